Background: an optimization exercise with open tools, aiming at small area. Do not read the settings as production practice.
At most, simulation tests tie the RTL to the original design; equivalence was not proved.
Order is by start time. A run may have started before the one above it ended, and the first run may already hold edits.
The series may have gaps, and a smaller design here may also do less where the tests do not look.
No functional check of the RTL was part of runs 3 and 4.
The clock cells of runs 10 to 15 come from the design's own scripts or RTL, not from TritonCTS.
The clock input has no modelled driver; a real chip could not lean on it and would need a root buffer or a full tree.
Power figures rest on the tool's default switching activity, not on a simulated workload.

File: run.sh
#!/bin/bash
# synth_recipe.tcl (not shown) runs the flow's synth.tcl, then flattens the netlist and writes it again
# the make line also repeats each setting of config.mk as NAME=value (left out here)
make -C /OpenROAD-flow-scripts/flow DESIGN_CONFIG=/design/flow/config.mk WORK_HOME=/design/flow/orfs CLKGATE_MAP_FILE= SYNTH_SCRIPT=/design/flow/synth_recipe.tcl finish
File: config.mk
export PLATFORM = sky130hd
export DESIGN_NAME = top
export DESIGN_NICKNAME = top
export VERILOG_FILES = /design/flow/design.v
export SDC_FILE = /design/flow/constraint.sdc
export NUM_CORES = 4
export LEC_CHECK = 0
export CAP_MARGIN = 20
export CORE_MARGIN = 2
export CORE_UTILIZATION = 40
export SLEW_MARGIN = 20
File: design.v
module arbiter (
    input  wire [1:0] dens_N,
    input  wire [1:0] dens_E,
    input  wire [1:0] dens_S,
    input  wire [1:0] dens_W,
    input  wire       ped_N,
    input  wire       ped_E,
    input  wire       ped_S,
    input  wire       ped_W,
    input  wire       emergency_N,
    input  wire       emergency_E,
    input  wire       emergency_S,
    input  wire       emergency_W,
    output reg        grant_N,
    output reg        grant_E,
    output reg        grant_S,
    output reg        grant_W
);
    integer score_N, score_E, score_S, score_W;
    always @(*) begin
        grant_N = 0; grant_E = 0; grant_S = 0; grant_W = 0;
        if (emergency_N | emergency_E | emergency_S | emergency_W) begin
            score_N = (emergency_N ? 100 : 0) + dens_N + (ped_N ? 2 : 0);
            score_E = (emergency_E ? 100 : 0) + dens_E + (ped_E ? 2 : 0);
            score_S = (emergency_S ? 100 : 0) + dens_S + (ped_S ? 2 : 0);
            score_W = (emergency_W ? 100 : 0) + dens_W + (ped_W ? 2 : 0);
        end else begin
            score_N = dens_N + (ped_N ? 2 : 0);
            score_E = dens_E + (ped_E ? 2 : 0);
            score_S = dens_S + (ped_S ? 2 : 0);
            score_W = dens_W + (ped_W ? 2 : 0);
        end
        if (score_N >= score_E && score_N >= score_S && score_N >= score_W) grant_N = 1;
        else if (score_E >= score_N && score_E >= score_S && score_E >= score_W) grant_E = 1;
        else if (score_S >= score_N && score_S >= score_E && score_S >= score_W) grant_S = 1;
        else grant_W = 1;
    end
endmodule
module lane_fsm #(
    parameter TIMER_WIDTH = 16,
    parameter GREEN_MIN = 50,   
    parameter GREEN_STEP = 25,  
    parameter YELLOW_TIME = 15  
)(
    input  wire clk,
    input  wire reset,
    input  wire grant,              
    input  wire ped_req,               
    input  wire [1:0] density,         
    output reg  green,
    output reg  yellow,
    output reg  red
);
    localparam S_RED    = 2'd0;
    localparam S_GREEN  = 2'd1;
    localparam S_YELLOW = 2'd2;
    reg [1:0] state, next_state;
    reg [TIMER_WIDTH-1:0] timer, next_timer;
    always @(posedge clk or posedge reset) begin
        if (reset) begin
            state <= S_RED;
            timer <= 0;
        end else begin
            state <= next_state;
            timer <= next_timer;
        end
    end
    always @(*) begin
        next_state = state;
        next_timer = timer;
        case (state)
            S_RED: begin
                if (grant) begin
                    next_state = S_GREEN;
                    next_timer = GREEN_MIN + (density * GREEN_STEP);
                    if (ped_req) next_timer = next_timer + GREEN_STEP;
                end
            end
            S_GREEN: begin
                if (timer == 0) begin
                    next_state = S_YELLOW;
                    next_timer = YELLOW_TIME; 
                end else begin
                    next_timer = timer - 1;
                end
            end
            S_YELLOW: begin
                if (timer == 0) begin
                    next_state = S_RED;
                    next_timer = 0;
                end else begin
                    next_timer = timer - 1;
                end
            end
            default: begin
                next_state = S_RED;
                next_timer = 0;
            end
        endcase
    end
    always @(*) begin
        green  = (state == S_GREEN);
        yellow = (state == S_YELLOW);
        red    = (state == S_RED);
    end
endmodule
module top (
    input  wire clk,
    input  wire reset,
    input  wire [1:0] sensor_N,
    input  wire [1:0] sensor_E,
    input  wire [1:0] sensor_S,
    input  wire [1:0] sensor_W,
    input  wire       ped_N,
    input  wire       ped_E,
    input  wire       ped_S,
    input  wire       ped_W,
    input  wire       emergency_N,
    input  wire       emergency_E,
    input  wire       emergency_S,
    input  wire       emergency_W,
    output wire green_N, yellow_N, red_N,
    output wire green_E, yellow_E, red_E,
    output wire green_S, yellow_S, red_S,
    output wire green_W, yellow_W, red_W
);
    wire grant_N, grant_E, grant_S, grant_W;
    arbiter arb_u (
        .dens_N(sensor_N), .dens_E(sensor_E), .dens_S(sensor_S), .dens_W(sensor_W),
        .ped_N(ped_N), .ped_E(ped_E), .ped_S(ped_S), .ped_W(ped_W),
        .emergency_N(emergency_N), .emergency_E(emergency_E), .emergency_S(emergency_S), .emergency_W(emergency_W),
        .grant_N(grant_N), .grant_E(grant_E), .grant_S(grant_S), .grant_W(grant_W)
    );
    lane_fsm #(.GREEN_MIN(100), .GREEN_STEP(50), .YELLOW_TIME(30)) laneN(
        .clk(clk), .reset(reset), .grant(grant_N), .ped_req(ped_N), .density(sensor_N),
        .green(green_N), .yellow(yellow_N), .red(red_N)
    );
    lane_fsm laneE(
        .clk(clk), .reset(reset), .grant(grant_E), .ped_req(ped_E), .density(sensor_E),
        .green(green_E), .yellow(yellow_E), .red(red_E)
    );
    lane_fsm laneS(
        .clk(clk), .reset(reset), .grant(grant_S), .ped_req(ped_S), .density(sensor_S),
        .green(green_S), .yellow(yellow_S), .red(red_S)
    );
    lane_fsm laneW(
        .clk(clk), .reset(reset), .grant(grant_W), .ped_req(ped_W), .density(sensor_W),
        .green(green_W), .yellow(yellow_W), .red(red_W)
    );
endmodule
File: constraint.sdc
create_clock -name core_clock -period 6.0 [get_ports {clk}]
set_input_delay 1.2000 -clock core_clock [delete_from_list [all_inputs] [get_ports {clk}]]
set_output_delay 1.2000 -clock core_clock [all_outputs]
set_load 0.01 [all_outputs]
==> qor.yml, run 1 <==
synth_top_family_by_area: "compound AO/OA/AOI/OAI gates"
clk_pin_slew_worst_paths_ns: 0.06
grt_overflow: 0
path_cells: "clkdlybuf4s50_1 -> ha_1 -> ha_1 -> mux2i_1 -> inv_1 -> ha_1 -> and3b_1 -> o21a_1 -> nor3_1 -> a221oi_1 -> or3_1 -> and2_4 -> a2111o_1"
cts_sinks: 72
chipHeight_um: 128
synth_xor_area_share_pct: 2.99
grt_pass1_vias: 5554
io_buffer_count: 29
worstPathMaxFanout: 17
synthArstFlopShare_pct: 100
synth_simple_gate_area_share_pct: 22.8
placed_cell_area_um2: 6570
min_period_over_period_pct: 86.0
power.total_mw: 2.44
post-cts-setup-buffers: 0
rsz0062_at_grt: "false"
p_int_mw: 1.49
clock-root-buffer: "clkbuf_16"
viasPerCell: 5.87
stdcell_area_um2: 6910
vdd_drop_max_mv: 0.219
netlist_area_um2: 6140
crit_required_ns: 6.23
final_net_count: 864
numCtsBuffers: 9
fp-row-count: 45
drt_iter0_markers: 419
core_um2: 15100
p_comb_share_pct: 38.9
grt_pass1_wl_um: 26300
htreeDepth: 3
synth-main-ff-cell: "dfrtp_1"
die_x_um: 128
cts_buffer_depth: 2
seq_area_frac_synth_pct: 29.3
max_freq_ghz: 0.194
syn_inst: 767
synth_compound_area_share_pct: 24.6
synth_mux_area_share_pct: 2.08
synthAdderAreaFrac_pct: 13.2
vias: 5723
hold_violations: 0
worstPathArrival_ns: 5.39
wire_per_inst_um: 15.6
ioPinCount: 30
p_sw_mw: 0.954
drcViolationCount: 0
start_util_pct: 40.7
cp-start-kind: "input pin"
dp_hpwl_um: 11200
fin_skew_ns: 0.00532
pwr-share-seq_pct: 35.5
post-place-ws_ns: 0.522
crit_top_cell: "ha_1"
finalSetupViolCount: 0
crit_path_end_kind: "flop"
maxCapViolCount: 0
swShare_pct: 39.1
slew_headroom_pct: 32.9
cts_tree: "done"
setup_tns_ns: 0
crit_family: "simple AND/OR/NAND/NOR gates"
diodes: 0
status: "no timing/DRC/antenna violations"
clock_latency_ns: 0.35
layout-drive-gt1-share_pct: 4.96
grt_max_degree: 40
setup_slack_ns: 0.841
max_stage_delay_ns: 0.72
grt_antenna_before_repair: 0
die_area_um2: 16400
fillCellCount: 1463
synth-edff-count: 0
finalCriticalPeriod_ns: 5.16
final_antenna_net_count: 0
p_leak_nw: 2.97
path_class: "input pin to flop"
power_density_nw_per_um2: 353
grt_usage_pct: 19.7
worst_pin_slew_ns: 0.997
routed_wl_um: 15200
synth_nets: 849
drt_pass1_iterations: 5
yosys.area.top_type: "dfrtp_1"
hp-class: "flop to flop"
ys_types: 66
crit_buf_inv: 2
ctsHoldBuffers: 0
slew_violations: 0
ys_top_cells_by_area: "dfrtp_1 (29%), ha_1 (13%), o21ai_0 (6.4%)"
ys_warn_count: 3
slowest_stage: "clkdlybuf4s50_1"
synth_top_area_share_pct: 29.3
synth_commonest_cells: "nor2_1 (89), o21ai_0 (79), dfrtp_1 (72), nand2_1 (66)"
cts.repair.resized: 0
avgSynthCellArea_um2: 8.01
hold-worst-slack_ns: 0.486
finalWeightedCongestion: 0.871
ff2ff_setup_slack_ns: 2.92
yosysMostFrequentCell: "nor2_1"
ys_ff_latch: 72
power_frac_clock_pct: 25.7
synthToLayoutAreaGrowth_pct: 12.5
## sequential cells by signal (all words and copies together) (netlist names)
register,cells
laneE.timer,16
laneN.timer,16
laneS.timer,16
laneW.timer,16
laneE.state,2
laneN.state,2
laneS.state,2
laneW.state,2
## layer usage
layer / global-route usage, % / routed length (um) / vias to the layer above
li1: - / - / 2833
met1: 25.4 / 7100 / 2750
met2: 33.4 / 7270 / 122
met3: 4.59 / 664 / 18
met4: 5.30 / 185 / 0
met5: 0 / 0 / -
## placed cells by master (no fill, tap or decap), types with 17 or more instances in the layout
cell / synthesis / layout
nand3_1: 17 / 17
nand2_1: 66 / 66
a21oi_1: 64 / 64
nor2_1: 89 / 89
o21ai_0: 79 / 79
a31oi_1: 17 / 17
inv_1: 42 / 41
clkdlybuf4s50_1: 0 / 29
ha_1: 64 / 64
nor3_1: 35 / 34
dfrtp_1: 72 / 72
## worst register-to-register path: stages (launching register included)
cell	delay, ns
dfrtp_1	0.42
or3_1	0.41
nor3_1	0.42
nand2_1	0.27
or4_1	0.58
a21oi_1	0.42
a21oi_1	0.08
a311oi_1	0.28
a21oi_1	0.08
## power by group through the flow
stage,sequential [mW],clock (mW),combinational [mW]
5_1_grt,0.899,0.659,1.09
3_5_place_dp,0.865,0,0.945
4_1_cts,0.861,0.637,0.949
3_3_place_gp,0.858,0,0.912
6_report,0.865,0.626,0.948
2_1_floorplan,0.810,0,0.758
## final timing paths
| kind | startpoint | to | cells past startpoint |
|---|---|---|---|
| worst max-delay path | ped_N | laneS.timer[7]$_DFFE_PP0P_ | 13 |
| worst min register to register | laneN.timer[13]$_DFFE_PP0P_ | laneN.timer[13]$_DFFE_PP0P_ | 1 |
| min in group asynchronous | reset | laneN.timer[7]$_DFFE_PP0P_ | 2 |
| worst min-delay path | laneN.timer[13]$_DFFE_PP0P_ | laneN.timer[13]$_DFFE_PP0P_ | 1 |
| max in group asynchronous | reset | laneW.timer[5]$_DFFE_PP0P_ | 3 |
| worst max register to register | laneE.timer[3]$_DFFE_PP0P_ | laneE.timer[1]$_DFFE_PP0P_ | 8 |
## kinds of logic (layout without fill, tap and decap cells)
| family | Yosys count | count (layout) |
|---|---|---|
| and+or+nand+nor | 287 | 287 |
| AOI/OAI and AO/OA | 236 | 236 |
| buffers and inverters | 74 | 94 |
| DFF | 72 | 72 |
| adders and majority gates | 65 | 65 |
| xor gates and xnor gates | 21 | 21 |
| muxes | 12 | 12 |
## metrics by stage
step,cells,util [%]
after floorplan,767,-
after global placement,959,43.6
after detailed placement,959,43.6
after CTS,975,45.8
after global routing,975,45.8
final,975,45.8
## area by class of cell
cell class	count	area, um2	share of cell area (%)
clock inverter	6	108	1.56
timing repair buffer	36	343	4.96
tap	188	235	3.40
multi-input combinational	621	4040	58.4
clock buffer	10	229	3.31
inverter	42	158	2.28
sequential	72	1800	26.1
==> run 2, diff against run 1 <==
==> design.v (replaced) <==
module arbiter (
    input  wire [1:0] dens_N, dens_E, dens_S, dens_W,
    input  wire       ped_N, ped_E, ped_S, ped_W,
    input  wire       emergency_N, emergency_E, emergency_S, emergency_W,
    output wire       grant_N, grant_E, grant_S, grant_W
);
    wire [3:0] kN = {emergency_N, {1'b0, dens_N} + {ped_N, 1'b0}};
    wire [3:0] kE = {emergency_E, {1'b0, dens_E} + {ped_E, 1'b0}};
    wire [3:0] kS = {emergency_S, {1'b0, dens_S} + {ped_S, 1'b0}};
    wire [3:0] kW = {emergency_W, {1'b0, dens_W} + {ped_W, 1'b0}};
    wire ne = kN >= kE;
    wire sw = kS >= kW;
    wire [3:0] k1 = ne ? kN : kE;
    wire [3:0] k2 = sw ? kS : kW;
    wire t = k1 >= k2;
    assign grant_N = t & ne;
    assign grant_E = t & ~ne;
    assign grant_S = ~t & sw;
    assign grant_W = ~t & ~sw;
endmodule
module lane_n (
    input  wire       clk,
    input  wire       reset,
    input  wire       grant,
    input  wire       ped_req,
    input  wire [1:0] density,
    output reg        green,
    output reg        yellow,
    output wire       red
);
    reg  [8:0] c;
    reg  [8:0] lg;
    always @(*) begin
        case ({density, ped_req})
            3'd0: lg = 9'd343;
            3'd1: lg = 9'd92;
            3'd2: lg = 9'd92;
            3'd3: lg = 9'd367;
            3'd4: lg = 9'd367;
            3'd5: lg = 9'd62;
            3'd6: lg = 9'd62;
            3'd7: lg = 9'd318;
            default: lg = 9'd0;
        endcase
    end
    wire g_end = ~c[0] & ~c[1] & ~c[2] & c[3] & c[4] & ~c[5] & ~c[8];
    wire y_end = c[1] & c[3] & c[6];
    assign red = ~(green | yellow);
    always @(posedge clk or posedge reset) begin
        if (reset) begin
            green  <= 1'b0;
            yellow <= 1'b0;
        end else begin
            green  <= (red & grant) | (green & ~g_end);
            yellow <= (green & g_end) | (yellow & ~y_end);
        end
    end
    always @(posedge clk)
        c <= red ? lg : {c[7:0], c[8] ^ c[3]};
endmodule
module lane_esw (
    input  wire       clk,
    input  wire       reset,
    input  wire       grant,
    input  wire       ped_req,
    input  wire [1:0] density,
    output reg        green,
    output reg        yellow,
    output wire       red
);
    reg  [7:0] c;
    reg  [7:0] lg;
    always @(*) begin
        case ({density, ped_req})
            3'd0: lg = 8'd87;
            3'd1: lg = 8'd77;
            3'd2: lg = 8'd77;
            3'd3: lg = 8'd173;
            3'd4: lg = 8'd173;
            3'd5: lg = 8'd53;
            3'd6: lg = 8'd53;
            3'd7: lg = 8'd45;
            default: lg = 8'd0;
        endcase
    end
    wire g_end = ~c[0] & ~c[1] & ~c[4] & ~c[6] & ~c[7];
    wire y_end = c[0] & c[2] & c[3];
    assign red = ~(green | yellow);
    always @(posedge clk or posedge reset) begin
        if (reset) begin
            green  <= 1'b0;
            yellow <= 1'b0;
        end else begin
            green  <= (red & grant) | (green & ~g_end);
            yellow <= (green & g_end) | (yellow & ~y_end);
        end
    end
    always @(posedge clk)
        c <= red ? lg : {c[6:0], ~(c[7] ^ c[2])};
endmodule
module top (
    input  wire clk,
    input  wire reset,
    input  wire [1:0] sensor_N,
    input  wire [1:0] sensor_E,
    input  wire [1:0] sensor_S,
    input  wire [1:0] sensor_W,
    input  wire       ped_N,
    input  wire       ped_E,
    input  wire       ped_S,
    input  wire       ped_W,
    input  wire       emergency_N,
    input  wire       emergency_E,
    input  wire       emergency_S,
    input  wire       emergency_W,
    output wire green_N, yellow_N, red_N,
    output wire green_E, yellow_E, red_E,
    output wire green_S, yellow_S, red_S,
    output wire green_W, yellow_W, red_W
);
    wire grant_N, grant_E, grant_S, grant_W;
    arbiter arb_u (
        .dens_N(sensor_N), .dens_E(sensor_E), .dens_S(sensor_S), .dens_W(sensor_W),
        .ped_N(ped_N), .ped_E(ped_E), .ped_S(ped_S), .ped_W(ped_W),
        .emergency_N(emergency_N), .emergency_E(emergency_E), .emergency_S(emergency_S), .emergency_W(emergency_W),
        .grant_N(grant_N), .grant_E(grant_E), .grant_S(grant_S), .grant_W(grant_W)
    );
    lane_n laneN(
        .clk(clk), .reset(reset), .grant(grant_N), .ped_req(ped_N), .density(sensor_N),
        .green(green_N), .yellow(yellow_N), .red(red_N)
    );
    lane_esw laneE(
        .clk(clk), .reset(reset), .grant(grant_E), .ped_req(ped_E), .density(sensor_E),
        .green(green_E), .yellow(yellow_E), .red(red_E)
    );
    lane_esw laneS(
        .clk(clk), .reset(reset), .grant(grant_S), .ped_req(ped_S), .density(sensor_S),
        .green(green_S), .yellow(yellow_S), .red(red_S)
    );
    lane_esw laneW(
        .clk(clk), .reset(reset), .grant(grant_W), .ped_req(ped_W), .density(sensor_W),
        .green(green_W), .yellow(yellow_W), .red(red_W)
    );
endmodule
==> run 2 against run 1 <==
Still clean on timing, DRC and antenna. Sequential power shrank 42%. Count of clock-buffer cells in the layout fell by 3. Register-to-register slack improved by 1.4 ns. Non-clock buffer count decreased by 7. Clock skew shrank 0.00079 ns. Via count down 73%. Die area is 63% lower. Highest routed layer unchanged.
==> qor.yml, run 2 <==
final_common_cell: "dfxtp_1"
dpl.cell_count: 318  # -67%
final_cell_mix: "dfxtp_1 (33), ha_1 (29), clkdlybuf4s50_1 (29)"
ctsHoldBuffers: 0  # unchanged
synth_nets: 271  # -68%
synth-main-ff-cell: "dfxtp_1"
grt_util_met2_pct: 20.9  # -13 points
p_sw_mw: 0.385  # -60%
avgSynthCellArea_um2: 9.71  # +21%
core_um2: 5170  # -66%
slew_headroom_pct: 49.6  # +17 points
grt_antenna_before_repair: 0  # unchanged
die_x_um: 77.8  # -39%
final_antenna_net_count: 0  # unchanged
synth_mux_area_share_pct: 9.66  # +7.6 points
pwr-share-seq_pct: 43.2  # +7.7 points
hold_violations: 0  # unchanged
fillCellCount: 485  # -67%
dp_hpwl_um: 2970  # -74%
finalSetupViolCount: 0  # unchanged
crit_path_end_kind: "flop"
grtUsageMet3_pct: 3.60  # -0.99 points
cts_sinks: 41  # -43%
drt_iter0_markers: 44  # -89%
synthToLayoutAreaGrowth_pct: 21.7
syn_inst: 224  # -71%
io_buffer_count: 29  # unchanged
grt_pass1_wl_um: 6810  # -74%
drt_pass1_iterations: 4  # -1
grt_usage_pct: 14.1  # -5.7 points
status: "no timing/DRC/antenna violations"
seq_area_frac_synth_pct: 39.6  # +10 points
power_density_nw_per_um2: 437  # +24%
rsz0062_at_grt: "false"
largest_register_ffs: 9
synth_compound_area_share_pct: 11.7  # -13 points
chipHeight_um: 77.8  # -39%
finalCriticalPeriod_ns: 4.21  # -0.947 ns
p_leak_nw: 1.25  # -58%
grt_pass1_vias: 1532  # -72%
clk_pin_slew_worst_paths_ns: 0.07  # about the same
diodes: 0  # unchanged
swShare_pct: 33.2  # -5.9 points
cp-start-kind: "input pin"
p_int_mw: 0.773  # -48%
cts.repair.resized: 0  # unchanged
numCtsBuffers: 5  # -4
final_net_count: 302  # -65%
power_frac_clock_pct: 19.6  # -6.1 points
htreeDepth: 2  # -1
path_class: "input pin to flop"
cts_tree: "done"
vdd_drop_max_mv: 0.215  # -2.0%
yosys.area.top_type: "dfxtp_1"
finalWeightedCongestion: 0.740  # -15%
fp-row-count: 26  # -42%
synth_xor_area_share_pct: 1.61  # -1.4 points
met1_usage_pct: 18.9  # -6.5 points
p_comb_share_pct: 37.2  # -1.7 points
layout-drive-gt1-share_pct: 8.98  # +4.0 points
setup_tns_ns: 0  # unchanged
die_area_um2: 6050  # -63%
ys_types: 36  # -45%
start_util_pct: 42.1  # +1.4 points
clock_latency_ns: 0.29  # -0.06 ns
ys_ff_latch: 41  # -43%
min_period_over_period_pct: 70.2  # -16 points
drcViolationCount: 0  # unchanged
post-cts-setup-buffers: 0  # unchanged
grt_max_degree: 14  # -65%
synth_commonest_cells: "dfxtp_1 (33), ha_1 (29), inv_1 (21), nand2_1 (21)"
synth_simple_gate_area_share_pct: 16.2  # -6.6 points
vias: 1563  # -73%
final_util_pct: 51.2  # +5.4 points
synth-edff-count: 0  # unchanged
viasPerCell: 4.79  # -18%
synth_top_family_by_area: "adder cells"
ioPinCount: 30  # unchanged
max_freq_ghz: 0.237  # +22%
hp-class: "flop to flop"
yosysMostFrequentCell: "dfxtp_1"
worstPathArrival_ns: 4.39  # -1.00 ns
synthArstFlopShare_pct: 19.5  # -80 points
wire_per_inst_um: 11.7  # -25%
ys_top_cells_by_area: "dfxtp_1 (30%), ha_1 (17%), dfrtp_1 (9.2%)"
routed_wl_um: 3800  # -75%
netlist_area_um2: 2180  # -65%
hold-worst-slack_ns: 0.428  # -0.0578 ns
maxCapViolCount: 0  # unchanged
largest_register: "laneN.c"
power.total_mw: 1.16  # -53%
crit_required_ns: 6.18  # -0.05 ns
final_cells: 326  # -67%
cts_buffer_depth: 2  # unchanged
clock-root-buffer: "clkbuf_8"
worstPathMaxFanout: 6  # -11
worst_pin_slew_ns: 0.753  # -0.244 ns
grt_overflow: 0  # unchanged
ys_warn_count: 2  # -1
grt_busiest_layer: "met2"
slew_violations: 0  # unchanged
synthAdderAreaFrac_pct: 16.7  # +3.5 points
synth_top_area_share_pct: 30.4  # +1.0 points
fin_skew_ns: 0.00453  # -0.000795 ns
## run 2: layer usage
layer	wire length (um)	share of wire [%]	up-vias
li1	-	-	831
met1	2030	53	697
met2	1520	40	30
met3	172	4.5	5
met4	72	1.9	0
met5	0	0	-
## run 2: cell families after synthesis
logic type,count (synthesis)
mux,19
flops,41
xor+xnor,4
compound gates,36
simple gates,69
buf+inv,26
fa+ha+maj,29
## run 2: metrics by stage
step	setup WS, ns	area, um2
floorplan	2.24	2180
global placement	1.56	2530
detailed placement	1.46	2530
CTS	1.78	2650
global route	1.51	2650
finish	1.79	2650
## run 2: worst paths after layout
path / startpoint / endpoint / slack [ns] / depth (start not counted)
max: sensor_W[1] / laneN.green$_DFF_PP0_ / 1.79 / 12
min: laneE.c[5]$_DFF_P_ / laneE.c[6]$_DFF_P_ / 0.43 / 1
max reg2reg: laneN.green$_DFF_PP0_ / laneN.c[0]$_DFF_P_ / 4.36 / 3
min reg2reg: laneE.c[5]$_DFF_P_ / laneE.c[6]$_DFF_P_ / 0.43 / 1
max in group asynchronous: reset / laneE.green$_DFF_PP0_ / 4.61 / 2
min in group asynchronous: reset / laneS.yellow$_DFF_PP0_ / 1.15 / 2
## run 2: critical path, stage by stage
cell,delay (ns)
clkdlybuf4s50_1,0.54
ha_1,0.36
inv_1,0.04
ha_1,0.25
a2111oi_0,0.33
or3_1,0.35
mux2i_1,0.24
ha_1,0.24
or2_2,0.29
a21oi_1,0.19
a21oi_1,0.09
a32o_1,0.27
## run 2: power by group through the flow
stage               Sequential [mW]  Combinational, mW  Clock (mW)
global placement              0.507              0.432           0
global route                  0.522              0.494       0.244
finish                        0.500              0.431       0.227
floorplan                     0.493              0.295           0
detailed placement            0.507              0.436           0
CTS                           0.502              0.439       0.233
## run 2: area by class of cell
| cell class | instances | area [um2] | share of cell area, % |
|---|---|---|---|
| Multi-Input combinational cell | 157 | 1210 | 45.8 |
| Tap cell | 70 | 87.6 | 3.31 |
| Clock buffer | 7 | 86.3 | 3.26 |
| Inverter | 21 | 78.8 | 2.98 |
| Timing Repair Buffer | 29 | 290 | 11.0 |
| Sequential cell | 41 | 861 | 32.5 |
| Clock inverter | 1 | 30.0 | 1.13 |
==> run 3, diff against run 2 <==
--- a/design.v
+++ b/design.v
@@ -5,13 +5,24 @@
     output wire       grant_N, grant_E, grant_S, grant_W
 );
-    wire [3:0] kN = {emergency_N, {1'b0, dens_N} + {ped_N, 1'b0}};
-    wire [3:0] kE = {emergency_E, {1'b0, dens_E} + {ped_E, 1'b0}};
-    wire [3:0] kS = {emergency_S, {1'b0, dens_S} + {ped_S, 1'b0}};
-    wire [3:0] kW = {emergency_W, {1'b0, dens_W} + {ped_W, 1'b0}};
-    wire ne = kN >= kE;
-    wire sw = kS >= kW;
+    function ge;    
+        input [3:0] a, b;
+        reg g3, e3, g2, e2, g1, e1, g0;
+        begin
+            g3 = a[3] & ~b[3]; e3 = ~(a[3] ^ b[3]);
+            g2 = a[2] & ~b[2]; e2 = ~(a[2] ^ b[2]);
+            g1 = a[1] & ~b[1]; e1 = ~(a[1] ^ b[1]);
+            g0 = a[0] | ~b[0];
+            ge = g3 | e3 & (g2 | e2 & (g1 | e1 & g0));
+        end
+    endfunction
+    wire [3:0] kN = {emergency_N, dens_N[1] & ped_N, dens_N[1] ^ ped_N, dens_N[0]};
+    wire [3:0] kE = {emergency_E, dens_E[1] & ped_E, dens_E[1] ^ ped_E, dens_E[0]};
+    wire [3:0] kS = {emergency_S, dens_S[1] & ped_S, dens_S[1] ^ ped_S, dens_S[0]};
+    wire [3:0] kW = {emergency_W, dens_W[1] & ped_W, dens_W[1] ^ ped_W, dens_W[0]};
+    wire ne = ge(kN, kE);
+    wire sw = ge(kS, kW);
     wire [3:0] k1 = ne ? kN : kE;
     wire [3:0] k2 = sw ? kS : kW;
-    wire t = k1 >= k2;
+    wire t = ge(k1, k2);
     assign grant_N = t & ne;
     assign grant_E = t & ~ne;
--- a/config.mk
+++ b/config.mk
@@ -6,4 +6,5 @@
 export NUM_CORES = 4
 export LEC_CHECK = 0
+export ABC_AREA = 1
 export CAP_MARGIN = 20
 export CORE_MARGIN = 2
==> run 3 against run 2 <==
Maximum frequency rose by 23%. Via count rose by 10%. Design area fell by 1.0%. Count of clock-buffer cells in the layout fell by 1. Non-clock buffer count did not move. Flip-flop and latch count did not move. Largest cell class unchanged. Largest power group unchanged.
==> qor.yml, run 3 <==
crit_family: "adder cells"
syn_inst: 286  # +28%
rsz0062_at_grt: "false"
synth_commonest_cells: "inv_1 (57), nand2_1 (55), dfxtp_1 (33), o21ai_0 (32), ha_1 (28)"
grt_pass1_wl_um: 6890  # +1.2%
status: "no timing/DRC/antenna violations"
wire_per_inst_um: 9.70  # -17%
core_um2: 5170  # unchanged
stdcell_area_um2: 2620  # -1.0%
path_class: "input pin to flop"
ys_top_cells_by_area: "dfxtp_1 (30%), ha_1 (16%), inv_1 (9.9%)"
crit_buf_inv: 2  # unchanged
final_cells: 391  # +20%
ff2ff_setup_slack_ns: 4.42  # +0.06 ns
seq_area_frac_synth_pct: 39.7  # +0.16 points
final_antenna_net_count: 0  # unchanged
cp-start-kind: "input pin"
routed_wl_um: 3790  # -0.11%
cts_buffer_depth: 2  # unchanged
synth-main-ff-cell: "dfxtp_1"
synthToLayoutAreaGrowth_pct: 20.9
r2r-start: "laneN.green$_DFF_PP0_"
die_x_um: 77.6  # -0.19%
drt_pass1_iterations: 4  # unchanged
setup_tns_ns: 0  # unchanged
endpoint: "laneE.green$_DFF_PP0_"
slew_headroom_pct: 57.3  # +7.7 points
vias: 1727  # +10%
cts_sinks: 41  # unchanged
hold_violations: 0  # unchanged
grt_max_degree: 13  # -1
chipHeight_um: 77.6  # -0.19%
slowest_stage: "clkdlybuf4s50_1"
post-cts-setup-buffers: 0  # unchanged
rr_worst_depth: 5  # +2
io_buffer_count: 29  # unchanged
crit_top_cell: "nand2_1"
fin_skew_ns: 0.00565  # +0.00113 ns
clock_latency_ns: 0.29  # about the same
largest_register_ffs: 9  # unchanged
finalWeightedCongestion: 0.810  # +9.5%
max_freq_ghz: 0.292  # +23%
hp-class: "flop to flop"
die_area_um2: 6020  # -0.39%
placed_cell_area_um2: 2540  # +0.25%
dp_hpwl_um: 3100  # +4.4%
crit_start: "sensor_S[1]"
fp-row-count: 26  # unchanged
grt_antenna_before_repair: 0  # unchanged
path_cells: "clkdlybuf4s50_1 -> ha_1 -> ha_1 -> o21ai_1 -> nand2_1 -> nand2_1 -> nand2_1 -> nand2_2 -> nand2_2 -> inv_1 -> nand2_1 -> o21ai_0 -> ha_1 -> nand2_1 -> nand2_1 -> nand2_1 -> nand2_1 -> nand2_2 -> nand2_2 -> nand2_1 -> nand2_1"
layout-drive-gt1-share_pct: 7.48  # -1.5 points
ctsHoldBuffers: 0  # unchanged
ioPinCount: 30  # unchanged
numCtsBuffers: 5  # unchanged
vdd_drop_max_mv: 0.128  # -40%
r2r_end: "laneN.green$_DFF_PP0_"
maxCapViolCount: 0  # unchanged
htreeDepth: 2  # unchanged
ys_warn_count: 3  # +1
worst_pin_slew_ns: 0.638  # -0.115 ns
power_density_nw_per_um2: 254  # -42%
worstPathArrival_ns: 3.62  # -0.77 ns
p_leak_nw: 1.33  # +6.5%
final_cell_mix: "inv_1 (57), nand2_1 (55), dfxtp_1 (33)"
max_stage_delay_ns: 0.47  # -0.07 ns
finalCriticalPeriod_ns: 3.42  # -0.789 ns
grt_overflow: 0  # unchanged
avgSynthCellArea_um2: 7.58  # -22%
grt_usage_pct: 14.3  # +0.28 points
synth-edff-count: 0  # unchanged
min_period_over_period_pct: 57.1  # -13 points
yosys.area.top_type: "dfxtp_1"
yosysMostFrequentCell: "inv_1"
drt_iter0_markers: 39  # -11%
final_net_count: 366  # +21%
worstPathMaxFanout: 5  # -1
crit_path_end_kind: "flop"
grt_pass1_vias: 1625  # +6.1%
dpl.cell_count: 383  # +20%
cp.depth: 21  # +9
final_common_cell: "inv_1"
netlist_area_um2: 2170  # -0.40%
diodes: 0  # unchanged
clk_pin_slew_worst_paths_ns: 0.08  # about the same
synth_top_area_share_pct: 30.5  # +0.12 points
clock-root-buffer: "clkbuf_8"
largest_register: "laneN.c"
synthArstFlopShare_pct: 19.5  # unchanged
crit_required_ns: 6.19  # about the same
start_util_pct: 41.9  # -0.17 points
drcViolationCount: 0  # unchanged
slew_violations: 0  # unchanged
cts.repair.resized: 0  # unchanged
viasPerCell: 4.42  # -7.9%
cts_tree: "done"
ys_ff_latch: 41  # unchanged
finalSetupViolCount: 0  # unchanged
ys_types: 22  # -39%
synth_nets: 332  # +23%
==> run 3: cell count changes after synthesis, moves of 4 or more <==
cell      delta
a21o_1       -4
inv_2        +5
nor2_1       +9
mux2_2       -4
nand2_1     +34
o21ai_0     +16
nand3_1      +8
inv_1       +36
nand2_2      +6
nor3_1       -6
nand2b_1     -4
mux2i_1     -12
==> run 3: layout make-up <==
type | instances | area, um2
Fill cell | 529 | 2550
Inverter | 65 | 262
Sequential cell | 41 | 861
Clock buffer | 6 | 72.6
Multi-Input combinational cell | 178 | 1040
Tap cell | 70 | 87.6
Timing Repair Buffer | 29 | 290
Clock inverter | 2 | 10.0
==> run 3: how the worst min path moves through the flow <==
stage,start,to,slack [ns],cells after the start
2_1_floorplan,laneN.c[7]$_SDFF_PP0_,laneN.c[8]$_DFF_P_,0.41,2
3_3_place_gp,laneN.c[7]$_SDFF_PP0_,laneN.c[8]$_DFF_P_,0.41,2
3_5_place_dp,laneN.c[7]$_SDFF_PP0_,laneN.c[8]$_DFF_P_,0.42,2
4_1_cts,laneN.c[7]$_SDFF_PP0_,laneN.c[8]$_DFF_P_,0.43,2
5_1_grt,laneE.c[1]$_DFF_P_,laneE.c[2]$_SDFF_PP1_,0.46,1
6_report,laneN.c[7]$_SDFF_PP0_,laneN.c[8]$_DFF_P_,0.43,2
==> run 3: stage by stage <==
step	utilization [%]	setup WS [ns]	hold WS [ns]	total power, mW
floorplan	-	2.95	0.406	0.442
global placement	49.1	2.28	0.408	0.500
finish	50.7	2.58	0.432	0.666
global route	50.7	2.28	0.459	0.723
CTS	50.7	2.56	0.435	0.677
detailed placement	49.1	2.24	0.417	0.505
==> run 3: power by group <==
part	leakage [nW]	total, mW	switching, mW	internal [mW]
clock network	0.0450	0.172	0.0910	0.0806
registers	0.369	0.327	0.0178	0.310
logic	0.919	0.167	0.0915	0.0759
total	1.33	0.666	0.200	0.466
==> run 3: kinds of logic (layout without fill, tap and decap cells) <==
group                    after synthesis  count (layout)  share of synthesized area (%)
AND/OR/NAND/NOR                      103             103                           20.0
buffers and inverters                 67             102                           12.4
AO/OA/AOI/OAI                         47              47                           11.7
flip-flops                            41              41                           39.7
adder cells (fa/ha/maj)               28              28                           16.2
==> run 3: per-layer routing <==
layer,track usage [%],share of wire (%)
met1,18.8,53
met2,21.9,42
met3,3.60,3.1
met4,6.96,2.3
met5,0,0
==> run 3: worst register-to-register path, cell delays in order (launching register included) <==
cell     delay [ns]
dfrtp_1        0.43
nor2_1         0.49
inv_1          0.28
a21oi_1        0.20
nand2_1        0.07
nand2_1        0.05
==> run 4, diff against run 3 <==
==> design.v (replaced) <==
module top(clk, reset, sensor_N, sensor_E, sensor_S, sensor_W, ped_N, ped_E, ped_S, ped_W, emergency_N, emergency_E, emergency_S, emergency_W, green_N, yellow_N, red_N, green_E, yellow_E, red_E, green_S
, yellow_S, red_S, green_W, yellow_W, red_W);
  input clk;
  wire clk;
  input reset;
  wire reset;
  input [1:0] sensor_N;
  wire [1:0] sensor_N;
  input [1:0] sensor_E;
  wire [1:0] sensor_E;
  input [1:0] sensor_S;
  wire [1:0] sensor_S;
  input [1:0] sensor_W;
  wire [1:0] sensor_W;
  input ped_N;
  wire ped_N;
  input ped_E;
  wire ped_E;
  input ped_S;
  wire ped_S;
  input ped_W;
  wire ped_W;
  input emergency_N;
  wire emergency_N;
  input emergency_E;
  wire emergency_E;
  input emergency_S;
  wire emergency_S;
  input emergency_W;
  wire emergency_W;
  output green_N;
  reg green_N;
  output yellow_N;
  reg yellow_N;
  output red_N;
  wire red_N;
  output green_E;
  reg green_E;
  output yellow_E;
  reg yellow_E;
  output red_E;
  wire red_E;
  output green_S;
  reg green_S;
  output yellow_S;
  reg yellow_S;
  output red_S;
  wire red_S;
  output green_W;
  reg green_W;
  output yellow_W;
  reg yellow_W;
  output red_W;
  wire red_W;
  reg [7:0] n_0;
  wire n_1;
  wire n_10;
  wire n_100;
  wire n_101;
  wire n_102;
  wire n_103;
  wire n_104;
  wire n_105;
  wire n_106;
  wire n_107;
  wire n_108;
  wire n_109;
  wire n_11;
  wire n_110;
  wire n_111;
  wire n_112;
  wire n_113;
  wire n_114;
  wire n_115;
  wire n_116;
  wire n_117;
  wire n_118;
  reg [8:0] n_119;
  wire n_12;
  wire n_120;
  wire n_121;
  wire n_122;
  wire n_123;
  wire n_124;
  wire n_125;
  wire n_126;
  wire n_127;
  wire n_128;
  wire n_129;
  wire n_13;
  wire n_130;
  wire n_131;
  wire n_132;
  wire n_133;
  wire n_134;
  wire n_135;
  wire n_136;
  wire n_137;
  wire n_138;
  wire n_139;
  wire n_14;
  wire n_140;
  wire n_141;
  wire n_142;
  wire n_143;
  wire n_144;
  wire n_145;
  wire n_146;
  wire n_147;
  wire n_148;
  wire n_149;
  wire n_15;
  wire n_150;
  wire n_16;
  wire n_17;
  wire n_18;
  wire n_19;
  wire n_2;
  wire n_20;
  wire n_21;
  wire n_22;
  wire n_23;
  wire n_24;
  wire n_25;
  wire n_26;
  wire n_27;
  wire n_28;
  wire n_29;
  wire n_3;
  wire n_30;
  wire n_31;
  wire n_32;
  wire n_33;
  wire n_34;
  wire n_35;
  wire n_36;
  wire n_37;
  wire n_38;
  wire n_39;
  wire n_4;
  wire n_40;
  wire n_41;
  wire n_42;
  wire n_43;
  wire n_44;
  wire n_45;
  wire n_46;
  wire n_47;
  wire n_48;
  wire n_49;
  wire n_5;
  wire n_50;
  wire n_51;
  wire n_52;
  wire n_53;
  wire n_54;
  wire n_55;
  wire n_56;
  wire n_57;
  wire n_58;
  wire n_59;
  reg [7:0] n_6;
  wire n_60;
  wire n_61;
  wire n_62;
  wire n_63;
  wire n_64;
  wire n_65;
  wire n_66;
  wire n_67;
  wire n_68;
  wire n_69;
  wire n_7;
  wire n_70;
  wire n_71;
  wire n_72;
  wire n_73;
  wire n_74;
  wire n_75;
  wire n_76;
  wire n_77;
  wire n_78;
  wire n_79;
  wire n_8;
  wire n_80;
  wire n_81;
  wire n_82;
  wire n_83;
  reg [7:0] n_84;
  wire n_85;
  wire n_86;
  wire n_87;
  wire n_88;
  wire n_89;
  wire n_9;
  wire n_90;
  wire n_91;
  wire n_92;
  wire n_93;
  wire n_94;
  wire n_95;
  wire n_96;
  wire n_97;
  wire n_98;
  wire n_99;
  assign n_32 = ( ~ (n_19) & ~ (n_30) & ~ (n_31) ) | ( ~ (n_19) & ~ (n_20) & ~ (n_31) ) | ( ~ (n_28) & ~ (n_30) & ~ (n_31) ) | ( ~ (n_28) & ~ (n_20) & ~ (n_31) );
  assign n_33 = ( (emergency_W) ) | ( ~ (emergency_S) );
  assign n_34 = ( ~ (n_30) & ~ (n_20) ) | ( ~ (n_19) & ~ (n_28) ) | ( ~ (n_33) );
  assign n_35 = ( (n_32) & (n_29) ) | ( (n_34) & (n_29) );
  assign n_36 = ( ~ (n_32) & ~ (n_34) ) | ( ~ (n_29) );
  assign n_37 = ( ~ (n_32) & ~ (n_34) ) | ( ~ (n_28) ) | ( ~ (n_29) );
  assign n_38 = ( ~ (n_19) & ~ (n_35) ) | ( ~ (n_37) );
  assign n_39 = ( ~ (n_99) ) | ( ~ (n_98) ) | ( ~ (n_38) );
  assign n_40 = ( ~ (n_99) & ~ (n_38) ) | ( ~ (n_98) & ~ (n_38) );
  assign n_41 = ( (n_17) & (n_37) ) | ( (n_35) & (n_37) ) | ( (n_17) & (n_30) ) | ( (n_35) & (n_30) );
  assign n_42 = ( ~ (n_109) & ~ (n_106) & ~ (n_100) ) | ( ~ (n_98) & ~ (n_104) );
  assign n_43 = ( ~ (n_41) ) | ( ~ (n_42) );
  assign n_44 = ( ~ (n_108) & ~ (n_101) ) | ( ~ (n_107) ) | ( ~ (sensor_N[0]) );
  assign n_45 = ( ~ (sensor_W[0]) & ~ (n_35) );
  assign n_50 = ( ~ (n_36) & ~ (sensor_S[0]) ) | ( ~ (n_25) & ~ (n_100) ) | ( ~ (n_44) );
  assign n_53 = ( ~ (n_45) & ~ (n_50) ) | ( ~ (n_41) & ~ (n_42) );
  assign n_57 = ( ~ (n_39) & ~ (n_40) ) | ( ~ (n_43) & ~ (n_40) ) | ( ~ (n_53) & ~ (n_40) );
  assign n_63 = ( ~ (n_111) & ~ (n_57) ) | ( ~ (n_110) );
  assign n_72 = ( (n_111) & (n_110) ) | ( (n_57) & (n_110) );
  assign n_49 = ( ~ (n_22) & ~ (n_35) & ~ (n_72) ) | ( ~ (n_113) & ~ (n_23) );
  assign n_74 = ( ~ (n_84[3]) ) | ( ~ (n_84[2]) ) | ( ~ (n_84[0]) );
  assign n_48 = ( (n_74) & (yellow_W) ) | ( (green_W) & (n_113) );
  assign n_76 = ( (n_84[2]) ) | ( (n_84[7]) );
  assign n_77 = ( ~ (n_84[2]) ) | ( ~ (n_84[7]) );
  assign n_47 = ( ~ (n_76) ) | ( ~ (n_77) );
  assign n_78 = ( ~ (n_84[6]) ) | ( ~ (n_22) );
  assign n_79 = ( ~ (sensor_W[0]) & ~ (sensor_W[1]) ) | ( ~ (red_W) ) | ( ~ (n_16) );
  assign n_46 = ( ~ (n_78) ) | ( ~ (n_79) );
  assign n_80 = ( ~ (n_0[4]) & ~ (n_0[1]) );
  assign n_81 = ( ~ (n_0[0]) & ~ (n_0[6]) & ~ (n_0[7]) );
  assign n_82 = ( ~ (n_80) ) | ( ~ (n_81) );
  assign n_3 = ( (red_S) & (n_35) & (n_63) ) | ( (n_82) & (green_S) );
  assign n_83 = ( ~ (n_0[3]) ) | ( ~ (n_0[2]) ) | ( ~ (n_0[0]) );
  assign n_2 = ( (green_S) & (n_80) & (n_81) ) | ( (n_83) & (yellow_S) );
  assign n_85 = ( (n_0[2]) ) | ( (n_0[7]) );
  assign n_86 = ( ~ (n_0[2]) ) | ( ~ (n_0[7]) );
  assign n_1 = ( ~ (n_85) ) | ( ~ (n_86) );
  assign n_128 = ( (n_148) & (n_145) ) | ( (n_0[6]) & (n_10) );
  assign n_87 = ( (n_6[4]) ) | ( (n_6[0]) ) | ( (n_6[6]) );
  assign n_88 = ( ~ (n_6[1]) & ~ (n_6[7]) & ~ (n_87) );
  assign n_149 = ( ~ (n_14) & ~ (n_100) & ~ (n_63) ) | ( ~ (n_88) & ~ (n_26) );
  assign n_89 = ( ~ (n_6[3]) ) | ( ~ (n_6[2]) ) | ( ~ (n_6[0]) );
  assign n_144 = ( (n_89) & (yellow_E) ) | ( (green_E) & (n_88) );
  assign n_90 = ( (n_6[2]) ) | ( (n_6[7]) );
  assign n_91 = ( ~ (n_6[2]) ) | ( ~ (n_6[7]) );
  assign n_143 = ( ~ (n_90) ) | ( ~ (n_91) );
  assign n_142 = ( (n_12) & (n_8) ) | ( (n_6[6]) & (n_14) );
  assign n_92 = ( ~ (n_84[0]) ) | ( ~ (n_22) );
  assign n_141 = ( ~ (sensor_W[0]) & ~ (n_22) & ~ (n_20) ) | ( ~ (n_92) );
  assign n_93 = ( ~ (n_119[2]) & ~ (n_119[0]) & ~ (n_119[1]) );
  assign n_94 = ( (n_119[5]) ) | ( ~ (n_119[4]) ) | ( ~ (n_120) ) | ( ~ (n_93) );
  assign n_126 = ( (red_N) & (n_100) & (n_72) ) | ( (n_94) & (green_N) );
  assign n_95 = ( ~ (n_119[3]) ) | ( ~ (n_119[1]) ) | ( ~ (n_119[6]) );
  assign n_96 = ( ~ (yellow_N) ) | ( ~ (n_95) );
  assign n_125 = ( ~ (n_24) & ~ (n_94) ) | ( ~ (n_96) );
  assign n_97 = ( ~ (yellow_N) & ~ (green_N) ) | ( ~ (n_119[7]) );
  assign n_124 = ( ~ (n_132) ) | ( ~ (n_97) );
  assign n_75 = ( (n_0[0]) & (n_139) ) | ( (red_S) & (n_139) );
  assign n_27 = ( ~ (ped_W) );
  assign n_26 = ( ~ (green_E) );
  assign n_25 = ( ~ (sensor_E[0]) );
  assign n_24 = ( ~ (green_N) );
  assign n_23 = ( ~ (green_W) );
  assign n_22 = ( (green_W) ) | ( (yellow_W) );
  assign red_W = ( ~ (n_22) );
  assign n_21 = ( ~ (n_84[3]) ) | ( ~ (n_22) );
  assign n_20 = ( (ped_W) ) | ( (sensor_W[1]) );
  assign n_19 = ( (ped_W) & (sensor_W[1]) );
  assign n_18 = ( ~ (ped_W) ) | ( ~ (sensor_W[1]) );
  assign n_17 = ( ~ (n_20) ) | ( ~ (n_18) );
  assign n_16 = ( ~ (sensor_W[0]) & ~ (n_17) ) | ( ~ (n_27) & ~ (n_17) );
  assign n_15 = ( (sensor_W[0]) & (n_17) ) | ( (n_16) ) | ( (n_22) );
  assign n_73 = ( ~ (n_21) ) | ( ~ (n_15) );
  assign n_14 = ( (yellow_E) ) | ( (green_E) );
  assign red_E = ( ~ (n_14) );
  assign n_13 = ( ~ (sensor_E[0]) & ~ (sensor_E[1]) ) | ( ~ (ped_E) & ~ (sensor_E[1]) );
  assign n_12 = ( ~ (n_14) & ~ (n_13) );
  assign n_11 = ( ~ (n_6[5]) & ~ (red_E) );
  assign n_71 = ( ~ (n_12) & ~ (n_11) );
  assign n_10 = ( (yellow_S) ) | ( (green_S) );
  assign red_S = ( ~ (n_10) );
  assign n_70 = ( (n_6[4]) & (n_14) ) | ( (n_12) );
  assign n_9 = ( ~ (n_6[3]) & ~ (red_E) );
  assign n_8 = ( ~ (sensor_E[0]) & ~ (ped_E) ) | ( ~ (sensor_E[1]) );
  assign n_7 = ( ~ (sensor_E[0]) & ~ (n_8) ) | ( ~ (ped_E) & ~ (n_8) );
  assign n_5 = ( ~ (sensor_E[1]) & ~ (sensor_E[0]) & ~ (ped_E) ) | ( ~ (red_E) );
  assign n_4 = ( ~ (n_7) & ~ (n_5) );
  assign n_69 = ( ~ (n_9) & ~ (n_4) );
  assign n_68 = ( (n_6[2]) & (n_14) ) | ( (n_4) );
  assign n_150 = ( ~ (sensor_S[0]) & ~ (sensor_S[1]) ) | ( ~ (ped_S) & ~ (sensor_S[1]) );
  assign n_148 = ( ~ (n_10) & ~ (n_150) );
  assign n_147 = ( ~ (n_0[5]) & ~ (red_S) );
  assign n_67 = ( ~ (n_148) & ~ (n_147) );
  assign n_66 = ( (n_6[0]) & (n_5) ) | ( (red_E) & (n_5) );
  assign n_65 = ( (n_0[4]) & (n_10) ) | ( (n_148) );
  assign n_146 = ( ~ (n_0[3]) & ~ (red_S) );
  assign n_145 = ( ~ (sensor_S[0]) & ~ (ped_S) ) | ( ~ (sensor_S[1]) );
  assign n_140 = ( ~ (sensor_S[0]) & ~ (n_145) ) | ( ~ (ped_S) & ~ (n_145) );
  assign n_139 = ( ~ (sensor_S[1]) & ~ (sensor_S[0]) & ~ (ped_S) ) | ( ~ (red_S) );
  assign n_138 = ( ~ (n_140) & ~ (n_139) );
  assign n_64 = ( ~ (n_146) & ~ (n_138) );
  assign red_N = ( ~ (yellow_N) & ~ (green_N) );
  assign n_137 = ( ~ (yellow_N) & ~ (green_N) ) | ( ~ (n_119[5]) );
  assign n_136 = ( ~ (sensor_N[1]) ) | ( ~ (ped_N) );
  assign n_135 = ( ~ (ped_N) & ~ (sensor_N[0]) );
  assign n_134 = ( ~ (ped_N) ) | ( ~ (sensor_N[0]) );
  assign n_133 = ( ~ (n_134) );
  assign n_132 = ( ~ (n_135) & ~ (n_133) ) | ( ~ (red_N) );
  assign n_131 = ( ~ (sensor_N[1]) & ~ (n_132) ) | ( ~ (ped_N) & ~ (n_132) );
  assign n_130 = ( ~ (yellow_N) & ~ (green_N) & ~ (sensor_N[1]) );
  assign n_129 = ( ~ (n_131) & ~ (n_130) );
  assign n_62 = ( ~ (n_137) ) | ( ~ (n_129) );
  assign n_127 = ( ~ (n_134) ) | ( ~ (n_130) );
  assign n_61 = ( (n_119[4]) & (n_127) ) | ( (red_N) & (n_127) );
  assign n_123 = ( ~ (n_119[3]) & ~ (red_N) ) | ( ~ (n_129) );
  assign n_60 = ( ~ (n_127) ) | ( ~ (n_123) );
  assign n_122 = ( ~ (n_119[2]) & ~ (red_N) );
  assign n_59 = ( ~ (n_135) & ~ (n_122) ) | ( ~ (n_130) & ~ (n_122) );
  assign n_58 = ( (n_0[2]) & (n_10) ) | ( (n_138) );
  assign n_121 = ( ~ (n_119[0]) & ~ (red_N) );
  assign n_56 = ( ~ (n_130) & ~ (n_121) ) | ( ~ (n_132) );
  assign n_120 = ( ~ (n_119[8]) & (n_119[3]) );
  assign n_118 = ( ~ (n_119[3]) & (n_119[8]) );
  assign n_117 = ( ~ (n_120) & ~ (n_118) );
  assign n_55 = ( ~ (red_N) & ~ (n_117) ) | ( (n_131) );
  assign n_116 = ( ~ (n_84[5]) & ~ (red_W) );
  assign n_115 = ( (sensor_W[0]) & (red_W) & (n_20) ) | ( (sensor_W[1]) & (red_W) & (n_20) );
  assign n_54 = ( ~ (n_116) & ~ (n_115) );
  assign n_52 = ( (n_84[2]) & (n_15) ) | ( (red_W) & (n_15) );
  assign n_51 = ( (n_84[4]) & (n_22) ) | ( (n_115) );
  assign n_114 = ( (n_84[4]) ) | ( (n_84[1]) ) | ( (n_84[6]) );
  assign n_113 = ( ~ (n_84[0]) & ~ (n_84[7]) & ~ (n_114) );
  assign n_112 = ( ~ (emergency_N) & ~ (emergency_E) );
  assign n_111 = ( ~ (emergency_S) & ~ (emergency_W) & ~ (n_112) );
  assign n_110 = ( ~ (emergency_S) & ~ (emergency_W) ) | ( ~ (n_112) );
  assign n_109 = ( (sensor_E[1]) & (ped_E) );
  assign n_108 = ( ~ (emergency_E) & (emergency_N) );
  assign n_107 = ( (emergency_N) ) | ( ~ (emergency_E) );
  assign n_106 = ( ~ (sensor_E[1]) & ~ (ped_E) );
  assign n_105 = ( ~ (sensor_E[1]) & ~ (ped_E) ) | ( (sensor_N[1]) & (ped_N) );
  assign n_104 = ( ~ (sensor_N[1]) & ~ (ped_N) );
  assign n_103 = ( (sensor_N[1]) & ~ (sensor_E[1]) ) | ( (sensor_N[1]) & ~ (ped_E) ) | ( (ped_N) & ~ (sensor_E[1]) ) | ( (ped_N) & ~ (ped_E) );
  assign n_102 = ( (sensor_N[0]) ) | ( ~ (sensor_E[0]) );
  assign n_101 = ( (n_105) & (n_103) ) | ( (n_105) & (n_102) ) | ( (n_103) & (n_102) );
  assign n_100 = ( (n_108) & (n_107) ) | ( (n_101) & (n_107) );
  assign n_99 = ( (n_109) ) | ( (n_100) );
  assign n_98 = ( ~ (n_108) & ~ (n_101) ) | ( ~ (n_107) ) | ( ~ (n_136) );
  assign n_28 = ( ~ (sensor_S[1]) ) | ( ~ (ped_S) );
  assign n_29 = ( (emergency_S) ) | ( ~ (emergency_W) );
  assign n_30 = ( ~ (sensor_S[1]) & ~ (ped_S) );
  assign n_31 = ( ~ (sensor_S[0]) & (sensor_W[0]) );
  always @(posedge clk)
    n_84[1] <= n_141;
  always @(posedge clk)
    n_84[3] <= n_52;
  always @(posedge clk)
    n_84[4] <= n_73;
  always @(posedge clk)
    n_84[5] <= n_51;
  always @(posedge clk)
    n_84[6] <= n_54;
  always @(posedge clk)
    n_84[7] <= n_46;
  always @(posedge clk)
    if (red_W) n_84[0] <= 1'h1;
    else n_84[0] <= n_47;
  always @(posedge clk)
    if (red_W) n_84[2] <= 1'h1;
    else n_84[2] <= n_84[1];
  always @(posedge clk)
    n_0[1] <= n_75;
  always @(posedge clk)
    n_0[3] <= n_58;
  always @(posedge clk)
    n_0[4] <= n_64;
  always @(posedge clk)
    n_0[5] <= n_65;
  always @(posedge clk)
    n_0[6] <= n_67;
  always @(posedge clk)
    n_0[7] <= n_128;
  always @(posedge clk)
    if (red_S) n_0[0] <= 1'h1;
    else n_0[0] <= n_1;
  always @(posedge clk)
    if (red_S) n_0[2] <= 1'h1;
    else n_0[2] <= n_0[1];
  always @(posedge clk)
    n_6[1] <= n_66;
  always @(posedge clk)
    n_6[3] <= n_68;
  always @(posedge clk)
    n_6[4] <= n_69;
  always @(posedge clk)
    n_6[5] <= n_70;
  always @(posedge clk)
    n_6[6] <= n_71;
  always @(posedge clk)
    n_6[7] <= n_142;
  always @(posedge clk)
    if (red_E) n_6[0] <= 1'h1;
    else n_6[0] <= n_143;
  always @(posedge clk)
    if (red_E) n_6[2] <= 1'h1;
    else n_6[2] <= n_6[1];
  always @(posedge clk)
    n_119[0] <= n_55;
  always @(posedge clk)
    n_119[1] <= n_56;
  always @(posedge clk)
    n_119[3] <= n_59;
  always @(posedge clk)
    n_119[4] <= n_60;
  always @(posedge clk)
    n_119[5] <= n_61;
  always @(posedge clk)
    n_119[6] <= n_62;
  always @(posedge clk)
    n_119[8] <= n_124;
  always @(posedge clk)
    if (red_N) n_119[2] <= 1'h1;
    else n_119[2] <= n_119[1];
  always @(posedge clk)
    if (red_N) n_119[7] <= 1'h0;
    else n_119[7] <= n_119[6];
  always @(posedge clk, posedge reset)
    if (reset) green_N <= 1'h0;
    else green_N <= n_126;
  always @(posedge clk, posedge reset)
    if (reset) yellow_N <= 1'h0;
    else yellow_N <= n_125;
  always @(posedge clk, posedge reset)
    if (reset) green_E <= 1'h0;
    else green_E <= n_149;
  always @(posedge clk, posedge reset)
    if (reset) yellow_E <= 1'h0;
    else yellow_E <= n_144;
  always @(posedge clk, posedge reset)
    if (reset) green_S <= 1'h0;
    else green_S <= n_3;
  always @(posedge clk, posedge reset)
    if (reset) yellow_S <= 1'h0;
    else yellow_S <= n_2;
  always @(posedge clk, posedge reset)
    if (reset) green_W <= 1'h0;
    else green_W <= n_49;
  always @(posedge clk, posedge reset)
    if (reset) yellow_W <= 1'h0;
    else yellow_W <= n_48;
endmodule
==> run 4 against run 3 <==
Count of clock-buffer cells in the layout grew 1. Still clean on timing, DRC and antenna. Register-to-register slack lost 0.10 ns. Clock power grew 31%. Sequential power grew 38%. Utilization grew 1.1 points. Hold slack lost 0.0035 ns. Maximum frequency grew 16%.
==> qor.yml, run 4 <==
routed_wl_um: 3740  # -1.4%
worstPathMaxFanout: 8  # +3
fillCellCount: 493  # -6.8%
ys_ff_latch: 41  # unchanged
ys_top_cells_by_area: "dfxtp_1 (34%), nand2_1 (16%), dfrtp_1 (10%)"
final_cells: 379  # -3.1%
layout-drive-gt1-share_pct: 5.77  # -1.7 points
hold_violations: 0  # unchanged
avgSynthCellArea_um2: 7.10  # -6.3%
synthToLayoutAreaGrowth_pct: 25.1
power.total_mw: 1.01  # +51%
fp-row-count: 25  # -3.8%
max_freq_ghz: 0.339  # +16%
vias: 1687  # -2.3%
grt_max_degree: 13  # unchanged
synth-main-ff-cell: "dfxtp_1"
post-cts-setup-buffers: 0  # unchanged
crit_start: "green_S$_DFF_PP0_"
dp_hpwl_um: 2960  # -4.6%
cts_buffer_depth: 2  # unchanged
hold_start: "n_119[7]$_SDFF_PP0_"
drt_pass1_iterations: 4  # unchanged
finalWeightedCongestion: 0.780  # -3.8%
final_cell_mix: "nand2_1 (84), inv_1 (45), dfxtp_1 (33)"
path_class: "flop to primary output"
chipHeight_um: 73.9  # -4.8%
setup_slack_ns: 3.05  # +0.469 ns
rsz0062_at_grt: "false"
synth_commonest_cells: "nand2_1 (84), inv_1 (45), dfxtp_1 (33), nor2_1 (21), o21ai_0 (18)"
setup_tns_ns: 0  # unchanged
post-place-ws_ns: 2.82  # +0.583 ns
largest_register_ffs: 9  # unchanged
clock_latency_ns: 0.29  # about the same
clock-root-buffer: "clkbuf_8"
diodes: 0  # unchanged
numCtsBuffers: 5  # unchanged
viasPerCell: 4.45  # +0.78%
die_x_um: 73.9  # -4.8%
seq_area_frac_synth_pct: 44.1  # +4.4 points
yosysMostFrequentCell: "nand2_1"
grt_antenna_before_repair: 0  # unchanged
min_period_over_period_pct: 49.2  # -7.8 points
synth-edff-count: 0  # unchanged
cts.repair.resized: 0  # unchanged
yosys.area.top_type: "dfxtp_1"
ys_warn_count: 1  # -2
netlist_area_um2: 1950  # -9.9%
core_um2: 4720  # -8.7%
io_buffer_count: 29  # unchanged
start_util_pct: 41.3  # -0.57 points
p_leak_nw: 1.25  # -6.1%
synthArstFlopShare_pct: 19.5  # unchanged
dpl.cell_count: 371  # -3.1%
die_area_um2: 5450  # -9.4%
power_density_nw_per_um2: 413  # +62%
synth_nets: 301  # -9.3%
clk_pin_slew_worst_paths_ns: 0.08  # about the same
r2r-start: "yellow_N$_DFF_PP0_"
worstPathArrival_ns: 1.75  # -1.87 ns
drcViolationCount: 0  # unchanged
slew_violations: 0  # unchanged
maxCapViolCount: 0  # unchanged
finalSetupViolCount: 0  # unchanged
grt_overflow: 0  # unchanged
grt_pass1_wl_um: 6820  # -1.0%
slew_headroom_pct: 66.9  # +9.6 points
status: "no timing/DRC/antenna violations"
cts_sinks: 41  # unchanged
drt_iter0_markers: 70  # +79%
ioPinCount: 30  # unchanged
finalCriticalPeriod_ns: 2.95  # -0.469 ns
hp-class: "flop to flop"
final_net_count: 337  # -7.9%
cp-start-kind: "flop"
final_util_pct: 51.7  # +1.1 points
cts_tree: "done"
worst_pin_slew_ns: 0.494  # -0.144 ns
final_antenna_net_count: 0  # unchanged
ctsHoldBuffers: 0  # unchanged
crit_required_ns: 4.80  # -1.39 ns
final_common_cell: "nand2_1"
wire_per_inst_um: 9.87  # +1.8%
vdd_drop_max_mv: 0.181  # +41%
crit_path_end_kind: "primary output"
grt_pass1_vias: 1631  # +0.37%
htreeDepth: 2  # unchanged
syn_inst: 275  # -3.8%
ys_types: 22  # unchanged
largest_register: "n_119"
synth_top_area_share_pct: 33.8  # +3.4 points
grt_usage_pct: 16.2  # +1.8 points
fin_skew_ns: 0.00407  # -0.00158 ns
==> run 4: cell types whose count changed in the layout (fill, tap and decap cells not counted), moves of 3 or more <==
| cell | previous run | this run |
|---|---|---|
| nor2_1 | 25 | 21 |
| nand2_1 | 55 | 84 |
| inv_2 | 5 | 1 |
| a21oi_1 | 6 | 14 |
| o31ai_1 | 4 | 1 |
| o21ai_0 | 32 | 18 |
| a22oi_1 | 3 | 0 |
| nand3_1 | 12 | 16 |
| inv_1 | 57 | 45 |
| nor3_1 | 1 | 5 |
| ha_1 | 28 | 8 |
| o21a_1 | 0 | 4 |
==> run 4: cells by family (layout without fill, tap and decap cells) <==
group	Yosys count	after routing	share of synthesized area [%]
AOI/OAI and AO/OA	41	41	11.9
buffers and inverters	46	83	8.85
DFF	41	41	44.1
and+or+nand+nor	139	139	30.0
adders and majority gates	8	8	5.13
==> run 4: critical path, stage by stage, from the launching register on <==
cell             delay, ns
dfrtp_1               0.42
nor2_1                0.41
clkdlybuf4s50_1       0.63
==> run 4: metal layers <==
| layer | up-vias | track usage, % | part of all wire (%) |
|---|---|---|---|
| li1 | 934 | - | - |
| met1 | 726 | 21.3 | 51 |
| met2 | 22 | 25.3 | 43 |
| met3 | 5 | 4.25 | 3.4 |
| met4 | 0 | 6.06 | 1.8 |
| met5 | - | 0 | 0 |
==> run 4: final timing paths <==
check | slack [ns] | cells after the start | to
min in group asynchronous | 1.15 | 2 | green_S$_DFF_PP0_
worst min-delay path | 0.43 | 2 | n_119[8]$_DFF_P_
worst min register to register | 0.43 | 2 | n_119[8]$_DFF_P_
worst max-delay path | 3.05 | 2 | red_S
max in group asynchronous | 4.61 | 2 | yellow_E$_DFF_PP0_
worst max register to register | 4.32 | 7 | n_119[5]$_DFF_P_
==> run 4: area by class of cell <==
class | instances | area (um2) | area share (%)
multi-input combinational | 188 | 918 | 37.6
sequential | 41 | 861 | 35.2
timing repair buffer | 29 | 290 | 11.9
inverter | 46 | 173 | 7.07
clock buffer | 7 | 86.3 | 3.53
tap | 67 | 83.8 | 3.43
clock inverter | 1 | 30.0 | 1.23
==> run 4: through the flow <==
| step | hold WS [ns] | area (um2) |
|---|---|---|
| 6_report | 0.429 | 2440 |
| 4_1_cts | 0.431 | 2440 |
| 3_3_place_gp | 0.409 | 2330 |
| 2_1_floorplan | 0.400 | 1950 |
| 5_1_grt | 0.459 | 2440 |
| 3_5_place_dp | 0.413 | 2330 |
==> run 4: power by group <==
| group | internal, mW | total, mW | switching [mW] |
|---|---|---|---|
| logic | 0.158 | 0.332 | 0.174 |
| registers | 0.385 | 0.450 | 0.0645 |
| clock network | 0.136 | 0.226 | 0.0907 |
| total | 0.679 | 1.01 | 0.329 |
==> run 5, diff against run 4 <==
==> design.v (replaced) <==
module top(clk, reset, sensor_N, sensor_E, sensor_S, sensor_W, ped_N, ped_E, ped_S, ped_W, emergency_N, emergency_E, emergency_S, emergency_W, green_N, yellow_N, red_N, green_E, yellow_E, red_E, green_S
, yellow_S, red_S, green_W, yellow_W, red_W);
  input clk;
  wire clk;
  input reset;
  wire reset;
  input [1:0] sensor_N;
  wire [1:0] sensor_N;
  input [1:0] sensor_E;
  wire [1:0] sensor_E;
  input [1:0] sensor_S;
  wire [1:0] sensor_S;
  input [1:0] sensor_W;
  wire [1:0] sensor_W;
  input ped_N;
  wire ped_N;
  input ped_E;
  wire ped_E;
  input ped_S;
  wire ped_S;
  input ped_W;
  wire ped_W;
  input emergency_N;
  wire emergency_N;
  input emergency_E;
  wire emergency_E;
  input emergency_S;
  wire emergency_S;
  input emergency_W;
  wire emergency_W;
  output green_N;
  reg green_N;
  output yellow_N;
  reg yellow_N;
  output red_N;
  wire red_N;
  output green_E;
  reg green_E;
  output yellow_E;
  reg yellow_E;
  output red_E;
  wire red_E;
  output green_S;
  reg green_S;
  output yellow_S;
  reg yellow_S;
  output red_S;
  wire red_S;
  output green_W;
  reg green_W;
  output yellow_W;
  reg yellow_W;
  output red_W;
  wire red_W;
  reg [7:0] laneE_c ;
  reg [8:0] laneN_c ;
  reg [7:0] laneS_c ;
  reg [7:0] laneW_c ;
  wire n0;
  wire n1;
  wire n10;
  wire n100;
  wire n101;
  wire n102;
  wire n103;
  wire n104;
  wire n105;
  wire n106;
  wire n107;
  wire n108;
  wire n109;
  wire n11;
  wire n110;
  wire n111;
  wire n112;
  wire n113;
  wire n114;
  wire n115;
  wire n116;
  wire n117;
  wire n118;
  wire n119;
  wire n12;
  wire n120;
  wire n121;
  wire n122;
  wire n123;
  wire n124;
  wire n125;
  wire n126;
  wire n127;
  wire n128;
  wire n129;
  wire n13;
  wire n130;
  wire n131;
  wire n132;
  wire n133;
  wire n134;
  wire n135;
  wire n136;
  wire n137;
  wire n138;
  wire n139;
  wire n14;
  wire n140;
  wire n141;
  wire n142;
  wire n143;
  wire n144;
  wire n145;
  wire n146;
  wire n15;
  wire n16;
  wire n17;
  wire n18;
  wire n19;
  wire n2;
  wire n20;
  wire n21;
  wire n22;
  wire n23;
  wire n24;
  wire n25;
  wire n26;
  wire n27;
  wire n28;
  wire n29;
  wire n3;
  wire n30;
  wire n31;
  wire n32;
  wire n33;
  wire n34;
  wire n35;
  wire n36;
  wire n37;
  wire n38;
  wire n39;
  wire n4;
  wire n40;
  wire n41;
  wire n42;
  wire n43;
  wire n44;
  wire n45;
  wire n46;
  wire n47;
  wire n48;
  wire n49;
  wire n5;
  wire n50;
  wire n51;
  wire n52;
  wire n53;
  wire n54;
  wire n55;
  wire n56;
  wire n57;
  wire n58;
  wire n59;
  wire n6;
  wire n60;
  wire n61;
  wire n62;
  wire n63;
  wire n64;
  wire n65;
  wire n66;
  wire n67;
  wire n68;
  wire n69;
  wire n7;
  wire n70;
  wire n71;
  wire n72;
  wire n73;
  wire n74;
  wire n75;
  wire n76;
  wire n77;
  wire n78;
  wire n79;
  wire n8;
  wire n80;
  wire n81;
  wire n82;
  wire n83;
  wire n84;
  wire n85;
  wire n86;
  wire n87;
  wire n88;
  wire n89;
  wire n9;
  wire n90;
  wire n91;
  wire n92;
  wire n93;
  wire n94;
  wire n95;
  wire n96;
  wire n97;
  wire n98;
  wire n99;
  g_o21ai_0 u_000_ (
    .A1(sensor_W[1]),
    .A2(ped_W),
    .B1(n107),
    .Y(n106)
  );
  g_o22a_1 u_001_ (
    .A1(n21),
    .A2(sensor_S[0]),
    .B1(n108),
    .B2(n106),
    .X(n105)
  );
  g_a221o_1 u_002_ (
    .A1(emergency_S),
    .A2(n16),
    .B1(n108),
    .B2(n106),
    .C1(n105),
    .X(n104)
  );
  g_o21ai_0 u_003_ (
    .A1(emergency_S),
    .A2(n16),
    .B1(n104),
    .Y(n103)
  );
  g_inv_1 u_004_ (
    .A(n103),
    .Y(n102)
  );
  g_nand3_1 u_005_ (
    .A(sensor_W[1]),
    .B(ped_W),
    .C(n103),
    .Y(n101)
  );
  g_o21ai_0 u_006_ (
    .A1(n107),
    .A2(n103),
    .B1(n101),
    .Y(n100)
  );
  g_nor2_1 u_007_ (
    .A(emergency_N),
    .B(n15),
    .Y(n99)
  );
  g_nand2_1 u_008_ (
    .A(n143),
    .B(n128),
    .Y(n98)
  );
  g_nand2b_1 u_009_ (
    .A_N(sensor_N[0]),
    .B(sensor_E[0]),
    .Y(n97)
  );
  g_nor2_1 u_010_ (
    .A(sensor_N[1]),
    .B(ped_N),
    .Y(n96)
  );
  g_nand2_1 u_011_ (
    .A(sensor_E[1]),
    .B(ped_E),
    .Y(n95)
  );
  g_o21a_1 u_012_ (
    .A1(sensor_N[1]),
    .A2(ped_N),
    .B1(n95),
    .X(n94)
  );
  g_o21ai_0 u_013_ (
    .A1(n97),
    .A2(n94),
    .B1(n98),
    .Y(n93)
  );
  g_nand2_1 u_014_ (
    .A(n97),
    .B(n94),
    .Y(n92)
  );
  g_nand2_1 u_015_ (
    .A(emergency_N),
    .B(n15),
    .Y(n91)
  );
  g_a31oi_1 u_016_ (
    .A1(n93),
    .A2(n92),
    .A3(n91),
    .B1(n99),
    .Y(n90)
  );
  g_nor2_1 u_017_ (
    .A(n143),
    .B(n90),
    .Y(n89)
  );
  g_a211o_1 u_018_ (
    .A1(n96),
    .A2(n90),
    .B1(n89),
    .C1(n100),
    .X(n88)
  );
  g_nand3_1 u_019_ (
    .A(sensor_N[1]),
    .B(ped_N),
    .C(n90),
    .Y(n31)
  );
  g_o32a_1 u_020_ (
    .A1(sensor_W[1]),
    .A2(ped_W),
    .A3(n102),
    .B1(n95),
    .B2(n90),
    .X(n32)
  );
  g_or3_1 u_021_ (
    .A(sensor_S[1]),
    .B(ped_S),
    .C(n103),
    .X(n33)
  );
  g_or2_0 u_022_ (
    .A(sensor_S[0]),
    .B(n103),
    .X(n34)
  );
  g_mux2i_1 u_023_ (
    .A0(sensor_E[0]),
    .A1(sensor_N[0]),
    .S(n90),
    .Y(n35)
  );
  g_o211a_1 u_024_ (
    .A1(sensor_W[0]),
    .A2(n102),
    .B1(n34),
    .C1(n35),
    .X(n36)
  );
  g_or3_1 u_025_ (
    .A(emergency_N),
    .B(emergency_E),
    .C(n110),
    .X(n37)
  );
  g_a32oi_1 u_026_ (
    .A1(n31),
    .A2(n32),
    .A3(n33),
    .B1(n36),
    .B2(n88),
    .Y(n38)
  );
  g_o21bai_1 u_027_ (
    .A1(n88),
    .A2(n36),
    .B1_N(n38),
    .Y(n39)
  );
  g_o21ai_0 u_028_ (
    .A1(n109),
    .A2(n39),
    .B1(n37),
    .Y(n40)
  );
  g_o21a_1 u_029_ (
    .A1(n109),
    .A2(n39),
    .B1(n37),
    .X(n41)
  );
  g_a32o_1 u_030_ (
    .A1(red_W),
    .A2(n103),
    .A3(n40),
    .B1(n111),
    .B2(green_W),
    .X(n48)
  );
  g_nand3_1 u_031_ (
    .A(laneW_c [3]),
    .B(laneW_c [2]),
    .C(laneW_c [0]),
    .Y(n42)
  );
  g_nand2_1 u_032_ (
    .A(yellow_W),
    .B(n42),
    .Y(n43)
  );
  g_o21ai_0 u_033_ (
    .A1(n22),
    .A2(n111),
    .B1(n43),
    .Y(n47)
  );
  g_o21ai_0 u_034_ (
    .A1(yellow_W),
    .A2(green_W),
    .B1(laneW_c [6]),
    .Y(n44)
  );
  g_o21ai_0 u_035_ (
    .A1(n9),
    .A2(n115),
    .B1(n44),
    .Y(n45)
  );
  g_or3_1 u_036_ (
    .A(laneS_c [0]),
    .B(laneS_c [4]),
    .C(laneS_c [6]),
    .X(n46)
  );
  g_or3_1 u_037_ (
    .A(laneS_c [1]),
    .B(laneS_c [7]),
    .C(n46),
    .X(n49)
  );
  g_a32o_1 u_038_ (
    .A1(red_S),
    .A2(n102),
    .A3(n40),
    .B1(n49),
    .B2(green_S),
    .X(n3)
  );
  g_nand3_1 u_039_ (
    .A(laneS_c [0]),
    .B(laneS_c [3]),
    .C(laneS_c [2]),
    .Y(n52)
  );
  g_nand2_1 u_040_ (
    .A(yellow_S),
    .B(n52),
    .Y(n56)
  );
  g_o21ai_0 u_041_ (
    .A1(n19),
    .A2(n49),
    .B1(n56),
    .Y(n2)
  );
  g_o21ai_0 u_042_ (
    .A1(yellow_S),
    .A2(green_S),
    .B1(laneS_c [6]),
    .Y(n62)
  );
  g_o21ai_0 u_043_ (
    .A1(n136),
    .A2(n132),
    .B1(n62),
    .Y(n0)
  );
  g_or3_1 u_044_ (
    .A(laneE_c [4]),
    .B(laneE_c [0]),
    .C(laneE_c [6]),
    .X(n71)
  );
  g_or3_1 u_045_ (
    .A(laneE_c [1]),
    .B(laneE_c [7]),
    .C(n71),
    .X(n73)
  );
  g_nor2_1 u_046_ (
    .A(n6),
    .B(n90),
    .Y(n75)
  );
  g_a22o_1 u_047_ (
    .A1(green_E),
    .A2(n73),
    .B1(n75),
    .B2(n41),
    .X(n145)
  );
  g_nand3_1 u_048_ (
    .A(laneE_c [3]),
    .B(laneE_c [2]),
    .C(laneE_c [0]),
    .Y(n76)
  );
  g_nand2_1 u_049_ (
    .A(yellow_E),
    .B(n76),
    .Y(n77)
  );
  g_o21ai_0 u_050_ (
    .A1(n20),
    .A2(n73),
    .B1(n77),
    .Y(n140)
  );
  g_nand2_1 u_051_ (
    .A(laneE_c [6]),
    .B(n6),
    .Y(n78)
  );
  g_nand2_1 u_052_ (
    .A(n144),
    .B(n95),
    .Y(n79)
  );
  g_o21ai_0 u_053_ (
    .A1(n4),
    .A2(n79),
    .B1(n78),
    .Y(n138)
  );
  g_nor2_1 u_054_ (
    .A(laneW_c [0]),
    .B(red_W),
    .Y(n80)
  );
  g_nor2_1 u_055_ (
    .A(n8),
    .B(n80),
    .Y(n137)
  );
  g_nand4bb_1 u_056_ (
    .A_N(laneN_c [5]),
    .B_N(laneN_c [8]),
    .C(laneN_c [3]),
    .D(laneN_c [4]),
    .Y(n81)
  );
  g_or4_1 u_057_ (
    .A(laneN_c [2]),
    .B(laneN_c [0]),
    .C(laneN_c [1]),
    .D(n81),
    .X(n82)
  );
  g_a32o_1 u_058_ (
    .A1(red_N),
    .A2(n90),
    .A3(n41),
    .B1(n82),
    .B2(green_N),
    .X(n122)
  );
  g_nand3_1 u_059_ (
    .A(laneN_c [3]),
    .B(laneN_c [1]),
    .C(laneN_c [6]),
    .Y(n83)
  );
  g_nand2_1 u_060_ (
    .A(yellow_N),
    .B(n83),
    .Y(n84)
  );
  g_o21ai_0 u_061_ (
    .A1(n18),
    .A2(n82),
    .B1(n84),
    .Y(n121)
  );
  g_a21o_1 u_062_ (
    .A1(laneN_c [7]),
    .A2(n130),
    .B1(n126),
    .X(n120)
  );
  g_xor2_1 u_063_ (
    .A(laneS_c [2]),
    .B(laneS_c [7]),
    .X(n85)
  );
  g_o21ai_0 u_064_ (
    .A1(yellow_S),
    .A2(green_S),
    .B1(n85),
    .Y(n30)
  );
  g_and2_0 u_065_ (
    .A(laneN_c [6]),
    .B(n130),
    .X(n29)
  );
  g_xor2_1 u_066_ (
    .A(laneW_c [2]),
    .B(laneW_c [7]),
    .X(n86)
  );
  g_o21ai_0 u_067_ (
    .A1(yellow_W),
    .A2(green_W),
    .B1(n86),
    .Y(n28)
  );
  g_nand2b_1 u_068_ (
    .A_N(laneE_c [1]),
    .B(n6),
    .Y(n27)
  );
  g_nand2b_1 u_069_ (
    .A_N(laneN_c [1]),
    .B(n130),
    .Y(n26)
  );
  g_xor2_1 u_070_ (
    .A(laneE_c [2]),
    .B(laneE_c [7]),
    .X(n87)
  );
  g_nand2_1 u_071_ (
    .A(n6),
    .B(n87),
    .Y(n25)
  );
  g_or2_0 u_072_ (
    .A(laneS_c [1]),
    .B(red_S),
    .X(n24)
  );
  g_or2_0 u_073_ (
    .A(laneW_c [1]),
    .B(red_W),
    .X(n23)
  );
  g_inv_1 u_074_ (
    .A(green_W),
    .Y(n22)
  );
  g_inv_1 u_075_ (
    .A(sensor_W[0]),
    .Y(n21)
  );
  g_inv_1 u_076_ (
    .A(green_E),
    .Y(n20)
  );
  g_inv_1 u_077_ (
    .A(green_S),
    .Y(n19)
  );
  g_inv_1 u_078_ (
    .A(green_N),
    .Y(n18)
  );
  g_inv_1 u_079_ (
    .A(sensor_N[1]),
    .Y(n17)
  );
  g_inv_1 u_080_ (
    .A(emergency_W),
    .Y(n16)
  );
  g_inv_1 u_081_ (
    .A(emergency_E),
    .Y(n15)
  );
  g_nor2_1 u_082_ (
    .A(yellow_S),
    .B(green_S),
    .Y(red_S)
  );
  g_nor2_1 u_083_ (
    .A(laneS_c [0]),
    .B(red_S),
    .Y(n14)
  );
  g_o31a_1 u_084_ (
    .A1(sensor_S[1]),
    .A2(sensor_S[0]),
    .A3(ped_S),
    .B1(red_S),
    .X(n13)
  );
  g_nor2_1 u_085_ (
    .A(n14),
    .B(n13),
    .Y(n74)
  );
  g_nor2_1 u_086_ (
    .A(yellow_W),
    .B(green_W),
    .Y(red_W)
  );
  g_and2_0 u_087_ (
    .A(sensor_W[0]),
    .B(ped_W),
    .X(n12)
  );
  g_nand2_1 u_088_ (
    .A(sensor_W[1]),
    .B(ped_W),
    .Y(n11)
  );
  g_o21ai_0 u_089_ (
    .A1(sensor_W[0]),
    .A2(ped_W),
    .B1(sensor_W[1]),
    .Y(n10)
  );
  g_inv_1 u_090_ (
    .A(n10),
    .Y(n9)
  );
  g_o31a_1 u_091_ (
    .A1(sensor_W[1]),
    .A2(sensor_W[0]),
    .A3(ped_W),
    .B1(red_W),
    .X(n8)
  );
  g_o21ai_0 u_092_ (
    .A1(n12),
    .A2(n10),
    .B1(n8),
    .Y(n7)
  );
  g_o21a_1 u_093_ (
    .A1(laneW_c [3]),
    .A2(red_W),
    .B1(n7),
    .X(n72)
  );
  g_or2_0 u_094_ (
    .A(yellow_E),
    .B(green_E),
    .X(n6)
  );
  g_inv_1 u_095_ (
    .A(n6),
    .Y(red_E)
  );
  g_a21o_1 u_096_ (
    .A1(sensor_E[0]),
    .A2(ped_E),
    .B1(sensor_E[1]),
    .X(n5)
  );
  g_nand2_1 u_097_ (
    .A(red_E),
    .B(n5),
    .Y(n4)
  );
  g_o21a_1 u_098_ (
    .A1(laneE_c [5]),
    .A2(red_E),
    .B1(n4),
    .X(n70)
  );
  g_nand2_1 u_099_ (
    .A(laneE_c [4]),
    .B(n6),
    .Y(n1)
  );
  g_nand2_1 u_100_ (
    .A(n4),
    .B(n1),
    .Y(n69)
  );
  g_nand2_1 u_101_ (
    .A(laneE_c [3]),
    .B(n6),
    .Y(n146)
  );
  g_xnor2_1 u_102_ (
    .A(sensor_E[0]),
    .B(ped_E),
    .Y(n144)
  );
  g_or2_0 u_103_ (
    .A(sensor_E[1]),
    .B(ped_E),
    .X(n143)
  );
  g_or3_1 u_104_ (
    .A(sensor_E[0]),
    .B(n6),
    .C(n143),
    .X(n142)
  );
  g_o21a_1 u_105_ (
    .A1(n4),
    .A2(n144),
    .B1(n142),
    .X(n141)
  );
  g_nand2_1 u_106_ (
    .A(n146),
    .B(n141),
    .Y(n68)
  );
  g_o21a_1 u_107_ (
    .A1(laneE_c [2]),
    .A2(red_E),
    .B1(n141),
    .X(n67)
  );
  g_and2_0 u_108_ (
    .A(sensor_S[0]),
    .B(ped_S),
    .X(n139)
  );
  g_o21ai_0 u_109_ (
    .A1(sensor_S[1]),
    .A2(n139),
    .B1(red_S),
    .Y(n136)
  );
  g_o21a_1 u_110_ (
    .A1(laneS_c [5]),
    .A2(red_S),
    .B1(n136),
    .X(n66)
  );
  g_nand2_1 u_111_ (
    .A(laneE_c [0]),
    .B(n6),
    .Y(n135)
  );
  g_nand2_1 u_112_ (
    .A(n142),
    .B(n135),
    .Y(n65)
  );
  g_o21ai_0 u_113_ (
    .A1(yellow_S),
    .A2(green_S),
    .B1(laneS_c [4]),
    .Y(n134)
  );
  g_nand2_1 u_114_ (
    .A(n136),
    .B(n134),
    .Y(n64)
  );
  g_o21ai_0 u_115_ (
    .A1(sensor_S[0]),
    .A2(ped_S),
    .B1(sensor_S[1]),
    .Y(n133)
  );
  g_inv_1 u_116_ (
    .A(n133),
    .Y(n132)
  );
  g_o21ai_0 u_117_ (
    .A1(n139),
    .A2(n133),
    .B1(n13),
    .Y(n131)
  );
  g_o21a_1 u_118_ (
    .A1(laneS_c [3]),
    .A2(red_S),
    .B1(n131),
    .X(n63)
  );
  g_or2_0 u_119_ (
    .A(yellow_N),
    .B(green_N),
    .X(n130)
  );
  g_inv_1 u_120_ (
    .A(n130),
    .Y(red_N)
  );
  g_nand2_1 u_121_ (
    .A(n17),
    .B(red_N),
    .Y(n129)
  );
  g_nand2_1 u_122_ (
    .A(sensor_N[1]),
    .B(ped_N),
    .Y(n128)
  );
  g_xor2_1 u_123_ (
    .A(ped_N),
    .B(sensor_N[0]),
    .X(n127)
  );
  g_nor2_1 u_124_ (
    .A(n130),
    .B(n127),
    .Y(n126)
  );
  g_nand2_1 u_125_ (
    .A(n128),
    .B(n126),
    .Y(n125)
  );
  g_nand2_1 u_126_ (
    .A(n129),
    .B(n125),
    .Y(n124)
  );
  g_a21o_1 u_127_ (
    .A1(laneN_c [5]),
    .A2(n130),
    .B1(n124),
    .X(n61)
  );
  g_a21o_1 u_128_ (
    .A1(ped_N),
    .A2(sensor_N[0]),
    .B1(n129),
    .X(n123)
  );
  g_o21a_1 u_129_ (
    .A1(laneN_c [4]),
    .A2(red_N),
    .B1(n123),
    .X(n60)
  );
  g_nor2_1 u_130_ (
    .A(laneN_c [3]),
    .B(red_N),
    .Y(n119)
  );
  g_o21ai_0 u_131_ (
    .A1(n124),
    .A2(n119),
    .B1(n123),
    .Y(n59)
  );
  g_o32a_1 u_132_ (
    .A1(ped_N),
    .A2(sensor_N[0]),
    .A3(n129),
    .B1(red_N),
    .B2(laneN_c [2]),
    .X(n58)
  );
  g_o21ai_0 u_133_ (
    .A1(yellow_S),
    .A2(green_S),
    .B1(laneS_c [2]),
    .Y(n118)
  );
  g_nand2_1 u_134_ (
    .A(n131),
    .B(n118),
    .Y(n57)
  );
  g_nor2_1 u_135_ (
    .A(laneN_c [0]),
    .B(red_N),
    .Y(n117)
  );
  g_a31oi_1 u_136_ (
    .A1(n17),
    .A2(red_N),
    .A3(n127),
    .B1(n117),
    .Y(n55)
  );
  g_xnor2_1 u_137_ (
    .A(laneN_c [3]),
    .B(laneN_c [8]),
    .Y(n116)
  );
  g_o21ai_0 u_138_ (
    .A1(red_N),
    .A2(n116),
    .B1(n125),
    .Y(n54)
  );
  g_o21ai_0 u_139_ (
    .A1(sensor_W[1]),
    .A2(n12),
    .B1(red_W),
    .Y(n115)
  );
  g_o21a_1 u_140_ (
    .A1(laneW_c [5]),
    .A2(red_W),
    .B1(n115),
    .X(n53)
  );
  g_o21ai_0 u_141_ (
    .A1(yellow_W),
    .A2(green_W),
    .B1(laneW_c [2]),
    .Y(n114)
  );
  g_nand2_1 u_142_ (
    .A(n7),
    .B(n114),
    .Y(n51)
  );
  g_o21ai_0 u_143_ (
    .A1(yellow_W),
    .A2(green_W),
    .B1(laneW_c [4]),
    .Y(n113)
  );
  g_nand2_1 u_144_ (
    .A(n115),
    .B(n113),
    .Y(n50)
  );
  g_or3_1 u_145_ (
    .A(laneW_c [4]),
    .B(laneW_c [1]),
    .C(laneW_c [6]),
    .X(n112)
  );
  g_or3_1 u_146_ (
    .A(laneW_c [0]),
    .B(laneW_c [7]),
    .C(n112),
    .X(n111)
  );
  g_nor2_1 u_147_ (
    .A(emergency_S),
    .B(emergency_W),
    .Y(n110)
  );
  g_o21a_1 u_148_ (
    .A1(emergency_N),
    .A2(emergency_E),
    .B1(n110),
    .X(n109)
  );
  g_o21a_1 u_149_ (
    .A1(sensor_S[1]),
    .A2(ped_S),
    .B1(n11),
    .X(n108)
  );
  g_nand2_1 u_150_ (
    .A(sensor_S[1]),
    .B(ped_S),
    .Y(n107)
  );
  always @(posedge clk)
    laneW_c [1] <= n137;
  always @(posedge clk)
    laneW_c [3] <= n51;
  always @(posedge clk)
    laneW_c [4] <= n72;
  always @(posedge clk)
    laneW_c [5] <= n50;
  always @(posedge clk)
    laneW_c [6] <= n53;
  always @(posedge clk)
    laneW_c [7] <= n45;
  always @(posedge clk)
    laneW_c [0] <= n28;
  always @(posedge clk)
    laneW_c [2] <= n23;
  always @(posedge clk)
    laneS_c [1] <= n74;
  always @(posedge clk)
    laneS_c [3] <= n57;
  always @(posedge clk)
    laneS_c [4] <= n63;
  always @(posedge clk)
    laneS_c [5] <= n64;
  always @(posedge clk)
    laneS_c [6] <= n66;
  always @(posedge clk)
    laneS_c [7] <= n0;
  always @(posedge clk)
    laneS_c [0] <= n30;
  always @(posedge clk)
    laneS_c [2] <= n24;
  always @(posedge clk)
    laneE_c [1] <= n65;
  always @(posedge clk)
    laneE_c [3] <= n67;
  always @(posedge clk)
    laneE_c [4] <= n68;
  always @(posedge clk)
    laneE_c [5] <= n69;
  always @(posedge clk)
    laneE_c [6] <= n70;
  always @(posedge clk)
    laneE_c [7] <= n138;
  always @(posedge clk)
    laneE_c [0] <= n25;
  always @(posedge clk)
    laneE_c [2] <= n27;
  always @(posedge clk)
    laneN_c [0] <= n54;
  always @(posedge clk)
    laneN_c [1] <= n55;
  always @(posedge clk)
    laneN_c [3] <= n58;
  always @(posedge clk)
    laneN_c [4] <= n59;
  always @(posedge clk)
    laneN_c [5] <= n60;
  always @(posedge clk)
    laneN_c [6] <= n61;
  always @(posedge clk)
    laneN_c [8] <= n120;
  always @(posedge clk)
    laneN_c [2] <= n26;
  always @(posedge clk)
    laneN_c [7] <= n29;
  always @(posedge clk, posedge reset)
    if (reset) green_N <= 1'h0;
    else green_N <= n122;
  always @(posedge clk, posedge reset)
    if (reset) yellow_N <= 1'h0;
    else yellow_N <= n121;
  always @(posedge clk, posedge reset)
    if (reset) green_E <= 1'h0;
    else green_E <= n145;
  always @(posedge clk, posedge reset)
    if (reset) yellow_E <= 1'h0;
    else yellow_E <= n140;
  always @(posedge clk, posedge reset)
    if (reset) green_S <= 1'h0;
    else green_S <= n3;
  always @(posedge clk, posedge reset)
    if (reset) yellow_S <= 1'h0;
    else yellow_S <= n2;
  always @(posedge clk, posedge reset)
    if (reset) green_W <= 1'h0;
    else green_W <= n48;
  always @(posedge clk, posedge reset)
    if (reset) yellow_W <= 1'h0;
    else yellow_W <= n47;
endmodule
module g_a211o_1 (input wire A1, input wire A2, input wire B1, input wire C1, output wire X);
    assign X = ( (A1) & (A2) ) | ( (B1) ) | ( (C1) );
endmodule
module g_a21o_1 (input wire A1, input wire A2, input wire B1, output wire X);
    assign X = ( (A1) & (A2) ) | ( (B1) );
endmodule
module g_a221o_1 (input wire A1, input wire A2, input wire B1, input wire B2, input wire C1, output wire X);
    assign X = ( (B1) & (B2) ) | ( (A1) & (A2) ) | ( (C1) );
endmodule
module g_a22o_1 (input wire A1, input wire A2, input wire B1, input wire B2, output wire X);
    assign X = ( (B1) & (B2) ) | ( (A1) & (A2) );
endmodule
module g_a31oi_1 (input wire A1, input wire A2, input wire A3, input wire B1, output wire Y);
    assign Y = ( ~ (A1) & ~ (B1) ) | ( ~ (A2) & ~ (B1) ) | ( ~ (A3) & ~ (B1) );
endmodule
module g_a32o_1 (input wire A1, input wire A2, input wire A3, input wire B1, input wire B2, output wire X);
    assign X = ( (A1) & (A2) & (A3) ) | ( (B1) & (B2) );
endmodule
module g_a32oi_1 (input wire A1, input wire A2, input wire A3, input wire B1, input wire B2, output wire Y);
    assign Y = ( ~ (A1) & ~ (B1) ) | ( ~ (A1) & ~ (B2) ) | ( ~ (A2) & ~ (B1) ) | ( ~ (A3) & ~ (B1) ) | ( ~ (A2) & ~ (B2) ) | ( ~ (A3) & ~ (B2) );
endmodule
module g_and2_0 (input wire A, input wire B, output wire X);
    assign X = ( (A) & (B) );
endmodule
module g_inv_1 (input wire A, output wire Y);
    assign Y = ( ~ (A) );
endmodule
module g_mux2i_1 (input wire A0, input wire A1, input wire S, output wire Y);
    assign Y = ( ~ (A0) & ~ (S) ) | ( ~ (A1) & (S) );
endmodule
module g_nand2_1 (input wire A, input wire B, output wire Y);
    assign Y = ( ~ (A) ) | ( ~ (B) );
endmodule
module g_nand2b_1 (input wire A_N, input wire B, output wire Y);
    assign Y = ( (A_N) ) | ( ~ (B) );
endmodule
module g_nand3_1 (input wire A, input wire B, input wire C, output wire Y);
    assign Y = ( ~ (A) ) | ( ~ (B) ) | ( ~ (C) );
endmodule
module g_nand4bb_1 (input wire A_N, input wire B_N, input wire C, input wire D, output wire Y);
    assign Y = ( (A_N) ) | ( (B_N) ) | ( ~ (C) ) | ( ~ (D) );
endmodule
module g_nor2_1 (input wire A, input wire B, output wire Y);
    assign Y = ( ~ (A) & ~ (B) );
endmodule
module g_o211a_1 (input wire A1, input wire A2, input wire B1, input wire C1, output wire X);
    assign X = ( (A1) & (B1) & (C1) ) | ( (A2) & (B1) & (C1) );
endmodule
module g_o21a_1 (input wire A1, input wire A2, input wire B1, output wire X);
    assign X = ( (A1) & (B1) ) | ( (A2) & (B1) );
endmodule
module g_o21ai_0 (input wire A1, input wire A2, input wire B1, output wire Y);
    assign Y = ( ~ (A1) & ~ (A2) ) | ( ~ (B1) );
endmodule
module g_o21bai_1 (input wire A1, input wire A2, input wire B1_N, output wire Y);
    assign Y = ( ~ (A1) & ~ (A2) ) | ( (B1_N) );
endmodule
module g_o22a_1 (input wire A1, input wire A2, input wire B1, input wire B2, output wire X);
    assign X = ( (A1) & (B1) ) | ( (A2) & (B1) ) | ( (A1) & (B2) ) | ( (A2) & (B2) );
endmodule
module g_o31a_1 (input wire A1, input wire A2, input wire A3, input wire B1, output wire X);
    assign X = ( (A1) & (B1) ) | ( (A2) & (B1) ) | ( (A3) & (B1) );
endmodule
module g_o32a_1 (input wire A1, input wire A2, input wire A3, input wire B1, input wire B2, output wire X);
    assign X = ( (A1) & (B1) ) | ( (A1) & (B2) ) | ( (A2) & (B1) ) | ( (A3) & (B1) ) | ( (A2) & (B2) ) | ( (A3) & (B2) );
endmodule
module g_or2_0 (input wire A, input wire B, output wire X);
    assign X = ( (A) ) | ( (B) );
endmodule
module g_or3_1 (input wire A, input wire B, input wire C, output wire X);
    assign X = ( (A) ) | ( (B) ) | ( (C) );
endmodule
module g_or4_1 (input wire A, input wire B, input wire C, input wire D, output wire X);
    assign X = ( (A) ) | ( (B) ) | ( (C) ) | ( (D) );
endmodule
module g_xnor2_1 (input wire A, input wire B, output wire Y);
    assign Y = ( ~ (A) & ~ (B) ) | ( (A) & (B) );
endmodule
module g_xor2_1 (input wire A, input wire B, output wire X);
    assign X = ( (A) & ~ (B) ) | ( ~ (A) & (B) );
endmodule
--- a/config.mk
+++ b/config.mk
@@ -6,7 +6,8 @@
 export NUM_CORES = 4
 export LEC_CHECK = 0
-export ABC_AREA = 1
 export CAP_MARGIN = 20
 export CORE_MARGIN = 2
 export CORE_UTILIZATION = 40
 export SLEW_MARGIN = 20
+export SYNTH_HIERARCHICAL = 1
+export SYNTH_MINIMUM_KEEP_SIZE = 0
==> run 5 against run 4 <==
Worst setup slack got worse by 0.74 ns. First-iteration DRC count increased by 40%. Global-route usage decreased by 0.45 points. Design area decreased by 9.8%. Highest routed layer unchanged. Sequential power increased by 13%. Combinational power increased by 14%. Sequential share of layout area increased by 3.8 points. Die area decreased by 11%. Final cell count decreased by 26%. Clock skew increased by 0.0025 ns. Synthesized area decreased by 12%.
==> qor.yml, run 5 <==
ys_top_cells_by_area: "dfxtp_1 (38%), dfrtp_1 (12%), o21ai_1 (8.2%)"
finalCriticalPeriod_ns: 3.69  # +0.735 ns
finalWeightedCongestion: 0.838  # +7.4%
final_net_count: 247  # -27%
grt_pass1_vias: 1322  # -19%
die_area_um2: 4830  # -11%
swShare_pct: 31.6  # -1.1 points
grt_max_degree: 14  # +1
ys_warn_count: 7  # +6
ys_types: 29  # +32%
viasPerCell: 5.25  # +18%
setup_tns_ns: 0  # unchanged
synth_top_area_share_pct: 38.5  # +4.6 points
min_period_over_period_pct: 61.5  # +12 points
status: "no timing/DRC/antenna violations"
power_density_nw_per_um2: 520  # +26%
hold_end: "laneW_c[2]$_DFF_P_"
r2r_end: "laneE_c[3]$_DFF_P_"
slew_headroom_pct: 57.7  # -9.3 points
synth-edff-count: 0  # unchanged
clock-root-buffer: "clkbuf_8"
yosysMostFrequentCell: "dfxtp_1"
hp-class: "flop to flop"
vias: 1470  # -13%
die_x_um: 69.5  # -5.9%
ioPinCount: 30  # unchanged
syn_inst: 193  # -30%
final_cell_mix: "dfxtp_1 (33), clkdlybuf4s50_1 (29), o21ai_1 (28), nand2_1 (28)"
worstPathMaxFanout: 7  # -1
p_int_mw: 0.785  # +16%
p_sw_mw: 0.362  # +10%
maxCapViolCount: 0  # unchanged
cts.repair.resized: 0  # unchanged
diodes: 0  # unchanged
drt_iter0_markers: 98  # +40%
placed_cell_area_um2: 2070  # -11%
pwr-share-seq_pct: 44.5  # about the same
vdd_drop_max_mv: 0.250  # +39%
cts_tree: "done"
finalSetupViolCount: 0  # unchanged
synth-main-ff-cell: "dfxtp_1"
largest_register: "laneN_c"
slew_violations: 0  # unchanged
chipHeight_um: 69.5  # -5.9%
grt_pass1_wl_um: 6110  # -10%
final_util_pct: 54.3  # +2.6 points
crit_path_end_kind: "flop"
crit_required_ns: 6.18  # +1.38 ns
io_buffer_count: 29  # unchanged
max_freq_ghz: 0.271  # -20%
fin_skew_ns: 0.00661  # +0.00253 ns
fillCellCount: 375  # -24%
cts_sinks: 41  # unchanged
grt_overflow: 0  # unchanged
routed_wl_um: 3650  # -2.4%
fp-row-count: 23  # -8.0%
numCtsBuffers: 5  # unchanged
wire_per_inst_um: 13.0  # +32%
min_path_cells: 1  # -1
p_leak_nw: 0.969  # -23%
ctsHoldBuffers: 0  # unchanged
dp_hpwl_um: 2790  # -5.6%
ys_ff_latch: 41  # unchanged
path_class: "input pin to flop"
worst_pin_slew_ns: 0.632  # +0.138 ns
power.total_mw: 1.15  # +14%
ff_latch_area_um2: 861  # unchanged
start_util_pct: 42.3  # +0.98 points
drcViolationCount: 0  # unchanged
drt_pass1_iterations: 4  # unchanged
synthArstFlopShare_pct: 19.5  # unchanged
htreeDepth: 2  # unchanged
r2r-start: "green_E$_DFF_PP0_"
rsz0062_at_grt: "false"
hold-worst-slack_ns: 0.440  # +0.0111 ns
multi_input_area_um2: 803  # -13%
yosys.area.top_type: "dfxtp_1"
avgSynthCellArea_um2: 8.89  # +25%
clk_pin_slew_worst_paths_ns: 0.08  # about the same
synth_commonest_cells: "dfxtp_1 (33), nand2_1 (28), o21ai_1 (28), inv_1 (14), nor2_1 (14)"
clock_latency_ns: 0.29  # about the same
seq_area_frac_synth_pct: 50.1  # +6.0 points
netlist_area_um2: 1720  # -12%
synth_nets: 211  # -30%
final_common_cell: "dfxtp_1"
largest_register_ffs: 9  # unchanged
ff2ff_setup_slack_ns: 4.46  # +0.14 ns
crit_start: "sensor_W[1]"
worstPathArrival_ns: 3.87  # +2.12 ns
cp-start-kind: "input pin"
final_antenna_net_count: 0  # unchanged
hold_start: "laneW_c[1]$_DFF_P_"
stdcell_area_um2: 2200  # -9.8%
power_frac_clock_pct: 22.6  # +0.2 points
grt_antenna_before_repair: 0  # unchanged
cts_buffer_depth: 2  # unchanged
core_um2: 4060  # -14%
rr_worst_depth: 4  # -3
layout-drive-gt1-share_pct: 3.48  # -2.3 points
post-cts-setup-buffers: 0  # unchanged
hold_violations: 0  # unchanged
synthToLayoutAreaGrowth_pct: 28.4
p_comb_share_pct: 33.0  # about the same
grt_usage_pct: 15.7  # -0.45 points
run 5: cell types whose count changed after synthesis, moves of 5 or more:
cell     change
nand2_1     -56
a21oi_1     -14
ha_1         -8
nor3_1       -5
nor2_1       -7
nand3_1     -10
o21ai_1     +28
o21a_1       +8
o21ai_0     -18
or3_1        +9
inv_1       -31
or2_1        +6
run 5: final cells by class:
class	count	area share, %
clock buffer	5	3.12
clock inverter	3	2.95
inverter	14	2.39
timing repair buffer	29	13.2
sequential	41	39.1
tap	50	2.84
multi-input combinational	138	36.5
run 5: worst max-delay path, stage by stage:
cell	delay [ns]
clkdlybuf4s50_1	0.60
nand2_1	0.08
o21a_1	0.12
o22a_1	0.21
a221o_1	0.25
o21ai_1	0.21
inv_1	0.14
o32a_1	0.30
a32oi_1	0.18
o21bai_1	0.16
o21ai_1	0.15
a32o_1	0.27
run 5: power by group through the flow:
stage | clock (mW) | combinational, mW | sequential [mW]
2_1_floorplan | 0 | 0.243 | 0.499
5_1_grt | 0.276 | 0.423 | 0.531
3_3_place_gp | 0 | 0.374 | 0.513
6_report | 0.259 | 0.378 | 0.510
4_1_cts | 0.264 | 0.384 | 0.511
3_5_place_dp | 0 | 0.381 | 0.517
run 5: how the worst max path moves through the flow:
stage / cells past startpoint / endpoint / slack (ns)
2_1_floorplan: 10 / green_S$_DFF_PP0_ / 2.86
4_1_cts: 12 / green_S$_DFF_PP0_ / 2.36
3_5_place_dp: 12 / green_S$_DFF_PP0_ / 2.05
6_report: 12 / green_S$_DFF_PP0_ / 2.31
5_1_grt: 12 / green_W$_DFF_PP0_ / 2.19
3_3_place_gp: 12 / green_W$_DFF_PP0_ / 2.12
run 5: cell families (layout without fill, tap and decap cells):
group           Yosys count  after routing  share of synthesized area [%]
compound gates           60             60                           23.5
mux                       1              1                          0.583
buf+inv                  14             51                           3.06
simple gates             71             71                           19.7
flops                    41             41                           50.1
xor+xnor                  6              6                           3.06
run 5: Yosys stat by module (local to each module, per instance), excerpt:
| module | cells inside | times used |
|---|---|---|
| g_and2_0 | 1 | 3 |
| top | 42 | 1 |
| g_nand2_1 | 1 | 28 |
| g_a31oi_1 | 1 | 2 |
| g_nor2_1 | 1 | 14 |
| g_o211a_1 | 1 | 1 |
| g_or3_1 | 1 | 9 |
| g_o32a_1 | 1 | 2 |
| g_nand3_1 | 1 | 6 |
run 5: metrics by stage:
stage	setup WS [ns]	std cells
after global placement	2.12	272
after global routing	2.19	280
final	2.31	280
after floorplan	2.86	193
after CTS	2.36	280
after detailed placement	2.05	272
run 5: metal layers:
layer | up-vias | wire, um | global-route usage [%]
met5 | - | 0 | 0
li1 | 749 | - | -
met1 | 677 | 1800 | 21.9
met4 | 0 | 44 | 5.88
met2 | 40 | 1630 | 24.0
met3 | 4 | 178 | 3.20
==> run 6, diff against run 5 <==
--- a/config.mk
+++ b/config.mk
@@ -9,4 +9,6 @@
 export CORE_MARGIN = 2
 export CORE_UTILIZATION = 40
+export CTS_CLUSTER_DIAMETER = 200
+export CTS_CLUSTER_SIZE = 50
 export SLEW_MARGIN = 20
 export SYNTH_HIERARCHICAL = 1
==> run 6 against run 5 <==
Still clean on timing, DRC and antenna. Utilization did not move. Clock power hardly changed. Hold slack unchanged. Die area stayed put. Critical path depth unchanged. Power is the same. Critical path type unchanged. Highest routed layer unchanged.
==> qor.yml, run 6 <==
status: "no timing/DRC/antenna violations"
p_int_mw: 0.785  # unchanged
swShare_pct: 31.6  # unchanged
synth_top_area_share_pct: 38.5  # unchanged
ff2ff_setup_slack_ns: 4.46  # about the same
final_common_cell: "dfxtp_1"
cts.repair.resized: 0  # unchanged
wire_per_inst_um: 13.0  # unchanged
hp-class: "flop to flop"
hold-worst-slack_ns: 0.440  # unchanged
power.total_mw: 1.15  # unchanged
io_buffer_count: 29  # unchanged
max_freq_ghz: 0.271  # unchanged
vias: 1470  # unchanged
drt_pass1_iterations: 4  # unchanged
finalCriticalPeriod_ns: 3.69  # unchanged
hold_end: "laneW_c[2]$_DFF_P_"
cts_sinks: 41  # unchanged
slew_violations: 0  # unchanged
clock-root-buffer: "clkbuf_8"
yosysMostFrequentCell: "dfxtp_1"
r2r_end: "laneE_c[3]$_DFF_P_"
seq_area_frac_synth_pct: 50.1  # unchanged
drcViolationCount: 0  # unchanged
dpl.cell_count: 272  # unchanged
worstPathArrival_ns: 3.87  # about the same
syn_inst: 193  # unchanged
maxCapViolCount: 0  # unchanged
core_um2: 4060  # unchanged
synth-main-ff-cell: "dfxtp_1"
grt_max_degree: 14  # unchanged
htreeDepth: 2  # unchanged
final_util_pct: 54.3  # unchanged
cts_buffer_depth: 2  # unchanged
final_cells: 280  # unchanged
crit_required_ns: 6.18  # about the same
path_class: "input pin to flop"
grt_antenna_before_repair: 0  # unchanged
p_leak_nw: 0.969  # unchanged
cp-start-kind: "input pin"
r2r-start: "green_E$_DFF_PP0_"
pwr-share-seq_pct: 44.5  # about the same
final_net_count: 247  # unchanged
synth_nets: 211  # unchanged
post-place-ws_ns: 2.05  # unchanged
grt_overflow: 0  # unchanged
power_density_nw_per_um2: 520  # unchanged
final_antenna_net_count: 0  # unchanged
p_comb_share_pct: 33.0  # about the same
largest_register_ffs: 9  # unchanged
largest_register: "laneN_c"
grt_pass1_vias: 1322  # unchanged
finalSetupViolCount: 0  # unchanged
min_path_cells: 1  # unchanged
grt_util_met2_pct: 24.0  # unchanged
yosys.area.top_type: "dfxtp_1"
fp-row-count: 23  # unchanged
ys_warn_count: 7  # unchanged
ioPinCount: 30  # unchanged
grt_pass1_wl_um: 6110  # unchanged
finalWeightedCongestion: 0.838  # unchanged
ctsHoldBuffers: 0  # unchanged
met1_usage_pct: 21.9  # unchanged
grtUsageMet3_pct: 3.20  # unchanged
viasPerCell: 5.25  # unchanged
clk_pin_slew_worst_paths_ns: 0.08  # about the same
routed_wl_um: 3650  # unchanged
final_cell_mix: "dfxtp_1 (33), clkdlybuf4s50_1 (29), o21ai_1 (28), nand2_1 (28)"
die_x_um: 69.5  # unchanged
drt_iter0_markers: 98  # unchanged
ys_types: 29  # unchanged
min_period_over_period_pct: 61.5  # unchanged
placed_cell_area_um2: 2070  # unchanged
p_sw_mw: 0.362  # unchanged
ys_ff_latch: 41  # unchanged
diodes: 0  # unchanged
numCtsBuffers: 5  # unchanged
vdd_drop_max_mv: 0.250  # unchanged
cts_tree: "done"
fillCellCount: 375  # unchanged
netlist_area_um2: 1720  # unchanged
die_area_um2: 4830  # unchanged
crit_path_end_kind: "flop"
rr_worst_depth: 4  # unchanged
ys_top_cells_by_area: "dfxtp_1 (38%), dfrtp_1 (12%), o21ai_1 (8.2%)"
synth_commonest_cells: "dfxtp_1 (33), nand2_1 (28), o21ai_1 (28), inv_1 (14), nor2_1 (14)"
slew_headroom_pct: 57.7  # unchanged
synthArstFlopShare_pct: 19.5  # unchanged
post-cts-setup-buffers: 0  # unchanged
setup_tns_ns: 0  # unchanged
grt_busiest_layer: "met2"
dp_hpwl_um: 2790  # unchanged
worstPathMaxFanout: 7  # unchanged
rsz0062_at_grt: "false"
grt_usage_pct: 15.7  # unchanged
setup_slack_ns: 2.31  # unchanged
layout-drive-gt1-share_pct: 3.48  # unchanged
stdcell_area_um2: 2200  # unchanged
fin_skew_ns: 0.00661  # unchanged
chipHeight_um: 69.5  # unchanged
power_frac_clock_pct: 22.6  # about the same
synthToLayoutAreaGrowth_pct: 28.4  # unchanged
synth-edff-count: 0  # unchanged
hold_start: "laneW_c[1]$_DFF_P_"
hold_violations: 0  # unchanged
clock_latency_ns: 0.29  # about the same
avgSynthCellArea_um2: 8.89  # unchanged
start_util_pct: 42.3  # unchanged
worst_pin_slew_ns: 0.632  # unchanged
run 6: cell counts in the layout (fill, tap and decap cells not counted):
No cell type changed its count.
run 6: routing by layer:
| layer | vias up | share of wire (%) | routed length [um] |
|---|---|---|---|
| met4 | 0 | 1.2 | 44 |
| met3 | 4 | 4.9 | 178 |
| li1 | 749 | - | - |
| met1 | 677 | 49 | 1800 |
| met2 | 40 | 45 | 1630 |
| met5 | - | 0 | 0 |
run 6: cell families after synthesis:
family / count (synthesis) / synth area share (%)
buffers and inverters: 14 / 3.06
DFF: 41 / 50.1
xor gates and xnor gates: 6 / 3.06
muxes: 1 / 0.583
AOI/OAI and AO/OA: 60 / 23.5
and+or+nand+nor: 71 / 19.7
run 6: final cells by class:
type / count / area [um2] / share of cell area [%]
clock buffer: 5 / 68.8 / 3.12
clock inverter: 3 / 65.1 / 2.95
inverter: 14 / 52.6 / 2.39
multi-input combinational: 138 / 803 / 36.5
sequential: 41 / 861 / 39.1
tap: 50 / 62.6 / 2.84
timing repair buffer: 29 / 290 / 13.2
run 6: power groups by stage:
stage	clock, mW	sequential [mW]	combinational (mW)
finish	0.259	0.510	0.378
CTS	0.264	0.511	0.384
global placement	0	0.513	0.374
global route	0.276	0.531	0.423
floorplan	0	0.499	0.243
detailed placement	0	0.517	0.381
run 6: worst max path at each step:
stage	start	endpoint	slack [ns]	cells past startpoint
2_1_floorplan	sensor_S[1]	green_S$_DFF_PP0_	2.86	10
3_3_place_gp	sensor_W[1]	green_W$_DFF_PP0_	2.12	12
3_5_place_dp	sensor_W[1]	green_S$_DFF_PP0_	2.05	12
4_1_cts	sensor_W[1]	green_S$_DFF_PP0_	2.36	12
5_1_grt	sensor_W[1]	green_W$_DFF_PP0_	2.19	12
6_report	sensor_W[1]	green_S$_DFF_PP0_	2.31	12
run 6: per-module statistics from Yosys, one instance, submodules excluded, a selection:
module	times used	cell area (um2)	cells	flip-flops and latches
g_o211a_1	1	10.0	1	0
g_a32oi_1	1	8.76	1	0
g_mux2i_1	1	10.0	1	0
g_a22o_1	1	8.76	1	0
g_o31a_1	2	8.76	1	0
g_nand2_1	28	3.75	1	0
g_nand4bb_1	1	11.3	1	0
run 6: worst max-delay path, stage by stage:
cell and delay [ns]:
clkdlybuf4s50_1 0.60, nand2_1 0.08, o21a_1 0.12, o22a_1 0.21, a221o_1 0.25, o21ai_1 0.21, inv_1 0.14, o32a_1 0.30
a32oi_1 0.18, o21bai_1 0.16, o21ai_1 0.15, a32o_1 0.27
==> run 7, diff against run 6 <==
==> flow/run.sh (new file) <==
#!/bin/bash
# Standard ORFS layout, with two changes: the port buffers are the smallest
# buffer (buf_1), and CTS adds no dummy loads.
set -euo pipefail
bash standard.sh \
  BUFFER_PORTS_ARGS="-buffer_cell sky130_fd_sc_hd__buf_1" \
  CTS_ARGS="-sink_clustering_enable -repair_clock_nets -dont_use_dummy_load" \
  finish > standard.log 2>&1
==> standard.sh (new file) <==
#!/bin/bash
# synth_recipe.tcl (not shown) runs the flow's synth.tcl, then flattens the netlist and writes it again
# the make line also repeats each setting of config.mk as NAME=value (left out here)
make -C /OpenROAD-flow-scripts/flow DESIGN_CONFIG=/design/flow/config.mk WORK_HOME=/design/flow/orfs CLKGATE_MAP_FILE= SYNTH_SCRIPT=/design/flow/synth_recipe.tcl "${@:-finish}"
--- a/config.mk
+++ b/config.mk
@@ -9,6 +9,4 @@
 export CORE_MARGIN = 2
 export CORE_UTILIZATION = 40
-export CTS_CLUSTER_DIAMETER = 200
-export CTS_CLUSTER_SIZE = 50
 export SLEW_MARGIN = 20
 export SYNTH_HIERARCHICAL = 1
removed: run.sh
==> run 7 against run 6 <==
Highest routed layer unchanged. Critical path depth is the same. Wire length shrank 6.8%. Sequential share of layout area grew 4.9 points. Synthesized area is the same. Non-clock buffer count is the same. Sequential power is essentially flat.
==> qor.yml, run 7 <==
finalSetupViolCount: 0  # unchanged
p_int_mw: 0.645  # -18%
maxCapViolCount: 0  # unchanged
crit_required_ns: 6.18  # about the same
clk_pin_slew_worst_paths_ns: 0.07  # about the same
multi_input_area_um2: 803  # unchanged
grt_max_degree: 12  # -2
r2r_end: "laneE_c[3]$_DFF_P_"
finalWeightedCongestion: 0.801  # -4.4%
synth_commonest_cells: "dfxtp_1 (33), nand2_1 (28), o21ai_1 (28), inv_1 (14), nor2_1 (14)"
layout-drive-gt1-share_pct: 2.20  # -1.3 points
post-cts-setup-buffers: 0  # unchanged
stdcell_area_um2: 1960  # -11%
vdd_drop_max_mv: 0.198  # -21%
min_path_cells: 1  # unchanged
wire_per_inst_um: 12.3  # -5.8%
cts_buffer_depth: 2  # unchanged
cts_tree: "done"
grt_usage_pct: 15.3  # -0.47 points
seq_area_frac_synth_pct: 50.1  # unchanged
final_util_pct: 48.2  # -6.1 points
final_common_cell: "dfxtp_1"
chipHeight_um: 69.5  # unchanged
fillCellCount: 408  # +8.8%
final_antenna_net_count: 0  # unchanged
drcViolationCount: 0  # unchanged
largest_register_ffs: 9  # unchanged
core_um2: 4060  # unchanged
hp-class: "flop to flop"
yosysMostFrequentCell: "dfxtp_1"
fp-row-count: 23  # unchanged
die_area_um2: 4830  # unchanged
worst_pin_slew_ns: 0.667  # +0.0349 ns
rsz0062_at_grt: "false"
hold-worst-slack_ns: 0.430  # -0.00940 ns
r2r-start: "green_E$_DFF_PP0_"
synth-edff-count: 0  # unchanged
worstPathMaxFanout: 7  # unchanged
p_comb_share_pct: 33.0  # about the same
swShare_pct: 34.9  # +3.3 points
setup_tns_ns: 0  # unchanged
power_frac_clock_pct: 15.7  # -6.9 points
ff2ff_setup_slack_ns: 4.46  # about the same
cts_sinks: 41  # unchanged
path_class: "input pin to flop"
syn_inst: 193  # unchanged
cts.repair.resized: 0  # unchanged
ctsHoldBuffers: 0  # unchanged
clock-root-buffer: "clkbuf_8"
ys_warn_count: 7  # unchanged
start_util_pct: 42.3  # unchanged
htreeDepth: 2  # unchanged
vias: 1429  # -2.8%
p_sw_mw: 0.345  # -4.5%
status: "no timing/DRC/antenna violations"
netlist_area_um2: 1720  # unchanged
hold_end: "laneW_c[2]$_DFF_P_"
synthToLayoutAreaGrowth_pct: 14.0
grt_pass1_vias: 1334  # +0.91%
clock_latency_ns: 0.28  # about the same
viasPerCell: 5.16  # -1.7%
slew_headroom_pct: 55.3  # -2.3 points
ys_top_cells_by_area: "dfxtp_1 (38%), dfrtp_1 (12%), o21ai_1 (8.2%)"
avgSynthCellArea_um2: 8.89  # unchanged
rr_worst_depth: 4  # unchanged
hold_violations: 0  # unchanged
yosys.area.top_type: "dfxtp_1"
hold_start: "laneW_c[1]$_DFF_P_"
cp-start-kind: "input pin"
drt_pass1_iterations: 4  # unchanged
ioPinCount: 30  # unchanged
largest_register: "laneN_c"
numCtsBuffers: 5  # unchanged
synthArstFlopShare_pct: 19.5  # unchanged
grt_antenna_before_repair: 0  # unchanged
ys_ff_latch: 41  # unchanged
crit_path_end_kind: "flop"
power_density_nw_per_um2: 506  # -2.7%
grt_overflow: 0  # unchanged
drt_iter0_markers: 125  # +28%
ys_types: 29  # unchanged
dp_hpwl_um: 2610  # -6.4%
final_cell_mix: "dfxtp_1 (33), buf_1 (29), o21ai_1 (28), nand2_1 (28)"
finalCriticalPeriod_ns: 3.24  # -0.451 ns
min_period_over_period_pct: 54.0  # -7.5 points
fin_skew_ns: 0.0142  # +0.00761 ns
routed_wl_um: 3410  # -6.8%
synth_nets: 211  # unchanged
diodes: 0  # unchanged
placed_cell_area_um2: 1890  # -8.8%
grt_pass1_wl_um: 5870  # -4.0%
pwr-share-seq_pct: 51.3  # +6.8 points
ff_latch_area_um2: 861  # unchanged
io_buffer_count: 29  # unchanged
slew_violations: 0  # unchanged
synth-main-ff-cell: "dfxtp_1"
worstPathArrival_ns: 3.42  # -0.45 ns
synth_top_area_share_pct: 38.5  # unchanged
max_freq_ghz: 0.309  # +14%
p_leak_nw: 0.860  # -11%
final_net_count: 247  # unchanged
die_x_um: 69.5  # unchanged
-- run 7: power by group through the flow --
stage	clock, mW	combinational, mW	sequential [mW]
6_report	0.156	0.327	0.508
2_1_floorplan	0	0.243	0.499
5_1_grt	0.176	0.374	0.529
4_1_cts	0.164	0.331	0.510
3_5_place_dp	0	0.330	0.514
3_3_place_gp	0	0.327	0.515
-- run 7: kinds of logic (layout without fill, tap and decap cells) --
group                     Yosys count  after routing  synth area share [%]
and+or+nand+nor                    71             71                  19.7
buffers and inverters              14             48                  3.06
DFF                                41             41                  50.1
muxes                               1              1                 0.583
AOI/OAI and AO/OA                  60             60                  23.5
xor gates and xnor gates            6              6                  3.06
-- run 7: per-stage QoR --
| stage | std cells | total power, mW | worst slack (ns) |
|---|---|---|---|
| after CTS | 277 | 1.01 | 2.76 |
| after global placement | 272 | 0.843 | 2.49 |
| after global routing | 277 | 1.08 | 2.59 |
| after detailed placement | 272 | 0.844 | 2.45 |
| after floorplan | 193 | 0.743 | 2.86 |
| final | 277 | 0.991 | 2.76 |
-- run 7: area by class of cell --
| type | instances | area share, % |
|---|---|---|
| clock buffers | 5 | 3.52 |
| inverters | 14 | 2.69 |
| multi-input cells | 138 | 41.0 |
| flip-flops and latches | 41 | 44.0 |
| well taps | 50 | 3.20 |
| repair buffers | 29 | 5.56 |
-- run 7: how the worst max path moves through the flow --
stage	cells after the start	slack [ns]	startpoint	to
final	12	2.76	sensor_W[1]	green_S$_DFF_PP0_
after global placement	12	2.49	sensor_W[1]	green_W$_DFF_PP0_
after floorplan	10	2.86	sensor_S[1]	green_S$_DFF_PP0_
after detailed placement	12	2.45	sensor_W[1]	green_S$_DFF_PP0_
after global routing	12	2.59	sensor_W[1]	green_W$_DFF_PP0_
after CTS	12	2.76	sensor_W[1]	green_S$_DFF_PP0_
-- run 7: modules after synthesis, one instance, submodules excluded, excerpt --
module / cell area (um2) / cells / flip-flops and latches
g_inv_1: 3.75 / 1 / 0
g_a221o_1: 10.0 / 1 / 0
g_a211o_1: 8.76 / 1 / 0
g_o22a_1: 8.76 / 1 / 0
g_nand3_1: 5.00 / 1 / 0
g_a32oi_1: 8.76 / 1 / 0
g_a32o_1: 10.0 / 1 / 0
-- run 7: worst max-delay path, stage by stage --
cell	delay, ns
buf_1	0.22
nand2_1	0.09
o21a_1	0.12
o22a_1	0.20
a221o_1	0.26
o21ai_1	0.19
inv_1	0.12
o32a_1	0.30
a32oi_1	0.17
o21bai_1	0.14
o21ai_1	0.12
a32o_1	0.27
-- run 7: routing by layer --
metal  vias up  share of wire (%)  track usage, %
li1        743                  -               -
met1       644                 50            20.7
met2        38                 43            22.3
met3         4                6.3            5.09
met4         0               0.94            5.88
met5         -                  0               0
==> run 8, diff against run 7 <==
--- a/flow/run.sh
+++ b/flow/run.sh
@@ -5,4 +5,4 @@
 bash standard.sh \
   BUFFER_PORTS_ARGS="-buffer_cell sky130_fd_sc_hd__buf_1" \
-  CTS_ARGS="-sink_clustering_enable -repair_clock_nets -dont_use_dummy_load" \
+  CTS_ARGS="-sink_clustering_enable -repair_clock_nets -dont_use_dummy_load -sink_clustering_size 50 -sink_clustering_max_diameter 300 -buf_list sky130_fd_sc_hd__clkbuf_8" \
   finish > standard.log 2>&1
==> run 8 against run 7 <==
Count of clock-buffer cells in the layout did not move. Die area did not move. Largest cell class unchanged. Still clean. Non-clock buffer count did not move. Highest routed layer unchanged.
==> qor.yml, run 8 <==
hold_violations: 0  # unchanged
wire_per_inst_um: 12.3  # unchanged
yosysMostFrequentCell: "dfxtp_1"
synth_nets: 211  # unchanged
maxCapViolCount: 0  # unchanged
setup_tns_ns: 0  # unchanged
die_area_um2: 4830  # unchanged
cts_tree: "done"
ys_top_cells_by_area: "dfxtp_1 (38%), dfrtp_1 (12%), o21ai_1 (8.2%)"
layout-drive-gt1-share_pct: 2.20  # unchanged
slew_headroom_pct: 55.3  # unchanged
p_leak_nw: 0.860  # unchanged
crit_top_cell: "o21ai_1"
synthToLayoutAreaGrowth_pct: 14.0  # unchanged
synth_commonest_cells: "dfxtp_1 (33), nand2_1 (28), o21ai_1 (28), inv_1 (14), nor2_1 (14)"
die_x_um: 69.5  # unchanged
start_util_pct: 42.3  # unchanged
synth_top_area_share_pct: 38.5  # unchanged
dpl.cell_count: 272  # unchanged
finalWeightedCongestion: 0.801  # unchanged
synth-edff-count: 0  # unchanged
viasPerCell: 5.16  # unchanged
power_density_nw_per_um2: 506  # unchanged
grt_usage_pct: 15.3  # unchanged
final_cells: 277  # unchanged
path_cells: "buf_1 -> nand2_1 -> o21a_1 -> o22a_1 -> a221o_1 -> o21ai_1 -> inv_1 -> o32a_1 -> a32oi_1 -> o21bai_1 -> o21ai_1 -> a32o_1"
dp_hpwl_um: 2610  # unchanged
clock-root-buffer: "clkbuf_8"
worstPathMaxFanout: 7  # unchanged
final_net_count: 247  # unchanged
post-cts-setup-buffers: 0  # unchanged
clk_pin_slew_worst_paths_ns: 0.07  # about the same
largest_register: "laneN_c"
stdcell_area_um2: 1960  # unchanged
ys_warn_count: 7  # unchanged
netlist_area_um2: 1720  # unchanged
slew_violations: 0  # unchanged
io_buffer_count: 29  # unchanged
synth-main-ff-cell: "dfxtp_1"
ys_types: 29  # unchanged
cts_sinks: 41  # unchanged
final_cell_mix: "dfxtp_1 (33), buf_1 (29), o21ai_1 (28), nand2_1 (28)"
crit_path_end_kind: "flop"
diodes: 0  # unchanged
fin_skew_ns: 0.0142  # unchanged
cp-start-kind: "input pin"
finalSetupViolCount: 0  # unchanged
grt_overflow: 0  # unchanged
dr_wl_met3_um: 213  # unchanged
rsz0062_at_grt: "false"
syn_inst: 193  # unchanged
path_class: "input pin to flop"
cts_buffer_depth: 2  # unchanged
routed_wl_um: 3410  # unchanged
ctsHoldBuffers: 0  # unchanged
ys_ff_latch: 41  # unchanged
drcViolationCount: 0  # unchanged
grt_antenna_before_repair: 0  # unchanged
ioPinCount: 30  # unchanged
drt-met1-wl_um: 1700  # unchanged
synthArstFlopShare_pct: 19.5  # unchanged
drt_pass1_iterations: 4  # unchanged
status: "no timing/DRC/antenna violations"
grt_pass1_wl_um: 5870  # unchanged
placed_cell_area_um2: 1890  # unchanged
min_period_over_period_pct: 54.0  # unchanged
final_antenna_net_count: 0  # unchanged
max_freq_ghz: 0.309  # unchanged
worstPathArrival_ns: 3.42  # about the same
cts.repair.resized: 0  # unchanged
htreeDepth: 2  # unchanged
max_stage_delay_ns: 0.30  # about the same
top_layer_used: "met4"
slowest_stage: "o32a_1"
final_common_cell: "dfxtp_1"
grt_pass1_vias: 1334  # unchanged
numCtsBuffers: 5  # unchanged
finalCriticalPeriod_ns: 3.24  # unchanged
avgSynthCellArea_um2: 8.89  # unchanged
grt_max_degree: 12  # unchanged
drt_iter0_markers: 125  # unchanged
core_um2: 4060  # unchanged
power.total_mw: 0.991  # unchanged
largest_register_ffs: 9  # unchanged
hp-class: "flop to flop"
vias: 1429  # unchanged
vdd_drop_max_mv: 0.198  # unchanged
final_util_pct: 48.2  # unchanged
worst_pin_slew_ns: 0.667  # unchanged
yosys.area.top_type: "dfxtp_1"
seq_area_frac_synth_pct: 50.1  # unchanged
fp-row-count: 23  # unchanged
chipHeight_um: 69.5  # unchanged
dr_wl_met2_um: 1460  # unchanged
crit_required_ns: 6.18  # about the same
clock_latency_ns: 0.28  # about the same
min_path_cells: 1  # unchanged
rr_worst_depth: 4  # unchanged
run 8: cell counts in the layout (fill, tap and decap cells not counted):
Identical to the previous run, type by type.
run 8: final timing paths:
kind / start / to / slack [ns]
worst min register to register: laneW_c[1]$_DFF_P_ / laneW_c[2]$_DFF_P_ / 0.43
max in group asynchronous: reset / green_N$_DFF_PP0_ / 4.90
worst min-delay path: laneW_c[1]$_DFF_P_ / laneW_c[2]$_DFF_P_ / 0.43
min in group asynchronous: reset / yellow_S$_DFF_PP0_ / 0.84
worst max-delay path: sensor_W[1] / green_S$_DFF_PP0_ / 2.76
worst max register to register: green_E$_DFF_PP0_ / laneE_c[3]$_DFF_P_ / 4.46
run 8: critical path: cells and delay by family:
| family | cells | cell delay (ns) |
|---|---|---|
| compound gates | 9 | 1.77 |
| buf+inv | 2 | 0.34 |
| simple gates | 1 | 0.09 |
run 8: layout make-up:
type | count | area (um2)
Tap cell | 50 | 62.6
Timing Repair Buffer | 29 | 109
Fill cell | 408 | 2100
Inverter | 14 | 52.6
Sequential cell | 41 | 861
Clock buffer | 5 | 68.8
Multi-Input combinational cell | 138 | 803
run 8: logic make-up (layout without fill, tap and decap cells):
kind of cell    count (synthesis)  in the layout  share of synthesized area (%)
flops                          41             41                           50.1
buf+inv                        14             48                           3.06
mux                             1              1                          0.583
xor+xnor                        6              6                           3.06
compound gates                 60             60                           23.5
simple gates                   71             71                           19.7
run 8: per-layer routing:
metal | vias up | global-route usage [%]
met5 | - | 0
met3 | 4 | 5.09
met2 | 38 | 22.3
met4 | 0 | 5.88
li1 | 743 | -
met1 | 644 | 20.7
run 8: stage by stage:
step	hold WS (ns)	worst slack, ns
4_1_cts	0.432	2.76
6_report	0.430	2.76
2_1_floorplan	0.401	2.86
5_1_grt	0.452	2.59
3_5_place_dp	0.414	2.45
3_3_place_gp	0.411	2.49
run 8: per-module statistics from Yosys (local to each module, per instance), excerpt:
module	copies in the design	flops+latches	cells inside
top	1	41	42
g_mux2i_1	1	0	1
g_o32a_1	2	0	1
g_a32o_1	3	0	1
g_o31a_1	2	0	1
g_xor2_1	4	0	1
g_a32oi_1	1	0	1
g_a211o_1	1	0	1
g_a22o_1	1	0	1
g_o21bai_1	1	0	1
g_or3_1	9	0	1
g_nand2b_1	3	0	1
g_o21ai_0	28	0	1
g_nand3_1	6	0	1
g_inv_1	13	0	1
g_nor2_1	14	0	1
run 8: report_power, final:
group          switching (mW)  internal (mW)
logic                   0.172          0.154
registers              0.0921          0.416
clock network          0.0811         0.0749
==> run 9, diff against run 8 <==
==> flow/run.sh (replaced) <==
#!/bin/bash
# Standard ORFS layout, with two changes: the port buffers are the smallest
# buffer (buf_1), and CTS adds no dummy loads.
set -euo pipefail
bash standard.sh \
  BUFFER_PORTS_ARGS="-buffer_cell sky130_fd_sc_hd__buf_1" \
  CTS_ARGS="-sink_clustering_enable -repair_clock_nets -dont_use_dummy_load -sink_clustering_size 50 -sink_clustering_max_diameter 300 -buf_list sky130_fd_sc_hd__clkbuf_4" \
  finish > standard.log 2>&1
--- a/config.mk
+++ b/config.mk
@@ -8,5 +8,5 @@
 export CAP_MARGIN = 20
 export CORE_MARGIN = 2
-export CORE_UTILIZATION = 40
+export CORE_UTILIZATION = 70
 export SLEW_MARGIN = 20
 export SYNTH_HIERARCHICAL = 1
==> run 9 against run 8 <==
Design area shrank 3.0%. Synthesized area is the same. Maximum frequency shrank 3.0%. Critical path depth is the same. Sequential share of layout area grew 1.4 points. Critical path type unchanged. Critical endpoint unchanged.
==> qor.yml, run 9 <==
cts_buffer_depth: 2  # unchanged
min_period_over_period_pct: 55.7  # +1.7 points
crit_family: "compound AO/OA/AOI/OAI gates"
synth-main-ff-cell: "dfxtp_1"
setup_slack_ns: 2.66  # -0.101 ns
grt_antenna_before_repair: 0  # unchanged
yosysMostFrequentCell: "dfxtp_1"
cts.repair.resized: 0  # unchanged
finalSetupViolCount: 0  # unchanged
ys_warn_count: 7  # unchanged
clk_pin_slew_worst_paths_ns: 0.11  # +0.04 ns
numCtsBuffers: 5  # unchanged
slew_headroom_pct: 57.8  # +2.5 points
fp-row-count: 17  # -26%
seq_area_frac_synth_pct: 50.1  # unchanged
post-cts-setup-buffers: 0  # unchanged
fin_skew_ns: 0.0214  # +0.00723 ns
htreeDepth: 2  # unchanged
cts_tree: "done"
ctsHoldBuffers: 0  # unchanged
clock-root-buffer: "clkbuf_4"
crit_path_end_kind: "flop"
max_stage_delay_ns: 0.31  # about the same
worstPathMaxFanout: 7  # unchanged
final_net_count: 247  # unchanged
status: "no timing/DRC/antenna violations"
ioPinCount: 30  # unchanged
hold_violations: 0  # unchanged
vias: 1462  # +2.3%
netlist_area_um2: 1720  # unchanged
wire_per_inst_um: 13.9  # +13%
clock_latency_ns: 0.34  # +0.06 ns
diodes: 0  # unchanged
largest_register: "laneN_c"
chipHeight_um: 53.5  # -23%
max_freq_ghz: 0.299  # -3.0%
post-place-ws_ns: 2.36  # -0.0956 ns
grt_overflow: 0  # unchanged
die_x_um: 53.5  # -23%
largest_register_ffs: 9  # unchanged
setup_tns_ns: 0  # unchanged
grt_pass1_wl_um: 5620  # -4.2%
synth_nets: 211  # unchanged
synthArstFlopShare_pct: 19.5  # unchanged
finalWeightedCongestion: 0.894  # +12%
rsz0062_at_grt: "false"
slowest_stage: "o32a_1"
synthToLayoutAreaGrowth_pct: 10.6
layout-drive-gt1-share_pct: 2.20  # unchanged
ys_top_cells_by_area: "dfxtp_1 (38%), dfrtp_1 (12%), o21ai_1 (8.2%)"
synth_top_area_share_pct: 38.5  # unchanged
crit_buf_inv: 2  # unchanged
synth_commonest_cells: "dfxtp_1 (33), nand2_1 (28), o21ai_1 (28), inv_1 (14), nor2_1 (14)"
power_density_nw_per_um2: 506  # about the same
final_common_cell: "dfxtp_1"
core_um2: 2280  # -44%
grt_usage_pct: 27.6  # +12 points
synth-edff-count: 0  # unchanged
grt_pass1_vias: 1379  # +3.4%
io_buffer_count: 29  # unchanged
syn_inst: 193  # unchanged
slew_violations: 0  # unchanged
routed_wl_um: 3540  # +4.0%
final_antenna_net_count: 0  # unchanged
viasPerCell: 5.73  # +11%
crit_top_cell: "o21ai_1"
cts_sinks: 41  # unchanged
drcViolationCount: 0  # unchanged
ys_types: 29  # unchanged
die_area_um2: 2860  # -41%
avgSynthCellArea_um2: 8.89  # unchanged
dp_hpwl_um: 2690  # +2.8%
path_class: "input pin to flop"
hp-class: "flop to flop"
maxCapViolCount: 0  # unchanged
worstPathArrival_ns: 3.58  # +0.16 ns
drt_iter0_markers: 34  # -73%
crit_required_ns: 6.24  # +0.06 ns
cp-start-kind: "input pin"
start_util_pct: 75.4  # +33 points
hold-worst-slack_ns: 0.414  # -0.0160 ns
drt_pass1_iterations: 4  # unchanged
yosys.area.top_type: "dfxtp_1"
stdcell_area_um2: 1900  # -3.0%
placed_cell_area_um2: 1860  # -1.5%
grt_max_degree: 13  # +1
final_cell_mix: "dfxtp_1 (33), buf_1 (29), o21ai_1 (28), nand2_1 (28)"
finalCriticalPeriod_ns: 3.34  # +0.101 ns
path_cells: "buf_1 -> nand2_1 -> o21a_1 -> o22a_1 -> a221o_1 -> o21ai_1 -> inv_1 -> o32a_1 -> a32oi_1 -> o21bai_1 -> o21ai_1 -> a32o_1"
p_leak_nw: 0.847  # -1.5%
vdd_drop_max_mv: 0.395  # +100%
ys_ff_latch: 41  # unchanged
worst_pin_slew_ns: 0.629  # -0.0377 ns
-- run 9: changes by cell type in the layout (fill, tap and decap cells not counted) --
cell / change
clkbuf_4: +5
clkbuf_8: -5
-- run 9: metal layers --
metal  track usage, %  vias up  part of all wire (%)
li1                 -      744                     -
met1             31.0      668                    45
met2             49.4       48                    49
met3             8.47        2                   5.9
met4             8.97        0                  0.14
met5                0        -                     0
-- run 9: path summary, 6_finish.rpt --
check / start / endpoint / slack, ns / depth (start not counted)
setup reg to reg: green_E$_DFF_PP0_ / laneE_c[3]$_DFF_P_ / 4.43 / 4
max in group asynchronous: reset / yellow_E$_DFF_PP0_ / 4.96 / 2
hold / removal: laneE_c[1]$_DFF_P_ / laneE_c[2]$_DFF_P_ / 0.41 / 1
setup / recovery: sensor_W[1] / green_S$_DFF_PP0_ / 2.66 / 12
min in group asynchronous: reset / yellow_S$_DFF_PP0_ / 0.76 / 2
hold reg to reg: laneE_c[1]$_DFF_P_ / laneE_c[2]$_DFF_P_ / 0.41 / 1
-- run 9: Yosys stat by module, one instance, submodules excluded, excerpt --
module      times used  area, um2
g_o22a_1             1       8.76
top                  1        865
g_nand3_1            6       5.00
g_nand2_1           28       3.75
g_nor2_1            14       3.75
g_a32o_1             3       10.0
g_o211a_1            1       10.0
g_o21bai_1           1       7.51
-- run 9: power breakdown --
group	switching [mW]	total, mW	internal (mW)	leakage (nW)
Sequential	0.0932	0.509	0.415	0.374
Combinational	0.182	0.337	0.155	0.449
Clock	0.0766	0.116	0.0392	0.0230
-- run 9: area by class of cell --
type                       instances  area, um2
clock buffer                       5       37.5
fill                             158        378
inverter                          14       52.6
multi-input combinational        138        803
sequential                        41        861
tap                               28       35.0
timing repair buffer              29        109
-- run 9: per-stage QoR --
step                util, %  instances  total power, mW
finish                 83.4        255            0.961
global route           83.4        255             1.04
CTS                    83.4        255            0.963
detailed placement     81.7        250            0.846
global placement       81.7        250            0.823
floorplan                 -        193            0.743
-- run 9: worst register-to-register path, delay by kind of cell, from the launching register on --
kind	cells	cell delay [ns]
simple gates	2	0.80
flops	1	0.42
compound gates	2	0.24
-- run 9: logic make-up after synthesis --
family / Yosys count / share of synthesized area (%)
and+or+nand+nor: 71 / 19.7
AOI/OAI and AO/OA: 60 / 23.5
DFF: 41 / 50.1
buffers and inverters: 14 / 3.06
xor gates and xnor gates: 6 / 3.06
muxes: 1 / 0.583
==> run 10, diff against run 9 <==
==> flow/run.sh (replaced) <==
#!/bin/bash
# Standard ORFS layout, with two changes: the port buffers are the smallest
# buffer (buf_1), and after CTS the clock tree is replaced by 4 clkbuf_4 cells,
# each driving a group of nearby flip-flops (flow/cts_post.tcl).
set -euo pipefail
bash standard.sh \
  BUFFER_PORTS_ARGS="-buffer_cell sky130_fd_sc_hd__buf_1" \
  CTS_ARGS="-sink_clustering_enable -repair_clock_nets -dont_use_dummy_load" \
  POST_CTS_TCL="$PWD/flow/cts_post.tcl" CLK_BUF_CELL=clkbuf_4 CLK_BUF_N=4 \
  finish > standard.log 2>&1
==> flow/cts_post.tcl (new file) <==
# After CTS: replace the clock tree by CLK_BUF_N buffers of type CLK_BUF_CELL,
# each driven by the clock port and driving one group of flip-flops (groups
# made by splitting the flip-flops in halves, alternately by x and by y), each
# buffer placed at the centre of its group.
set cell $::env(CLK_BUF_CELL)
set nbuf $::env(CLK_BUF_N)
set block [ord::get_db_block]
set db [ord::get_db]
set clk_net [$block findNet clk]
set sinks {}
set old_insts {}
set old_nets {}
set todo [list $clk_net]
while { [llength $todo] > 0 } {
  set n [lindex $todo 0]
  set todo [lrange $todo 1 end]
  foreach it [$n getITerms] {
    if { ![$it isInputSignal] } { continue }
    set inst [$it getInst]
    set m [[$inst getMaster] getName]
    if { [regexp {__(clkbuf|clkinv|bufinv|clkdlybuf|buf)_} $m] } {
      lappend old_insts $inst
      foreach ot [$inst getITerms] {
        if { [$ot isOutputSignal] && [$ot getNet] ne "NULL" } {
          lappend old_nets [$ot getNet]
          lappend todo [$ot getNet]
        }
      }
    } else {
      if { ![string match "sky130_fd_sc_hd__df*" $m] } {
        error "cts_post: unexpected clock sink [$inst getName] ($m)"
      }
      lappend sinks $it
    }
  }
}
puts "cts_post: [llength $sinks] clock sinks, [llength $old_insts] tree cells removed"
proc centre { it } {
  set bb [[$it getInst] getBBox]
  return [list [expr {([$bb xMin] + [$bb xMax]) / 2}] [expr {([$bb yMin] + [$bb yMax]) / 2}]]
}
proc split_groups { items n axis } {
  if { $n <= 1 } { return [list $items] }
  set keyed {}
  foreach it $items { lappend keyed [list [lindex [centre $it] $axis] $it] }
  set sorted {}
  foreach k [lsort -integer -index 0 $keyed] { lappend sorted [lindex $k 1] }
  set h [expr {[llength $sorted] / 2}]
  set na [expr {$n / 2}]
  return [concat [split_groups [lrange $sorted 0 [expr {$h - 1}]] $na [expr {1 - $axis}]] \
                 [split_groups [lrange $sorted $h end] [expr {$n - $na}] [expr {1 - $axis}]]]
}
set die [$block getDieArea]
set axis [expr {([$die dx] >= [$die dy]) ? 0 : 1}]
set groups [split_groups $sinks $nbuf $axis]
foreach it $sinks { $it disconnect }
foreach inst $old_insts { odb::dbInst_destroy $inst }
foreach n $old_nets { odb::dbNet_destroy $n }
set master [$db findMaster sky130_fd_sc_hd__$cell]
set i 0
foreach g $groups {
  set sx 0; set sy 0
  foreach it $g { lassign [centre $it] x y; set sx [expr {$sx + $x}]; set sy [expr {$sy + $y}] }
  set buf [odb::dbInst_create $block $master clkbuf_leaf_$i]
  set leaf [odb::dbNet_create $block clknet_leaf_$i]
  $leaf setSigType CLOCK
  [$buf findITerm A] connect $clk_net
  [$buf findITerm X] connect $leaf
  foreach it $g { $it connect $leaf }
  $buf setLocation [expr {$sx / [llength $g]}] [expr {$sy / [llength $g]}]
  $buf setPlacementStatus PLACED
  puts "cts_post: clkbuf_leaf_$i drives [llength $g] flip-flops"
  incr i
}
detailed_placement
check_placement -verbose
estimate_parasitics -placement
report_checks -path_delay min_max -format end
report_check_types -max_slew -max_capacitance
==> run 10 against run 9 <==
Still clean on timing, DRC and antenna. Synthesized cell count stayed put. Worst setup slack got worse by 0.15 ns. Power shrank 2.1%. Wire length down 0.96%. Utilization down 0.33 points. Design area shrank 0.40%. First-iteration DRC count increased by 12%. Largest power group unchanged.
==> qor.yml, run 10 <==
finalCriticalPeriod_ns: 3.49  # +0.150 ns
grt_pass1_wl_um: 5620  # unchanged
final_net_count: 246  # -0.40%
die_x_um: 53.5  # unchanged
synth_nets: 211  # unchanged
ys_top_cells_by_area: "dfxtp_1 (38%), dfrtp_1 (12%), o21ai_1 (8.2%)"
grt_usage_pct: 27.2  # -0.43 points
chipHeight_um: 53.5  # unchanged
finalWeightedCongestion: 0.894  # unchanged
avgSynthCellArea_um2: 8.89  # unchanged
rr_worst_depth: 5  # +1
grt_max_degree: 12  # -1
grt_overflow: 0  # unchanged
maxCapViolCount: 0  # unchanged
hold_violations: 0  # unchanged
ys_warn_count: 7  # unchanged
cp-start-kind: "input pin"
wire_per_inst_um: 13.8  # -0.57%
synth-edff-count: 0  # unchanged
grt_pass1_vias: 1357  # -1.6%
io_buffer_count: 29  # unchanged
worstPathMaxFanout: 7  # unchanged
largest_register: "laneN_c"
seq_area_frac_synth_pct: 50.1  # unchanged
fin_skew_ns: 0.00203  # -0.0194 ns
crit_path_end_kind: "flop"
max_freq_ghz: 0.287  # -4.3%
min_period_over_period_pct: 58.1  # +2.5 points
worst_pin_slew_ns: 0.617  # -0.0121 ns
hold-worst-slack_ns: 0.442  # +0.0277 ns
worstPathArrival_ns: 3.55  # -0.03 ns
hp-class: "flop to flop"
rsz0062_at_grt: "false"
crit_required_ns: 6.06  # -0.18 ns
status: "no timing/DRC/antenna violations"
layout-drive-gt1-share_pct: 1.77  # -0.43 points
ys_ff_latch: 41  # unchanged
diodes: 0  # unchanged
synth_top_area_share_pct: 38.5  # unchanged
drcViolationCount: 0  # unchanged
clock_latency_ns: 0.17  # -0.17 ns
clk_pin_slew_worst_paths_ns: 0.10  # about the same
ioPinCount: 30  # unchanged
vias: 1482  # +1.4%
synth-main-ff-cell: "dfxtp_1"
slew_violations: 0  # unchanged
placed_cell_area_um2: 1860  # unchanged
ys_types: 29  # unchanged
die_area_um2: 2860  # unchanged
vdd_drop_max_mv: 0.417  # +5.7%
dp_hpwl_um: 2690  # unchanged
path_class: "input pin to flop"
p_leak_nw: 0.842  # -0.54%
final_antenna_net_count: 0  # unchanged
power_density_nw_per_um2: 498  # -1.7%
final_common_cell: "dfxtp_1"
drt_iter0_markers: 38  # +12%
fp-row-count: 17  # unchanged
grt_antenna_before_repair: 0  # unchanged
synthToLayoutAreaGrowth_pct: 10.1
routed_wl_um: 3510  # -0.96%
viasPerCell: 5.83  # +1.8%
final_cell_mix: "dfxtp_1 (33), buf_1 (29), o21ai_1 (28), nand2_1 (28)"
syn_inst: 193  # unchanged
core_um2: 2280  # unchanged
finalSetupViolCount: 0  # unchanged
synthArstFlopShare_pct: 19.5  # unchanged
drt_pass1_iterations: 4  # unchanged
start_util_pct: 75.4  # unchanged
cts_sinks: 41  # unchanged
netlist_area_um2: 1720  # unchanged
stdcell_area_um2: 1890  # -0.40%
largest_register_ffs: 9  # unchanged
synth_commonest_cells: "dfxtp_1 (33), nand2_1 (28), o21ai_1 (28), inv_1 (14), nor2_1 (14)"
yosys.area.top_type: "dfxtp_1"
slew_headroom_pct: 58.7  # +0.81 points
setup_tns_ns: 0  # unchanged
min_path_cells: 1  # unchanged
yosysMostFrequentCell: "dfxtp_1"
[run 10: cell counts after synthesis]
No cell type changed its count.
[run 10: per-layer routing]
| metal | wire length (um) | track usage [%] |
|---|---|---|
| met1 | 1530 | 31.6 |
| met2 | 1750 | 49.0 |
| met3 | 197 | 5.08 |
| met4 | 32 | 10.3 |
| met5 | 0 | 0 |
[run 10: cell families after synthesis]
kind of cell,Yosys count,synth area share [%]
AO/OA/AOI/OAI,60,23.5
AND/OR/NAND/NOR,71,19.7
buffers and inverters,14,3.06
XOR/XNOR,6,3.06
multiplexers,1,0.583
flip-flops,41,50.1
[run 10: per-module statistics from Yosys, one instance, submodules excluded, a selection]
module / cells inside / cell area [um2] / flops+latches / copies in the design
g_a221o_1: 1 / 10.0 / 0 / 1
g_or2_0: 1 / 6.26 / 0 / 6
g_inv_1: 1 / 3.75 / 0 / 13
g_o32a_1: 1 / 10.0 / 0 / 2
g_a22o_1: 1 / 8.76 / 0 / 1
g_xnor2_1: 1 / 8.76 / 0 / 2
g_o21bai_1: 1 / 7.51 / 0 / 1
g_mux2i_1: 1 / 10.0 / 0 / 1
g_a32o_1: 1 / 10.0 / 0 / 3
g_o22a_1: 1 / 8.76 / 0 / 1
[run 10: power breakdown]
part	internal [mW]	switching, mW
Clock	0.0320	0.0660
Combinational	0.155	0.180
Sequential	0.415	0.0936
[run 10: area by class of cell]
cell class | count | area [um2]
well taps | 28 | 35.0
flip-flops and latches | 41 | 861
multi-input cells | 138 | 803
inverters | 14 | 52.6
fillers | 157 | 385
repair buffers | 29 | 109
plain buffers | 4 | 30.0
[run 10: through the flow]
stage               worst slack [ns]  util (%)  power, mW  instances
finish                          2.51      83.1      0.941        254
global route                    2.38      83.1       1.01        254
floorplan                       2.86         -      0.743        193
detailed placement              2.36      81.7      0.846        250
global placement                2.56      81.7      0.823        250
[run 10: critical path, stage by stage]
cell	delay [ns]
buf_1	0.24
nand2_1	0.09
o21a_1	0.12
o22a_1	0.20
a221o_1	0.27
o21ai_1	0.22
inv_1	0.14
o32a_1	0.30
a32oi_1	0.18
o21bai_1	0.15
o21ai_1	0.14
a32o_1	0.28
[run 10: path summary, 6_finish.rpt]
kind | from | end | slack, ns
setup / recovery | sensor_W[1] | green_W$_DFF_PP0_ | 2.51
max in group asynchronous | reset | yellow_E$_DFF_PP0_ | 4.80
setup reg to reg | green_N$_DFF_PP0_ | laneN_c[5]$_DFF_P_ | 4.45
min in group asynchronous | reset | green_S$_DFF_PP0_ | 0.94
hold / removal | laneE_c[1]$_DFF_P_ | laneE_c[2]$_DFF_P_ | 0.44
hold reg to reg | laneE_c[1]$_DFF_P_ | laneE_c[2]$_DFF_P_ | 0.44
==> run 11, diff against run 10 <==
==> flow/run.sh (replaced) <==
#!/bin/bash
# Standard ORFS layout, with two changes: the port buffers are the smallest
# buffer (buf_1), and after CTS the clock tree is replaced by 2 clkbuf_8 cells,
# each driving a group of nearby flip-flops (flow/cts_post.tcl).
set -euo pipefail
bash standard.sh \
  BUFFER_PORTS_ARGS="-buffer_cell sky130_fd_sc_hd__buf_1" \
  CTS_ARGS="-sink_clustering_enable -repair_clock_nets -dont_use_dummy_load" \
  POST_CTS_TCL="$PWD/flow/cts_post.tcl" CLK_BUF_CELL=clkbuf_8 CLK_BUF_N=2 \
  finish > standard.log 2>&1
==> run 11 against run 10 <==
Design area fell by 0.13%. Power is 0.13% lower. Register-to-register slack barely moved. Largest power group unchanged. Utilization shrank 0.11 points. Global-route usage shrank 1.2 points. Clock power is 2% lower. Sequential power barely moved. Wire length shrank 0.74%. Critical path type unchanged. Maximum frequency down 0.66%. Sequential share of layout area rose by 0.060 points. Still clean on timing, DRC and antenna.
==> qor.yml, run 11 <==
setup_slack_ns: 2.49  # -0.0232 ns
vdd_drop_max_mv: 0.363  # -13%
synthToLayoutAreaGrowth_pct: 9.99
wire_per_inst_um: 13.8  # about the same
chipHeight_um: 53.5  # unchanged
p_leak_nw: 0.838  # -0.48%
grt_usage_pct: 26.0  # -1.2 points
maxCapViolCount: 0  # unchanged
placed_cell_area_um2: 1860  # unchanged
die_area_um2: 2860  # unchanged
final_common_cell: "dfxtp_1"
synth-main-ff-cell: "dfxtp_1"
synth_commonest_cells: "dfxtp_1 (33), nand2_1 (28), o21ai_1 (28), inv_1 (14), nor2_1 (14)"
hold_violations: 0  # unchanged
met1_usage_pct: 30.8  # -0.83 points
finalSetupViolCount: 0  # unchanged
max_freq_ghz: 0.285  # -0.66%
ioPinCount: 30  # unchanged
finalWeightedCongestion: 0.894  # unchanged
dpl.cell_count: 250  # unchanged
netlist_area_um2: 1720  # unchanged
power_density_nw_per_um2: 498  # about the same
diodes: 0  # unchanged
cts_sinks: 41  # unchanged
p_int_mw: 0.601  # -0.14%
worst_pin_slew_ns: 0.637  # +0.0203 ns
grt_pass1_vias: 1349  # -0.59%
fp-row-count: 17  # unchanged
synthArstFlopShare_pct: 19.5  # unchanged
worstPathArrival_ns: 3.58  # +0.03 ns
crit_start: "sensor_W[1]"
ys_ff_latch: 41  # unchanged
finalCriticalPeriod_ns: 3.51  # +0.0232 ns
p_comb_share_pct: 35.8  # +0.3 points
min_path_cells: 1  # unchanged
final_antenna_net_count: 0  # unchanged
io_buffer_count: 29  # unchanged
vias: 1454  # -1.9%
hp-class: "flop to flop"
drt_iter0_markers: 35  # -7.9%
r2r_end: "laneE_c[3]$_DFF_P_"
cp-start-kind: "input pin"
clock_latency_ns: 0.17  # about the same
hold_end: "laneW_c[2]$_DFF_P_"
grt_overflow: 0  # unchanged
p_sw_mw: 0.339  # -0.12%
crit_path_end_kind: "flop"
synth-edff-count: 0  # unchanged
r2r-start: "green_E$_DFF_PP0_"
final_net_count: 244  # -0.81%
rr_worst_depth: 4  # -1
slew_violations: 0  # unchanged
drt_pass1_iterations: 4  # unchanged
synth_top_area_share_pct: 38.5  # unchanged
yosysMostFrequentCell: "dfxtp_1"
yosys.area.top_type: "dfxtp_1"
crit_required_ns: 6.07  # about the same
start_util_pct: 75.4  # unchanged
slew_headroom_pct: 57.3  # -1.4 points
final_util_pct: 83.0  # -0.11 points
routed_wl_um: 3480  # -0.74%
min_period_over_period_pct: 58.5  # +0.39 points
path_class: "input pin to flop"
viasPerCell: 5.77  # -1.1%
largest_register_ffs: 9  # unchanged
ff2ff_setup_slack_ns: 4.46  # about the same
grt_util_met2_pct: 49.4  # +0.41 points
worstPathMaxFanout: 7  # unchanged
ys_types: 29  # unchanged
fin_skew_ns: 0.00435  # +0.00233 ns
layout-drive-gt1-share_pct: 0.893  # -0.88 points
power_frac_clock_pct: 10.2  # -0.2 points
drcViolationCount: 0  # unchanged
grt_pass1_wl_um: 5500  # -2.2%
hold_start: "laneW_c[1]$_DFF_P_"
setup_tns_ns: 0  # unchanged
core_um2: 2280  # unchanged
synth_nets: 211  # unchanged
ys_top_cells_by_area: "dfxtp_1 (38%), dfrtp_1 (12%), o21ai_1 (8.2%)"
pwr-share-seq_pct: 54.0  # about the same
grt_max_degree: 22  # +10
stdcell_area_um2: 1890  # -0.13%
grtUsageMet3_pct: 4.24  # -0.85 points
seq_area_frac_synth_pct: 50.1  # unchanged
status: "no timing/DRC/antenna violations"
largest_register: "laneN_c"
ys_warn_count: 7  # unchanged
syn_inst: 193  # unchanged
avgSynthCellArea_um2: 8.89  # unchanged
final_cell_mix: "dfxtp_1 (33), buf_1 (29), o21ai_1 (28), nand2_1 (28)"
rsz0062_at_grt: "false"
die_x_um: 53.5  # unchanged
dp_hpwl_um: 2690  # unchanged
final_cells: 252  # -0.79%
post-place-ws_ns: 2.36  # unchanged
fillCellCount: 157  # unchanged
grt_antenna_before_repair: 0  # unchanged
clk_pin_slew_worst_paths_ns: 0.12  # +0.02 ns
swShare_pct: 36.0  # about the same
grt_busiest_layer: "met2"
==> run 11: cell counts after synthesis <==
Identical to the previous run, type by type.
==> run 11: modules after synthesis, one instance, submodules excluded, excerpt <==
module / area [um2] / flip-flops and latches
g_or3_1: 6.26 / 0
g_o32a_1: 10.0 / 0
g_nand2_1: 3.75 / 0
g_a22o_1: 8.76 / 0
g_nor2_1: 3.75 / 0
g_and2_0: 6.26 / 0
g_a21o_1: 7.51 / 0
g_o21a_1: 7.51 / 0
g_xor2_1: 8.76 / 0
g_o21ai_0: 5.00 / 0
g_o22a_1: 8.76 / 0
g_a32o_1: 10.0 / 0
g_xnor2_1: 8.76 / 0
==> run 11: per-layer routing <==
metal / up-vias / wire (um)
met3: 0 / 170
met4: 0 / 0
met2: 38 / 1740
met1: 675 / 1570
met5: - / 0
li1: 741 / -
==> run 11: cell families after synthesis <==
| logic type | share of synthesized area, % |
|---|---|
| AO/OA/AOI/OAI | 23.5 |
| XOR/XNOR | 3.06 |
| buffers and inverters | 3.06 |
| flip-flops | 50.1 |
| multiplexers | 0.583 |
| AND/OR/NAND/NOR | 19.7 |
==> run 11: cell type report <==
type	instances	area [um2]	area share (%)
multi-input cells	138	803	42.5
repair buffers	29	109	5.77
inverters	14	52.6	2.78
plain buffers	2	27.5	1.46
flip-flops and latches	41	861	45.6
well taps	28	35.0	1.86
==> run 11: how the worst max path moves through the flow <==
stage | end | slack (ns) | depth (start not counted)
after floorplan | green_S$_DFF_PP0_ | 2.86 | 10
after global placement | green_W$_DFF_PP0_ | 2.56 | 12
after detailed placement | green_S$_DFF_PP0_ | 2.36 | 12
after global routing | green_W$_DFF_PP0_ | 2.40 | 12
final | green_S$_DFF_PP0_ | 2.49 | 12
==> run 11: power by group through the flow <==
| stage | clock [mW] | combinational, mW | sequential, mW |
|---|---|---|---|
| 2_1_floorplan | 0 | 0.243 | 0.499 |
| 3_3_place_gp | 0 | 0.316 | 0.507 |
| 3_5_place_dp | 0 | 0.333 | 0.513 |
| 5_1_grt | 0.106 | 0.376 | 0.530 |
| 6_report | 0.0961 | 0.336 | 0.508 |
==> run 11: metrics by stage <==
step,total power [mW],hold slack (ns)
2_1_floorplan,0.743,0.401
3_3_place_gp,0.823,0.403
3_5_place_dp,0.846,0.414
5_1_grt,1.01,0.471
6_report,0.940,0.443
==> run 11: critical path: stages <==
cell      delay, ns
buf_1          0.24
nand2_1        0.09
o21a_1         0.12
o22a_1         0.21
a221o_1        0.27
o21ai_1        0.22
inv_1          0.14
o32a_1         0.30
a32oi_1        0.18
o21bai_1       0.15
o21ai_1        0.15
a32o_1         0.29
==> run 12, diff against run 11 <==
==> design.v (replaced) <==
module top(clk, reset, sensor_N, sensor_E, sensor_S, sensor_W, ped_N, ped_E, ped_S, ped_W, emergency_N, emergency_E, emergency_S, emergency_W, green_N, yellow_N, red_N, green_E, yellow_E, red_E, green_S
, yellow_S, red_S, green_W, yellow_W, red_W);
  input clk;
  wire clk;
  input reset;
  wire reset;
  input [1:0] sensor_N;
  wire [1:0] sensor_N;
  input [1:0] sensor_E;
  wire [1:0] sensor_E;
  input [1:0] sensor_S;
  wire [1:0] sensor_S;
  input [1:0] sensor_W;
  wire [1:0] sensor_W;
  input ped_N;
  wire ped_N;
  input ped_E;
  wire ped_E;
  input ped_S;
  wire ped_S;
  input ped_W;
  wire ped_W;
  input emergency_N;
  wire emergency_N;
  input emergency_E;
  wire emergency_E;
  input emergency_S;
  wire emergency_S;
  input emergency_W;
  wire emergency_W;
  output green_N;
  reg green_N;
  output yellow_N;
  reg yellow_N;
  output red_N;
  wire red_N;
  output green_E;
  reg green_E;
  output yellow_E;
  reg yellow_E;
  output red_E;
  wire red_E;
  output green_S;
  reg green_S;
  output yellow_S;
  reg yellow_S;
  output red_S;
  wire red_S;
  output green_W;
  reg green_W;
  output yellow_W;
  reg yellow_W;
  output red_W;
  wire red_W;
  reg [7:0] laneE_c ;
  reg [8:0] laneN_c ;
  reg [7:0] laneS_c ;
  reg [7:0] laneW_c ;
  wire n0;
  wire n1;
  wire n10;
  wire n100;
  wire n101;
  wire n102;
  wire n103;
  wire n104;
  wire n105;
  wire n106;
  wire n107;
  wire n108;
  wire n109;
  wire n11;
  wire n110;
  wire n111;
  wire n112;
  wire n113;
  wire n114;
  wire n115;
  wire n116;
  wire n117;
  wire n118;
  wire n119;
  wire n12;
  wire n120;
  wire n121;
  wire n122;
  wire n123;
  wire n124;
  wire n125;
  wire n126;
  wire n127;
  wire n128;
  wire n129;
  wire n13;
  wire n130;
  wire n131;
  wire n132;
  wire n133;
  wire n134;
  wire n135;
  wire n136;
  wire n137;
  wire n138;
  wire n139;
  wire n14;
  wire n140;
  wire n141;
  wire n142;
  wire n143;
  wire n144;
  wire n145;
  wire n146;
  wire n147;
  wire n148;
  wire n15;
  wire n16;
  wire n17;
  wire n18;
  wire n19;
  wire n2;
  wire n20;
  wire n21;
  wire n22;
  wire n23;
  wire n24;
  wire n25;
  wire n26;
  wire n27;
  wire n28;
  wire n29;
  wire n3;
  wire n30;
  wire n31;
  wire n32;
  wire n33;
  wire n34;
  wire n35;
  wire n36;
  wire n37;
  wire n38;
  wire n39;
  wire n4;
  wire n40;
  wire n41;
  wire n42;
  wire n43;
  wire n44;
  wire n45;
  wire n46;
  wire n47;
  wire n48;
  wire n49;
  wire n5;
  wire n50;
  wire n51;
  wire n52;
  wire n53;
  wire n54;
  wire n55;
  wire n56;
  wire n57;
  wire n58;
  wire n59;
  wire n6;
  wire n60;
  wire n61;
  wire n62;
  wire n63;
  wire n64;
  wire n65;
  wire n66;
  wire n67;
  wire n68;
  wire n69;
  wire n7;
  wire n70;
  wire n71;
  wire n72;
  wire n73;
  wire n74;
  wire n75;
  wire n76;
  wire n77;
  wire n78;
  wire n79;
  wire n8;
  wire n80;
  wire n81;
  wire n82;
  wire n83;
  wire n84;
  wire n85;
  wire n86;
  wire n87;
  wire n88;
  wire n89;
  wire n9;
  wire n90;
  wire n91;
  wire n92;
  wire n93;
  wire n94;
  wire n95;
  wire n96;
  wire n97;
  wire n98;
  wire n99;
  g_inv_1 u_000_ (
    .A(green_S),
    .Y(n32)
  );
  g_inv_1 u_001_ (
    .A(sensor_N[1]),
    .Y(n26)
  );
  g_inv_1 u_002_ (
    .A(green_W),
    .Y(n23)
  );
  g_inv_1 u_003_ (
    .A(green_E),
    .Y(n21)
  );
  g_inv_1 u_004_ (
    .A(emergency_N),
    .Y(n18)
  );
  g_inv_1 u_005_ (
    .A(emergency_E),
    .Y(n16)
  );
  g_nor2_1 u_006_ (
    .A(yellow_E),
    .B(green_E),
    .Y(red_E)
  );
  g_and2_0 u_007_ (
    .A(sensor_E[0]),
    .B(ped_E),
    .X(n13)
  );
  g_o21ai_0 u_008_ (
    .A1(sensor_E[1]),
    .A2(n13),
    .B1(red_E),
    .Y(n10)
  );
  g_o21ai_0 u_009_ (
    .A1(yellow_E),
    .A2(green_E),
    .B1(laneE_c [4]),
    .Y(n5)
  );
  g_nand2_1 u_010_ (
    .A(n10),
    .B(n5),
    .Y(n56)
  );
  g_nand2_1 u_011_ (
    .A(sensor_E[1]),
    .B(ped_E),
    .Y(n4)
  );
  g_o21ai_0 u_012_ (
    .A1(sensor_E[0]),
    .A2(ped_E),
    .B1(sensor_E[1]),
    .Y(n3)
  );
  g_inv_1 u_013_ (
    .A(n3),
    .Y(n2)
  );
  g_nor2_1 u_014_ (
    .A(sensor_E[1]),
    .B(ped_E),
    .Y(n1)
  );
  g_o31a_1 u_015_ (
    .A1(sensor_E[1]),
    .A2(sensor_E[0]),
    .A3(ped_E),
    .B1(red_E),
    .X(n0)
  );
  g_o21ai_0 u_016_ (
    .A1(n13),
    .A2(n3),
    .B1(n0),
    .Y(n148)
  );
  g_o21a_1 u_017_ (
    .A1(laneE_c [3]),
    .A2(red_E),
    .B1(n148),
    .X(n55)
  );
  g_o21ai_0 u_018_ (
    .A1(yellow_E),
    .A2(green_E),
    .B1(laneE_c [2]),
    .Y(n147)
  );
  g_nand2_1 u_019_ (
    .A(n148),
    .B(n147),
    .Y(n54)
  );
  g_or2_0 u_020_ (
    .A(yellow_S),
    .B(green_S),
    .X(n146)
  );
  g_inv_1 u_021_ (
    .A(n146),
    .Y(red_S)
  );
  g_o21a_1 u_022_ (
    .A1(laneE_c [5]),
    .A2(red_E),
    .B1(n10),
    .X(n57)
  );
  g_nand2_1 u_023_ (
    .A(laneS_c [0]),
    .B(n146),
    .Y(n145)
  );
  g_nand2_1 u_024_ (
    .A(ped_S),
    .B(sensor_S[1]),
    .Y(n144)
  );
  g_xor2_1 u_025_ (
    .A(ped_S),
    .B(sensor_S[1]),
    .X(n143)
  );
  g_nand3b_1 u_026_ (
    .A_N(ped_S),
    .B(sensor_S[0]),
    .C(sensor_S[1]),
    .Y(n142)
  );
  g_o21ai_0 u_027_ (
    .A1(sensor_S[0]),
    .A2(n143),
    .B1(n142),
    .Y(n141)
  );
  g_nand2_1 u_028_ (
    .A(red_S),
    .B(n141),
    .Y(n140)
  );
  g_o21ai_0 u_029_ (
    .A1(sensor_S[1]),
    .A2(n140),
    .B1(n145),
    .Y(n52)
  );
  g_nor2_1 u_030_ (
    .A(laneE_c [0]),
    .B(red_E),
    .Y(n139)
  );
  g_nor2_1 u_031_ (
    .A(n0),
    .B(n139),
    .Y(n51)
  );
  g_o21a_1 u_032_ (
    .A1(laneS_c [2]),
    .A2(red_S),
    .B1(n140),
    .X(n50)
  );
  g_nand2_1 u_033_ (
    .A(laneS_c [4]),
    .B(n146),
    .Y(n138)
  );
  g_nor2_1 u_034_ (
    .A(sensor_S[0]),
    .B(sensor_S[1]),
    .Y(n137)
  );
  g_nor2_1 u_035_ (
    .A(n146),
    .B(n137),
    .Y(n136)
  );
  g_o21ai_0 u_036_ (
    .A1(ped_S),
    .A2(sensor_S[1]),
    .B1(n136),
    .Y(n135)
  );
  g_nand2_1 u_037_ (
    .A(n138),
    .B(n135),
    .Y(n49)
  );
  g_or2_0 u_038_ (
    .A(yellow_N),
    .B(green_N),
    .X(n134)
  );
  g_inv_1 u_039_ (
    .A(n134),
    .Y(red_N)
  );
  g_nand2_1 u_040_ (
    .A(n26),
    .B(red_N),
    .Y(n133)
  );
  g_nand2_1 u_041_ (
    .A(sensor_N[1]),
    .B(ped_N),
    .Y(n132)
  );
  g_xor2_1 u_042_ (
    .A(ped_N),
    .B(sensor_N[0]),
    .X(n131)
  );
  g_nor2_1 u_043_ (
    .A(n134),
    .B(n131),
    .Y(n130)
  );
  g_nand2_1 u_044_ (
    .A(n132),
    .B(n130),
    .Y(n129)
  );
  g_nand2_1 u_045_ (
    .A(n133),
    .B(n129),
    .Y(n128)
  );
  g_a21o_1 u_046_ (
    .A1(laneN_c [5]),
    .A2(n134),
    .B1(n128),
    .X(n47)
  );
  g_a21o_1 u_047_ (
    .A1(ped_N),
    .A2(sensor_N[0]),
    .B1(n133),
    .X(n127)
  );
  g_o21a_1 u_048_ (
    .A1(laneN_c [4]),
    .A2(red_N),
    .B1(n127),
    .X(n46)
  );
  g_nor2_1 u_049_ (
    .A(laneN_c [3]),
    .B(red_N),
    .Y(n126)
  );
  g_o21ai_0 u_050_ (
    .A1(n128),
    .A2(n126),
    .B1(n127),
    .Y(n45)
  );
  g_o32a_1 u_051_ (
    .A1(ped_N),
    .A2(sensor_N[0]),
    .A3(n133),
    .B1(red_N),
    .B2(laneN_c [2]),
    .X(n35)
  );
  g_nor2_1 u_052_ (
    .A(laneN_c [0]),
    .B(red_N),
    .Y(n125)
  );
  g_a31oi_1 u_053_ (
    .A1(n26),
    .A2(red_N),
    .A3(n131),
    .B1(n125),
    .Y(n34)
  );
  g_xnor2_1 u_054_ (
    .A(laneN_c [3]),
    .B(laneN_c [8]),
    .Y(n124)
  );
  g_o21ai_0 u_055_ (
    .A1(red_N),
    .A2(n124),
    .B1(n129),
    .Y(n33)
  );
  g_nor2_1 u_056_ (
    .A(yellow_W),
    .B(green_W),
    .Y(red_W)
  );
  g_and2_0 u_057_ (
    .A(sensor_W[0]),
    .B(ped_W),
    .X(n123)
  );
  g_o21ai_0 u_058_ (
    .A1(sensor_W[1]),
    .A2(n123),
    .B1(red_W),
    .Y(n122)
  );
  g_o21a_1 u_059_ (
    .A1(laneW_c [5]),
    .A2(red_W),
    .B1(n122),
    .X(n31)
  );
  g_nand2_1 u_060_ (
    .A(laneS_c [3]),
    .B(n146),
    .Y(n121)
  );
  g_nand2_1 u_061_ (
    .A(n140),
    .B(n121),
    .Y(n30)
  );
  g_nand2_1 u_062_ (
    .A(sensor_W[1]),
    .B(ped_W),
    .Y(n120)
  );
  g_o21ai_0 u_063_ (
    .A1(sensor_W[0]),
    .A2(ped_W),
    .B1(sensor_W[1]),
    .Y(n119)
  );
  g_inv_1 u_064_ (
    .A(n119),
    .Y(n118)
  );
  g_or2_0 u_065_ (
    .A(sensor_W[1]),
    .B(ped_W),
    .X(n117)
  );
  g_o21a_1 u_066_ (
    .A1(sensor_W[0]),
    .A2(n117),
    .B1(red_W),
    .X(n116)
  );
  g_o21ai_0 u_067_ (
    .A1(n123),
    .A2(n119),
    .B1(n116),
    .Y(n115)
  );
  g_o21a_1 u_068_ (
    .A1(laneW_c [3]),
    .A2(red_W),
    .B1(n115),
    .X(n29)
  );
  g_o21ai_0 u_069_ (
    .A1(yellow_W),
    .A2(green_W),
    .B1(laneW_c [4]),
    .Y(n114)
  );
  g_nand2_1 u_070_ (
    .A(n122),
    .B(n114),
    .Y(n28)
  );
  g_o21ai_0 u_071_ (
    .A1(yellow_W),
    .A2(green_W),
    .B1(laneW_c [2]),
    .Y(n113)
  );
  g_nand2_1 u_072_ (
    .A(n115),
    .B(n113),
    .Y(n27)
  );
  g_or3_1 u_073_ (
    .A(laneW_c [4]),
    .B(laneW_c [1]),
    .C(laneW_c [6]),
    .X(n112)
  );
  g_or3_1 u_074_ (
    .A(laneW_c [0]),
    .B(laneW_c [7]),
    .C(n112),
    .X(n111)
  );
  g_or4_1 u_075_ (
    .A(emergency_N),
    .B(emergency_E),
    .C(emergency_W),
    .D(emergency_S),
    .X(n110)
  );
  g_and2_0 u_076_ (
    .A(n16),
    .B(n110),
    .X(n109)
  );
  g_nand2_1 u_077_ (
    .A(n18),
    .B(n110),
    .Y(n108)
  );
  g_nand3_1 u_078_ (
    .A(sensor_N[1]),
    .B(ped_N),
    .C(n108),
    .Y(n107)
  );
  g_nand2b_1 u_079_ (
    .A_N(emergency_S),
    .B(n110),
    .Y(n106)
  );
  g_nand3_1 u_080_ (
    .A(ped_S),
    .B(sensor_S[1]),
    .C(n106),
    .Y(n105)
  );
  g_nand2b_1 u_081_ (
    .A_N(emergency_W),
    .B(n110),
    .Y(n104)
  );
  g_nand3_1 u_082_ (
    .A(sensor_W[1]),
    .B(ped_W),
    .C(n104),
    .Y(n103)
  );
  g_nand3_1 u_083_ (
    .A(n107),
    .B(n105),
    .C(n103),
    .Y(n102)
  );
  g_o21bai_1 u_084_ (
    .A1(n4),
    .A2(n109),
    .B1_N(n102),
    .Y(n101)
  );
  g_nor2_1 u_085_ (
    .A(sensor_N[1]),
    .B(ped_N),
    .Y(n100)
  );
  g_o21a_1 u_086_ (
    .A1(sensor_N[1]),
    .A2(ped_N),
    .B1(n108),
    .X(n44)
  );
  g_nand2_1 u_087_ (
    .A(n120),
    .B(n117),
    .Y(n48)
  );
  g_a32oi_1 u_088_ (
    .A1(n120),
    .A2(n117),
    .A3(n104),
    .B1(n106),
    .B2(n143),
    .Y(n53)
  );
  g_o21ai_0 u_089_ (
    .A1(n1),
    .A2(n109),
    .B1(n53),
    .Y(n58)
  );
  g_nor2_1 u_090_ (
    .A(n44),
    .B(n58),
    .Y(n59)
  );
  g_nor2_1 u_091_ (
    .A(n101),
    .B(n59),
    .Y(n60)
  );
  g_a222oi_1 u_092_ (
    .A1(n16),
    .A2(n110),
    .B1(n102),
    .B2(n4),
    .C1(n60),
    .C2(n1),
    .Y(n61)
  );
  g_nand2_1 u_093_ (
    .A(n48),
    .B(n60),
    .Y(n62)
  );
  g_nand2_1 u_094_ (
    .A(n120),
    .B(n101),
    .Y(n63)
  );
  g_and2_0 u_095_ (
    .A(sensor_W[0]),
    .B(n104),
    .X(n64)
  );
  g_a32oi_1 u_096_ (
    .A1(n62),
    .A2(n63),
    .A3(n64),
    .B1(n61),
    .B2(sensor_E[0]),
    .Y(n65)
  );
  g_nand2_1 u_097_ (
    .A(n144),
    .B(n101),
    .Y(n66)
  );
  g_o311a_1 u_098_ (
    .A1(n143),
    .A2(n101),
    .A3(n59),
    .B1(n66),
    .C1(n106),
    .X(n67)
  );
  g_nand2_1 u_099_ (
    .A(sensor_S[0]),
    .B(n67),
    .Y(n68)
  );
  g_nand2_1 u_100_ (
    .A(n65),
    .B(n68),
    .Y(n69)
  );
  g_inv_1 u_101_ (
    .A(n69),
    .Y(n70)
  );
  g_a222oi_1 u_102_ (
    .A1(n18),
    .A2(n110),
    .B1(n100),
    .B2(n58),
    .C1(n101),
    .C2(n132),
    .Y(n71)
  );
  g_o21ai_0 u_103_ (
    .A1(sensor_N[0]),
    .A2(n70),
    .B1(n71),
    .Y(n72)
  );
  g_inv_1 u_104_ (
    .A(n72),
    .Y(n73)
  );
  g_o21a_1 u_105_ (
    .A1(sensor_E[0]),
    .A2(n70),
    .B1(n61),
    .X(n74)
  );
  g_nor2_1 u_106_ (
    .A(n73),
    .B(n74),
    .Y(n75)
  );
  g_o21ai_0 u_107_ (
    .A1(sensor_S[0]),
    .A2(n65),
    .B1(n67),
    .Y(n76)
  );
  g_a32o_1 u_108_ (
    .A1(red_W),
    .A2(n75),
    .A3(n76),
    .B1(n111),
    .B2(green_W),
    .X(n25)
  );
  g_nand3_1 u_109_ (
    .A(laneW_c [3]),
    .B(laneW_c [2]),
    .C(laneW_c [0]),
    .Y(n77)
  );
  g_nand2_1 u_110_ (
    .A(yellow_W),
    .B(n77),
    .Y(n78)
  );
  g_o21ai_0 u_111_ (
    .A1(n23),
    .A2(n111),
    .B1(n78),
    .Y(n24)
  );
  g_o21ai_0 u_112_ (
    .A1(yellow_W),
    .A2(green_W),
    .B1(laneW_c [6]),
    .Y(n79)
  );
  g_o21ai_0 u_113_ (
    .A1(n122),
    .A2(n118),
    .B1(n79),
    .Y(n22)
  );
  g_or3_1 u_114_ (
    .A(laneS_c [0]),
    .B(laneS_c [4]),
    .C(laneS_c [6]),
    .X(n80)
  );
  g_or3_1 u_115_ (
    .A(laneS_c [1]),
    .B(laneS_c [7]),
    .C(n80),
    .X(n81)
  );
  g_nor2_1 u_116_ (
    .A(n146),
    .B(n76),
    .Y(n82)
  );
  g_a22o_1 u_117_ (
    .A1(green_S),
    .A2(n81),
    .B1(n82),
    .B2(n75),
    .X(n20)
  );
  g_nand3_1 u_118_ (
    .A(laneS_c [0]),
    .B(laneS_c [2]),
    .C(laneS_c [3]),
    .Y(n83)
  );
  g_nand2_1 u_119_ (
    .A(yellow_S),
    .B(n83),
    .Y(n84)
  );
  g_o21ai_0 u_120_ (
    .A1(n32),
    .A2(n81),
    .B1(n84),
    .Y(n19)
  );
  g_a32o_1 u_121_ (
    .A1(n143),
    .A2(n142),
    .A3(n136),
    .B1(n146),
    .B2(laneS_c [6]),
    .X(n17)
  );
  g_or3_1 u_122_ (
    .A(laneE_c [4]),
    .B(laneE_c [0]),
    .C(laneE_c [6]),
    .X(n85)
  );
  g_or3_1 u_123_ (
    .A(laneE_c [1]),
    .B(laneE_c [7]),
    .C(n85),
    .X(n86)
  );
  g_a32o_1 u_124_ (
    .A1(red_E),
    .A2(n72),
    .A3(n74),
    .B1(n86),
    .B2(green_E),
    .X(n15)
  );
  g_nand3_1 u_125_ (
    .A(laneE_c [3]),
    .B(laneE_c [2]),
    .C(laneE_c [0]),
    .Y(n87)
  );
  g_nand2_1 u_126_ (
    .A(yellow_E),
    .B(n87),
    .Y(n88)
  );
  g_o21ai_0 u_127_ (
    .A1(n21),
    .A2(n86),
    .B1(n88),
    .Y(n14)
  );
  g_o21ai_0 u_128_ (
    .A1(yellow_E),
    .A2(green_E),
    .B1(laneE_c [6]),
    .Y(n89)
  );
  g_o21ai_0 u_129_ (
    .A1(n10),
    .A2(n2),
    .B1(n89),
    .Y(n12)
  );
  g_nor2_1 u_130_ (
    .A(laneW_c [0]),
    .B(red_W),
    .Y(n90)
  );
  g_nor2_1 u_131_ (
    .A(n116),
    .B(n90),
    .Y(n11)
  );
  g_nor2_1 u_132_ (
    .A(yellow_N),
    .B(n72),
    .Y(n91)
  );
  g_nor2_1 u_133_ (
    .A(laneN_c [2]),
    .B(laneN_c [0]),
    .Y(n92)
  );
  g_and4bb_1 u_134_ (
    .A_N(laneN_c [5]),
    .B_N(laneN_c [8]),
    .C(laneN_c [3]),
    .D(green_N),
    .X(n93)
  );
  g_nand4b_1 u_135_ (
    .A_N(laneN_c [1]),
    .B(n92),
    .C(n93),
    .D(laneN_c [4]),
    .Y(n94)
  );
  g_o21a_1 u_136_ (
    .A1(green_N),
    .A2(n91),
    .B1(n94),
    .X(n9)
  );
  g_nand3_1 u_137_ (
    .A(laneN_c [3]),
    .B(laneN_c [1]),
    .C(laneN_c [6]),
    .Y(n95)
  );
  g_nand2_1 u_138_ (
    .A(yellow_N),
    .B(n95),
    .Y(n96)
  );
  g_nand2_1 u_139_ (
    .A(n94),
    .B(n96),
    .Y(n8)
  );
  g_a21o_1 u_140_ (
    .A1(laneN_c [7]),
    .A2(n134),
    .B1(n130),
    .X(n7)
  );
  g_o21a_1 u_141_ (
    .A1(laneS_c [5]),
    .A2(red_S),
    .B1(n135),
    .X(n6)
  );
  g_xor2_1 u_142_ (
    .A(laneE_c [2]),
    .B(laneE_c [7]),
    .X(n97)
  );
  g_o21ai_0 u_143_ (
    .A1(yellow_E),
    .A2(green_E),
    .B1(n97),
    .Y(n43)
  );
  g_and2_0 u_144_ (
    .A(laneN_c [6]),
    .B(n134),
    .X(n42)
  );
  g_xor2_1 u_145_ (
    .A(laneS_c [2]),
    .B(laneS_c [7]),
    .X(n98)
  );
  g_nand2_1 u_146_ (
    .A(n146),
    .B(n98),
    .Y(n41)
  );
  g_or2_0 u_147_ (
    .A(laneE_c [1]),
    .B(red_E),
    .X(n40)
  );
  g_xor2_1 u_148_ (
    .A(laneW_c [2]),
    .B(laneW_c [7]),
    .X(n99)
  );
  g_o21ai_0 u_149_ (
    .A1(yellow_W),
    .A2(green_W),
    .B1(n99),
    .Y(n39)
  );
  g_nand2b_1 u_150_ (
    .A_N(laneN_c [1]),
    .B(n134),
    .Y(n38)
  );
  g_nand2b_1 u_151_ (
    .A_N(laneS_c [1]),
    .B(n146),
    .Y(n37)
  );
  g_or2_0 u_152_ (
    .A(laneW_c [1]),
    .B(red_W),
    .X(n36)
  );
  always @(posedge clk)
    laneW_c [1] <= n11;
  always @(posedge clk)
    laneW_c [3] <= n27;
  always @(posedge clk)
    laneW_c [4] <= n29;
  always @(posedge clk)
    laneW_c [5] <= n28;
  always @(posedge clk)
    laneW_c [6] <= n31;
  always @(posedge clk)
    laneW_c [7] <= n22;
  always @(posedge clk)
    laneW_c [0] <= n39;
  always @(posedge clk)
    laneW_c [2] <= n36;
  always @(posedge clk)
    laneS_c [1] <= n52;
  always @(posedge clk)
    laneS_c [3] <= n50;
  always @(posedge clk)
    laneS_c [4] <= n30;
  always @(posedge clk)
    laneS_c [5] <= n49;
  always @(posedge clk)
    laneS_c [6] <= n6;
  always @(posedge clk)
    laneS_c [7] <= n17;
  always @(posedge clk)
    laneS_c [0] <= n41;
  always @(posedge clk)
    laneS_c [2] <= n37;
  always @(posedge clk)
    laneE_c [1] <= n51;
  always @(posedge clk)
    laneE_c [3] <= n54;
  always @(posedge clk)
    laneE_c [4] <= n55;
  always @(posedge clk)
    laneE_c [5] <= n56;
  always @(posedge clk)
    laneE_c [6] <= n57;
  always @(posedge clk)
    laneE_c [7] <= n12;
  always @(posedge clk)
    laneE_c [0] <= n43;
  always @(posedge clk)
    laneE_c [2] <= n40;
  always @(posedge clk)
    laneN_c [0] <= n33;
  always @(posedge clk)
    laneN_c [1] <= n34;
  always @(posedge clk)
    laneN_c [3] <= n35;
  always @(posedge clk)
    laneN_c [4] <= n45;
  always @(posedge clk)
    laneN_c [5] <= n46;
  always @(posedge clk)
    laneN_c [6] <= n47;
  always @(posedge clk)
    laneN_c [8] <= n7;
  always @(posedge clk)
    laneN_c [2] <= n38;
  always @(posedge clk)
    laneN_c [7] <= n42;
  always @(posedge clk, posedge reset)
    if (reset) green_N <= 1'h0;
    else green_N <= n9;
  always @(posedge clk, posedge reset)
    if (reset) yellow_N <= 1'h0;
    else yellow_N <= n8;
  always @(posedge clk, posedge reset)
    if (reset) green_E <= 1'h0;
    else green_E <= n15;
  always @(posedge clk, posedge reset)
    if (reset) yellow_E <= 1'h0;
    else yellow_E <= n14;
  always @(posedge clk, posedge reset)
    if (reset) green_S <= 1'h0;
    else green_S <= n20;
  always @(posedge clk, posedge reset)
    if (reset) yellow_S <= 1'h0;
    else yellow_S <= n19;
  always @(posedge clk, posedge reset)
    if (reset) green_W <= 1'h0;
    else green_W <= n25;
  always @(posedge clk, posedge reset)
    if (reset) yellow_W <= 1'h0;
    else yellow_W <= n24;
endmodule
module g_a21o_1 (input wire A1, input wire A2, input wire B1, output wire X);
    assign X = ( (A1) & (A2) ) | ( (B1) );
endmodule
module g_a222oi_1 (input wire A1, input wire A2, input wire B1, input wire B2, input wire C1, input wire C2, output wire Y);
    assign Y = ( ~ (A1) & ~ (B1) & ~ (C1) ) | ( ~ (A1) & ~ (B1) & ~ (C2) ) | ( ~ (A1) & ~ (B2) & ~ (C1) ) | ( ~ (A2) & ~ (B1) & ~ (C1) ) | ( ~ (A1) & ~ (B2) & ~ (C2) ) | ( ~ (A2) & ~ (B1) & ~ (C2) ) | ( ~ (A2) & ~ (B2) & ~ (C1) ) | ( ~ (A2) & ~ (B2) & ~ (C2) );
endmodule
module g_a22o_1 (input wire A1, input wire A2, input wire B1, input wire B2, output wire X);
    assign X = ( (B1) & (B2) ) | ( (A1) & (A2) );
endmodule
module g_a31oi_1 (input wire A1, input wire A2, input wire A3, input wire B1, output wire Y);
    assign Y = ( ~ (A1) & ~ (B1) ) | ( ~ (A2) & ~ (B1) ) | ( ~ (A3) & ~ (B1) );
endmodule
module g_a32o_1 (input wire A1, input wire A2, input wire A3, input wire B1, input wire B2, output wire X);
    assign X = ( (A1) & (A2) & (A3) ) | ( (B1) & (B2) );
endmodule
module g_a32oi_1 (input wire A1, input wire A2, input wire A3, input wire B1, input wire B2, output wire Y);
    assign Y = ( ~ (A1) & ~ (B1) ) | ( ~ (A1) & ~ (B2) ) | ( ~ (A2) & ~ (B1) ) | ( ~ (A3) & ~ (B1) ) | ( ~ (A2) & ~ (B2) ) | ( ~ (A3) & ~ (B2) );
endmodule
module g_and2_0 (input wire A, input wire B, output wire X);
    assign X = ( (A) & (B) );
endmodule
module g_and4bb_1 (input wire A_N, input wire B_N, input wire C, input wire D, output wire X);
    assign X = ( ~ (A_N) & ~ (B_N) & (C) & (D) );
endmodule
module g_inv_1 (input wire A, output wire Y);
    assign Y = ( ~ (A) );
endmodule
module g_nand2_1 (input wire A, input wire B, output wire Y);
    assign Y = ( ~ (A) ) | ( ~ (B) );
endmodule
module g_nand2b_1 (input wire A_N, input wire B, output wire Y);
    assign Y = ( (A_N) ) | ( ~ (B) );
endmodule
module g_nand3_1 (input wire A, input wire B, input wire C, output wire Y);
    assign Y = ( ~ (A) ) | ( ~ (B) ) | ( ~ (C) );
endmodule
module g_nand3b_1 (input wire A_N, input wire B, input wire C, output wire Y);
    assign Y = ( (A_N) ) | ( ~ (B) ) | ( ~ (C) );
endmodule
module g_nand4b_1 (input wire A_N, input wire B, input wire C, input wire D, output wire Y);
    assign Y = ( (A_N) ) | ( ~ (B) ) | ( ~ (C) ) | ( ~ (D) );
endmodule
module g_nor2_1 (input wire A, input wire B, output wire Y);
    assign Y = ( ~ (A) & ~ (B) );
endmodule
module g_o21a_1 (input wire A1, input wire A2, input wire B1, output wire X);
    assign X = ( (A1) & (B1) ) | ( (A2) & (B1) );
endmodule
module g_o21ai_0 (input wire A1, input wire A2, input wire B1, output wire Y);
    assign Y = ( ~ (A1) & ~ (A2) ) | ( ~ (B1) );
endmodule
module g_o21bai_1 (input wire A1, input wire A2, input wire B1_N, output wire Y);
    assign Y = ( ~ (A1) & ~ (A2) ) | ( (B1_N) );
endmodule
module g_o311a_1 (input wire A1, input wire A2, input wire A3, input wire B1, input wire C1, output wire X);
    assign X = ( (A1) & (B1) & (C1) ) | ( (A2) & (B1) & (C1) ) | ( (A3) & (B1) & (C1) );
endmodule
module g_o31a_1 (input wire A1, input wire A2, input wire A3, input wire B1, output wire X);
    assign X = ( (A1) & (B1) ) | ( (A2) & (B1) ) | ( (A3) & (B1) );
endmodule
module g_o32a_1 (input wire A1, input wire A2, input wire A3, input wire B1, input wire B2, output wire X);
    assign X = ( (A1) & (B1) ) | ( (A1) & (B2) ) | ( (A2) & (B1) ) | ( (A3) & (B1) ) | ( (A2) & (B2) ) | ( (A3) & (B2) );
endmodule
module g_or2_0 (input wire A, input wire B, output wire X);
    assign X = ( (A) ) | ( (B) );
endmodule
module g_or3_1 (input wire A, input wire B, input wire C, output wire X);
    assign X = ( (A) ) | ( (B) ) | ( (C) );
endmodule
module g_or4_1 (input wire A, input wire B, input wire C, input wire D, output wire X);
    assign X = ( (A) ) | ( (B) ) | ( (C) ) | ( (D) );
endmodule
module g_xnor2_1 (input wire A, input wire B, output wire Y);
    assign Y = ( ~ (A) & ~ (B) ) | ( (A) & (B) );
endmodule
module g_xor2_1 (input wire A, input wire B, output wire X);
    assign X = ( (A) & ~ (B) ) | ( ~ (A) & (B) );
endmodule
==> flow/run.sh (replaced) <==
#!/bin/bash
# Standard ORFS layout, with two changes: the port buffers are the smallest
# buffer (buf_1), and after CTS the clock tree is replaced by 4 clkbuf_4 cells,
# each driving a group of nearby flip-flops (flow/cts_post.tcl).
set -euo pipefail
bash standard.sh \
  BUFFER_PORTS_ARGS="-buffer_cell sky130_fd_sc_hd__buf_1" \
  CTS_ARGS="-sink_clustering_enable -repair_clock_nets -dont_use_dummy_load" \
  POST_CTS_TCL="$PWD/flow/cts_post.tcl" CLK_BUF_CELL=clkbuf_4 CLK_BUF_N=4 \
  finish > standard.log 2>&1
--- a/config.mk
+++ b/config.mk
@@ -7,6 +7,6 @@
 export LEC_CHECK = 0
 export CAP_MARGIN = 20
-export CORE_MARGIN = 2
-export CORE_UTILIZATION = 70
+export CORE_AREA = 2.3 2.72 60.7 60.3
+export DIE_AREA = 0 0 63 63
 export SLEW_MARGIN = 20
 export SYNTH_HIERARCHICAL = 1
==> run 12 against run 11 <==
Flip-flop and latch count unchanged. Combinational power up 2%. Synthesized cell count up 1.0%. Critical path type unchanged. Clock power up 0.7%.
==> qor.yml, run 12 <==
status: "no timing/DRC/antenna violations"
grt_usage_pct: 19.2  # -6.8 points
crit_path_end_kind: "flop"
synthToLayoutAreaGrowth_pct: 11.5
power_density_nw_per_um2: 501  # +0.70%
stdcell_area_um2: 1900  # +0.80%
finalSetupViolCount: 0  # unchanged
setup_slack_ns: 2.17  # -0.322 ns
finalCriticalPeriod_ns: 3.83  # +0.322 ns
fp-row-count: 21  # +4
rr_worst_depth: 4  # unchanged
start_util_pct: 51.5  # -24 points
seq_area_frac_synth_pct: 50.4  # +0.29 points
slew_headroom_pct: 67.0  # +9.7 points
drt_iter0_markers: 63  # +80%
path_class: "input pin to flop"
synth_commonest_cells: "dfxtp_1 (33), nand2_1 (30), o21ai_1 (27), nor2_1 (19), inv_1 (13)"
routed_wl_um: 3500  # +0.46%
diodes: 0  # unchanged
core_um2: 3310  # +45%
hp-class: "flop to flop"
final_cell_mix: "dfxtp_1 (33), nand2_1 (30), buf_1 (29)"
ioPinCount: 30  # unchanged
hold_start: "laneW_c[1]$_DFF_P_"
synthArstFlopShare_pct: 19.5  # unchanged
min_path_cells: 1  # unchanged
min_period_over_period_pct: 63.9  # +5.4 points
final_antenna_net_count: 0  # unchanged
max_freq_ghz: 0.261  # -8.4%
r2r_end: "laneN_c[3]$_DFF_P_"
final_net_count: 248  # +1.6%
rsz0062_at_grt: "false"
placed_cell_area_um2: 1870  # +0.67%
synth_top_area_share_pct: 38.7  # +0.23 points
cp-start-kind: "input pin"
wire_per_inst_um: 12.8  # -7.6%
drt_pass1_iterations: 4  # unchanged
multi_input_area_um2: 797  # -0.78%
maxCapViolCount: 0  # unchanged
setup_tns_ns: 0  # unchanged
ys_top_cells_by_area: "dfxtp_1 (39%), dfrtp_1 (12%), o21ai_1 (7.9%)"
layout-drive-gt1-share_pct: 2.19  # +1.3 points
largest_register_ffs: 9  # unchanged
chipHeight_um: 63  # +18%
yosys.area.top_type: "dfxtp_1"
grt_overflow: 0  # unchanged
crit_required_ns: 6.11  # +0.04 ns
grt_pass1_wl_um: 5980  # +8.7%
viasPerCell: 5.18  # -10%
dpl.cell_count: 270  # +8.0%
ff2ff_setup_slack_ns: 4.54  # +0.08 ns
syn_inst: 195  # +1.0%
synth-edff-count: 0  # unchanged
fin_skew_ns: 0.00859  # +0.00424 ns
p_leak_nw: 0.831  # -0.79%
vias: 1420  # -2.3%
ff_latch_area_um2: 861  # unchanged
drcViolationCount: 0  # unchanged
largest_register: "laneN_c"
grt_max_degree: 12  # -45%
final_common_cell: "dfxtp_1"
hold_end: "laneW_c[2]$_DFF_P_"
power.total_mw: 0.954  # +1.5%
hold_violations: 0  # unchanged
r2r-start: "green_N$_DFF_PP0_"
post-place-ws_ns: 2.02  # -0.332 ns
ys_warn_count: 7  # unchanged
cts_sinks: 41  # unchanged
yosysMostFrequentCell: "dfxtp_1"
ys_ff_latch: 41  # unchanged
io_buffer_count: 29  # unchanged
dp_hpwl_um: 2780  # +3.4%
worst_pin_slew_ns: 0.493  # -0.144 ns
clock_latency_ns: 0.17  # about the same
worstPathMaxFanout: 6  # -1
grt_pass1_vias: 1348  # -0.074%
worstPathArrival_ns: 3.94  # +0.36 ns
fillCellCount: 342  # +120%
clk_pin_slew_worst_paths_ns: 0.10  # -0.02 ns
finalWeightedCongestion: 0.815  # -8.9%
die_x_um: 63  # +18%
final_cells: 274  # +8.7%
ys_types: 28  # -3.4%
die_area_um2: 3970  # +39%
slew_violations: 0  # unchanged
netlist_area_um2: 1710  # -0.58%
vdd_drop_max_mv: 0.260  # -28%
grt_antenna_before_repair: 0  # unchanged
synth_nets: 213  # +0.95%
avgSynthCellArea_um2: 8.75  # -1.6%
synth-main-ff-cell: "dfxtp_1"
## run 12: worst max path at each step
stage / cells past startpoint / slack [ns] / endpoint / from
after floorplan: 14 / 2.51 / green_W$_DFF_PP0_ / emergency_E
after global placement: 15 / 2.06 / green_W$_DFF_PP0_ / emergency_E
after detailed placement: 15 / 2.02 / green_W$_DFF_PP0_ / emergency_E
after global routing: 15 / 1.88 / green_W$_DFF_PP0_ / emergency_E
final: 15 / 2.17 / green_W$_DFF_PP0_ / emergency_E
## run 12: worst max-delay path, stage by stage
cell,delay [ns]
buf_1,0.08
or4_1,0.62
nand2b_1,0.17
nand3_1,0.09
nand3_1,0.11
o21bai_1,0.21
nor2_1,0.11
a222oi_1,0.40
a32oi_1,0.14
nand2_1,0.09
inv_1,0.05
o21ai_1,0.23
inv_1,0.07
nor2_1,0.18
a32o_1,0.19
## run 12: cell families (layout without fill, tap and decap cells)
family                    after synthesis  count (layout)  share of synthesized area, %
xor gates and xnor gates                6               6                          3.08
buffers and inverters                  13              46                          2.86
DFF                                    41              41                          50.4
and+or+nand+nor                        81              81                          22.6
AOI/OAI and AO/OA                      54              54                          21.0
## run 12: power by group
group,switching [mW],total (mW),internal [mW],leakage (nW)
sequential,0.0957,0.514,0.419,0.374
clock,0.0648,0.0968,0.0320,0.0184
combinational,0.183,0.343,0.160,0.439
## run 12: metal layers
metal	GRT usage, %	vias up	wire (um)
met5	0	-	0
met4	6.11	0	53
met3	3.96	5	102
met2	32.4	26	1650
met1	24.4	645	1690
li1	-	744	-
## run 12: final cells by class
cell class	count	share of cell area, %
sequential	41	45.2
multi-input combinational	141	41.9
tap	46	3.02
inverter	13	2.56
timing repair buffer	29	5.72
buffer	4	1.58
## run 12: Yosys stat by module, one instance, submodules excluded, excerpt
module | area [um2] | cells inside | copies in the design
g_nand2b_1 | 6.26 | 1 | 4
g_a222oi_1 | 10.0 | 1 | 2
g_a31oi_1 | 6.26 | 1 | 1
g_a21o_1 | 7.51 | 1 | 3
top | 865 | 42 | 1
g_a32o_1 | 10.0 | 1 | 3
g_o21ai_0 | 5.00 | 1 | 27
g_o32a_1 | 10.0 | 1 | 1
g_and2_0 | 6.26 | 1 | 5
g_nand2_1 | 3.75 | 1 | 30
g_or2_0 | 6.26 | 1 | 5
g_nand4b_1 | 8.76 | 1 | 1
## run 12: metrics by stage
step	hold WS, ns	utilization, %
3_3_place_gp	0.409	56.6
3_5_place_dp	0.419	56.6
5_1_grt	0.482	57.5
2_1_floorplan	0.401	-
6_report	0.439	57.5
==> run 13, diff against run 12 <==
==> flow/run.sh (replaced) <==
#!/bin/bash
# Standard ORFS layout, with two changes: the port buffers are the smallest
# buffer (buf_1), and after CTS the clock tree is replaced by 2 clkbuf_8 cells,
# each driving a group of nearby flip-flops (flow/cts_post.tcl).
set -euo pipefail
bash standard.sh \
  BUFFER_PORTS_ARGS="-buffer_cell sky130_fd_sc_hd__buf_1" \
  CTS_ARGS="-sink_clustering_enable -repair_clock_nets -dont_use_dummy_load" \
  POST_CTS_TCL="$PWD/flow/cts_post.tcl" CLK_BUF_CELL=clkbuf_8 CLK_BUF_N=2 \
  finish > standard.log 2>&1
==> run 13 against run 12 <==
Synthesized area did not move. Sequential share of layout area grew 0.060 points. Combinational power barely moved. Maximum frequency decreased by 0.22%. Register-to-register slack about the same. Final cell count is 0.73% lower. Critical path depth stayed put. Via count is 0.77% lower. Flip-flop and latch count did not move. Global-route usage is 0.69 points lower. Synthesized cell count unchanged. Sequential power hardly changed. Critical path type unchanged.
==> qor.yml, run 13 <==
path_class: "input pin to flop"
slew_headroom_pct: 66.8  # -0.21 points
stdcell_area_um2: 1900  # -0.13%
synth_mux_area_share_pct: 0  # unchanged
setup_tns_ns: 0  # unchanged
hp-class: "flop to flop"
synth_nets: 213  # unchanged
drt_pass1_iterations: 4  # unchanged
final_common_cell: "dfxtp_1"
pwr-share-seq_pct: 53.9  # about the same
synth_top_family_by_area: "simple AND/OR/NAND/NOR gates"
synthArstFlopShare_pct: 19.5  # unchanged
chipHeight_um: 63  # unchanged
worst_pin_slew_ns: 0.496  # +0.00307 ns
rsz0062_at_grt: "false"
hold-worst-slack_ns: 0.446  # +0.00615 ns
post-place-ws_ns: 2.02  # unchanged
max_freq_ghz: 0.260  # -0.22%
vdd_drop_max_mv: 0.255  # -1.9%
yosys.area.top_type: "dfxtp_1"
die_x_um: 63  # unchanged
avgSynthCellArea_um2: 8.75  # unchanged
ys_types: 28  # unchanged
p_leak_nw: 0.827  # -0.48%
worstPathMaxFanout: 6  # unchanged
slowest_stage: "or4_1"
final_cells: 272  # -0.73%
synth-main-ff-cell: "dfxtp_1"
fin_skew_ns: 0.0113  # +0.00270 ns
grt_max_degree: 22  # +10
slew_violations: 0  # unchanged
synth_simple_gate_area_share_pct: 22.6  # unchanged
finalSetupViolCount: 0  # unchanged
finalCriticalPeriod_ns: 3.84  # +0.00834 ns
routed_wl_um: 3430  # -2.0%
seq_area_frac_synth_pct: 50.4  # unchanged
wire_per_inst_um: 12.6  # -1.3%
p_comb_share_pct: 35.9  # about the same
dpl.cell_count: 270  # unchanged
final_cell_mix: "dfxtp_1 (33), nand2_1 (30), buf_1 (29)"
largest_register_ffs: 9  # unchanged
power_density_nw_per_um2: 501  # about the same
vias: 1409  # -0.77%
grt_usage_pct: 18.5  # -0.69 points
clock_latency_ns: 0.17  # about the same
synthToLayoutAreaGrowth_pct: 11.4
max_stage_delay_ns: 0.63  # about the same
viasPerCell: 5.18  # about the same
synth_top_area_share_pct: 38.7  # unchanged
drcViolationCount: 0  # unchanged
dp_hpwl_um: 2780  # unchanged
grt_pass1_wl_um: 5880  # -1.6%
synth_commonest_cells: "dfxtp_1 (33), nand2_1 (30), o21ai_1 (27), nor2_1 (19), inv_1 (13)"
final_antenna_net_count: 0  # unchanged
synthAdderAreaFrac_pct: 0  # unchanged
worstPathArrival_ns: 3.97  # +0.03 ns
p_int_mw: 0.609  # -0.17%
grt_pass1_vias: 1316  # -2.4%
final_util_pct: 57.4  # -0.076 points
diodes: 0  # unchanged
final_net_count: 246  # -0.81%
cts_sinks: 41  # unchanged
drt_iter0_markers: 85  # +35%
min_period_over_period_pct: 64.0  # +0.14 points
largest_register: "laneN_c"
layout-drive-gt1-share_pct: 1.33  # -0.87 points
start_util_pct: 51.5  # unchanged
swShare_pct: 36.0  # about the same
ys_warn_count: 7  # unchanged
grt_overflow: 0  # unchanged
cp-start-kind: "input pin"
syn_inst: 195  # unchanged
status: "no timing/DRC/antenna violations"
power.total_mw: 0.952  # -0.20%
ioPinCount: 30  # unchanged
io_buffer_count: 29  # unchanged
synth-edff-count: 0  # unchanged
maxCapViolCount: 0  # unchanged
grt_antenna_before_repair: 0  # unchanged
placed_cell_area_um2: 1870  # unchanged
synth_xor_area_share_pct: 3.08  # unchanged
path_cells: "buf_1 -> or4_1 -> nand2b_1 -> nand3_1 -> nand3_1 -> o21bai_1 -> nor2_1 -> a222oi_1 -> a32oi_1 -> nand2_1 -> inv_1 -> o21ai_1 -> inv_1 -> nor2_1 -> a32o_1"
power_frac_clock_pct: 10.2  # about the same
core_um2: 3310  # unchanged
ys_ff_latch: 41  # unchanged
yosysMostFrequentCell: "dfxtp_1"
hold_violations: 0  # unchanged
p_sw_mw: 0.343  # -0.27%
finalWeightedCongestion: 0.815  # unchanged
fp-row-count: 21  # unchanged
die_area_um2: 3970  # unchanged
clk_pin_slew_worst_paths_ns: 0.12  # +0.02 ns
crit_required_ns: 6.12  # about the same
netlist_area_um2: 1710  # unchanged
ys_top_cells_by_area: "dfxtp_1 (39%), dfrtp_1 (12%), o21ai_1 (7.9%)"
crit_path_end_kind: "flop"
synth_compound_area_share_pct: 21.0  # unchanged
setup_slack_ns: 2.16  # -0.00834 ns
[run 13: cell counts after synthesis]
Identical to the previous run, type by type.
[run 13: area by class of cell]
type,count,area [um2]
Sequential cell,41,861
Multi-Input combinational cell,141,797
Inverter,13,48.8
Tap cell,46,57.6
Fill cell,349,1410
Timing Repair Buffer,29,109
Buffer,2,27.5
[run 13: power groups by stage]
stage	logic (mW)	clock network, mW	registers (mW)
global placement	0.332	0	0.516
finish	0.342	0.0973	0.513
floorplan	0.249	0	0.507
detailed placement	0.344	0	0.521
global route	0.391	0.110	0.535
[run 13: worst max-delay path: cells and delay by family]
kind | cells | cell delay, ns
and+or+nand+nor | 7 | 1.41
buffers and inverters | 3 | 0.21
AOI/OAI and AO/OA | 5 | 1.17
[run 13: per-module statistics from Yosys, one instance, submodules excluded, excerpt]
| module | cells inside | copies in the design |
|---|---|---|
| g_or2_0 | 1 | 5 |
| g_and2_0 | 1 | 5 |
| g_a32o_1 | 1 | 3 |
| g_nand2_1 | 1 | 30 |
| g_o31a_1 | 1 | 1 |
| g_a222oi_1 | 1 | 2 |
[run 13: final timing paths]
check	slack [ns]	start	depth (start not counted)	endpoint
worst max-delay path	2.16	emergency_E	15	green_W$_DFF_PP0_
worst min-delay path	0.45	laneW_c[1]$_DFF_P_	1	laneW_c[2]$_DFF_P_
worst max register to register	4.53	green_N$_DFF_PP0_	4	laneN_c[3]$_DFF_P_
worst min register to register	0.45	laneW_c[1]$_DFF_P_	1	laneW_c[2]$_DFF_P_
max in group asynchronous	4.79	reset	2	yellow_S$_DFF_PP0_
min in group asynchronous	0.94	reset	2	green_E$_DFF_PP0_
[run 13: kinds of logic (layout without fill, tap and decap cells)]
group	count (synthesis)	after routing
xor gates and xnor gates	6	6
AOI/OAI and AO/OA	54	54
and+or+nand+nor	81	81
buffers and inverters	13	44
DFF	41	41
[run 13: layer usage]
metal	global-route usage (%)	vias to the layer above	wire (um)
li1	-	741	-
met1	24.7	646	1700
met2	31.9	20	1620
met3	3.24	2	84
met4	2.50	0	23
met5	0	-	0
==> run 14, diff against run 13 <==
==> design.v (replaced) <==
module top(clk, reset, sensor_N, sensor_E, sensor_S, sensor_W, ped_N, ped_E, ped_S, ped_W, emergency_N, emergency_E, emergency_S, emergency_W, green_N, yellow_N, red_N, green_E, yellow_E, red_E, green_S
, yellow_S, red_S, green_W, yellow_W, red_W);
  input clk;
  wire clk;
  input reset;
  wire reset;
  input [1:0] sensor_N;
  wire [1:0] sensor_N;
  input [1:0] sensor_E;
  wire [1:0] sensor_E;
  input [1:0] sensor_S;
  wire [1:0] sensor_S;
  input [1:0] sensor_W;
  wire [1:0] sensor_W;
  input ped_N;
  wire ped_N;
  input ped_E;
  wire ped_E;
  input ped_S;
  wire ped_S;
  input ped_W;
  wire ped_W;
  input emergency_N;
  wire emergency_N;
  input emergency_E;
  wire emergency_E;
  input emergency_S;
  wire emergency_S;
  input emergency_W;
  wire emergency_W;
  output green_N;
  reg green_N;
  output yellow_N;
  reg yellow_N;
  output red_N;
  wire red_N;
  output green_E;
  reg green_E;
  output yellow_E;
  reg yellow_E;
  output red_E;
  wire red_E;
  output green_S;
  reg green_S;
  output yellow_S;
  reg yellow_S;
  output red_S;
  wire red_S;
  output green_W;
  reg green_W;
  output yellow_W;
  reg yellow_W;
  output red_W;
  wire red_W;
  reg [7:0] laneE_c ;
  reg [8:0] laneN_c ;
  reg [7:0] laneS_c ;
  reg [7:0] laneW_c ;
  wire n0;
  wire n1;
  wire n10;
  wire n100;
  wire n101;
  wire n102;
  wire n103;
  wire n104;
  wire n105;
  wire n106;
  wire n107;
  wire n108;
  wire n109;
  wire n11;
  wire n110;
  wire n111;
  wire n112;
  wire n113;
  wire n114;
  wire n115;
  wire n116;
  wire n117;
  wire n118;
  wire n119;
  wire n12;
  wire n120;
  wire n121;
  wire n122;
  wire n123;
  wire n124;
  wire n125;
  wire n126;
  wire n127;
  wire n128;
  wire n129;
  wire n13;
  wire n130;
  wire n131;
  wire n132;
  wire n133;
  wire n134;
  wire n135;
  wire n136;
  wire n137;
  wire n138;
  wire n139;
  wire n14;
  wire n15;
  wire n16;
  wire n17;
  wire n18;
  wire n19;
  wire n2;
  wire n20;
  wire n21;
  wire n22;
  wire n23;
  wire n24;
  wire n25;
  wire n26;
  wire n27;
  wire n28;
  wire n29;
  wire n3;
  wire n30;
  wire n31;
  wire n32;
  wire n33;
  wire n34;
  wire n35;
  wire n36;
  wire n37;
  wire n38;
  wire n39;
  wire n4;
  wire n40;
  wire n41;
  wire n42;
  wire n43;
  wire n44;
  wire n45;
  wire n46;
  wire n47;
  wire n48;
  wire n49;
  wire n5;
  wire n50;
  wire n51;
  wire n52;
  wire n53;
  wire n54;
  wire n55;
  wire n56;
  wire n57;
  wire n58;
  wire n59;
  wire n6;
  wire n60;
  wire n61;
  wire n62;
  wire n63;
  wire n64;
  wire n65;
  wire n66;
  wire n67;
  wire n68;
  wire n69;
  wire n7;
  wire n70;
  wire n71;
  wire n72;
  wire n73;
  wire n74;
  wire n75;
  wire n76;
  wire n77;
  wire n78;
  wire n79;
  wire n8;
  wire n80;
  wire n81;
  wire n82;
  wire n83;
  wire n84;
  wire n85;
  wire n86;
  wire n87;
  wire n88;
  wire n89;
  wire n9;
  wire n90;
  wire n91;
  wire n92;
  wire n93;
  wire n94;
  wire n95;
  wire n96;
  wire n97;
  wire n98;
  wire n99;
  g_inv_1 u_000_ (
    .A(green_S),
    .Y(n24)
  );
  g_inv_1 u_001_ (
    .A(green_W),
    .Y(n18)
  );
  g_inv_1 u_002_ (
    .A(green_E),
    .Y(n15)
  );
  g_or2_0 u_003_ (
    .A(yellow_E),
    .B(green_E),
    .X(n13)
  );
  g_inv_1 u_004_ (
    .A(n13),
    .Y(red_E)
  );
  g_a21oi_1 u_005_ (
    .A1(sensor_E[0]),
    .A2(ped_E),
    .B1(sensor_E[1]),
    .Y(n10)
  );
  g_nor2_1 u_006_ (
    .A(n13),
    .B(n10),
    .Y(n8)
  );
  g_a21o_1 u_007_ (
    .A1(laneE_c [4]),
    .A2(n13),
    .B1(n8),
    .X(n48)
  );
  g_nor2_1 u_008_ (
    .A(laneE_c [3]),
    .B(red_E),
    .Y(n5)
  );
  g_nand2_1 u_009_ (
    .A(sensor_E[1]),
    .B(ped_E),
    .Y(n2)
  );
  g_o21ai_0 u_010_ (
    .A1(sensor_E[0]),
    .A2(ped_E),
    .B1(sensor_E[1]),
    .Y(n137)
  );
  g_a21oi_1 u_011_ (
    .A1(sensor_E[0]),
    .A2(ped_E),
    .B1(n137),
    .Y(n136)
  );
  g_nor2_1 u_012_ (
    .A(sensor_E[1]),
    .B(ped_E),
    .Y(n135)
  );
  g_o31ai_1 u_013_ (
    .A1(sensor_E[1]),
    .A2(sensor_E[0]),
    .A3(ped_E),
    .B1(red_E),
    .Y(n134)
  );
  g_nor2_1 u_014_ (
    .A(n136),
    .B(n134),
    .Y(n133)
  );
  g_nor2_1 u_015_ (
    .A(n5),
    .B(n133),
    .Y(n47)
  );
  g_a21o_1 u_016_ (
    .A1(laneE_c [2]),
    .A2(n13),
    .B1(n133),
    .X(n46)
  );
  g_or2_0 u_017_ (
    .A(yellow_S),
    .B(green_S),
    .X(n132)
  );
  g_inv_1 u_018_ (
    .A(n132),
    .Y(red_S)
  );
  g_nor2_1 u_019_ (
    .A(laneE_c [5]),
    .B(red_E),
    .Y(n131)
  );
  g_nor2_1 u_020_ (
    .A(n8),
    .B(n131),
    .Y(n49)
  );
  g_nand2_1 u_021_ (
    .A(laneS_c [0]),
    .B(n132),
    .Y(n130)
  );
  g_nand2_1 u_022_ (
    .A(ped_S),
    .B(sensor_S[1]),
    .Y(n129)
  );
  g_xor2_1 u_023_ (
    .A(ped_S),
    .B(sensor_S[1]),
    .X(n128)
  );
  g_inv_1 u_024_ (
    .A(n128),
    .Y(n127)
  );
  g_nand3b_1 u_025_ (
    .A_N(ped_S),
    .B(sensor_S[0]),
    .C(sensor_S[1]),
    .Y(n126)
  );
  g_o21ai_0 u_026_ (
    .A1(sensor_S[0]),
    .A2(n128),
    .B1(n126),
    .Y(n125)
  );
  g_nand2_1 u_027_ (
    .A(red_S),
    .B(n125),
    .Y(n124)
  );
  g_o21ai_0 u_028_ (
    .A1(sensor_S[1]),
    .A2(n124),
    .B1(n130),
    .Y(n44)
  );
  g_o21a_1 u_029_ (
    .A1(laneE_c [0]),
    .A2(red_E),
    .B1(n134),
    .X(n43)
  );
  g_o21a_1 u_030_ (
    .A1(laneS_c [2]),
    .A2(red_S),
    .B1(n124),
    .X(n42)
  );
  g_a21oi_1 u_031_ (
    .A1(ped_S),
    .A2(sensor_S[0]),
    .B1(sensor_S[1]),
    .Y(n123)
  );
  g_nor2_1 u_032_ (
    .A(n132),
    .B(n123),
    .Y(n122)
  );
  g_a21o_1 u_033_ (
    .A1(laneS_c [4]),
    .A2(n132),
    .B1(n122),
    .X(n41)
  );
  g_nor2_1 u_034_ (
    .A(yellow_N),
    .B(green_N),
    .Y(red_N)
  );
  g_o21ai_0 u_035_ (
    .A1(yellow_N),
    .A2(green_N),
    .B1(laneN_c [5]),
    .Y(n121)
  );
  g_nor3_1 u_036_ (
    .A(yellow_N),
    .B(green_N),
    .C(sensor_N[1]),
    .Y(n120)
  );
  g_nand2_1 u_037_ (
    .A(sensor_N[1]),
    .B(ped_N),
    .Y(n119)
  );
  g_nor2_1 u_038_ (
    .A(ped_N),
    .B(sensor_N[0]),
    .Y(n118)
  );
  g_nand2_1 u_039_ (
    .A(ped_N),
    .B(sensor_N[0]),
    .Y(n117)
  );
  g_nor2b_1 u_040_ (
    .A(n118),
    .B_N(n117),
    .Y(n116)
  );
  g_nor3_1 u_041_ (
    .A(yellow_N),
    .B(green_N),
    .C(n116),
    .Y(n115)
  );
  g_nand2_1 u_042_ (
    .A(n119),
    .B(n115),
    .Y(n114)
  );
  g_a21oi_1 u_043_ (
    .A1(n119),
    .A2(n115),
    .B1(n120),
    .Y(n113)
  );
  g_nand2_1 u_044_ (
    .A(n121),
    .B(n113),
    .Y(n39)
  );
  g_nand2_1 u_045_ (
    .A(n120),
    .B(n117),
    .Y(n112)
  );
  g_o21a_1 u_046_ (
    .A1(laneN_c [4]),
    .A2(red_N),
    .B1(n112),
    .X(n38)
  );
  g_o21ai_0 u_047_ (
    .A1(laneN_c [3]),
    .A2(red_N),
    .B1(n113),
    .Y(n111)
  );
  g_nand2_1 u_048_ (
    .A(n112),
    .B(n111),
    .Y(n37)
  );
  g_nor2_1 u_049_ (
    .A(laneN_c [2]),
    .B(red_N),
    .Y(n110)
  );
  g_a21oi_1 u_050_ (
    .A1(n120),
    .A2(n118),
    .B1(n110),
    .Y(n27)
  );
  g_nor2_1 u_051_ (
    .A(laneN_c [0]),
    .B(red_N),
    .Y(n109)
  );
  g_a21oi_1 u_052_ (
    .A1(n120),
    .A2(n116),
    .B1(n109),
    .Y(n26)
  );
  g_xnor2_1 u_053_ (
    .A(laneN_c [3]),
    .B(laneN_c [8]),
    .Y(n108)
  );
  g_o21ai_0 u_054_ (
    .A1(red_N),
    .A2(n108),
    .B1(n114),
    .Y(n25)
  );
  g_or2_0 u_055_ (
    .A(yellow_W),
    .B(green_W),
    .X(n107)
  );
  g_inv_1 u_056_ (
    .A(n107),
    .Y(red_W)
  );
  g_a21oi_1 u_057_ (
    .A1(sensor_W[0]),
    .A2(ped_W),
    .B1(sensor_W[1]),
    .Y(n106)
  );
  g_nor2_1 u_058_ (
    .A(n107),
    .B(n106),
    .Y(n105)
  );
  g_nor2_1 u_059_ (
    .A(laneW_c [5]),
    .B(red_W),
    .Y(n104)
  );
  g_nor2_1 u_060_ (
    .A(n105),
    .B(n104),
    .Y(n23)
  );
  g_nand2_1 u_061_ (
    .A(laneS_c [3]),
    .B(n132),
    .Y(n103)
  );
  g_nand2_1 u_062_ (
    .A(n124),
    .B(n103),
    .Y(n22)
  );
  g_nand2_1 u_063_ (
    .A(sensor_W[1]),
    .B(ped_W),
    .Y(n102)
  );
  g_o21ai_0 u_064_ (
    .A1(sensor_W[0]),
    .A2(ped_W),
    .B1(sensor_W[1]),
    .Y(n101)
  );
  g_a21oi_1 u_065_ (
    .A1(sensor_W[0]),
    .A2(ped_W),
    .B1(n101),
    .Y(n100)
  );
  g_o31ai_1 u_066_ (
    .A1(sensor_W[1]),
    .A2(sensor_W[0]),
    .A3(ped_W),
    .B1(red_W),
    .Y(n99)
  );
  g_nor2_1 u_067_ (
    .A(n100),
    .B(n99),
    .Y(n98)
  );
  g_nor2_1 u_068_ (
    .A(laneW_c [3]),
    .B(red_W),
    .Y(n97)
  );
  g_nor2_1 u_069_ (
    .A(n98),
    .B(n97),
    .Y(n21)
  );
  g_a21o_1 u_070_ (
    .A1(laneW_c [4]),
    .A2(n107),
    .B1(n105),
    .X(n20)
  );
  g_a21o_1 u_071_ (
    .A1(laneW_c [2]),
    .A2(n107),
    .B1(n98),
    .X(n19)
  );
  g_or3_1 u_072_ (
    .A(laneW_c [4]),
    .B(laneW_c [1]),
    .C(laneW_c [6]),
    .X(n96)
  );
  g_nor3_1 u_073_ (
    .A(laneW_c [0]),
    .B(laneW_c [7]),
    .C(n96),
    .Y(n95)
  );
  g_nor4_1 u_074_ (
    .A(emergency_N),
    .B(emergency_E),
    .C(emergency_W),
    .D(emergency_S),
    .Y(n94)
  );
  g_nor2_1 u_075_ (
    .A(emergency_E),
    .B(n94),
    .Y(n93)
  );
  g_nor2_1 u_076_ (
    .A(emergency_N),
    .B(n94),
    .Y(n92)
  );
  g_nor2_1 u_077_ (
    .A(emergency_S),
    .B(n94),
    .Y(n91)
  );
  g_o21bai_1 u_078_ (
    .A1(emergency_W),
    .A2(n94),
    .B1_N(n102),
    .Y(n90)
  );
  g_o221ai_1 u_079_ (
    .A1(n119),
    .A2(n92),
    .B1(n91),
    .B2(n129),
    .C1(n90),
    .Y(n89)
  );
  g_o21bai_1 u_080_ (
    .A1(n2),
    .A2(n93),
    .B1_N(n89),
    .Y(n88)
  );
  g_nor2_1 u_081_ (
    .A(sensor_N[1]),
    .B(ped_N),
    .Y(n87)
  );
  g_nor2_1 u_082_ (
    .A(n92),
    .B(n87),
    .Y(n86)
  );
  g_xor2_1 u_083_ (
    .A(sensor_W[1]),
    .B(ped_W),
    .X(n85)
  );
  g_o21ai_0 u_084_ (
    .A1(emergency_W),
    .A2(n94),
    .B1(n85),
    .Y(n84)
  );
  g_o221ai_1 u_085_ (
    .A1(n135),
    .A2(n93),
    .B1(n91),
    .B2(n127),
    .C1(n84),
    .Y(n83)
  );
  g_nor2_1 u_086_ (
    .A(n86),
    .B(n83),
    .Y(n36)
  );
  g_nor2_1 u_087_ (
    .A(n88),
    .B(n36),
    .Y(n40)
  );
  g_a221oi_1 u_088_ (
    .A1(n2),
    .A2(n89),
    .B1(n40),
    .B2(n135),
    .C1(n93),
    .Y(n45)
  );
  g_or3_1 u_089_ (
    .A(n88),
    .B(n85),
    .C(n36),
    .X(n50)
  );
  g_o21ai_0 u_090_ (
    .A1(emergency_W),
    .A2(n94),
    .B1(sensor_W[0]),
    .Y(n51)
  );
  g_a21oi_1 u_091_ (
    .A1(n102),
    .A2(n88),
    .B1(n51),
    .Y(n52)
  );
  g_a22oi_1 u_092_ (
    .A1(sensor_E[0]),
    .A2(n45),
    .B1(n50),
    .B2(n52),
    .Y(n53)
  );
  g_a221oi_1 u_093_ (
    .A1(n129),
    .A2(n88),
    .B1(n40),
    .B2(n127),
    .C1(n91),
    .Y(n54)
  );
  g_a21boi_0 u_094_ (
    .A1(sensor_S[0]),
    .A2(n54),
    .B1_N(n53),
    .Y(n55)
  );
  g_a221oi_1 u_095_ (
    .A1(n119),
    .A2(n88),
    .B1(n87),
    .B2(n83),
    .C1(n92),
    .Y(n56)
  );
  g_o21ai_0 u_096_ (
    .A1(sensor_N[0]),
    .A2(n55),
    .B1(n56),
    .Y(n57)
  );
  g_o21ai_0 u_097_ (
    .A1(sensor_E[0]),
    .A2(n55),
    .B1(n45),
    .Y(n58)
  );
  g_nand2_1 u_098_ (
    .A(n57),
    .B(n58),
    .Y(n59)
  );
  g_o21ai_0 u_099_ (
    .A1(sensor_S[0]),
    .A2(n53),
    .B1(n54),
    .Y(n60)
  );
  g_nand2_1 u_100_ (
    .A(red_W),
    .B(n60),
    .Y(n61)
  );
  g_o22ai_1 u_101_ (
    .A1(n18),
    .A2(n95),
    .B1(n59),
    .B2(n61),
    .Y(n17)
  );
  g_nand3_1 u_102_ (
    .A(laneW_c [3]),
    .B(laneW_c [2]),
    .C(laneW_c [0]),
    .Y(n62)
  );
  g_a22o_1 u_103_ (
    .A1(green_W),
    .A2(n95),
    .B1(n62),
    .B2(yellow_W),
    .X(n16)
  );
  g_a22o_1 u_104_ (
    .A1(laneW_c [6]),
    .A2(n107),
    .B1(n105),
    .B2(n101),
    .X(n14)
  );
  g_or3_1 u_105_ (
    .A(laneS_c [0]),
    .B(laneS_c [4]),
    .C(laneS_c [6]),
    .X(n63)
  );
  g_nor3_1 u_106_ (
    .A(laneS_c [1]),
    .B(laneS_c [7]),
    .C(n63),
    .Y(n64)
  );
  g_o32ai_1 u_107_ (
    .A1(n132),
    .A2(n59),
    .A3(n60),
    .B1(n64),
    .B2(n24),
    .Y(n12)
  );
  g_nand3_1 u_108_ (
    .A(laneS_c [0]),
    .B(laneS_c [2]),
    .C(laneS_c [3]),
    .Y(n65)
  );
  g_a22o_1 u_109_ (
    .A1(green_S),
    .A2(n64),
    .B1(n65),
    .B2(yellow_S),
    .X(n11)
  );
  g_nand2_1 u_110_ (
    .A(laneS_c [6]),
    .B(n132),
    .Y(n66)
  );
  g_nand2_1 u_111_ (
    .A(n129),
    .B(n122),
    .Y(n67)
  );
  g_o21ai_0 u_112_ (
    .A1(n125),
    .A2(n67),
    .B1(n66),
    .Y(n9)
  );
  g_or3_1 u_113_ (
    .A(laneE_c [4]),
    .B(laneE_c [0]),
    .C(laneE_c [6]),
    .X(n68)
  );
  g_nor3_1 u_114_ (
    .A(laneE_c [1]),
    .B(laneE_c [7]),
    .C(n68),
    .Y(n69)
  );
  g_nand2_1 u_115_ (
    .A(red_E),
    .B(n57),
    .Y(n70)
  );
  g_o22ai_1 u_116_ (
    .A1(n15),
    .A2(n69),
    .B1(n70),
    .B2(n58),
    .Y(n7)
  );
  g_nand3_1 u_117_ (
    .A(laneE_c [3]),
    .B(laneE_c [2]),
    .C(laneE_c [0]),
    .Y(n71)
  );
  g_a22o_1 u_118_ (
    .A1(green_E),
    .A2(n69),
    .B1(n71),
    .B2(yellow_E),
    .X(n6)
  );
  g_a22o_1 u_119_ (
    .A1(laneE_c [6]),
    .A2(n13),
    .B1(n8),
    .B2(n137),
    .X(n4)
  );
  g_o21a_1 u_120_ (
    .A1(laneW_c [0]),
    .A2(red_W),
    .B1(n99),
    .X(n3)
  );
  g_nor2_1 u_121_ (
    .A(yellow_N),
    .B(n57),
    .Y(n72)
  );
  g_nor4b_1 u_122_ (
    .A(laneN_c [2]),
    .B(laneN_c [0]),
    .C(laneN_c [1]),
    .D_N(laneN_c [4]),
    .Y(n73)
  );
  g_nor4bb_1 u_123_ (
    .A(laneN_c [5]),
    .B(laneN_c [8]),
    .C_N(laneN_c [3]),
    .D_N(green_N),
    .Y(n74)
  );
  g_nand2_1 u_124_ (
    .A(n73),
    .B(n74),
    .Y(n75)
  );
  g_o21a_1 u_125_ (
    .A1(green_N),
    .A2(n72),
    .B1(n75),
    .X(n1)
  );
  g_nand3_1 u_126_ (
    .A(laneN_c [3]),
    .B(laneN_c [1]),
    .C(laneN_c [6]),
    .Y(n76)
  );
  g_nand2_1 u_127_ (
    .A(yellow_N),
    .B(n76),
    .Y(n77)
  );
  g_nand2_1 u_128_ (
    .A(n75),
    .B(n77),
    .Y(n0)
  );
  g_o21ai_0 u_129_ (
    .A1(yellow_N),
    .A2(green_N),
    .B1(laneN_c [7]),
    .Y(n78)
  );
  g_nand2b_1 u_130_ (
    .A_N(n115),
    .B(n78),
    .Y(n139)
  );
  g_nor2_1 u_131_ (
    .A(laneS_c [5]),
    .B(red_S),
    .Y(n79)
  );
  g_nor2_1 u_132_ (
    .A(n122),
    .B(n79),
    .Y(n138)
  );
  g_a21oi_1 u_133_ (
    .A1(laneE_c [2]),
    .A2(laneE_c [7]),
    .B1(red_E),
    .Y(n80)
  );
  g_o21ai_0 u_134_ (
    .A1(laneE_c [2]),
    .A2(laneE_c [7]),
    .B1(n80),
    .Y(n35)
  );
  g_nor2b_1 u_135_ (
    .A(red_N),
    .B_N(laneN_c [6]),
    .Y(n34)
  );
  g_a21oi_1 u_136_ (
    .A1(laneS_c [2]),
    .A2(laneS_c [7]),
    .B1(red_S),
    .Y(n81)
  );
  g_o21ai_0 u_137_ (
    .A1(laneS_c [2]),
    .A2(laneS_c [7]),
    .B1(n81),
    .Y(n33)
  );
  g_nand2b_1 u_138_ (
    .A_N(laneE_c [1]),
    .B(n13),
    .Y(n32)
  );
  g_a21oi_1 u_139_ (
    .A1(laneW_c [2]),
    .A2(laneW_c [7]),
    .B1(red_W),
    .Y(n82)
  );
  g_o21ai_0 u_140_ (
    .A1(laneW_c [2]),
    .A2(laneW_c [7]),
    .B1(n82),
    .Y(n31)
  );
  g_or2_0 u_141_ (
    .A(laneN_c [1]),
    .B(red_N),
    .X(n30)
  );
  g_nand2b_1 u_142_ (
    .A_N(laneS_c [1]),
    .B(n132),
    .Y(n29)
  );
  g_nand2b_1 u_143_ (
    .A_N(laneW_c [1]),
    .B(n107),
    .Y(n28)
  );
  always @(posedge clk)
    laneW_c [1] <= n3;
  always @(posedge clk)
    laneW_c [3] <= n19;
  always @(posedge clk)
    laneW_c [4] <= n21;
  always @(posedge clk)
    laneW_c [5] <= n20;
  always @(posedge clk)
    laneW_c [6] <= n23;
  always @(posedge clk)
    laneW_c [7] <= n14;
  always @(posedge clk)
    laneW_c [0] <= n31;
  always @(posedge clk)
    laneW_c [2] <= n28;
  always @(posedge clk)
    laneS_c [1] <= n44;
  always @(posedge clk)
    laneS_c [3] <= n42;
  always @(posedge clk)
    laneS_c [4] <= n22;
  always @(posedge clk)
    laneS_c [5] <= n41;
  always @(posedge clk)
    laneS_c [6] <= n138;
  always @(posedge clk)
    laneS_c [7] <= n9;
  always @(posedge clk)
    laneS_c [0] <= n33;
  always @(posedge clk)
    laneS_c [2] <= n29;
  always @(posedge clk)
    laneE_c [1] <= n43;
  always @(posedge clk)
    laneE_c [3] <= n46;
  always @(posedge clk)
    laneE_c [4] <= n47;
  always @(posedge clk)
    laneE_c [5] <= n48;
  always @(posedge clk)
    laneE_c [6] <= n49;
  always @(posedge clk)
    laneE_c [7] <= n4;
  always @(posedge clk)
    laneE_c [0] <= n35;
  always @(posedge clk)
    laneE_c [2] <= n32;
  always @(posedge clk)
    laneN_c [0] <= n25;
  always @(posedge clk)
    laneN_c [1] <= n26;
  always @(posedge clk)
    laneN_c [3] <= n27;
  always @(posedge clk)
    laneN_c [4] <= n37;
  always @(posedge clk)
    laneN_c [5] <= n38;
  always @(posedge clk)
    laneN_c [6] <= n39;
  always @(posedge clk)
    laneN_c [8] <= n139;
  always @(posedge clk)
    laneN_c [2] <= n30;
  always @(posedge clk)
    laneN_c [7] <= n34;
  always @(posedge clk, posedge reset)
    if (reset) green_N <= 1'h0;
    else green_N <= n1;
  always @(posedge clk, posedge reset)
    if (reset) yellow_N <= 1'h0;
    else yellow_N <= n0;
  always @(posedge clk, posedge reset)
    if (reset) green_E <= 1'h0;
    else green_E <= n7;
  always @(posedge clk, posedge reset)
    if (reset) yellow_E <= 1'h0;
    else yellow_E <= n6;
  always @(posedge clk, posedge reset)
    if (reset) green_S <= 1'h0;
    else green_S <= n12;
  always @(posedge clk, posedge reset)
    if (reset) yellow_S <= 1'h0;
    else yellow_S <= n11;
  always @(posedge clk, posedge reset)
    if (reset) green_W <= 1'h0;
    else green_W <= n17;
  always @(posedge clk, posedge reset)
    if (reset) yellow_W <= 1'h0;
    else yellow_W <= n16;
endmodule
module g_a21boi_0 (input wire A1, input wire A2, input wire B1_N, output wire Y);
    assign Y = ( ~ (A1) & (B1_N) ) | ( ~ (A2) & (B1_N) );
endmodule
module g_a21o_1 (input wire A1, input wire A2, input wire B1, output wire X);
    assign X = ( (A1) & (A2) ) | ( (B1) );
endmodule
module g_a21oi_1 (input wire A1, input wire A2, input wire B1, output wire Y);
    assign Y = ( ~ (A1) & ~ (B1) ) | ( ~ (A2) & ~ (B1) );
endmodule
module g_a221oi_1 (input wire A1, input wire A2, input wire B1, input wire B2, input wire C1, output wire Y);
    assign Y = ( ~ (A1) & ~ (B1) & ~ (C1) ) | ( ~ (A1) & ~ (B2) & ~ (C1) ) | ( ~ (A2) & ~ (B1) & ~ (C1) ) | ( ~ (A2) & ~ (B2) & ~ (C1) );
endmodule
module g_a22o_1 (input wire A1, input wire A2, input wire B1, input wire B2, output wire X);
    assign X = ( (B1) & (B2) ) | ( (A1) & (A2) );
endmodule
module g_a22oi_1 (input wire A1, input wire A2, input wire B1, input wire B2, output wire Y);
    assign Y = ( ~ (A1) & ~ (B1) ) | ( ~ (A1) & ~ (B2) ) | ( ~ (A2) & ~ (B1) ) | ( ~ (A2) & ~ (B2) );
endmodule
module g_inv_1 (input wire A, output wire Y);
    assign Y = ( ~ (A) );
endmodule
module g_nand2_1 (input wire A, input wire B, output wire Y);
    assign Y = ( ~ (A) ) | ( ~ (B) );
endmodule
module g_nand2b_1 (input wire A_N, input wire B, output wire Y);
    assign Y = ( (A_N) ) | ( ~ (B) );
endmodule
module g_nand3_1 (input wire A, input wire B, input wire C, output wire Y);
    assign Y = ( ~ (A) ) | ( ~ (B) ) | ( ~ (C) );
endmodule
module g_nand3b_1 (input wire A_N, input wire B, input wire C, output wire Y);
    assign Y = ( (A_N) ) | ( ~ (B) ) | ( ~ (C) );
endmodule
module g_nor2_1 (input wire A, input wire B, output wire Y);
    assign Y = ( ~ (A) & ~ (B) );
endmodule
module g_nor2b_1 (input wire A, input wire B_N, output wire Y);
    assign Y = ( ~ (A) & (B_N) );
endmodule
module g_nor3_1 (input wire A, input wire B, input wire C, output wire Y);
    assign Y = ( ~ (A) & ~ (B) & ~ (C) );
endmodule
module g_nor4_1 (input wire A, input wire B, input wire C, input wire D, output wire Y);
    assign Y = ( ~ (A) & ~ (B) & ~ (C) & ~ (D) );
endmodule
module g_nor4b_1 (input wire A, input wire B, input wire C, input wire D_N, output wire Y);
    assign Y = ( ~ (A) & ~ (B) & ~ (C) & (D_N) );
endmodule
module g_nor4bb_1 (input wire A, input wire B, input wire C_N, input wire D_N, output wire Y);
    assign Y = ( ~ (A) & ~ (B) & (C_N) & (D_N) );
endmodule
module g_o21a_1 (input wire A1, input wire A2, input wire B1, output wire X);
    assign X = ( (A1) & (B1) ) | ( (A2) & (B1) );
endmodule
module g_o21ai_0 (input wire A1, input wire A2, input wire B1, output wire Y);
    assign Y = ( ~ (A1) & ~ (A2) ) | ( ~ (B1) );
endmodule
module g_o21bai_1 (input wire A1, input wire A2, input wire B1_N, output wire Y);
    assign Y = ( ~ (A1) & ~ (A2) ) | ( (B1_N) );
endmodule
module g_o221ai_1 (input wire A1, input wire A2, input wire B1, input wire B2, input wire C1, output wire Y);
    assign Y = ( ~ (B1) & ~ (B2) ) | ( ~ (A1) & ~ (A2) ) | ( ~ (C1) );
endmodule
module g_o22ai_1 (input wire A1, input wire A2, input wire B1, input wire B2, output wire Y);
    assign Y = ( ~ (B1) & ~ (B2) ) | ( ~ (A1) & ~ (A2) );
endmodule
module g_o31ai_1 (input wire A1, input wire A2, input wire A3, input wire B1, output wire Y);
    assign Y = ( ~ (A1) & ~ (A2) & ~ (A3) ) | ( ~ (B1) );
endmodule
module g_o32ai_1 (input wire A1, input wire A2, input wire A3, input wire B1, input wire B2, output wire Y);
    assign Y = ( ~ (A1) & ~ (A2) & ~ (A3) ) | ( ~ (B1) & ~ (B2) );
endmodule
module g_or2_0 (input wire A, input wire B, output wire X);
    assign X = ( (A) ) | ( (B) );
endmodule
module g_or3_1 (input wire A, input wire B, input wire C, output wire X);
    assign X = ( (A) ) | ( (B) ) | ( (C) );
endmodule
module g_xnor2_1 (input wire A, input wire B, output wire Y);
    assign Y = ( ~ (A) & ~ (B) ) | ( (A) & (B) );
endmodule
module g_xor2_1 (input wire A, input wire B, output wire X);
    assign X = ( (A) & ~ (B) ) | ( ~ (A) & (B) );
endmodule
==> flow/run.sh (replaced) <==
#!/bin/bash
# Standard ORFS layout, with three changes: after floorplan every
# combinational cell gets the smallest drive strength of its function
# (flow/downsize.tcl); the port buffers are the smallest buffer (buf_1); and
# after CTS the clock tree is replaced by 4 clkbuf_4 cells, each driving a
# group of nearby flip-flops (flow/cts_post.tcl).
set -euo pipefail
bash standard.sh \
  POST_FLOORPLAN_TCL="$PWD/flow/downsize.tcl" \
  BUFFER_PORTS_ARGS="-buffer_cell sky130_fd_sc_hd__buf_1" \
  CTS_ARGS="-sink_clustering_enable -repair_clock_nets -dont_use_dummy_load" \
  POST_CTS_TCL="$PWD/flow/cts_post.tcl" CLK_BUF_CELL=clkbuf_4 CLK_BUF_N=4 \
  finish > standard.log 2>&1
==> flow/downsize.tcl (new file) <==
# After floorplan: give every combinational cell the smallest drive strength
# of its function (synthesis sizes some gates up; timing has ample slack, and
# placement's repair_design fixes any slew or capacitance limit afterwards).
set db [ord::get_db]
set block [ord::get_db_block]
set swapped 0
foreach inst [$block getInsts] {
  set m [$inst getMaster]
  set name [$m getName]
  if { ![regexp {^sky130_fd_sc_hd__([a-z0-9]+)_([0-9]+)$} $name -> fn drive] } { continue }
  if { [regexp {^(df|sdf|edf|dl|sdl|buf|clk|tap|fill|decap|diode|conb|probe|lpflow|bufinv|bufbuf|dly|einv|ebuf)} $fn] } { continue }
  set best $m
  foreach d {0 1 2} {
    set cand [$db findMaster sky130_fd_sc_hd__${fn}_$d]
    if { $cand eq "NULL" } { continue }
    if { [expr {[$cand getWidth] * [$cand getHeight]}] < [expr {[$best getWidth] * [$best getHeight]}] } {
      set best $cand
    }
  }
  if { $best ne $m } {
    $inst swapMaster $best
    incr swapped
  }
}
puts "downsize: $swapped cells swapped to a smaller drive strength"
==> run 14 against run 13 <==
Flip-flop and latch count is the same. Maximum frequency shrank 5.3%. Wire length shrank 5.9%. Critical endpoint is now green_S$_DFF_PP0_. Clock skew shrank 0.010 ns. Final cell count shrank 2.6%. Clock power grew 0.7%. Utilization shrank 1.9 points. Sequential share of layout area grew 1.5 points. Synthesized area grew 5.4%. Combinational power shrank 5.8%. Sequential power shrank 1%.
==> qor.yml, run 14 <==
status: "no timing/DRC/antenna violations"
drcViolationCount: 0  # unchanged
synth_top_family_by_area: "compound AO/OA/AOI/OAI gates"
yosys.area.top_type: "dfxtp_1"
synthToLayoutAreaGrowth_pct: 2.30
rr_worst_depth: 5  # +1
placed_cell_area_um2: 1810  # -3.4%
largest_register_ffs: 9  # unchanged
seq_area_frac_synth_pct: 47.9  # -2.6 points
synth_xor_area_share_pct: 1.46  # -1.6 points
post-place-ws_ns: 1.88  # -0.139 ns
fin_skew_ns: 0.00106  # -0.0102 ns
p_int_mw: 0.597  # -2.0%
die_x_um: 63  # unchanged
slew_violations: 0  # unchanged
final_cell_mix: "dfxtp_1 (33), buf_1 (29), nor2_1 (28)"
fillCellCount: 355  # +1.7%
synthArstFlopShare_pct: 19.5  # unchanged
worstPathMaxFanout: 6  # unchanged
clk_pin_slew_worst_paths_ns: 0.10  # -0.02 ns
largest_register: "laneN_c"
rsz0062_at_grt: "false"
chipHeight_um: 63  # unchanged
synth_compound_area_share_pct: 26.5  # +5.5 points
setup_slack_ns: 1.94  # -0.215 ns
start_util_pct: 54.3  # +2.8 points
drt_iter0_markers: 80  # -5.9%
synth_top_area_share_pct: 36.7  # -2.0 points
hp-class: "flop to flop"
finalWeightedCongestion: 0.865  # +6.2%
maxCapViolCount: 0  # unchanged
hold-worst-slack_ns: 0.436  # -0.00936 ns
cp-start-kind: "input pin"
min_period_over_period_pct: 67.6  # +3.6 points
die_area_um2: 3970  # unchanged
crit_required_ns: 6.07  # -0.05 ns
ioPinCount: 30  # unchanged
ys_types: 30  # +7.1%
p_comb_share_pct: 34.7  # -1.2 points
max_freq_ghz: 0.247  # -5.3%
worstPathArrival_ns: 4.13  # +0.16 ns
dpl.cell_count: 261  # -3.3%
vias: 1407  # -0.14%
slew_headroom_pct: 46.2  # -21 points
cts_sinks: 41  # unchanged
power_density_nw_per_um2: 505  # +0.73%
ys_warn_count: 7  # unchanged
dp_hpwl_um: 2560  # -8.0%
syn_inst: 186  # -4.6%
ys_ff_latch: 41  # unchanged
drt_pass1_iterations: 4  # unchanged
crit_path_end_kind: "flop"
synth_commonest_cells: "dfxtp_1 (33), nor2_1 (28), nand2_1 (21), o21ai_1 (17), a21oi_2 (12)"
hold_violations: 0  # unchanged
synth_nets: 204  # -4.2%
synthAdderAreaFrac_pct: 0  # unchanged
min_path_cells: 1  # unchanged
final_cells: 265  # -2.6%
grt_overflow: 0  # unchanged
yosysMostFrequentCell: "dfxtp_1"
worst_pin_slew_ns: 0.799  # +0.303 ns
grt_antenna_before_repair: 0  # unchanged
hold_end: "laneW_c[2]$_DFF_P_"
ys_top_cells_by_area: "dfxtp_1 (37%), dfrtp_1 (11%), nor2_1 (5.8%)"
vdd_drop_max_mv: 0.249  # -2.5%
pwr-share-seq_pct: 54.7  # +0.8 points
swShare_pct: 35.7  # -0.31 points
final_util_pct: 55.6  # -1.9 points
grt_max_degree: 12  # -45%
grt_pass1_vias: 1313  # -0.23%
layout-drive-gt1-share_pct: 2.28  # +0.96 points
core_um2: 3310  # unchanged
power_frac_clock_pct: 10.6  # +0.4 points
hold_start: "laneW_c[1]$_DFF_P_"
ff2ff_setup_slack_ns: 4.58  # +0.05 ns
finalCriticalPeriod_ns: 4.06  # +0.215 ns
fp-row-count: 21  # unchanged
wire_per_inst_um: 12.2  # -3.4%
p_sw_mw: 0.331  # -3.4%
final_common_cell: "dfxtp_1"
diodes: 0  # unchanged
synth_simple_gate_area_share_pct: 22.5  # -0.10 points
io_buffer_count: 29  # unchanged
synth_mux_area_share_pct: 0  # unchanged
clock_latency_ns: 0.16  # about the same
final_net_count: 239  # -2.8%
p_leak_nw: 0.782  # -5.5%
grt_pass1_wl_um: 5710  # -2.8%
finalSetupViolCount: 0  # unchanged
power.total_mw: 0.928  # -2.5%
netlist_area_um2: 1800  # +5.4%
setup_tns_ns: 0  # unchanged
final_antenna_net_count: 0  # unchanged
r2r-start: "green_E$_DFF_PP0_"
stdcell_area_um2: 1840  # -3.2%
grt_usage_pct: 18.2  # -0.32 points
avgSynthCellArea_um2: 9.67  # +10%
synth-main-ff-cell: "dfxtp_1"
synth-edff-count: 0  # unchanged
r2r_end: "laneE_c[4]$_DFF_P_"
routed_wl_um: 3230  # -5.9%
viasPerCell: 5.31  # +2.5%
path_class: "input pin to flop"
## run 14: cell count changes after synthesis, sizes merged, moves of 5 or more
cell,before,now
nand2,30,21
nor3,0,5
and2,5,0
a21oi,0,12
o21ai,27,17
o21a,11,5
inv,13,8
nor2,19,28
## run 14: per-module statistics from Yosys (local to each module, per instance), a selection
module      cells inside  area (um2)  flip-flops and latches  times used
g_a221oi_1             1        15.0                       0           3
g_a22oi_1              1        12.5                       0           1
g_inv_1                1        3.75                       0           7
g_nand2b_1             1        6.26                       0           4
g_nand3b_1             1        7.51                       0           1
g_nor4b_1              1        15.0                       0           1
g_o221ai_1             1        15.0                       0           2
g_or3_1                1        6.26                       0           4
## run 14: how the worst max path moves through the flow
stage,cells past startpoint,slack (ns),start,to
finish,12,1.94,emergency_E,green_S$_DFF_PP0_
global route,12,1.67,emergency_E,green_S$_DFF_PP0_
detailed placement,12,1.88,emergency_E,green_S$_DFF_PP0_
global placement,12,2.11,emergency_E,green_S$_DFF_PP0_
floorplan,11,2.45,emergency_E,green_S$_DFF_PP0_
## run 14: power by group through the flow
stage          clock network (mW)  registers, mW  logic (mW)
2_1_floorplan                   0          0.511       0.267
3_3_place_gp                    0          0.510       0.318
3_5_place_dp                    0          0.515       0.324
5_1_grt                     0.114          0.531       0.368
6_report                   0.0980          0.508       0.322
## run 14: critical path: stages
cell	delay, ns
buf_1	0.08
nor4_1	0.70
nor2_1	0.19
o221ai_1	0.27
o21bai_1	0.24
nor2_1	0.10
a221oi_1	0.38
a22oi_1	0.17
a21boi_0	0.16
o21ai_1	0.25
nand2_1	0.11
o32ai_1	0.27
## run 14: logic make-up after synthesis
family | count (synthesis)
AO/OA/AOI/OAI | 58
XOR/XNOR | 3
buffers and inverters | 8
flip-flops | 41
AND/OR/NAND/NOR | 76
## run 14: cell type report
| cell class | instances | area, um2 | area share [%] |
|---|---|---|---|
| tap | 46 | 57.6 | 3.13 |
| inverter | 8 | 30.0 | 1.63 |
| buffer | 4 | 30.0 | 1.63 |
| sequential | 41 | 861 | 46.8 |
| timing repair buffer | 29 | 109 | 5.92 |
| multi-input combinational | 137 | 752 | 40.9 |
## run 14: per-layer routing
metal  routed length [um]  vias up  GRT usage (%)  share of wire, %
met5                    0        -              0                 0
met4                   21        0           4.17              0.65
met3                  110        2           5.41               3.4
met2                 1490       29           29.3                46
met1                 1600      650           24.0                50
li1                     -      726              -                 -
==> run 15, diff against run 14 <==
==> design.v (replaced) <==
module top(clk, reset, sensor_N, sensor_E, sensor_S, sensor_W, ped_N, ped_E, ped_S, ped_W, emergency_N, emergency_E, emergency_S, emergency_W, green_N, yellow_N, red_N, green_E, yellow_E, red_E, green_S
, yellow_S, red_S, green_W, yellow_W, red_W);
  input clk;
  wire clk;
  input reset;
  wire reset;
  input [1:0] sensor_N;
  wire [1:0] sensor_N;
  input [1:0] sensor_E;
  wire [1:0] sensor_E;
  input [1:0] sensor_S;
  wire [1:0] sensor_S;
  input [1:0] sensor_W;
  wire [1:0] sensor_W;
  input ped_N;
  wire ped_N;
  input ped_E;
  wire ped_E;
  input ped_S;
  wire ped_S;
  input ped_W;
  wire ped_W;
  input emergency_N;
  wire emergency_N;
  input emergency_E;
  wire emergency_E;
  input emergency_S;
  wire emergency_S;
  input emergency_W;
  wire emergency_W;
  output green_N;
  reg green_N;
  output yellow_N;
  reg yellow_N;
  output red_N;
  wire red_N;
  output green_E;
  reg green_E;
  output yellow_E;
  reg yellow_E;
  output red_E;
  wire red_E;
  output green_S;
  reg green_S;
  output yellow_S;
  reg yellow_S;
  output red_S;
  wire red_S;
  output green_W;
  reg green_W;
  output yellow_W;
  reg yellow_W;
  output red_W;
  wire red_W;
  reg [7:0] laneE_c ;
  reg [8:0] laneN_c ;
  reg [7:0] laneS_c ;
  reg [7:0] laneW_c ;
  wire n0;
  wire n1;
  wire n10;
  wire n100;
  wire n101;
  wire n102;
  wire n103;
  wire n104;
  wire n105;
  wire n106;
  wire n107;
  wire n108;
  wire n109;
  wire n11;
  wire n110;
  wire n111;
  wire n112;
  wire n113;
  wire n114;
  wire n115;
  wire n116;
  wire n117;
  wire n118;
  wire n119;
  wire n12;
  wire n120;
  wire n121;
  wire n122;
  wire n123;
  wire n124;
  wire n125;
  wire n126;
  wire n127;
  wire n128;
  wire n129;
  wire n13;
  wire n130;
  wire n131;
  wire n132;
  wire n14;
  wire n15;
  wire n16;
  wire n17;
  wire n18;
  wire n19;
  wire n2;
  wire n20;
  wire n21;
  wire n22;
  wire n23;
  wire n24;
  wire n25;
  wire n26;
  wire n27;
  wire n28;
  wire n29;
  wire n3;
  wire n30;
  wire n31;
  wire n32;
  wire n33;
  wire n34;
  wire n35;
  wire n36;
  wire n37;
  wire n38;
  wire n39;
  wire n4;
  wire n40;
  wire n41;
  wire n42;
  wire n43;
  wire n44;
  wire n45;
  wire n46;
  wire n47;
  wire n48;
  wire n49;
  wire n5;
  wire n50;
  wire n51;
  wire n52;
  wire n53;
  wire n54;
  wire n55;
  wire n56;
  wire n57;
  wire n58;
  wire n59;
  wire n6;
  wire n60;
  wire n61;
  wire n62;
  wire n63;
  wire n64;
  wire n65;
  wire n66;
  wire n67;
  wire n68;
  wire n69;
  wire n7;
  wire n70;
  wire n71;
  wire n72;
  wire n73;
  wire n74;
  wire n75;
  wire n76;
  wire n77;
  wire n78;
  wire n79;
  wire n8;
  wire n80;
  wire n81;
  wire n82;
  wire n83;
  wire n84;
  wire n85;
  wire n86;
  wire n87;
  wire n88;
  wire n89;
  wire n9;
  wire n90;
  wire n91;
  wire n92;
  wire n93;
  wire n94;
  wire n95;
  wire n96;
  wire n97;
  wire n98;
  wire n99;
  g_inv_1 u_000_ (
    .A(green_S),
    .Y(n12)
  );
  g_inv_1 u_001_ (
    .A(green_E),
    .Y(n9)
  );
  g_or2_0 u_002_ (
    .A(yellow_E),
    .B(green_E),
    .X(n7)
  );
  g_inv_1 u_003_ (
    .A(n7),
    .Y(red_E)
  );
  g_a21oi_1 u_004_ (
    .A1(sensor_E[0]),
    .A2(ped_E),
    .B1(sensor_E[1]),
    .Y(n4)
  );
  g_nor2_1 u_005_ (
    .A(n7),
    .B(n4),
    .Y(n1)
  );
  g_a21o_1 u_006_ (
    .A1(laneE_c [4]),
    .A2(n7),
    .B1(n1),
    .X(n42)
  );
  g_nor2_1 u_007_ (
    .A(laneE_c [3]),
    .B(red_E),
    .Y(n131)
  );
  g_o21ai_0 u_008_ (
    .A1(sensor_E[0]),
    .A2(ped_E),
    .B1(sensor_E[1]),
    .Y(n129)
  );
  g_a21oi_1 u_009_ (
    .A1(sensor_E[0]),
    .A2(ped_E),
    .B1(n129),
    .Y(n124)
  );
  g_o31ai_1 u_010_ (
    .A1(sensor_E[0]),
    .A2(ped_E),
    .A3(sensor_E[1]),
    .B1(red_E),
    .Y(n123)
  );
  g_nor2_1 u_011_ (
    .A(n124),
    .B(n123),
    .Y(n122)
  );
  g_nor2_1 u_012_ (
    .A(n131),
    .B(n122),
    .Y(n41)
  );
  g_a21o_1 u_013_ (
    .A1(laneE_c [2]),
    .A2(n7),
    .B1(n122),
    .X(n40)
  );
  g_o21a_1 u_014_ (
    .A1(laneE_c [0]),
    .A2(red_E),
    .B1(n123),
    .X(n39)
  );
  g_or2_0 u_015_ (
    .A(yellow_W),
    .B(green_W),
    .X(n121)
  );
  g_inv_1 u_016_ (
    .A(n121),
    .Y(red_W)
  );
  g_nor2_1 u_017_ (
    .A(laneE_c [5]),
    .B(red_E),
    .Y(n120)
  );
  g_nor2_1 u_018_ (
    .A(n1),
    .B(n120),
    .Y(n43)
  );
  g_nor2_1 u_019_ (
    .A(laneW_c [5]),
    .B(red_W),
    .Y(n119)
  );
  g_a21oi_1 u_020_ (
    .A1(sensor_W[0]),
    .A2(ped_W),
    .B1(sensor_W[1]),
    .Y(n118)
  );
  g_nor2_1 u_021_ (
    .A(n121),
    .B(n118),
    .Y(n117)
  );
  g_nor2_1 u_022_ (
    .A(n119),
    .B(n117),
    .Y(n37)
  );
  g_nor2_1 u_023_ (
    .A(yellow_N),
    .B(green_N),
    .Y(red_N)
  );
  g_nand2_1 u_024_ (
    .A(sensor_N[0]),
    .B(ped_N),
    .Y(n116)
  );
  g_nand2_1 u_025_ (
    .A(sensor_N[1]),
    .B(red_N),
    .Y(n115)
  );
  g_o22a_1 u_026_ (
    .A1(laneN_c [5]),
    .A2(red_N),
    .B1(n116),
    .B2(n115),
    .X(n35)
  );
  g_nor2_1 u_027_ (
    .A(sensor_N[0]),
    .B(ped_N),
    .Y(n114)
  );
  g_or2_0 u_028_ (
    .A(n115),
    .B(n114),
    .X(n113)
  );
  g_nand2_1 u_029_ (
    .A(red_N),
    .B(n116),
    .Y(n112)
  );
  g_o21ai_0 u_030_ (
    .A1(yellow_N),
    .A2(green_N),
    .B1(laneN_c [4]),
    .Y(n111)
  );
  g_o211ai_1 u_031_ (
    .A1(sensor_N[1]),
    .A2(n112),
    .B1(n111),
    .C1(n113),
    .Y(n34)
  );
  g_o21a_1 u_032_ (
    .A1(laneN_c [3]),
    .A2(red_N),
    .B1(n113),
    .X(n33)
  );
  g_o22a_1 u_033_ (
    .A1(laneN_c [2]),
    .A2(red_N),
    .B1(n112),
    .B2(sensor_N[1]),
    .X(n32)
  );
  g_o22a_1 u_034_ (
    .A1(laneN_c [0]),
    .A2(red_N),
    .B1(n114),
    .B2(n112),
    .X(n31)
  );
  g_xor2_1 u_035_ (
    .A(laneN_c [4]),
    .B(laneN_c [8]),
    .X(n110)
  );
  g_o22a_1 u_036_ (
    .A1(n116),
    .A2(n115),
    .B1(n110),
    .B2(red_N),
    .X(n21)
  );
  g_or2_0 u_037_ (
    .A(yellow_S),
    .B(green_S),
    .X(n109)
  );
  g_inv_1 u_038_ (
    .A(n109),
    .Y(red_S)
  );
  g_nand2_1 u_039_ (
    .A(laneS_c [3]),
    .B(n109),
    .Y(n108)
  );
  g_xnor2_1 u_040_ (
    .A(ped_S),
    .B(sensor_S[0]),
    .Y(n107)
  );
  g_a21oi_1 u_041_ (
    .A1(ped_S),
    .A2(sensor_S[0]),
    .B1(sensor_S[1]),
    .Y(n106)
  );
  g_nor2_1 u_042_ (
    .A(n109),
    .B(n106),
    .Y(n105)
  );
  g_nor3_1 u_043_ (
    .A(n109),
    .B(n107),
    .C(n106),
    .Y(n104)
  );
  g_nor4_1 u_044_ (
    .A(sensor_S[1]),
    .B(ped_S),
    .C(sensor_S[0]),
    .D(n109),
    .Y(n103)
  );
  g_nor2_1 u_045_ (
    .A(n104),
    .B(n103),
    .Y(n102)
  );
  g_nand2_1 u_046_ (
    .A(n108),
    .B(n102),
    .Y(n19)
  );
  g_a21o_1 u_047_ (
    .A1(laneS_c [0]),
    .A2(n109),
    .B1(n103),
    .X(n18)
  );
  g_nor2_1 u_048_ (
    .A(sensor_W[1]),
    .B(ped_W),
    .Y(n101)
  );
  g_o31ai_1 u_049_ (
    .A1(sensor_W[1]),
    .A2(sensor_W[0]),
    .A3(ped_W),
    .B1(red_W),
    .Y(n100)
  );
  g_nand2_1 u_050_ (
    .A(sensor_W[1]),
    .B(ped_W),
    .Y(n99)
  );
  g_o21ai_0 u_051_ (
    .A1(sensor_W[0]),
    .A2(ped_W),
    .B1(sensor_W[1]),
    .Y(n98)
  );
  g_a21oi_1 u_052_ (
    .A1(sensor_W[0]),
    .A2(ped_W),
    .B1(n98),
    .Y(n97)
  );
  g_nor2_1 u_053_ (
    .A(n100),
    .B(n97),
    .Y(n96)
  );
  g_a21o_1 u_054_ (
    .A1(laneW_c [2]),
    .A2(n121),
    .B1(n96),
    .X(n17)
  );
  g_nor2_1 u_055_ (
    .A(laneW_c [3]),
    .B(red_W),
    .Y(n95)
  );
  g_nor2_1 u_056_ (
    .A(n96),
    .B(n95),
    .Y(n16)
  );
  g_a21o_1 u_057_ (
    .A1(laneW_c [4]),
    .A2(n121),
    .B1(n117),
    .X(n15)
  );
  g_nor2_1 u_058_ (
    .A(laneS_c [5]),
    .B(red_S),
    .Y(n94)
  );
  g_nor2_1 u_059_ (
    .A(n105),
    .B(n94),
    .Y(n14)
  );
  g_a21o_1 u_060_ (
    .A1(laneS_c [4]),
    .A2(n109),
    .B1(n105),
    .X(n13)
  );
  g_nor2_1 u_061_ (
    .A(laneW_c [4]),
    .B(laneW_c [1]),
    .Y(n93)
  );
  g_nor3_1 u_062_ (
    .A(laneW_c [0]),
    .B(laneW_c [6]),
    .C(laneW_c [7]),
    .Y(n92)
  );
  g_nand2_1 u_063_ (
    .A(n93),
    .B(n92),
    .Y(n91)
  );
  g_nor4_1 u_064_ (
    .A(emergency_N),
    .B(emergency_E),
    .C(emergency_W),
    .D(emergency_S),
    .Y(n90)
  );
  g_nor2_1 u_065_ (
    .A(emergency_E),
    .B(n90),
    .Y(n89)
  );
  g_nor2_1 u_066_ (
    .A(emergency_S),
    .B(n90),
    .Y(n88)
  );
  g_nand2_1 u_067_ (
    .A(sensor_S[1]),
    .B(ped_S),
    .Y(n87)
  );
  g_o211ai_1 u_068_ (
    .A1(emergency_E),
    .A2(n90),
    .B1(ped_E),
    .C1(sensor_E[1]),
    .Y(n86)
  );
  g_nor2_1 u_069_ (
    .A(emergency_N),
    .B(n90),
    .Y(n85)
  );
  g_nand2_1 u_070_ (
    .A(sensor_N[1]),
    .B(ped_N),
    .Y(n84)
  );
  g_o21ai_0 u_071_ (
    .A1(n88),
    .A2(n87),
    .B1(n86),
    .Y(n83)
  );
  g_o21ba_1 u_072_ (
    .A1(n85),
    .A2(n84),
    .B1_N(n83),
    .X(n82)
  );
  g_nor2_1 u_073_ (
    .A(emergency_W),
    .B(n90),
    .Y(n81)
  );
  g_o21ai_0 u_074_ (
    .A1(n99),
    .A2(n81),
    .B1(n82),
    .Y(n80)
  );
  g_o21ai_0 u_075_ (
    .A1(n89),
    .A2(n80),
    .B1(n86),
    .Y(n79)
  );
  g_o21ai_0 u_076_ (
    .A1(ped_E),
    .A2(sensor_E[1]),
    .B1(n79),
    .Y(n78)
  );
  g_a21oi_1 u_077_ (
    .A1(n87),
    .A2(n80),
    .B1(n88),
    .Y(n77)
  );
  g_o21ai_0 u_078_ (
    .A1(sensor_S[1]),
    .A2(ped_S),
    .B1(n77),
    .Y(n76)
  );
  g_o22ai_1 u_079_ (
    .A1(sensor_N[1]),
    .A2(ped_N),
    .B1(emergency_N),
    .B2(n90),
    .Y(n75)
  );
  g_and3_1 u_080_ (
    .A(n78),
    .B(n76),
    .C(n75),
    .X(n74)
  );
  g_o21a_1 u_081_ (
    .A1(n101),
    .A2(n81),
    .B1(n74),
    .X(n73)
  );
  g_nand2_1 u_082_ (
    .A(n79),
    .B(n73),
    .Y(n72)
  );
  g_nand2_1 u_083_ (
    .A(n78),
    .B(n72),
    .Y(n29)
  );
  g_nor3_1 u_084_ (
    .A(sensor_W[1]),
    .B(ped_W),
    .C(n74),
    .Y(n30)
  );
  g_a21oi_1 u_085_ (
    .A1(sensor_W[1]),
    .A2(ped_W),
    .B1(n82),
    .Y(n36)
  );
  g_nor4b_1 u_086_ (
    .A(n81),
    .B(n30),
    .C(n36),
    .D_N(sensor_W[0]),
    .Y(n38)
  );
  g_a21oi_1 u_087_ (
    .A1(sensor_E[0]),
    .A2(n29),
    .B1(n38),
    .Y(n44)
  );
  g_nand2_1 u_088_ (
    .A(n77),
    .B(n73),
    .Y(n45)
  );
  g_nand2_1 u_089_ (
    .A(n76),
    .B(n45),
    .Y(n46)
  );
  g_a21boi_0 u_090_ (
    .A1(sensor_S[0]),
    .A2(n46),
    .B1_N(n44),
    .Y(n47)
  );
  g_nor2_1 u_091_ (
    .A(sensor_N[0]),
    .B(n47),
    .Y(n48)
  );
  g_nor3_1 u_092_ (
    .A(sensor_N[1]),
    .B(ped_N),
    .C(n73),
    .Y(n49)
  );
  g_a2111oi_0 u_093_ (
    .A1(n84),
    .A2(n80),
    .B1(n48),
    .C1(n49),
    .D1(n85),
    .Y(n50)
  );
  g_o21ai_0 u_094_ (
    .A1(sensor_E[0]),
    .A2(n47),
    .B1(n29),
    .Y(n51)
  );
  g_nor2b_1 u_095_ (
    .A(n50),
    .B_N(n51),
    .Y(n52)
  );
  g_o21ai_0 u_096_ (
    .A1(sensor_S[0]),
    .A2(n44),
    .B1(n46),
    .Y(n53)
  );
  g_a32o_1 u_097_ (
    .A1(red_W),
    .A2(n52),
    .A3(n53),
    .B1(n91),
    .B2(green_W),
    .X(n11)
  );
  g_nand3_1 u_098_ (
    .A(laneW_c [2]),
    .B(laneW_c [3]),
    .C(laneW_c [0]),
    .Y(n54)
  );
  g_a32o_1 u_099_ (
    .A1(green_W),
    .A2(n93),
    .A3(n92),
    .B1(n54),
    .B2(yellow_W),
    .X(n10)
  );
  g_a22o_1 u_100_ (
    .A1(laneW_c [6]),
    .A2(n121),
    .B1(n117),
    .B2(n98),
    .X(n8)
  );
  g_or3_1 u_101_ (
    .A(laneS_c [0]),
    .B(laneS_c [4]),
    .C(laneS_c [6]),
    .X(n55)
  );
  g_nor3_1 u_102_ (
    .A(laneS_c [1]),
    .B(laneS_c [7]),
    .C(n55),
    .Y(n56)
  );
  g_nor2_1 u_103_ (
    .A(n109),
    .B(n53),
    .Y(n57)
  );
  g_o2bb2ai_1 u_104_ (
    .A1_N(n52),
    .A2_N(n57),
    .B1(n56),
    .B2(n12),
    .Y(n6)
  );
  g_nand3_1 u_105_ (
    .A(laneS_c [3]),
    .B(laneS_c [0]),
    .C(laneS_c [2]),
    .Y(n58)
  );
  g_a22o_1 u_106_ (
    .A1(green_S),
    .A2(n56),
    .B1(n58),
    .B2(yellow_S),
    .X(n5)
  );
  g_a32o_1 u_107_ (
    .A1(n107),
    .A2(n105),
    .A3(n87),
    .B1(n109),
    .B2(laneS_c [6]),
    .X(n3)
  );
  g_o21a_1 u_108_ (
    .A1(laneS_c [2]),
    .A2(red_S),
    .B1(n102),
    .X(n2)
  );
  g_or3_1 u_109_ (
    .A(laneE_c [4]),
    .B(laneE_c [0]),
    .C(laneE_c [6]),
    .X(n59)
  );
  g_nor3_1 u_110_ (
    .A(laneE_c [1]),
    .B(laneE_c [7]),
    .C(n59),
    .Y(n60)
  );
  g_o32ai_1 u_111_ (
    .A1(n7),
    .A2(n50),
    .A3(n51),
    .B1(n60),
    .B2(n9),
    .Y(n0)
  );
  g_nand3_1 u_112_ (
    .A(laneE_c [3]),
    .B(laneE_c [2]),
    .C(laneE_c [0]),
    .Y(n61)
  );
  g_a22o_1 u_113_ (
    .A1(green_E),
    .A2(n60),
    .B1(n61),
    .B2(yellow_E),
    .X(n132)
  );
  g_a22o_1 u_114_ (
    .A1(laneE_c [6]),
    .A2(n7),
    .B1(n1),
    .B2(n129),
    .X(n130)
  );
  g_nand3b_1 u_115_ (
    .A_N(laneN_c [8]),
    .B(laneN_c [1]),
    .C(laneN_c [3]),
    .Y(n62)
  );
  g_nand2b_1 u_116_ (
    .A_N(laneN_c [2]),
    .B(laneN_c [0]),
    .Y(n63)
  );
  g_or4b_1 u_117_ (
    .A(laneN_c [5]),
    .B(n62),
    .C(n63),
    .D_N(green_N),
    .X(n64)
  );
  g_nor2b_1 u_118_ (
    .A(yellow_N),
    .B_N(n50),
    .Y(n65)
  );
  g_o21a_1 u_119_ (
    .A1(green_N),
    .A2(n65),
    .B1(n64),
    .X(n128)
  );
  g_o21ai_0 u_120_ (
    .A1(laneN_c [7]),
    .A2(n63),
    .B1(yellow_N),
    .Y(n66)
  );
  g_nand2_1 u_121_ (
    .A(n64),
    .B(n66),
    .Y(n127)
  );
  g_nor2_1 u_122_ (
    .A(laneN_c [7]),
    .B(red_N),
    .Y(n67)
  );
  g_a21oi_1 u_123_ (
    .A1(sensor_N[0]),
    .A2(ped_N),
    .B1(n113),
    .Y(n68)
  );
  g_nor2_1 u_124_ (
    .A(n67),
    .B(n68),
    .Y(n126)
  );
  g_o21a_1 u_125_ (
    .A1(laneW_c [0]),
    .A2(red_W),
    .B1(n100),
    .X(n125)
  );
  g_a21oi_1 u_126_ (
    .A1(laneE_c [2]),
    .A2(laneE_c [7]),
    .B1(red_E),
    .Y(n69)
  );
  g_o21ai_0 u_127_ (
    .A1(laneE_c [2]),
    .A2(laneE_c [7]),
    .B1(n69),
    .Y(n28)
  );
  g_or2_0 u_128_ (
    .A(laneN_c [6]),
    .B(red_N),
    .X(n27)
  );
  g_a21oi_1 u_129_ (
    .A1(laneS_c [7]),
    .A2(laneS_c [2]),
    .B1(red_S),
    .Y(n70)
  );
  g_o21ai_0 u_130_ (
    .A1(laneS_c [7]),
    .A2(laneS_c [2]),
    .B1(n70),
    .Y(n26)
  );
  g_nand2b_1 u_131_ (
    .A_N(laneE_c [1]),
    .B(n7),
    .Y(n25)
  );
  g_a21oi_1 u_132_ (
    .A1(laneW_c [2]),
    .A2(laneW_c [7]),
    .B1(red_W),
    .Y(n71)
  );
  g_o21ai_0 u_133_ (
    .A1(laneW_c [2]),
    .A2(laneW_c [7]),
    .B1(n71),
    .Y(n24)
  );
  g_nor2b_1 u_134_ (
    .A(red_N),
    .B_N(laneN_c [1]),
    .Y(n23)
  );
  g_nand2b_1 u_135_ (
    .A_N(laneS_c [1]),
    .B(n109),
    .Y(n22)
  );
  g_nand2b_1 u_136_ (
    .A_N(laneW_c [1]),
    .B(n121),
    .Y(n20)
  );
  always @(posedge clk)
    laneW_c [1] <= n125;
  always @(posedge clk)
    laneW_c [3] <= n17;
  always @(posedge clk)
    laneW_c [4] <= n16;
  always @(posedge clk)
    laneW_c [5] <= n15;
  always @(posedge clk)
    laneW_c [6] <= n37;
  always @(posedge clk)
    laneW_c [7] <= n8;
  always @(posedge clk)
    laneW_c [0] <= n24;
  always @(posedge clk)
    laneW_c [2] <= n20;
  always @(posedge clk)
    laneS_c [1] <= n18;
  always @(posedge clk)
    laneS_c [3] <= n2;
  always @(posedge clk)
    laneS_c [4] <= n19;
  always @(posedge clk)
    laneS_c [5] <= n13;
  always @(posedge clk)
    laneS_c [6] <= n14;
  always @(posedge clk)
    laneS_c [7] <= n3;
  always @(posedge clk)
    laneS_c [0] <= n26;
  always @(posedge clk)
    laneS_c [2] <= n22;
  always @(posedge clk)
    laneE_c [1] <= n39;
  always @(posedge clk)
    laneE_c [3] <= n40;
  always @(posedge clk)
    laneE_c [4] <= n41;
  always @(posedge clk)
    laneE_c [5] <= n42;
  always @(posedge clk)
    laneE_c [6] <= n43;
  always @(posedge clk)
    laneE_c [7] <= n130;
  always @(posedge clk)
    laneE_c [0] <= n28;
  always @(posedge clk)
    laneE_c [2] <= n25;
  always @(posedge clk)
    laneN_c [0] <= n21;
  always @(posedge clk)
    laneN_c [1] <= n31;
  always @(posedge clk)
    laneN_c [3] <= n32;
  always @(posedge clk)
    laneN_c [4] <= n33;
  always @(posedge clk)
    laneN_c [5] <= n34;
  always @(posedge clk)
    laneN_c [6] <= n35;
  always @(posedge clk)
    laneN_c [8] <= n126;
  always @(posedge clk)
    laneN_c [2] <= n23;
  always @(posedge clk)
    laneN_c [7] <= n27;
  always @(posedge clk, posedge reset)
    if (reset) green_N <= 1'h0;
    else green_N <= n128;
  always @(posedge clk, posedge reset)
    if (reset) yellow_N <= 1'h0;
    else yellow_N <= n127;
  always @(posedge clk, posedge reset)
    if (reset) green_E <= 1'h0;
    else green_E <= n0;
  always @(posedge clk, posedge reset)
    if (reset) yellow_E <= 1'h0;
    else yellow_E <= n132;
  always @(posedge clk, posedge reset)
    if (reset) green_S <= 1'h0;
    else green_S <= n6;
  always @(posedge clk, posedge reset)
    if (reset) yellow_S <= 1'h0;
    else yellow_S <= n5;
  always @(posedge clk, posedge reset)
    if (reset) green_W <= 1'h0;
    else green_W <= n11;
  always @(posedge clk, posedge reset)
    if (reset) yellow_W <= 1'h0;
    else yellow_W <= n10;
endmodule
module g_a2111oi_0 (input wire A1, input wire A2, input wire B1, input wire C1, input wire D1, output wire Y);
    assign Y = ( ~ (A1) & ~ (B1) & ~ (C1) & ~ (D1) ) | ( ~ (A2) & ~ (B1) & ~ (C1) & ~ (D1) );
endmodule
module g_a21boi_0 (input wire A1, input wire A2, input wire B1_N, output wire Y);
    assign Y = ( ~ (A1) & (B1_N) ) | ( ~ (A2) & (B1_N) );
endmodule
module g_a21o_1 (input wire A1, input wire A2, input wire B1, output wire X);
    assign X = ( (A1) & (A2) ) | ( (B1) );
endmodule
module g_a21oi_1 (input wire A1, input wire A2, input wire B1, output wire Y);
    assign Y = ( ~ (A1) & ~ (B1) ) | ( ~ (A2) & ~ (B1) );
endmodule
module g_a22o_1 (input wire A1, input wire A2, input wire B1, input wire B2, output wire X);
    assign X = ( (B1) & (B2) ) | ( (A1) & (A2) );
endmodule
module g_a32o_1 (input wire A1, input wire A2, input wire A3, input wire B1, input wire B2, output wire X);
    assign X = ( (A1) & (A2) & (A3) ) | ( (B1) & (B2) );
endmodule
module g_and3_1 (input wire A, input wire B, input wire C, output wire X);
    assign X = ( (A) & (B) & (C) );
endmodule
module g_inv_1 (input wire A, output wire Y);
    assign Y = ( ~ (A) );
endmodule
module g_nand2_1 (input wire A, input wire B, output wire Y);
    assign Y = ( ~ (A) ) | ( ~ (B) );
endmodule
module g_nand2b_1 (input wire A_N, input wire B, output wire Y);
    assign Y = ( (A_N) ) | ( ~ (B) );
endmodule
module g_nand3_1 (input wire A, input wire B, input wire C, output wire Y);
    assign Y = ( ~ (A) ) | ( ~ (B) ) | ( ~ (C) );
endmodule
module g_nand3b_1 (input wire A_N, input wire B, input wire C, output wire Y);
    assign Y = ( (A_N) ) | ( ~ (B) ) | ( ~ (C) );
endmodule
module g_nor2_1 (input wire A, input wire B, output wire Y);
    assign Y = ( ~ (A) & ~ (B) );
endmodule
module g_nor2b_1 (input wire A, input wire B_N, output wire Y);
    assign Y = ( ~ (A) & (B_N) );
endmodule
module g_nor3_1 (input wire A, input wire B, input wire C, output wire Y);
    assign Y = ( ~ (A) & ~ (B) & ~ (C) );
endmodule
module g_nor4_1 (input wire A, input wire B, input wire C, input wire D, output wire Y);
    assign Y = ( ~ (A) & ~ (B) & ~ (C) & ~ (D) );
endmodule
module g_nor4b_1 (input wire A, input wire B, input wire C, input wire D_N, output wire Y);
    assign Y = ( ~ (A) & ~ (B) & ~ (C) & (D_N) );
endmodule
module g_o211ai_1 (input wire A1, input wire A2, input wire B1, input wire C1, output wire Y);
    assign Y = ( ~ (A1) & ~ (A2) ) | ( ~ (B1) ) | ( ~ (C1) );
endmodule
module g_o21a_1 (input wire A1, input wire A2, input wire B1, output wire X);
    assign X = ( (A1) & (B1) ) | ( (A2) & (B1) );
endmodule
module g_o21ai_0 (input wire A1, input wire A2, input wire B1, output wire Y);
    assign Y = ( ~ (A1) & ~ (A2) ) | ( ~ (B1) );
endmodule
module g_o21ba_1 (input wire A1, input wire A2, input wire B1_N, output wire X);
    assign X = ( (A1) & ~ (B1_N) ) | ( (A2) & ~ (B1_N) );
endmodule
module g_o22a_1 (input wire A1, input wire A2, input wire B1, input wire B2, output wire X);
    assign X = ( (A1) & (B1) ) | ( (A2) & (B1) ) | ( (A1) & (B2) ) | ( (A2) & (B2) );
endmodule
module g_o22ai_1 (input wire A1, input wire A2, input wire B1, input wire B2, output wire Y);
    assign Y = ( ~ (B1) & ~ (B2) ) | ( ~ (A1) & ~ (A2) );
endmodule
module g_o2bb2ai_1 (input wire A1_N, input wire A2_N, input wire B1, input wire B2, output wire Y);
    assign Y = ( ~ (B1) & ~ (B2) ) | ( (A1_N) & (A2_N) );
endmodule
module g_o31ai_1 (input wire A1, input wire A2, input wire A3, input wire B1, output wire Y);
    assign Y = ( ~ (A1) & ~ (A2) & ~ (A3) ) | ( ~ (B1) );
endmodule
module g_o32ai_1 (input wire A1, input wire A2, input wire A3, input wire B1, input wire B2, output wire Y);
    assign Y = ( ~ (A1) & ~ (A2) & ~ (A3) ) | ( ~ (B1) & ~ (B2) );
endmodule
module g_or2_0 (input wire A, input wire B, output wire X);
    assign X = ( (A) ) | ( (B) );
endmodule
module g_or3_1 (input wire A, input wire B, input wire C, output wire X);
    assign X = ( (A) ) | ( (B) ) | ( (C) );
endmodule
module g_or4b_1 (input wire A, input wire B, input wire C, input wire D_N, output wire X);
    assign X = ( (A) ) | ( (B) ) | ( (C) ) | ( ~ (D_N) );
endmodule
module g_xnor2_1 (input wire A, input wire B, output wire Y);
    assign Y = ( ~ (A) & ~ (B) ) | ( (A) & (B) );
endmodule
module g_xor2_1 (input wire A, input wire B, output wire X);
    assign X = ( (A) & ~ (B) ) | ( ~ (A) & (B) );
endmodule
==> run 15 against run 14 <==
Still clean on timing, DRC and antenna. Flip-flop and latch count stayed put. Via count is 1.0% lower. Design area decreased by 0.34%. Worst setup slack lost 0.33 ns. Power increased by 0.30%. Critical path type unchanged. Highest routed layer unchanged.
==> qor.yml, run 15 <==
status: "no timing/DRC/antenna violations"
min_path_cells: 1  # unchanged
cts_sinks: 41  # unchanged
path_class: "input pin to flop"
finalSetupViolCount: 0  # unchanged
grt_max_degree: 12  # unchanged
crit_path_end_kind: "flop"
crit_required_ns: 6.06  # about the same
r2r_end: "laneN_c[8]$_DFF_P_"
power_density_nw_per_um2: 508  # +0.64%
viasPerCell: 5.40  # +1.7%
avgSynthCellArea_um2: 10.0  # +3.8%
ys_types: 33  # +10%
drt_iter0_markers: 69  # -14%
fp-row-count: 21  # unchanged
slew_violations: 0  # unchanged
final_cells: 258  # -2.6%
fin_skew_ns: 0.00422  # +0.00316 ns
crit_top_cell: "o21ai_1"
slew_headroom_pct: 48.9  # +2.6 points
grt_pass1_vias: 1313  # unchanged
ys_warn_count: 7  # unchanged
wire_per_inst_um: 12.5  # +2.5%
chipHeight_um: 63  # unchanged
yosysMostFrequentCell: "dfxtp_1"
netlist_area_um2: 1800  # about the same
ff2ff_setup_slack_ns: 4.30  # -0.28 ns
final_cell_mix: "dfxtp_1 (33), buf_1 (29), nor2_1 (28)"
synthArstFlopShare_pct: 19.5  # unchanged
hp-class: "flop to flop"
grt_pass1_wl_um: 5550  # -2.8%
rsz0062_at_grt: "false"
die_x_um: 63  # unchanged
grt_overflow: 0  # unchanged
syn_inst: 179  # -3.8%
largest_register: "laneN_c"
stdcell_area_um2: 1830  # -0.34%
synth-edff-count: 0  # unchanged
start_util_pct: 54.3  # about the same
max_stage_delay_ns: 0.69  # about the same
synth-main-ff-cell: "dfxtp_1"
worst_pin_slew_ns: 0.748  # -0.0514 ns
largest_register_ffs: 9  # unchanged
power.total_mw: 0.931  # +0.30%
hold_end: "laneN_c[7]$_DFF_P_"
grt_antenna_before_repair: 0  # unchanged
hold_start: "laneN_c[6]$_DFF_P_"
yosys.area.top_type: "dfxtp_1"
vdd_drop_max_mv: 0.245  # -1.5%
die_area_um2: 3970  # unchanged
clock_latency_ns: 0.17  # about the same
synth_commonest_cells: "dfxtp_1 (33), nor2_1 (28), nand2_1 (14), o21ai_1 (14), a21oi_2 (12)"
io_buffer_count: 29  # unchanged
finalCriticalPeriod_ns: 4.39  # +0.333 ns
dpl.cell_count: 254  # -2.7%
placed_cell_area_um2: 1800  # -0.35%
synth_top_area_share_pct: 36.8  # about the same
layout-drive-gt1-share_pct: 1.89  # -0.40 points
ioPinCount: 30  # unchanged
synth_nets: 197  # -3.4%
final_net_count: 232  # -2.9%
ys_top_cells_by_area: "dfxtp_1 (37%), dfrtp_1 (11%), nor2_1 (5.8%)"
clk_pin_slew_worst_paths_ns: 0.10  # about the same
setup_tns_ns: 0  # unchanged
final_common_cell: "dfxtp_1"
hold_violations: 0  # unchanged
min_period_over_period_pct: 73.2  # +5.5 points
ys_ff_latch: 41  # unchanged
final_antenna_net_count: 0  # unchanged
grt_usage_pct: 17.4  # -0.79 points
diodes: 0  # unchanged
core_um2: 3310  # unchanged
r2r-start: "green_N$_DFF_PP0_"
path_cells: "buf_1 -> nor4_1 -> o211ai_1 -> o21ai_1 -> o21ba_1 -> o21ai_1 -> o21ai_1 -> o21ai_1 -> nand2_1 -> a21oi_1 -> a21boi_0 -> nor2_1 -> a2111oi_0 -> nor2b_1 -> a32o_1"
vias: 1393  # -1.0%
slowest_stage: "nor4_1"
rr_worst_depth: 5  # unchanged
max_freq_ghz: 0.228  # -7.6%
routed_wl_um: 3220  # -0.22%
drt_pass1_iterations: 5  # +1
worstPathMaxFanout: 6  # unchanged
maxCapViolCount: 0  # unchanged
cp-start-kind: "input pin"
hold-worst-slack_ns: 0.418  # -0.0185 ns
dp_hpwl_um: 2520  # -1.4%
drcViolationCount: 0  # unchanged
worstPathArrival_ns: 4.45  # +0.32 ns
finalWeightedCongestion: 0.819  # -5.4%
synthToLayoutAreaGrowth_pct: 2.02
seq_area_frac_synth_pct: 47.9  # about the same
p_leak_nw: 0.762  # -2.6%
[run 15: cell count changes in the layout (fill, tap and decap cells not counted), moves of 2 or more]
cell      change
nand2_1       -7
o22a_1        +4
a221oi_1      -3
a32o_1        +3
o21ai_1       -3
inv_1         -2
o211ai_1      +2
o21bai_1      -2
o221ai_1      -2
or3_1         -2
[run 15: cells by family after synthesis]
logic type,after synthesis,share of synthesized area (%)
flops,41,47.9
simple gates,71,22.6
compound gates,59,27.2
xor+xnor,2,0.975
buf+inv,6,1.25
[run 15: per-stage QoR]
step	util, %	setup WS (ns)
global route	55.4	1.31
finish	55.4	1.61
floorplan	-	2.18
global placement	54.5	1.64
detailed placement	54.5	1.46
[run 15: area by class of cell]
class                           count  area [um2]
Sequential cell                    41         861
Fill cell                         320        1480
Timing Repair Buffer               29         109
Multi-Input combinational cell    132         753
Tap cell                           46        57.6
Buffer                              4        30.0
Inverter                            6        22.5
[run 15: per-module statistics from Yosys, one instance, submodules excluded, a selection]
module       cells  area [um2]  copies in the design
top             42         865                     1
g_o32ai_1        1        16.3                     1
g_a2111oi_0      1        15.0                     1
g_o2bb2ai_1      1        15.0                     1
g_o211ai_1       1        12.5                     2
g_nor4_1         1        12.5                     2
g_or4b_1         1        10.0                     1
g_nor3_1         1        10.0                     6
g_xnor2_1        1        8.76                     1
g_a21oi_1        1        8.76                    12
g_a21o_1         1        7.51                     6
g_or3_1          1        6.26                     2
g_and3_1         1        6.26                     1
g_nand3_1        1        5.00                     3
g_nor2_1         1        3.75                    28
g_inv_1          1        3.75                     5
[run 15: per-layer routing]
metal	global-route usage (%)	routed length (um)	part of all wire, %	vias up
met5	0	0	0	-
met4	4.44	23	0.71	0
met3	6.13	115	3.6	3
met2	28.5	1510	47	27
met1	21.7	1570	49	649
li1	-	-	-	714
[run 15: worst max-delay path, delay by kind of cell]
kind / cells / cell delay (ns)
and+or+nand+nor: 4 / 1.00
buffers and inverters: 1 / 0.10
AOI/OAI and AO/OA: 10 / 2.16
[run 15: how the worst max path moves through the flow]
| stage | start | endpoint | depth (start not counted) |
|---|---|---|---|
| after floorplan | emergency_E | green_W$_DFF_PP0_ | 13 |
| after global placement | emergency_E | green_W$_DFF_PP0_ | 15 |
| after detailed placement | emergency_E | green_W$_DFF_PP0_ | 15 |
| after global routing | emergency_E | green_W$_DFF_PP0_ | 15 |
| final | emergency_E | green_W$_DFF_PP0_ | 15 |
[run 15: report_power, final]
| part | switching (mW) | internal (mW) | leakage (nW) |
|---|---|---|---|
| Clock | 0.0656 | 0.0320 | 0.0184 |
| Sequential | 0.0870 | 0.417 | 0.373 |
| Combinational | 0.174 | 0.155 | 0.370 |

==> port drivers added, routing unchanged <==
How much do the figures lean on ideal ports? The routed layouts below were timed once more, with nothing changed but the port constraints.
Step 1 assumes that a clkbuf_16 drives the clock port and a buf_2 every other input.
Step 2 times the ports against the registers' clock, not the clock port: input delays grow and output delays shrink by t, the midpoint of the rising clock arrivals with the driver on.
Slacks: ideal / step 1 / step 2; pairs: ideal / step 1.
| run | t (ns) | setup slack, ns | worst hold slack (ns) | worst data-port slew with drivers (ns) |
|---|---|---|---|---|
| run 1 | 0.387 | 0.841 / 0.854 / 0.467 | 0.486 / 0.486 / 0.486 | 0.06 |
| run 2 | 0.315 | 1.788 / 1.793 / 1.479 | 0.428 / 0.428 / 0.428 | 0.03 |
| run 3 | 0.318 | 2.577 / 2.582 / 2.264 | 0.432 / 0.432 / 0.432 | 0.03 |
| run 4 | 0.313 | 3.046 / 3.020 / 2.825 | 0.429 / 0.429 / 0.429 | 0.03 |
| run 5 | 0.315 | 2.311 / 2.312 / 1.998 | 0.440 / 0.440 / 0.440 | 0.04 |
| run 6 | 0.315 | 2.311 / 2.312 / 1.998 | 0.440 / 0.440 / 0.440 | 0.04 |
| run 7 | 0.304 | 2.762 / 2.764 / 2.460 | 0.430 / 0.430 / 0.430 | 0.04 |
| run 8 | 0.304 | 2.762 / 2.764 / 2.460 | 0.430 / 0.430 / 0.430 | 0.04 |
| run 9 | 0.351 | 2.661 / 2.660 / 2.309 | 0.414 / 0.414 / 0.414 | 0.03 |
| run 10 | 0.202 | 2.511 / 2.530 / 2.328 | 0.442 / 0.442 / 0.442 | 0.03 |
| run 11 | 0.199 | 2.488 / 2.499 / 2.300 | 0.443 / 0.443 / 0.443 | 0.03 |
| run 12 | 0.206 | 2.166 / 2.182 / 1.977 | 0.439 / 0.439 / 0.439 | 0.04 |
| run 13 | 0.203 | 2.158 / 2.164 / 1.961 | 0.446 / 0.446 / 0.446 | 0.04 |
| run 14 | 0.203 | 1.943 / 1.963 / 1.760 | 0.436 / 0.436 / 0.436 | 0.03 |
| run 15 | 0.204 | 1.611 / 1.633 / 1.429 | 0.418 / 0.418 / 0.418 | 0.03 |
After both steps every run listed still meets setup and hold. The setup slack of run 1, which loses most, moves by +0.013 ns with the drivers and by -0.374 ns with both steps.
